Source: an optimization exercise on an open RTL-to-GDS flow (aim: small area). Production flows keep margins and buffers that such runs may drop. Where RTL was checked, it was by simulation tests only, not by an equivalence proof against the original. Runs are listed by start time; runs that overlapped did not see each other's results, and the first one shown may already differ from the original design. The series may have gaps, and a smaller design here may also do less where the tests do not look. For run 4, only the layout was checked, not whether the RTL still works. The clock port is modelled as an ideal driver; clocking choices that lean on that would not hold on a real chip. Power and IR drop assume default switching activity.

[flow/design.v]
`timescale 1ns / 1ps
module clk_divider(
	input clk_in,
	input rst,
	output reg divided_clk,
	output tick
    );
parameter toggle_value = 4;
reg [2:0] cnt;
assign tick = (cnt==toggle_value) & ~divided_clk;
always@(posedge clk_in)
begin
	if (rst) begin
		cnt <= 0;
		divided_clk <= 0;
	end
	else begin
		if (cnt==toggle_value) begin
			cnt <= 0;
			divided_clk <= ~divided_clk;
		end
		else begin
			cnt <= cnt +1;
			divided_clk <= divided_clk;		
		end
	end
end
endmodule
`timescale 1ns / 1ps
module debouncer(
	input 		clk,
	input 		rst,
	input 		ce,
	input 		noisy_in,  
	output reg 	clean_out  
    );
reg noisy_in_reg;
reg clean_out_tmp1;  
reg clean_out_tmp2;  
always@(posedge clk)
begin
	if (rst==1'b1) begin
		noisy_in_reg <= 0;
		clean_out_tmp1 <= 0;
		clean_out_tmp2 <= 0;
		clean_out <= 0;
	end
	else if (ce) begin
		noisy_in_reg <= noisy_in; 
		clean_out_tmp1 <= noisy_in_reg;
		clean_out_tmp2 <= clean_out_tmp1;
		clean_out <= ~clean_out_tmp2 & clean_out_tmp1;  
	end
end
endmodule
`timescale 1ns / 1ps
module hockey(
    input clk,
    input rst,
    input ce,
    input BTNA,
    input BTNB,
    input [1:0] DIRA,
    input [1:0] DIRB,
    input [2:0] YA,
    input [2:0] YB,
    output reg LEDA,
    output reg LEDB,
    output reg [4:0] LEDX,
    output reg [6:0] SSD7,
    output reg [6:0] SSD6,
    output reg [6:0] SSD5,
    output reg [6:0] SSD4, 
    output reg [6:0] SSD3,
    output reg [6:0] SSD2,
    output reg [6:0] SSD1,
    output reg [6:0] SSD0   
    );
    reg [2:0] X_COORD;
	reg [2:0] Y_COORD;
    localparam [9:0] mytime = 10'b0001100100;
    reg [2:0] blink ;
    reg [9:0] counter;
    parameter IDLE   = 4'b0000;
    parameter DISP   = 4'b0001;
    parameter HIT_B  = 4'b0010;
    parameter HIT_A  = 4'b0011;
    parameter SEND_A = 4'b0100;
    parameter SEND_B = 4'b0101;
    parameter RESP_A = 4'b0110;
    parameter RESP_B = 4'b0111;
    parameter GOAL_A = 4'b1000;
    parameter GOAL_B = 4'b1001;
    parameter ENDstate = 4'b1010;
    reg [3:0] current_state;
    reg [3:0] next_state;
    reg [1:0] a_score;
    reg [1:0] b_score;
    reg turn;
    reg [1:0] dirY;
    always @(posedge clk)begin
        if (rst)begin
            counter <= 0;
            a_score <= 0;
            b_score <=0;
            X_COORD <= 0;
            Y_COORD <= 0;
            current_state <= IDLE;
            dirY <= 0;
            blink <= 0;
            turn <= 0;
        end 
        else if (ce) case(current_state)
            IDLE:
            begin
                if (BTNA == 1 && BTNB == 0)begin
                   turn <= 0;
                   current_state <= DISP;           
                end
                else if (BTNA == 0 && BTNB == 1)begin
                    turn <= 1;
                    current_state <= DISP;
                end
                else if (BTNA == 0 && BTNB == 0)begin
                    current_state <= IDLE;
                end
                else begin
                    current_state <= IDLE;
                end
            end
            DISP:
            begin
                if (counter < mytime) begin
                    counter <= counter + 1;
                    current_state <= DISP;
                end
                else begin
                    counter <= 0;
                    if (turn == 1)begin
                        current_state <= HIT_B;
                    end
                    else begin
                        current_state <= HIT_A;
                    end
                end
            end
            HIT_A:
            begin
                if (BTNA == 1 && YA < 5 )begin
                    X_COORD <= 0;
                    Y_COORD <= YA;
                    dirY <= DIRA;
                    current_state <= SEND_B;
                end
                else begin
                    current_state <= HIT_A;
                end
            end
            HIT_B:
            begin
                if (BTNB == 1 && YB < 5)begin
                    X_COORD <= 4;
                    Y_COORD <= YB;
                    dirY <= DIRB;
                    current_state <= SEND_A;
                end
                else begin
                    current_state <= HIT_B;
                end
            end
            SEND_A:
            begin
                if (counter < mytime) begin
                    counter <= counter + 1;
                    current_state <= SEND_A;
                end 
                else begin
                    counter <= 0;
                    if(dirY == 2'b10)begin
                        if(Y_COORD == 0)begin
                            dirY <= 2'b01;
                            Y_COORD <= Y_COORD + 1;
                            if(X_COORD > 1)begin
                                X_COORD <= X_COORD - 1;
                                current_state <= SEND_A;
                            end
                            else begin
                                X_COORD <= 0;
                                current_state <= RESP_A;
                            end
                        end
                        else begin
                            Y_COORD <= Y_COORD - 1;
                            if(X_COORD > 1)begin
                                X_COORD <= X_COORD - 1;
                                current_state <= SEND_A;
                            end
                            else begin
                                X_COORD <= 0;
                                current_state <= RESP_A;
                            end
                        end
                    end
                    else if(dirY == 2'b01)begin
                        if(Y_COORD == 4)begin
                            dirY <= 2'b10;
                            Y_COORD <= Y_COORD - 1;
                            if(X_COORD > 1)begin
                                X_COORD <= X_COORD - 1;
                                current_state <= SEND_A;
                            end
                            else begin
                                X_COORD <= 0;
                                current_state <= RESP_A;
                            end
                        end
                        else begin
                            Y_COORD <= Y_COORD + 1;
                            if(X_COORD > 1)begin
                                X_COORD <= X_COORD - 1;
                                current_state <= SEND_A;
                            end
                            else begin
                                X_COORD <= 0;
                                current_state <= RESP_A;
                            end
                        end
                    end
                    else if (dirY == 2'b00)begin
                        if(X_COORD > 1)begin
                            X_COORD <= X_COORD - 1;
                            current_state <= SEND_A;
                        end
                        else begin
                            X_COORD <= 0;
                            current_state <= RESP_A;
                        end
                    end
                    else begin
                        if(X_COORD > 1)begin
                            X_COORD <= X_COORD + 1;
                            current_state <= SEND_A;
                        end
                        else begin
                            X_COORD <= 0;
                            current_state <= RESP_A;
                        end
                    end
                end
            end
            RESP_A:
            begin
                if (counter < mytime) begin
                    if(BTNA == 1 && Y_COORD == YA)begin
                        X_COORD <= 1;
                        counter <= 0;
                        if(DIRA == 2'b00)begin
                            dirY <= DIRA;
                            current_state <= SEND_B;
                        end
                        else if(DIRA == 2'b01)begin
                            if(Y_COORD == 4)begin
                                dirY <= 2'b10;
                                Y_COORD <= Y_COORD - 1;
                                current_state <= SEND_B;
                            end
                            else begin
                                dirY <= DIRA;
                                Y_COORD <= Y_COORD + 1;
                                current_state <= SEND_B;
                            end
                        end
                        else if(DIRA == 2'b10)begin
                            if(Y_COORD == 0)begin
                                dirY <= 2'b01;
                                Y_COORD <= Y_COORD + 1;
                                current_state <= SEND_B;
                            end
                            else begin
                                dirY <= DIRA;
                                Y_COORD <= Y_COORD -1;
                                current_state <= SEND_B;
                            end
                        end
                        else begin
                            dirY <= DIRA;
                            current_state <= SEND_B;
                        end
                    end
                    else begin
                        counter <= counter + 1;
                        current_state <= RESP_A;
                    end
                end 
                else begin
                    counter <= 0;
                    b_score <= b_score + 1;
                    current_state <= GOAL_B;                                       
               end
            end
            GOAL_B:
            begin
                if (counter < mytime) begin
                    counter <= counter + 1;
                    current_state <= GOAL_B;
                end 
                else begin
                    counter <= 0;
                    if(b_score == 3)begin
                        turn <= 1;
                        counter <= 0;
                        current_state <= ENDstate;
                    end
                    else begin
                        current_state <= HIT_A;
                    end
                end
            end
            SEND_B:
            begin
                if (counter < mytime) begin
                    counter <= counter + 1;
                    current_state <= SEND_B;
                end 
                else begin
                    counter <= 0;
                    if(dirY == 2'b10)begin
                        if(Y_COORD == 0)begin
                            dirY <= 2'b01;
                            Y_COORD <= Y_COORD + 1;
                            if(X_COORD < 3)begin
                                X_COORD <= X_COORD + 1;
                                current_state <= SEND_B;
                            end
                            else begin
                                X_COORD <= 4;
                                current_state <= RESP_B;
                            end
                        end
                        else begin
                            Y_COORD <= Y_COORD - 1;
                            if(X_COORD < 3)begin
                                X_COORD <= X_COORD + 1;
                                current_state <= SEND_B;
                            end
                            else begin
                                X_COORD <= 4;
                                current_state <= RESP_B;
                            end
                        end
                    end
                    else if(dirY == 2'b01)begin
                        if(Y_COORD == 4)begin
                            dirY <= 2'b10;
                            Y_COORD <= Y_COORD - 1;
                            if(X_COORD < 3)begin
                                X_COORD <= X_COORD + 1;
                                current_state <= SEND_B;
                            end
                            else begin
                                X_COORD <= 4;
                                current_state <= RESP_B;
                            end
                        end
                        else begin
                            Y_COORD <= Y_COORD + 1;
                            if(X_COORD < 3)begin
                                X_COORD <= X_COORD + 1;
                                current_state <= SEND_B;
                            end
                            else begin
                                X_COORD <= 4;
                                current_state <= RESP_B;
                            end
                        end
                    end
                    else if (dirY == 2'b00)begin
                        if(X_COORD < 3)begin
                            X_COORD <= X_COORD + 1;
                            current_state <= SEND_B;
                        end
                        else begin
                            X_COORD <= 4;
                            current_state <= RESP_B;
                        end
                    end
                    else begin
                        if(X_COORD < 3)begin
                            X_COORD <= X_COORD + 1;
                            current_state <= SEND_B;
                        end
                        else begin
                            X_COORD <= 4;
                            current_state <= RESP_B;
                        end
                    end
                end
            end
            RESP_B:
            begin
                if (counter < mytime) begin
                    if (BTNB == 1 && Y_COORD == YB)begin
                        X_COORD <= 3;
                        counter <= 0;
                        if (DIRB == 2'b00)begin
                            dirY <= DIRB;
                            current_state <= SEND_A;
                        end
                        if (DIRB == 2'b01)begin
                            if (Y_COORD == 4) begin
                                dirY <= 2'b10;
                                Y_COORD <= Y_COORD - 1;
                                current_state <= SEND_A;
                            end
                            else begin
                                dirY <= DIRB;
                                Y_COORD <= Y_COORD + 1;
                                current_state <= SEND_A;
                            end
                        end
                        if (DIRB == 2'b10) begin
                            if (Y_COORD == 0) begin
                                dirY <= 2'b01;
                                Y_COORD <= Y_COORD + 1;
                                current_state <= SEND_A;
                            end
                            else begin
                                dirY <= DIRB;
                                Y_COORD <= Y_COORD - 1;
                                current_state <= SEND_A;
                            end
                        end
                        else begin
                            dirY <= DIRB;
                            current_state <= SEND_A;
                        end
                    end
                    else begin
                        counter <= counter + 1;
                        current_state <= RESP_B;
                    end
                end
                else begin
                    counter <= 0;
                    a_score <= a_score + 1;
                    current_state <= GOAL_A;
                end
            end
            GOAL_A:
            begin
                if (counter < mytime) begin
                    counter <= counter + 1;
                    current_state <= GOAL_A;
                end    
                else begin
                    counter <= 0;
                    if (a_score == 3) begin
                        turn <= 0;
                        counter <= 0;
                        current_state <= ENDstate;
                    end
                    else begin
                        current_state <= HIT_B;
                    end
                end
            end
            ENDstate:
            begin
                current_state <= ENDstate;
                if(counter < (mytime/2))begin
                    counter <= 1+ counter;
                    blink <= 0;
                end
                else if (counter< mytime)begin
                    counter <= counter + 1;
                    blink <= 1;
                end
                else begin
                    counter <= 0;
                    blink <= 0;
                end        
            end
            default:
            begin
                current_state <= ENDstate;
                if(counter < (mytime/2))begin
                    counter <= 1+ counter;
                    blink <= 0;
                end
                else if (counter< mytime)begin
                    counter <= counter + 1;
                    blink <= 1;
                end
                else begin
                    counter <= 0;
                    blink <= 0;
                end        
            end
        endcase
    end
    always @ (*)
    begin
        SSD3 = 7'b1111111;
        SSD5 = 7'b1111111;
        SSD6 = 7'b1111111;
        SSD7 = 7'b1111111;
        case (current_state)
            IDLE:
            begin
                SSD0 = 7'b1100000;
                SSD1 = 7'b1111110;
                SSD2 = 7'b0001000;
                SSD4 = 7'b1111111;
            end
            DISP:
            begin
                SSD0 = 7'b0000001;
                SSD1 = 7'b1111110;
                SSD2 = 7'b0000001;
                SSD4 = 7'b1111111;
            end
            HIT_A:
            begin
                if(YA < 3'b101)
                begin
                    if(YA == 3'b000)
                    begin
                        SSD0 = 7'b1111111;
                        SSD1 = 7'b1111111;
                        SSD2 = 7'b1111111;
                        SSD4 = 7'b0000001;
                    end
                    else if(YA == 3'b001)
                    begin
                        SSD0 = 7'b1111111;
                        SSD1 = 7'b1111111;
                        SSD2 = 7'b1111111;
                        SSD4 = 7'b1001111;
                    end
                    else if(YA == 3'b010)
                    begin
                        SSD0 = 7'b1111111;
                        SSD1 = 7'b1111111;
                        SSD2 = 7'b1111111;
                        SSD4 = 7'b0010010;
                    end
                    else if(YA == 3'b011)
                    begin
                        SSD0 = 7'b1111111;
                        SSD1 = 7'b1111111;
                        SSD2 = 7'b1111111;
                        SSD4 = 7'b0000110;
                    end
                    else if(YA == 3'b100)
                    begin
                        SSD0 = 7'b1111111;
                        SSD1 = 7'b1111111;
                        SSD2 = 7'b1111111;
                        SSD4 = 7'b1001100;
                    end
                    else
                    begin
                        SSD0 = 7'b1111111;
                        SSD1 = 7'b1111111;
                        SSD2 = 7'b1111111;
                        SSD4 = 7'b1001100;
                    end
                end
                else
                begin
                    SSD0 = 7'b1111111;
                    SSD1 = 7'b1111111;
                    SSD2 = 7'b1111111;
                    SSD4 = 7'b1111110;
                end
            end
            HIT_B:
            begin
                if(YB < 3'b101)
                begin
                    if(YB == 3'b000)
                    begin
                        SSD0 = 7'b1111111;
                        SSD1 = 7'b1111111;
                        SSD2 = 7'b1111111;
                        SSD4 = 7'b0000001;
                    end
                    else if(YB == 3'b001)
                    begin
                        SSD0 = 7'b1111111;
                        SSD1 = 7'b1111111;
                        SSD2 = 7'b1111111;
                        SSD4 = 7'b1001111;
                    end
                    else if(YB == 3'b010)
                    begin
                        SSD0 = 7'b1111111;
                        SSD1 = 7'b1111111;
                        SSD2 = 7'b1111111;
                        SSD4 = 7'b0010010;
                    end
                    else if(YB == 3'b011)
                    begin
                        SSD0 = 7'b1111111;
                        SSD1 = 7'b1111111;
                        SSD2 = 7'b1111111;
                        SSD4 = 7'b0000110;
                    end
                    else if(YB == 3'b100)
                    begin
                        SSD0 = 7'b1111111;
                        SSD1 = 7'b1111111;
                        SSD2 = 7'b1111111;
                        SSD4 = 7'b1001100;
                    end
                    else
                    begin
                        SSD0 = 7'b1111111;
                        SSD1 = 7'b1111111;
                        SSD2 = 7'b1111111;
                        SSD4 = 7'b1001100;
                    end
                end
                else
                begin
                    SSD0 = 7'b1111111;
                    SSD1 = 7'b1111111;
                    SSD2 = 7'b1111111;
                    SSD4 = 7'b1111110;
                end
            end
            RESP_A:
            begin
                if(Y_COORD == 3'b000)
                begin
                    SSD0 = 7'b1111111;
                    SSD1 = 7'b1111111;
                    SSD2 = 7'b1111111;
                    SSD4 = 7'b0000001;
                end
                else if(Y_COORD == 3'b001)
                begin
                    SSD0 = 7'b1111111;
                    SSD1 = 7'b1111111;
                    SSD2 = 7'b1111111;
                    SSD4 = 7'b1001111;
                end
                else if(Y_COORD == 3'b010)
                begin
                    SSD0 = 7'b1111111;
                    SSD1 = 7'b1111111;
                    SSD2 = 7'b1111111;
                    SSD4 = 7'b0010010;
                end
                else if(Y_COORD == 3'b011)
                begin
                    SSD0 = 7'b1111111;
                    SSD1 = 7'b1111111;
                    SSD2 = 7'b1111111;
                    SSD4 = 7'b0000110;
                end
                else if(Y_COORD == 3'b100)
                begin
                    SSD0 = 7'b1111111;
                    SSD1 = 7'b1111111;
                    SSD2 = 7'b1111111;
                    SSD4 = 7'b1001100;
                end
                else
                    begin
                        SSD0 = 7'b1111111;
                        SSD1 = 7'b1111111;
                        SSD2 = 7'b1111111;
                        SSD4 = 7'b1001100;
                    end
            end
            RESP_B:
            begin
                if(Y_COORD == 3'b000)
                begin
                    SSD0 = 7'b1111111;
                    SSD1 = 7'b1111111;
                    SSD2 = 7'b1111111;
                    SSD4 = 7'b0000001;
                end
                else if(Y_COORD == 3'b001)
                begin
                    SSD0 = 7'b1111111;
                    SSD1 = 7'b1111111;
                    SSD2 = 7'b1111111;
                    SSD4 = 7'b1001111;
                end
                else if(Y_COORD == 3'b010)
                begin
                    SSD0 = 7'b1111111;
                    SSD1 = 7'b1111111;
                    SSD2 = 7'b1111111;
                    SSD4 = 7'b0010010;
                end
                else if(Y_COORD == 3'b011)
                begin
                    SSD0 = 7'b1111111;
                    SSD1 = 7'b1111111;
                    SSD2 = 7'b1111111;
                    SSD4 = 7'b0000110;
                end
                else if(Y_COORD == 3'b100)
                begin
                    SSD0 = 7'b1111111;
                    SSD1 = 7'b1111111;
                    SSD2 = 7'b1111111;
                    SSD4 = 7'b1001100;
                end
                else
                    begin
                        SSD0 = 7'b1111111;
                        SSD1 = 7'b1111111;
                        SSD2 = 7'b1111111;
                        SSD4 = 7'b1001100;
                    end
            end
            SEND_A:
            begin
                if(Y_COORD == 3'b000)
                begin
                    SSD0 = 7'b1111111;
                    SSD1 = 7'b1111111;
                    SSD2 = 7'b1111111;
                    SSD4 = 7'b0000001;
                end
                else if(Y_COORD == 3'b001)
                begin
                    SSD0 = 7'b1111111;
                    SSD1 = 7'b1111111;
                    SSD2 = 7'b1111111;
                    SSD4 = 7'b1001111;
                end
                else if(Y_COORD == 3'b010)
                begin
                    SSD0 = 7'b1111111;
                    SSD1 = 7'b1111111;
                    SSD2 = 7'b1111111;
                    SSD4 = 7'b0010010;
                end
                else if(Y_COORD == 3'b011)
                begin
                    SSD0 = 7'b1111111;
                    SSD1 = 7'b1111111;
                    SSD2 = 7'b1111111;
                    SSD4 = 7'b0000110;
                end
                else if(Y_COORD == 3'b100)
                begin
                    SSD0 = 7'b1111111;
                    SSD1 = 7'b1111111;
                    SSD2 = 7'b1111111;
                    SSD4 = 7'b1001100;
                end
                else
                    begin
                        SSD0 = 7'b1111111;
                        SSD1 = 7'b1111111;
                        SSD2 = 7'b1111111;
                        SSD4 = 7'b1001100;
                    end
            end
            SEND_B:
            begin
                if(Y_COORD == 3'b000)
                begin
                    SSD0 = 7'b1111111;
                    SSD1 = 7'b1111111;
                    SSD2 = 7'b1111111;
                    SSD4 = 7'b0000001;
                end
                else if(Y_COORD == 3'b001)
                begin
                    SSD0 = 7'b1111111;
                    SSD1 = 7'b1111111;
                    SSD2 = 7'b1111111;
                    SSD4 = 7'b1001111;
                end
                else if(Y_COORD == 3'b010)
                begin
                    SSD0 = 7'b1111111;
                    SSD1 = 7'b1111111;
                    SSD2 = 7'b1111111;
                    SSD4 = 7'b0010010;
                end
                else if(Y_COORD == 3'b011)
                begin
                    SSD0 = 7'b1111111;
                    SSD1 = 7'b1111111;
                    SSD2 = 7'b1111111;
                    SSD4 = 7'b0000110;
                end
                else if(Y_COORD == 3'b100)
                begin
                    SSD0 = 7'b1111111;
                    SSD1 = 7'b1111111;
                    SSD2 = 7'b1111111;
                    SSD4 = 7'b1001100;
                end
                else 
                    begin
                        SSD0 = 7'b1111111;
                        SSD1 = 7'b1111111;
                        SSD2 = 7'b1111111;
                        SSD4 = 7'b1001100;
                    end
            end
            GOAL_A:
            begin
                if(a_score == 3'b000)
                begin
                    SSD2 = 7'b0000001;
                end
                else if(a_score == 3'b001)
                begin
                    SSD2 = 7'b1001111;
                end
                else if(a_score == 3'b010)
                begin
                    SSD2 = 7'b0010010;
                end
                else if(a_score == 3'b011)
                begin
                    SSD2 = 7'b0000110;
                end
                else
                begin
                    SSD2 = 7'b0000110;
                    SSD4 = 7'b1111111;
                    SSD1 = 7'b1111110;
                    SSD0 = 7'b0000001;
                end
                if(b_score == 3'b000)
                begin
                    SSD4 = 7'b1111111;
                    SSD1 = 7'b1111110;
                    SSD0 = 7'b0000001;
                end
                else if(b_score == 3'b001)
                begin
                    SSD4 = 7'b1111111;
                    SSD1 = 7'b1111110;
                    SSD0 = 7'b1001111;
                end
                else if(b_score == 3'b010)
                begin
                    SSD4 = 7'b1111111;
                    SSD1 = 7'b1111110;
                    SSD0 = 7'b0010010;
                end
                else if(b_score == 3'b011)
                begin
                    SSD4 = 7'b1111111;
                    SSD1 = 7'b1111110;
                    SSD0 = 7'b0000110;
                end
                else
                begin
                    SSD2 = 7'b0000110;
                    SSD4 = 7'b1111111;
                    SSD1 = 7'b1111110;
                    SSD0 = 7'b0000110;
                end
            end
            GOAL_B:
            begin
                if(a_score == 3'b000)
                begin
                    SSD2 = 7'b0000001;
                end
                else if(a_score == 3'b001)
                begin
                    SSD2 = 7'b1001111;
                end
                else if(a_score == 3'b010)
                begin
                    SSD2 = 7'b0010010;
                end
                else if(a_score == 3'b011)
                begin
                    SSD2 = 7'b0000110;
                end
                else 
                begin
                    SSD2 = 7'b0000110;
                    SSD4 = 7'b1111111;
                    SSD1 = 7'b1111110;
                    SSD0 = 7'b0000001;
                end
                if(b_score == 3'b000)
                begin
                    SSD4 = 7'b1111111;
                    SSD1 = 7'b1111110;
                    SSD0 = 7'b0000001;
                end
                else if(b_score == 3'b001)
                begin
                    SSD4 = 7'b1111111;
                    SSD1 = 7'b1111110;
                    SSD0 = 7'b1001111;
                end
                else if(b_score == 3'b010)
                begin
                    SSD4 = 7'b1111111;
                    SSD1 = 7'b1111110;
                    SSD0 = 7'b0010010;
                end
                else if(b_score == 3'b011)
                begin
                    SSD4 = 7'b1111111;
                    SSD1 = 7'b1111110;
                    SSD0 = 7'b0000110;
                end
                else 
                begin
                    SSD2 = 7'b0000110;
                    SSD4 = 7'b1111111;
                    SSD1 = 7'b1111110;
                    SSD0 = 7'b0000001;
                end
            end
            ENDstate:
            begin
                if(a_score == 3)
                begin
                    SSD4 = 7'b0001000;
                    SSD2 = 7'b0000110;
                    SSD1 = 7'b1111110;
                    if(b_score == 3'b000)
                    begin
                        SSD0 = 7'b0000001;
                    end
                    else if(b_score == 3'b001)
                    begin
                        SSD0 = 7'b1001111;
                    end
                    else if(b_score == 3'b010)
                    begin
                        SSD0 = 7'b0010010;
                    end
                    else
                    begin
                        SSD0 = 7'b0010010;
                    end
                end
                else if(b_score == 3)
                begin
                    SSD4 = 7'b1100000;
                    SSD1 = 7'b1111110;
                    SSD0 = 7'b0000110;
                    if(a_score == 3'b000)
                    begin
                        SSD2 = 7'b0000001;
                    end
                    else if(a_score == 3'b001)
                    begin
                        SSD2 = 7'b1001111;
                    end
                    else if(a_score == 3'b010)
                    begin
                        SSD2 = 7'b0010010;
                    end
                    else
                    begin
                        SSD2 = 7'b0010010;
                    end
                end
                else if(b_score == 3)
                begin
                    SSD4 = 7'b1100000;
                    SSD1 = 7'b1111110;
                    SSD0 = 7'b0000110;
                    if(a_score == 3'b000)
                    begin
                        SSD2 = 7'b0000001;
                    end
                    else if(a_score == 3'b001)
                    begin
                        SSD2 = 7'b1001111;
                    end
                    else if(a_score == 3'b010)
                    begin
                        SSD2 = 7'b0010010;
                    end
                    else
                    begin
                        SSD2 = 7'b0010010;
                    end
                end
                else
                begin
                    SSD4 = 7'b1100000;
                    SSD1 = 7'b1111110;
                    SSD0 = 7'b0000110;
                    if(a_score == 3'b000)
                    begin
                        SSD2 = 7'b0000001;
                    end
                    else if(a_score == 3'b001)
                    begin
                        SSD2 = 7'b1001111;
                    end
                    else if(a_score == 3'b010)
                    begin
                        SSD2 = 7'b0010010;
                    end
                    else
                    begin
                        SSD2 = 7'b0010010;
                    end
                end
            end
            default:
            begin
                if(a_score == 3)
                begin
                    SSD4 = 7'b0001000;
                    SSD2 = 7'b0000110;
                    SSD1 = 7'b1111110;
                    if(b_score == 3'b000)
                    begin
                        SSD0 = 7'b0000001;
                    end
                    else if(b_score == 3'b001)
                    begin
                        SSD0 = 7'b1001111;
                    end
                    else if(b_score == 3'b010)
                    begin
                        SSD0 = 7'b0010010;
                    end
                    else
                    begin
                        SSD0 = 7'b0010010;
                    end
                end
                else if(b_score == 3)
                begin
                    SSD4 = 7'b1100000;
                    SSD1 = 7'b1111110;
                    SSD0 = 7'b0000110;
                    if(a_score == 3'b000)
                    begin
                        SSD2 = 7'b0000001;
                    end
                    else if(a_score == 3'b001)
                    begin
                        SSD2 = 7'b1001111;
                    end
                    else if(a_score == 3'b010)
                    begin
                        SSD2 = 7'b0010010;
                    end
                    else
                    begin
                        SSD2 = 7'b0010010;
                    end
                end
                else if(b_score == 3)
                begin
                    SSD4 = 7'b1100000;
                    SSD1 = 7'b1111110;
                    SSD0 = 7'b0000110;
                    if(a_score == 3'b000)
                    begin
                        SSD2 = 7'b0000001;
                    end
                    else if(a_score == 3'b001)
                    begin
                        SSD2 = 7'b1001111;
                    end
                    else if(a_score == 3'b010)
                    begin
                        SSD2 = 7'b0010010;
                    end
                    else
                    begin
                        SSD2 = 7'b0010010;
                    end
                end
                else
                begin
                    SSD4 = 7'b1100000;
                    SSD1 = 7'b1111110;
                    SSD0 = 7'b0000110;
                    if(a_score == 3'b000)
                    begin
                        SSD2 = 7'b0000001;
                    end
                    else if(a_score == 3'b001)
                    begin
                        SSD2 = 7'b1001111;
                    end
                    else if(a_score == 3'b010)
                    begin
                        SSD2 = 7'b0010010;
                    end
                    else
                    begin
                        SSD2 = 7'b0010010;
                    end
                end
            end
        endcase
    end
    always @ (*)
    begin
        case(current_state)
        IDLE:
        begin
            LEDA = 1;
            LEDB = 1;
            LEDX[0]= 0;
            LEDX[1]= 0;
            LEDX[2]= 0;
            LEDX[3]= 0;
            LEDX[4]= 0;
        end
        DISP:
        begin
            LEDA = 0;
            LEDB = 0;
            LEDX[0]= 1;
            LEDX[1]= 1;
            LEDX[2]= 1;
            LEDX[3]= 1;
            LEDX[4]= 1;
        end
        HIT_B:
        begin
            LEDA = 0;
            LEDB = 1;
            LEDX[0]= 0;
            LEDX[1]= 0;
            LEDX[2]= 0;
            LEDX[3]= 0;
            LEDX[4]= 0;
        end
        HIT_A:
        begin
            LEDA = 1;
            LEDB = 0;
            LEDX[0]= 0;
            LEDX[1]= 0;
            LEDX[2]= 0;
            LEDX[3]= 0;
            LEDX[4]= 0;
        end
        GOAL_A:
        begin
            LEDA = 0;
            LEDB = 0;
            LEDX[0]= 1;
            LEDX[1]= 1;
            LEDX[2]= 1;
            LEDX[3]= 1;
            LEDX[4]= 1;
        end
        GOAL_B:
        begin
            LEDA = 0;
            LEDB = 0;
            LEDX[0]= 1;
            LEDX[1]= 1;
            LEDX[2]= 1;
            LEDX[3]= 1;
            LEDX[4]= 1;
        end
        SEND_A:
        begin
            if(X_COORD == 3'b000)
            begin
                LEDA = 0;
                LEDB = 0;
                LEDX[0]= 0;
                LEDX[1]= 0;
                LEDX[2]= 0;
                LEDX[3]= 0;
                LEDX[4]= 1;
            end
            else if(X_COORD == 3'b001)
            begin
                LEDA = 0;
                LEDB = 0;
                LEDX[0]= 0;
                LEDX[1]= 0;
                LEDX[2]= 0;
                LEDX[3]= 1;
                LEDX[4]= 0;
            end
           else if(X_COORD == 3'b010)
            begin
                LEDA = 0;
                LEDB = 0;
                LEDX[0]= 0;
                LEDX[1]= 0;
                LEDX[2]= 1;
                LEDX[3]= 0;
                LEDX[4]= 0;
            end
            else if(X_COORD == 3'b011)
            begin
                LEDA = 0;
                LEDB = 0;
                LEDX[0]= 0;
                LEDX[1]= 1;
                LEDX[2]= 0;
                LEDX[3]= 0;
                LEDX[4]= 0;
            end
            else if(X_COORD == 3'b100)
            begin
                LEDA = 0;
                LEDB = 0;
                LEDX[0]= 1;
                LEDX[1]= 0;
                LEDX[2]= 0;
                LEDX[3]= 0;
                LEDX[4]= 0;
            end
            else
            begin
                LEDA = 0;
                LEDB = 0;
                LEDX[0]= 1;
                LEDX[1]= 0;
                LEDX[2]= 0;
                LEDX[3]= 0;
                LEDX[4]= 0;
            end
        end
        SEND_B:
        begin
            if(X_COORD == 3'b000)
            begin
                LEDA = 0;
                LEDB = 0;
                LEDX[0]= 0;
                LEDX[1]= 0;
                LEDX[2]= 0;
                LEDX[3]= 0;
                LEDX[4]= 1;
            end
            else if(X_COORD == 3'b001)
            begin
                LEDA = 0;
                LEDB = 0;
                LEDX[0]= 0;
                LEDX[1]= 0;
                LEDX[2]= 0;
                LEDX[3]= 1;
                LEDX[4]= 0;
            end
            else if(X_COORD == 3'b010)
            begin
                LEDA = 0;
                LEDB = 0;
                LEDX[0]= 0;
                LEDX[1]= 0;
                LEDX[2]= 1;
                LEDX[3]= 0;
                LEDX[4]= 0;
            end
            else if(X_COORD == 3'b011)
            begin
                LEDA = 0;
                LEDB = 0;
                LEDX[0]= 0;
                LEDX[1]= 1;
                LEDX[2]= 0;
                LEDX[3]= 0;
                LEDX[4]= 0;
            end
            else if(X_COORD == 3'b100)
            begin
                LEDA = 0;
                LEDB = 0;
                LEDX[0]= 1;
                LEDX[1]= 0;
                LEDX[2]= 0;
                LEDX[3]= 0;
                LEDX[4]= 0;
            end
            else
            begin
                LEDA = 0;
                LEDB = 0;
                LEDX[0]= 1;
                LEDX[1]= 0;
                LEDX[2]= 0;
                LEDX[3]= 0;
                LEDX[4]= 0;
            end
        end
        RESP_A:
        begin
            LEDA = 1;
            LEDB = 0;
            LEDX[0]= 0;
            LEDX[1]= 0;
            LEDX[2]= 0;
            LEDX[3]= 0;
            LEDX[4]= 1;
        end
        RESP_B:
        begin
            LEDA = 0;
            LEDB = 1;
            LEDX[0]= 1;
            LEDX[1]= 0;
            LEDX[2]= 0;
            LEDX[3]= 0;
            LEDX[4]= 0;
        end
        ENDstate:
        begin
            LEDA = 0;
            LEDB = 0;
            if(blink == 0)
            begin
                LEDX[0]= 1;
                LEDX[1]= 0;
                LEDX[2]= 1;
                LEDX[3]= 0;
                LEDX[4]= 1;
            end
            else if(blink == 1)
            begin
                LEDX[0]= 0;
                LEDX[1]= 1;
                LEDX[2]= 0;
                LEDX[3]= 1;
                LEDX[4]= 0;   
            end   
            else
            begin
                LEDX[0]= 0;
                LEDX[1]= 1;
                LEDX[2]= 0;
                LEDX[3]= 1;
                LEDX[4]= 0;   
            end                       
        end
        default:
        begin
            LEDA = 0;
            LEDB = 0;
            if(blink == 0)
            begin
                LEDX[0]= 1;
                LEDX[1]= 0;
                LEDX[2]= 1;
                LEDX[3]= 0;
                LEDX[4]= 1;
            end
            else if(blink == 1)
            begin
                LEDX[0]= 0;
                LEDX[1]= 1;
                LEDX[2]= 0;
                LEDX[3]= 1;
                LEDX[4]= 0;   
            end   
            else
            begin
                LEDX[0]= 0;
                LEDX[1]= 1;
                LEDX[2]= 0;
                LEDX[3]= 1;
                LEDX[4]= 0;   
            end  
        end
        endcase
    end
endmodule
`timescale 1ns / 1ps
module ssd(
    input clk,
    input rst,
    input [6:0] SSD7,
    input [6:0] SSD6,
    input [6:0] SSD5,
    input [6:0] SSD4,
    input [6:0] SSD3,
    input [6:0] SSD2,
    input [6:0] SSD1,
    input [6:0] SSD0,
    output reg a_out,
    output reg b_out,
    output reg c_out,
    output reg d_out,
    output reg e_out,
    output reg f_out,
    output reg g_out,
    output reg p_out,
	output reg [7:0] an
          );
reg [2:0] state; 
reg [6:0] counter; 
always @ (posedge clk) begin  
	if(rst) begin	 
		state <= 0;  
		counter <= 0;
	end 
	else begin  
		if(counter == 7'd99) begin	  
			state <= state + 1;
			counter <= 0;
		end
		else
			counter <= counter + 1;  
	end
end
always@(posedge clk)
begin
	if(rst) 
	begin
		an[7:0] <= 8'b11111111;
		a_out <= 1;
		b_out  <= 1;
		c_out  <= 1;
		d_out  <= 1;
		e_out  <= 1;
		f_out  <= 1;
		g_out  <= 1;
		p_out  <= 1;
	end
	else
	begin
	   case(state)
	   0:
	   begin
            an[7:0] <= 8'b11111110;
            a_out  <= SSD0[6];
            b_out  <= SSD0[5];
            c_out  <= SSD0[4];
            d_out  <= SSD0[3];
            e_out  <= SSD0[2];
            f_out  <= SSD0[1];
            g_out  <= SSD0[0];
	   end
	   1:
	   begin
            an[7:0] <= 8'b11111101;
            a_out  <= SSD1[6];
            b_out  <= SSD1[5];
            c_out  <= SSD1[4];
            d_out  <= SSD1[3];
            e_out  <= SSD1[2];
            f_out  <= SSD1[1];
            g_out  <= SSD1[0];
	   end
	   2:
	   begin
            an[7:0] <= 8'b11111011;
            a_out  <= SSD2[6];
            b_out  <= SSD2[5];
            c_out  <= SSD2[4];
            d_out  <= SSD2[3];
            e_out  <= SSD2[2];
            f_out  <= SSD2[1];
            g_out  <= SSD2[0];
	   end
	   3:
	   begin
            an[7:0] <= 8'b11110111;
            a_out  <= SSD3[6];
            b_out  <= SSD3[5];
            c_out  <= SSD3[4];
            d_out  <= SSD3[3];
            e_out  <= SSD3[2];
            f_out  <= SSD3[1];
            g_out  <= SSD3[0];
	   end
	   4:
	   begin
            an[7:0] <= 8'b11101111;
            a_out  <= SSD4[6];
            b_out  <= SSD4[5];
            c_out  <= SSD4[4];
            d_out  <= SSD4[3];
            e_out  <= SSD4[2];
            f_out  <= SSD4[1];
            g_out  <= SSD4[0];
	   end
	   5:
	   begin
            an[7:0] <= 8'b11011111;
            a_out  <= SSD5[6];
            b_out  <= SSD5[5];
            c_out  <= SSD5[4];
            d_out  <= SSD5[3];
            e_out  <= SSD5[2];
            f_out  <= SSD5[1];
            g_out  <= SSD5[0];
	   end
	   6:
	   begin
            an[7:0] <= 8'b10111111;
            a_out  <= SSD6[6];
            b_out  <= SSD6[5];
            c_out  <= SSD6[4];
            d_out  <= SSD6[3];
            e_out  <= SSD6[2];
            f_out  <= SSD6[1];
            g_out  <= SSD6[0];
	   end
	   7:
	   begin
            an[7:0] <= 8'b01111111;
            a_out  <= SSD7[6];
            b_out  <= SSD7[5];
            c_out  <= SSD7[4];
            d_out  <= SSD7[3];
            e_out  <= SSD7[2];
            f_out  <= SSD7[1];
            g_out  <= SSD7[0];
	   end
	   endcase
	end
end
endmodule
`timescale 1ns / 1ps
module top_module(
    input clk,
    input rst,
    input BTNA,
    input BTNB,
    input [1:0] DIRA,
    input [1:0] DIRB,
    input [2:0] YA,
    input [2:0] YB,
    output LEDA,
    output LEDB,
    output [4:0] LEDX,
    output a_out,b_out,c_out,d_out,e_out,f_out,g_out,p_out,
    output [7:0]an
);
wire clock ,tick ,btn_a ,btn_b;
wire [6:0] ssd0;
wire [6:0] ssd1;
wire [6:0] ssd2;
wire [6:0] ssd3;
wire [6:0] ssd4;
wire [6:0] ssd5;
wire [6:0] ssd6;
wire [6:0] ssd7;
clk_divider dividermodule (clk,rst,clock,tick);
debouncer A (clk,rst,tick,BTNA,btn_a);
debouncer B (clk,rst,tick,BTNB,btn_b);
hockey mymodule (clk,rst,tick,btn_a,btn_b,DIRA,DIRB,YA,YB,LEDA,LEDB,LEDX,ssd7,ssd6,ssd5,ssd4,ssd3,ssd2,ssd1,ssd0);
ssd displa_ssd (clk,rst,ssd7,ssd6,ssd5,ssd4,ssd3,ssd2,ssd1,ssd0,a_out,b_out,c_out,d_out,e_out,f_out,g_out,p_out,an);
endmodule
[flow/config.mk]
export PLATFORM = sky130hd
export DESIGN_NAME = top_module
export DESIGN_NICKNAME = top_module
export VERILOG_FILES = /design/flow/design.v
export SDC_FILE = /design/flow/constraint.sdc
export NUM_CORES = 4
export LEC_CHECK = 0
export CAP_MARGIN = 20
export CORE_MARGIN = 2
export CORE_UTILIZATION = 40
export PLACE_DENSITY = 0.6
export SLEW_MARGIN = 20
[flow/constraint.sdc]
create_clock -name core_clock -period 5.0 [get_ports {clk}]
set_input_delay 1.0000 -clock core_clock [delete_from_list [all_inputs] [get_ports {clk}]]
set_output_delay 1.0000 -clock core_clock [all_outputs]
set_load 0.01 [all_outputs]
[flow/run.sh]
#!/bin/bash
# synth_recipe.tcl (not shown) runs the flow's synth.tcl, then flattens the netlist and writes it again
# the make line also repeats each setting of config.mk as NAME=value (left out here)
make -C /OpenROAD-flow-scripts/flow DESIGN_CONFIG=/design/flow/config.mk WORK_HOME=/design/flow/orfs CLKGATE_MAP_FILE= SYNTH_SCRIPT=/design/flow/synth_recipe.tcl finish
==> flow_summary.ini, run 1 <==
[timing]
final.setup.tns_ns = 0
final_max_slew_viol_count = 0
final_hold_viol_count = 0
timing.final.crit_share = 0.759
slew_headroom = 0.399
worst_slew_pin_slew_ns = 0.898
max_freq_ghz = 0.264
period_needed_ns = 3.79
grt_setup_unrepaired = no
fin_skew_ns = 0.00894
final-setup-viol-count = 0

[floorplanning]
floorplan.initialDensity = 0.413
core.rowCount = 39
floorplan.die_area_um2 = 12800
die_w_um = 113
design.core.area_um2 = 11600
num_ports = 37
die_height_um = 113

[global_routing]
globalRoute.totalOverflow = 0
grt_max_degree = 37
globalRouteTotalUtil = 0.209
grt_pass1_vias = 4216
grt_pass1_wl_um = 21500
antenna_violations_before_repair = 0

[layout]
max_flop_register = mymodule.counter
number_of_fill_cells = 1153
largest_register_ff_count = 10
diodes = 0
final_core_utilization = 0.474
multiInputGateArea_um2 = 3190
seq_area_um2 = 1300
biggestRegsByFlops = mymodule.counter (10), displa_ssd.an (8), displa_ssd.counter (7)
fin_nets = 673
area.growth.synth_to_final_pct = 14.7
final_layout_size_suffix_gt1_frac = 0.0701

[hold_path]
holdCritPathClass = flop to flop
timing.hold.worst.start = displa_ssd.counter[0]
worstHoldPathCells = 1
holdPathEnd = displa_ssd.counter[0]

[logic_synthesis]
ys_top_cells_by_area = sky130_fd_sc_hd__dfxtp_1 27%, sky130_fd_sc_hd__ha_1 9.4%, sky130_fd_sc_hd__a21oi_1 5.7%
synth_common_cells = 70 x sky130_fd_sc_hd__nor2_1, 65 x sky130_fd_sc_hd__dfxtp_1, 54 x sky130_fd_sc_hd__a21oi_1
synthDistinctLibCells = 87
postSynth.topFlopCell = sky130_fd_sc_hd__dfxtp_1
synth-warning-count = 4
yosysMostFrequentCell = sky130_fd_sc_hd__nor2_1
post_synth_instance_area_um2 = 4780
synth_enable_flop_cells = 0
yosysTopAreaCellShare = 0.272
post_synthesis_cell_count = 612
synth-async-reset-ratio = 0
syn_nets = 662
post-synth-top-area-cell = sky130_fd_sc_hd__dfxtp_1
post_synth.cell_area_avg_um2 = 7.81
synth-seq-cells = 65
synth_seq_area_share = 0.272

[place]
io_buffer_count = 35
place.detailed.hpwl_um = 9610
finalWeightedCongestion = 0.901

[clock_tree]
worstSkewPairLatency_ns = 0.34
cts_inserted_buffers = 9
cts_setup_buffers = 0
tritoncts_num_sinks = 65
root_buffer = sky130_fd_sc_hd__clkbuf_16
post_cts_hold_buffer_count = 0
cts.reportedPaths.clkPinSlew_ns = 0.05
max-clock-path-buffers = 2
h-tree-depth = 3
cts_resized = 0
tritoncts = built

[setup_path]
critical-path-slowest-cell = sky130_fd_sc_hd__dfxtp_1
cp_max_fo = 20
worst_ep_arrival_time_ns = 2.79
timing_worst_setup_path_type = flop to output pin
crit_path_start_kind = flop
crit_path_cell_trace = nand2b_1, nor2_1, o21ai_0, o211ai_1, clkdlybuf4s50_1
r2r_cells = 5
critical_path_rt_ns = 4.00
timing.reg2reg.setup_slack_ns = 2.33
setup.worst_path.end_class = output pin
crit_path_max_incr_delay_ns = 0.72
r2r_start = mymodule.current_state[3]
r2r_end = mymodule.Y_COORD[2]

[power]
power.density_cell_area_nw_per_um2 = 241
leakage_nw = 1.94
power.ir.vdd_worst_mv = 0.133

[detailed_routing]
remaining_drcs = 0
detail_route.iter0.violations = 378
drt_pre_antenna_iters = 5
via_per_inst = 5.91
vias = 4555
avgRoutedWirePerCell_um = 17.2
postRouteWirelength_um = 13300
antenna_left = 0

[run]
max_cap_violations = 0

[outcome]
outcome = no timing/DRC/antenna violations
==> logic make-up after synthesis <==
group | Yosys count | share of synthesized area
other | 1 | 0.000784
flip-flops | 65 | 0.272
buffers and inverters | 68 | 0.0612
AND/OR/NAND/NOR | 232 | 0.245
AO/OA/AOI/OAI | 168 | 0.245
XOR/XNOR | 31 | 0.0568
adder cells (fa/ha/maj) | 36 | 0.0942
multiplexers | 11 | 0.0243
==> critical path: cells and delay by family, from the launching register on <==
kind            cells  cell delay [ns]
simple gates        2             0.83
buf+inv             1             0.49
flops               1             0.72
compound gates      2             0.41
==> layer usage <==
layer | wire, um | track usage | up-vias | part of all wire
li1 | - | - | 2220 | -
met2 | 5950 | 0.322 | 150 | 0.45
met5 | 0 | 0 | - | 0
met1 | 6230 | 0.284 | 2167 | 0.47
met4 | 274 | 0.0797 | 0 | 0.021
met3 | 838 | 0.0482 | 18 | 0.063
==> per-stage QoR <==
step	instance area (um^2)	std cells	power [mW]	setup WS, ns	hold WS [ns]
2_1_floorplan	4780	612	0.609	2.45	0.413
3_3_place_gp	5160	755	0.650	1.68	0.422
3_5_place_dp	5160	755	0.652	1.59	0.439
4_1_cts	5480	771	1.34	1.23	0.451
5_1_grt	5480	771	1.37	1.03	0.481
6_report	5480	771	1.32	1.21	0.445
==> layout by cell type (no fill, tap or decap), types with 6 or more instances in the layout <==
cell type and instances:
sky130_fd_sc_hd__nor2_1 70, sky130_fd_sc_hd__dfxtp_1 65, sky130_fd_sc_hd__a21oi_1 54, sky130_fd_sc_hd__nand2_1 51, sky130_fd_sc_hd__ha_1 36, sky130_fd_sc_hd__clkdlybuf4s50_1 35
sky130_fd_sc_hd__o21ai_0 29, sky130_fd_sc_hd__inv_1 26, sky130_fd_sc_hd__nor3_1 25, sky130_fd_sc_hd__xnor2_1 23, sky130_fd_sc_hd__nand3_1 16, sky130_fd_sc_hd__nand2b_1 11
sky130_fd_sc_hd__mux2i_1 9, sky130_fd_sc_hd__clkbuf_16 9, sky130_fd_sc_hd__nor2b_1 8, sky130_fd_sc_hd__o211ai_1 8, sky130_fd_sc_hd__xor2_1 8, sky130_fd_sc_hd__a21o_1 7
sky130_fd_sc_hd__nand3b_1 7, sky130_fd_sc_hd__nand4_1 6
==> worst max path at each step <==
stage          cells past startpoint                 startpoint                   to
4_1_cts                            5  mymodule.current_state[3]              LEDX[0]
3_3_place_gp                       5  mymodule.current_state[3]              LEDX[0]
6_report                           5  mymodule.current_state[3]              LEDX[0]
2_1_floorplan                      7                      YB[2]  mymodule.Y_COORD[2]
5_1_grt                            5  mymodule.current_state[3]              LEDX[0]
3_5_place_dp                       5  mymodule.current_state[3]              LEDX[0]
==> power breakdown <==
group	total [mW]	leakage, nW	internal [mW]	switching [mW]
Sequential	0.534	0.527	0.527	0.00683
Clock	0.682	0.159	0.449	0.233
Combinational	0.107	1.25	0.0475	0.0599
==> layout make-up <==
class	count	area share
Inverter	28	0.0192
Sequential cell	65	0.237
Timing Repair Buffer	40	0.0708
Tap cell	143	0.0326
Multi-Input combinational cell	479	0.581
Clock inverter	5	0.0144
Clock buffer	11	0.0443
==> inputs of run 2 (changes only) <==
==> flow/design.v (replaced) <==
`timescale 1ns / 1ps
module clk_divider(
	input clk_in,
	input rst,
	output tick,
	output reg [2:0] digit,
	output [2:0] digit_nx,
	output reg first
    );
reg [3:0] p;
reg [3:0] t;
wire p9 = p[3] & p[0];
wire t9 = t[3] & t[0];
wire c99 = p9 & t9;
assign tick = ~p[2] & p[1] & p[0];
wire [3:0] p_inc = {p[3] ^ (p[2] & p[1] & p[0]), p[2] ^ (p[1] & p[0]), p[1] ^ p[0], ~p[0]};
wire [3:0] t_inc = {t[3] ^ (t[2] & t[1] & t[0]), t[2] ^ (t[1] & t[0]), t[1] ^ t[0], ~t[0]};
assign digit_nx = c99 ? {digit[2] ^ (digit[1] & digit[0]), digit[1] ^ digit[0], ~digit[0]} : digit;
always @(posedge clk_in) begin
	first <= rst;
	if (rst) begin
		p <= 4'd9;
		t <= 4'd9;
		digit <= 3'd7;
	end
	else begin
		p <= p9 ? 4'd0 : p_inc;
		if (p9) t <= t9 ? 4'd0 : t_inc;
		digit <= digit_nx;
	end
end
endmodule
`timescale 1ns / 1ps
module debouncer(
	input 		clk,
	input 		rst,
	input 		ce,
	input 		noisy_in,  
	output reg 	clean_out  
    );
reg noisy_in_reg;
reg clean_out_tmp1;
reg clean_out_tmp2;
always @(posedge clk) begin
	if (rst) begin
		noisy_in_reg <= 0;
		clean_out_tmp1 <= 0;
		clean_out_tmp2 <= 0;
		clean_out <= 0;
	end
	else if (ce) begin
		noisy_in_reg <= noisy_in;
		clean_out_tmp1 <= noisy_in_reg;
		clean_out_tmp2 <= clean_out_tmp1;
		clean_out <= ~clean_out_tmp2 & clean_out_tmp1;
	end
end
endmodule
`timescale 1ns / 1ps
module hockey(
    input clk,
    input rst,
    input ce,
    input BTNA,
    input BTNB,
    input [1:0] DIRA,
    input [1:0] DIRB,
    input [2:0] YA,
    input [2:0] YB,
    output LEDA,
    output LEDB,
    output [4:0] LEDX,
    input [2:0] digit_nx,     
    output reg [3:0] sym_nx   
    );
    localparam [3:0] IDLE   = 4'b1100;
    localparam [3:0] HIT_A  = 4'b0100;
    localparam [3:0] HIT_B  = 4'b0000;
    localparam [3:0] RESP_A = 4'b0101;
    localparam [3:0] RESP_B = 4'b0001;
    localparam [3:0] SEND_A = 4'b0111;
    localparam [3:0] SEND_B = 4'b0011;
    localparam [3:0] GOAL_A = 4'b0110;
    localparam [3:0] GOAL_B = 4'b0010;
    localparam [3:0] ENDST  = 4'b1010;
    localparam [6:0] CNT0 = 7'd13;
    reg [3:0] st;
    reg [6:0] cnt;
    reg [2:0] X;
    reg [2:0] Y;
    reg [1:0] dirY;
    reg [1:0] a_score;
    reg [1:0] b_score;
    wire done = cnt[6] & cnt[5] & cnt[4] & cnt[0];
    wire blink = cnt[6];
    wire e = st[3];
    wire s = st[2];
    wire is_idle = e & s;
    wire is_end  = e & ~s;
    wire is_hit  = ~e & ~st[1] & ~st[0];
    wire is_resp = ~st[1] & st[0];
    wire is_send = st[1] & st[0];
    wire is_goal = ~e & st[1] & ~st[0];
    wire is_sc   = st[1] & ~st[0];         
    wire is_mov  = st[0];                  
    wire btn  = s ? BTNA : BTNB;           
    wire [2:0] yin = s ? YA : YB;
    wire [1:0] din = s ? DIRA : DIRB;
    wire [1:0] score = s ? a_score : b_score;
    wire serve = btn & ~(yin[2] & (yin[1] | yin[0]));
    wire ret   = btn & (Y == yin);
    wire [1:0] d = is_resp ? din : dirY;
    reg [2:0] my;
    reg [1:0] md;
    always @(*) begin
        my = Y;
        md = d;
        if (d == 2'b10) begin
            if (Y == 3'd0) begin md = 2'b01; my = 3'd1; end
            else my = {1'b0, ~(Y[1] ^ Y[0]), ~Y[0]};
        end
        else if (d == 2'b01) begin
            if (Y[2]) begin md = 2'b10; my = 3'd3; end
            else my = {Y[1] & Y[0], Y[1] ^ Y[0], ~Y[0]};
        end
        if (is_resp & ~s & (DIRB == 2'b01)) md = 2'b01;
    end
    wire up = s ? is_resp | (dirY == 2'b11) : is_send;
    wire up_b = ~s | is_resp;
    wire [2:0] x_up = {X[2] ^ (X[1] & X[0]), X[1] ^ X[0], ~X[0] & (X[2] | X[1] | up_b)};
    wire [2:0] x_dn = {X[2] & (X[1] | X[0]), ~(X[1] ^ X[0]), ~X[0]};
    wire last = s ? ~X[2] & ~X[1] : X[1] & X[0];
    wire step = is_send ? done : (is_resp & ~done & ret);
    wire [6:0] cnt_inc;
    assign cnt_inc[0] = ~cnt[0];
    genvar i;
    generate for (i = 1; i < 7; i = i + 1) begin : g_inc
        assign cnt_inc[i] = cnt[i] ^ (&cnt[i-1:0]);
    end endgenerate
    always @(posedge clk) begin
        if (rst) begin
            st <= IDLE;
            cnt <= CNT0;
            X <= 0;
            Y <= 0;
            dirY <= 0;
            a_score <= 0;
            b_score <= 0;
        end
        else if (ce) begin
            cnt <= (is_hit | is_idle | done | step) ? CNT0 : cnt_inc;
            if (is_hit & serve) begin
                X <= s ? 3'd0 : 3'd4;
                Y <= yin;
                dirY <= din;
                st <= {1'b0, ~s, 2'b11};    
            end
            if (step) begin
                X <= up ? x_up : x_dn;
                Y <= my;
                dirY <= md;
                if (is_resp) st <= {1'b0, ~s, 2'b11};    
                else if (last) st <= {1'b0, s, 2'b01};   
            end
            if (is_resp & done) begin
                st <= {1'b0, ~s, 2'b10};                 
                if (s) b_score <= {b_score[1] ^ b_score[0], ~b_score[0]};
                else a_score <= {a_score[1] ^ a_score[0], ~a_score[0]};
            end
            if (is_goal & done)
                st <= (score == 2'd3) ? ENDST : {1'b0, ~s, 2'b00};
            if (is_idle) begin
                if (BTNA & ~BTNB) st <= GOAL_B;
                else if (~BTNA & BTNB) st <= GOAL_A;
            end
        end
    end
    assign LEDA = ~st[1] & s & (~e | ~st[0]) & ~is_send | is_idle;
    assign LEDB = ~e & ~s & ~st[1] | is_idle;
    wire [2:0] xm = X;
    assign LEDX = is_goal ? 5'b11111 :
                  is_end  ? (blink ? 5'b01010 : 5'b10101) :
                  is_mov  ? {xm == 3'd0, xm == 3'd1, xm == 3'd2, xm == 3'd3, xm[2]} :
                  5'b00000;
    localparam [3:0] S_DASH  = 4'd5;
    localparam [3:0] S_BLANK = 4'd8;
    localparam [3:0] S_A     = 4'd9;
    localparam [3:0] S_B     = 4'd10;
    always @(*) begin
        sym_nx = S_BLANK;
        case (digit_nx)
        3'd0: sym_nx = is_idle ? S_B : is_sc ? {2'b00, b_score} : S_BLANK;
        3'd1: sym_nx = (is_idle | is_sc) ? S_DASH : S_BLANK;
        3'd2: sym_nx = is_idle ? S_A : is_sc ? {2'b00, a_score} : S_BLANK;
        3'd4: sym_nx = is_hit ? {1'b0, yin} : is_mov ? {1'b0, Y} :
                       is_end ? ((a_score == 2'd3) ? S_A : S_B) : S_BLANK;
        default: sym_nx = S_BLANK;
        endcase
    end
endmodule
`timescale 1ns / 1ps
module ssd(
    input clk,
    input rst,
    input first,
    input [2:0] digit,
    input [3:0] sym_nx,
    output a_out,
    output b_out,
    output c_out,
    output d_out,
    output e_out,
    output f_out,
    output g_out,
    output p_out,
    output [7:0] an
    );
reg [3:0] sym;
reg [6:0] seg;
always @(posedge clk) begin
	if (rst) sym <= 4'd8;
	else sym <= sym_nx;
end
wire [2:0] n = sym[2:0];
wire dsh = n[2] & (n[1] | n[0]);
wire [6:0] dig;
assign dig[6] = (n == 3'd1) | (n == 3'd4) | dsh;            
assign dig[5] = dsh;                                       
assign dig[4] = (n == 3'd2) | dsh;                          
assign dig[3] = (n == 3'd1) | (n == 3'd4) | dsh;            
assign dig[2] = (n == 3'd1) | (n == 3'd3) | (n == 3'd4) | dsh;  
assign dig[1] = (n == 3'd1) | (n == 3'd2) | (n == 3'd3) | dsh;  
assign dig[0] = ~n[2] & ~n[1];                              
always @(*) begin
	if (~sym[3]) seg = dig;
	else if (sym[1:0] == 2'd1) seg = 7'b0001000;
	else if (sym[1:0] == 2'd2) seg = 7'b1100000;
	else seg = 7'b1111111;
end
assign {a_out, b_out, c_out, d_out, e_out, f_out, g_out} = seg;
assign p_out = 1'b1;
genvar i;
generate for (i = 0; i < 8; i = i + 1) begin : g_an
	assign an[i] = first | (digit != i);
end endgenerate
endmodule
`timescale 1ns / 1ps
module top_module(
    input clk,
    input rst,
    input BTNA,
    input BTNB,
    input [1:0] DIRA,
    input [1:0] DIRB,
    input [2:0] YA,
    input [2:0] YB,
    output LEDA,
    output LEDB,
    output [4:0] LEDX,
    output a_out,b_out,c_out,d_out,e_out,f_out,g_out,p_out,
    output [7:0]an
);
wire tick, first, btn_a, btn_b;
wire [2:0] digit, digit_nx;
wire [3:0] sym_nx;
clk_divider dividermodule (.clk_in(clk), .rst(rst), .tick(tick), .digit(digit), .digit_nx(digit_nx), .first(first));
debouncer A (clk, rst, tick, BTNA, btn_a);
debouncer B (clk, rst, tick, BTNB, btn_b);
hockey mymodule (.clk(clk), .rst(rst), .ce(tick), .BTNA(btn_a), .BTNB(btn_b),
    .DIRA(DIRA), .DIRB(DIRB), .YA(YA), .YB(YB),
    .LEDA(LEDA), .LEDB(LEDB), .LEDX(LEDX),
    .digit_nx(digit_nx), .sym_nx(sym_nx));
ssd displa_ssd (.clk(clk), .rst(rst), .first(first), .digit(digit), .sym_nx(sym_nx),
    .a_out(a_out), .b_out(b_out), .c_out(c_out), .d_out(d_out), .e_out(e_out),
    .f_out(f_out), .g_out(g_out), .p_out(p_out), .an(an));
endmodule
--- a/flow/config.mk
+++ b/flow/config.mk
@@ -7,2 +7,3 @@
 export LEC_CHECK = 0
+export ABC_AREA = 1
 export CAP_MARGIN = 20
==> run 2 against run 1 <==
- clock power down 59%
- cell count down 23%
- final area down 34%
- sequential share of layout area up 2.1 points
- combinational power rose to 2.6 times the previous value
- routed wire length down 44%
- clock skew down 0.0049 ns
- hold slack better by 0.0012 ns
- setup slack better by 0.31 ns
- first-iteration DRC count down 58%
- critical path type unchanged
==> flow_summary.ini, run 2 <==
[detailed_routing]
postRouteWirelength_um = 7480
remaining_drcs = 0
vias = 3028
antenna_left = 0
drt_pre_antenna_iters = 4
detail_route.iter0.violations = 157
via_per_inst = 5.07
avgRoutedWirePerCell_um = 12.5

[logic_synthesis]
synth-async-reset-ratio = 0
synth_seq_area_share = 0.302
synth-warning-count = 4
yosysMostFrequentCell = sky130_fd_sc_hd__nand2_1
synthDistinctLibCells = 41
synth_common_cells = 106 x sky130_fd_sc_hd__nand2_1, 61 x sky130_fd_sc_hd__inv_1, 48 x sky130_fd_sc_hd__nor2_1
ys_top_cells_by_area = sky130_fd_sc_hd__dfxtp_1 30%, sky130_fd_sc_hd__nand2_1 13%, sky130_fd_sc_hd__ha_1 10%
post-synth-top-area-cell = sky130_fd_sc_hd__dfxtp_1
yosysTopAreaCellShare = 0.302
synth-seq-cells = 47
post_synth.cell_area_avg_um2 = 6.72
synth_enable_flop_cells = 0
postSynth.topFlopCell = sky130_fd_sc_hd__dfxtp_1
syn_nets = 502
post_synth_instance_area_um2 = 3110
post_synthesis_cell_count = 463

[global_routing]
grt_pass1_wl_um = 13000
grt_pass1_vias = 2879
antenna_violations_before_repair = 0
grt_max_degree = 25
globalRouteTotalUtil = 0.184
globalRoute.totalOverflow = 0

[timing]
final_hold_viol_count = 0
max_freq_ghz = 0.287
grt_setup_unrepaired = no
fin_skew_ns = 0.00402
final.setup.tns_ns = 0
timing.final.crit_share = 0.696
final_max_slew_viol_count = 0
slew_headroom = 0.431
final-setup-viol-count = 0
worst_slew_pin_slew_ns = 0.852
period_needed_ns = 3.48
finalHoldWorstSlack_ns = 0.446

[setup_path]
crit_path_max_incr_delay_ns = 0.89
crit_path_start_kind = flop
worst_ep_arrival_time_ns = 2.48
timing_worst_setup_path_type = flop to output pin
cp_max_fo = 24
critical-path-top-cell-by-count = sky130_fd_sc_hd__nand2_1
critical-path-slowest-cell = sky130_fd_sc_hd__dfxtp_1
crit_path_cell_trace = nor2_1, nor3_1, nand2_1, nand2_1, clkdlybuf4s50_1
critical_path_rt_ns = 4.00
setup.worst_path.end_class = output pin

[layout]
max_flop_register = mymodule.cnt
fin_nets = 534
area.growth.synth_to_final_pct = 17.0
final_layout_size_suffix_gt1_frac = 0.0626
layout.cells.most_common = sky130_fd_sc_hd__nand2_1
largest_register_ff_count = 7
diodes = 0
most_frequent_cells_in_the_layout = 106 x sky130_fd_sc_hd__nand2_1, 61 x sky130_fd_sc_hd__inv_1, 48 x sky130_fd_sc_hd__nor2_1
final_core_utilization = 0.476

[power]
leakage_nw = 1.62
power.ir.vdd_worst_mv = 0.142
power.density_cell_area_nw_per_um2 = 268

[run]
max_cap_violations = 0

[clock_tree]
cts.reportedPaths.clkPinSlew_ns = 0.09
cts_inserted_buffers = 5
worstSkewPairLatency_ns = 0.30
post_cts_hold_buffer_count = 0
root_buffer = sky130_fd_sc_hd__clkbuf_8
h-tree-depth = 2
cts_resized = 0
max-clock-path-buffers = 2
tritoncts = built
cts_setup_buffers = 0
tritoncts_num_sinks = 47

[floorplanning]
num_ports = 37
floorplan.die_area_um2 = 8500
die_w_um = 92.2
die_height_um = 92.2
floorplan.initialDensity = 0.407
core.rowCount = 32
design.core.area_um2 = 7650

[outcome]
outcome = no timing/DRC/antenna violations

[place]
io_buffer_count = 35
finalWeightedCongestion = 0.856
place.detailed.hpwl_um = 5640

[hold_path]
holdCritPathClass = flop to flop
-- run 2: cell count changes after synthesis, moves of 11 or more --
cell | before | now
sky130_fd_sc_hd__a21oi_1 | 54 | 24
sky130_fd_sc_hd__buf_2 | 14 | 2
sky130_fd_sc_hd__clkbuf_1 | 16 | 5
sky130_fd_sc_hd__dfxtp_1 | 65 | 47
sky130_fd_sc_hd__ha_1 | 36 | 25
sky130_fd_sc_hd__inv_1 | 26 | 61
sky130_fd_sc_hd__nand2_1 | 51 | 106
sky130_fd_sc_hd__nand2b_1 | 11 | 0
sky130_fd_sc_hd__nand3_1 | 16 | 30
sky130_fd_sc_hd__nor2_1 | 70 | 48
sky130_fd_sc_hd__nor3_1 | 25 | 5
sky130_fd_sc_hd__xnor2_1 | 23 | 1
-- run 2: area by class of cell --
class / count / area (um^2)
Clock buffer: 5 / 68.8
Clock inverter: 2 / 37.5
Fill cell: 795 / 4010
Inverter: 65 / 249
Multi-Input combinational cell: 339 / 1850
Sequential cell: 47 / 941
Tap cell: 102 / 128
Timing Repair Buffer: 37 / 365
-- run 2: layer usage --
layer / GRT usage / wire length [um] / vias to the layer above
li1: - / - / 1569
met1: 0.231 / 3440 / 1393
met2: 0.328 / 3660 / 53
met3: 0.0247 / 237 / 13
met4: 0.0535 / 143 / 0
met5: 0 / 0 / -
-- run 2: stage by stage --
| step | cells | area (um^2) | worst slack (ns) | power, mW |
|---|---|---|---|---|
| after floorplan | 463 | 3110 | 2.72 | 0.594 |
| after global placement | 590 | 3530 | 1.95 | 0.702 |
| after detailed placement | 590 | 3530 | 1.88 | 0.706 |
| after CTS | 597 | 3640 | 1.56 | 0.985 |
| after global routing | 597 | 3640 | 1.36 | 1.04 |
| final | 597 | 3640 | 1.52 | 0.976 |
-- run 2: power by group --
part,total (mW),internal [mW],switching [mW]
clock,0.279,0.146,0.133
combinational,0.275,0.123,0.152
sequential,0.421,0.397,0.0244
-- run 2: worst max-delay path, delay by kind of cell (launching register included) --
kind / cells / cell delay [ns]
buffers and inverters: 1 / 0.53
flip-flops: 1 / 0.89
AND/OR/NAND/NOR: 4 / 0.75
-- run 2: kinds of logic after synthesis --
group | share of synthesized area
AND/OR/NAND/NOR | 0.301
AO/OA/AOI/OAI | 0.175
buffers and inverters | 0.103
flip-flops | 0.302
adder cells (fa/ha/maj) | 0.100
XOR/XNOR | 0.0169
other | 0.00120
-- run 2: final timing paths --
path                                         start                  to  cells after the start  slack, ns
worst max-delay path                mymodule.st[2]             LEDX[4]                      5       1.52
worst min-delay path            dividermodule.p[0]  dividermodule.p[0]                      1       0.45
worst min register to register  dividermodule.p[0]  dividermodule.p[0]                      1       0.45
worst max register to register      mymodule.st[2]       mymodule.Y[0]                     12       2.24
==> inputs of run 3 (changes only) <==
==> flow/flow/run.sh (new file) <==
#!/bin/bash
# Own layout flow: the standard ORFS flow with
#  - synthesis: the standard script with an area-oriented ABC mapping (flow/synth.tcl),
#  - port buffers of the smallest buffer cell (buf_1) instead of the default choice,
#  - CTS without dummy loads.
# Each tool's full output is in the ORFS logs under orfs/logs; make's own output
# goes to flow_make.log in this folder.
set -euo pipefail
W=$(pwd)
F=$W/flow
bash "$W/standard.sh" \
  "SYNTH_SCRIPT=$F/synth.tcl" \
  "ADDER_MAP_FILE=" \
  "BUFFER_PORTS_ARGS=-buffer_cell sky130_fd_sc_hd__buf_1" \
  "CTS_ARGS=-sink_clustering_enable -repair_clock_nets -dont_use_dummy_load" \
  finish > "$W/flow_make.log" 2>&1
==> flow/flow/area.abc (new file) <==
strash
dc2
dch -f
map -a
strash
dc2
dch -f
map -a
topo
==> flow/flow/synth.tcl (new file) <==
# The standard synthesis (synth_recipe.tcl), with only the combinational
# technology mapping changed: ABC runs an area-oriented script instead of
# ORFS's, and adders are left to ABC instead of being mapped to ha/fa cells.
# Registers, their names and their cell types are those of the standard run.
set own_abc_script [file join [file dirname [file normalize [info script]]] area.abc]
proc synth {args} { yosys synth -nofsm -noshare {*}$args }
proc abc {args} {
  set i [lsearch -exact $args -script]
  if { $i >= 0 } {
    set args [lreplace $args $i [expr { $i + 1 }] -script $::own_abc_script]
  }
  yosys abc {*}$args
}
source $::env(SCRIPTS_DIR)/synth.tcl
# left out here: clear keep_hierarchy, flatten, clean up, hide names made inside functions, write 1_2_yosys.v
==> flow/standard.sh (new file) <==
#!/bin/bash
# synth_recipe.tcl (not shown) runs the flow's synth.tcl, then flattens the netlist and writes it again
# the make line also repeats each setting of config.mk as NAME=value (left out here)
make -C /OpenROAD-flow-scripts/flow DESIGN_CONFIG=/design/flow/config.mk WORK_HOME=/design/flow/orfs CLKGATE_MAP_FILE= SYNTH_SCRIPT=/design/flow/synth_recipe.tcl "${@:-finish}"
--- a/flow/config.mk
+++ b/flow/config.mk
@@ -7,3 +7,2 @@
 export LEC_CHECK = 0
-export ABC_AREA = 1
 export CAP_MARGIN = 20
removed: flow/run.sh
==> run 3 against run 2 <==
- core utilization down 1.5 points
- clock power fell by 25%
- highest routed layer unchanged
- critical path depth increased by 5
- non-clock buffer count rose by 1
- fmax fell by 6.4%
- clock skew rose by 0.021 ns
- final area is 20% lower
- hold slack lost 0.013 ns
- via count down 10%
- still clean
- first-iteration DRC count down 15%
==> flow_summary.ini, run 3 <==
[detailed_routing]
detail_route.iter0.violations = 133
postRouteWirelength_um = 6140
vias = 2717
remaining_drcs = 0
drt_pre_antenna_iters = 5
via_per_inst = 5.21
avgRoutedWirePerCell_um = 11.8
antenna_left = 0

[timing]
period_needed_ns = 3.72
fin_skew_ns = 0.0253
final-setup-viol-count = 0
timing.final.crit_share = 0.743
worst_slew_pin_slew_ns = 0.986
final_max_slew_viol_count = 0
slew_headroom = 0.336
setup_ws_ns = 1.28
final.setup.tns_ns = 0
max_freq_ghz = 0.269
grt_setup_unrepaired = no
final_hold_viol_count = 0

[setup_path]
timing_worst_setup_path_type = flop to flop
critical_path_rt_ns = 5.22
r2r_start = mymodule.st[2]
worst_ep_arrival_time_ns = 3.93
r2r_end = mymodule.Y[1]
crit_path_max_incr_delay_ns = 0.86
r2r_cells = 10
top_family_by_delay_on_critical_path = compound AO/OA/AOI/OAI gates
cp.buffers_inverters = 1
critical-path-slowest-cell = sky130_fd_sc_hd__o21ai_0
crit_path_start_kind = flop
crit_path_cell_trace = clkinv_1, or2_2, o21ai_0, xor2_1, nand4_1, nand2_1, o21ai_0, or2_2, o21ai_0, a21oi_1
critical-path-top-cell-by-count = sky130_fd_sc_hd__o21ai_0
setup.worst_path.end_class = flop
cp_max_fo = 18
timing.reg2reg.setup_slack_ns = 1.28

[layout]
diodes = 0
multiInputGateArea_um2 = 1370
area.growth.synth_to_final_pct = 12.0
fin_nets = 460
number_of_fill_cells = 695
max_flop_register = mymodule.cnt
layout.cells.most_common = sky130_fd_sc_hd__clkinv_1
final_design_area_no_fill_um2 = 2910
largest_register_ff_count = 7
final_core_utilization = 0.461
final_layout_size_suffix_gt1_frac = 0.0293
most_frequent_cells_in_the_layout = 74 x sky130_fd_sc_hd__clkinv_1, 68 x sky130_fd_sc_hd__nor2_1, 59 x sky130_fd_sc_hd__nand2_1
seq_area_um2 = 941

[hold_path]
holdPathEnd = dividermodule.p[0]
timing.hold.worst.start = dividermodule.p[0]
worstHoldPathCells = 1
holdCritPathClass = flop to flop

[logic_synthesis]
synth_common_cells = 74 x sky130_fd_sc_hd__clkinv_1, 68 x sky130_fd_sc_hd__nor2_1, 59 x sky130_fd_sc_hd__nand2_1
yosysTopAreaCellShare = 0.362
synth_seq_area_share = 0.362
post_synthesis_cell_count = 402
synth-warning-count = 4
synthDistinctLibCells = 29
synth_enable_flop_cells = 0
syn_nets = 416
synth-seq-cells = 47
post_synth_instance_area_um2 = 2600
synth-async-reset-ratio = 0
ys_top_cells_by_area = sky130_fd_sc_hd__dfxtp_1 36%, sky130_fd_sc_hd__clkinv_1 11%, sky130_fd_sc_hd__nor2_1 9.8%
postSynth.topFlopCell = sky130_fd_sc_hd__dfxtp_1
post-synth-top-area-cell = sky130_fd_sc_hd__dfxtp_1
post_synth.cell_area_avg_um2 = 6.47
yosysMostFrequentCell = sky130_fd_sc_hd__clkinv_1

[clock_tree]
root_buffer = sky130_fd_sc_hd__clkbuf_8
post_cts_hold_buffer_count = 0
tritoncts = built
cts_inserted_buffers = 5
cts_resized = 0
h-tree-depth = 2
cts.reportedPaths.clkPinSlew_ns = 0.08
cts_setup_buffers = 0
worstSkewPairLatency_ns = 0.31
max-clock-path-buffers = 2
tritoncts_num_sinks = 47

[floorplanning]
die_w_um = 84.6
design.core.area_um2 = 6310
floorplan.initialDensity = 0.412
core.rowCount = 29
num_ports = 37
floorplan.die_area_um2 = 7160
die_height_um = 84.6

[place]
placed_cell_area_um2 = 2840
io_buffer_count = 35
place.detailed.hpwl_um = 4590
finalWeightedCongestion = 0.915
detailedPlace.worstSlack_ns = 1.33

[global_routing]
globalRoute.totalOverflow = 0
grt_pass1_vias = 2466
grt_pass1_wl_um = 11000
antenna_violations_before_repair = 0
grt_max_degree = 20
globalRouteTotalUtil = 0.184

[run]
max_cap_violations = 0

[power]
leakage_nw = 0.985
power.density_cell_area_nw_per_um2 = 263
finalPower_mw = 0.765
power.ir.vdd_worst_mv = 0.128

[outcome]
outcome = no timing/DRC/antenna violations
## run 3: changes by cell type in the layout (fill, tap and decap cells not counted), sizes merged, moves of 6 or more
| cell | previous run | this run |
|---|---|---|
| buf | 2 | 38 |
| nor2 | 51 | 68 |
| nand3 | 30 | 8 |
| clkinv | 0 | 74 |
| nand2 | 112 | 59 |
| a21oi | 25 | 31 |
| nor3 | 5 | 16 |
| inv | 65 | 0 |
| clkdlybuf4s50 | 35 | 0 |
| ha | 25 | 0 |
## run 3: through the flow
| stage | instances | hold WS, ns |
|---|---|---|
| 2_1_floorplan | 402 | 0.393 |
| 3_3_place_gp | 516 | 0.410 |
| 3_5_place_dp | 516 | 0.415 |
| 4_1_cts | 521 | 0.436 |
| 5_1_grt | 521 | 0.456 |
| 6_report | 521 | 0.434 |
## run 3: where the power goes
group	internal (mW)	switching, mW	leakage (nW)
logic	0.0474	0.0995	0.566
registers	0.392	0.0165	0.383
clock network	0.0904	0.119	0.0359
## run 3: layout make-up
cell class	count	area share
clock buffer	5	0.0236
inverter	74	0.0954
multi-input combinational	280	0.472
sequential	47	0.323
tap	77	0.0331
timing repair buffer	38	0.0529
## run 3: layer usage
metal  wire, um  track usage  part of all wire
met1       3070        0.250              0.50
met2       2710        0.295              0.44
met3        302       0.0383             0.049
met4         55       0.0534            0.0090
met5          0            0                 0
## run 3: logic make-up (layout without fill, tap and decap cells)
kind of cell | Yosys count | after routing | share of synthesized area
xor+xnor | 3 | 3 | 0.0101
other cells | 1 | 1 | 0.00144
buf+inv | 75 | 117 | 0.110
mux | 3 | 3 | 0.0116
simple gates | 169 | 169 | 0.273
compound gates | 104 | 104 | 0.232
flops | 47 | 47 | 0.362
## run 3: worst max-delay path by stage
stage,start,endpoint,slack (ns),cells past startpoint
after detailed placement,mymodule.st[2],mymodule.Y[2],1.33,10
final,mymodule.st[2],mymodule.Y[1],1.28,10
after floorplan,YA[0],mymodule.Y[1],2.04,9
after global routing,mymodule.st[2],mymodule.Y[2],0.90,10
after global placement,mymodule.st[2],mymodule.Y[2],1.54,10
after CTS,mymodule.st[2],mymodule.Y[2],1.34,10
==> inputs of run 4 (changes only) <==
==> flow/design.v (replaced) <==
`timescale 1ns / 1ps
module clk_divider(
	input clk_in,
	input rst,
	output tick,
	output reg [2:0] digit,
	output [2:0] digit_nx,
	output first
    );
reg [3:0] p;
reg [3:0] t;
wire p9 = p[3] & p[0];
wire t9 = t[3] & t[0];
wire c99 = p9 & t9;
assign tick = ~p[2] & p[1] & p[0];
assign first = p[3] & p[2];
wire [3:0] p_inc = {p[3] ^ (p[2] & p[1] & p[0]), p[2] ^ (p[1] & p[0]), p[1] ^ p[0], ~p[0]};
wire [3:0] t_inc = {t[3] ^ (t[2] & t[1] & t[0]), t[2] ^ (t[1] & t[0]), t[1] ^ t[0], ~t[0]};
assign digit_nx = c99 ? {digit[2] ^ (digit[1] & digit[0]), digit[1] ^ digit[0], ~digit[0]} : digit;
always @(posedge clk_in) begin
	if (rst) begin
		p <= 4'd15;
		t <= 4'd9;
		digit <= 3'd7;
	end
	else begin
		p <= p9 ? 4'd0 : p_inc;
		if (p9) t <= t9 ? 4'd0 : t_inc;
		digit <= digit_nx;
	end
end
endmodule
`timescale 1ns / 1ps
module debouncer(
	input 		clk,
	input 		rst,
	input 		ce,
	input 		noisy_in,  
	output 		clean_out  
    );
reg noisy_in_reg;
reg clean_out_tmp1;
reg clean_out_tmp2;
reg clean_out_tmp3;
assign clean_out = clean_out_tmp2 & ~clean_out_tmp3;
always @(posedge clk) begin
	if (rst) begin
		noisy_in_reg <= 0;
		clean_out_tmp1 <= 0;
		clean_out_tmp2 <= 0;
		clean_out_tmp3 <= 0;
	end
	else if (ce) begin
		noisy_in_reg <= noisy_in;
		clean_out_tmp1 <= noisy_in_reg;
		clean_out_tmp2 <= clean_out_tmp1;
		clean_out_tmp3 <= clean_out_tmp2;
	end
end
endmodule
`timescale 1ns / 1ps
module hockey(
    input clk,
    input rst,
    input ce,
    input BTNA,
    input BTNB,
    input [1:0] DIRA,
    input [1:0] DIRB,
    input [2:0] YA,
    input [2:0] YB,
    output LEDA,
    output LEDB,
    output [4:0] LEDX,
    input [2:0] digit_nx,     
    output reg [3:0] sym_nx   
    );
    localparam [6:0] CNT0 = 7'd13;
    reg e, s, p1, p0;
    reg [6:0] cnt;
    reg [2:0] X;
    reg [2:0] Y;
    reg [1:0] dirY;
    reg [1:0] a_score;
    reg [1:0] b_score;
    wire done  = cnt[6] & cnt[5] & cnt[4] & cnt[0];
    wire blink = cnt[6];
    wire is_idle = e & ~p1;
    wire is_end  = e & p1;
    wire hit  = ~e & ~p1 & ~p0;
    wire resp = ~p1 & p0;
    wire send = p1 & p0;
    wire goal = ~e & p1 & ~p0;
    wire sc   = p1 & ~p0;                  
    wire mov  = p0;                        
    wire btn = s ? BTNA : BTNB;
    wire [2:0] yin = s ? YA : YB;
    wire [1:0] din = s ? DIRA : DIRB;
    wire score3 = s ? (a_score[1] & a_score[0]) : (b_score[1] & b_score[0]);
    wire serve = btn & ~(yin[2] & (yin[1] | yin[0]));
    wire ret   = btn & (Y == yin);
    wire last  = s ? ~X[2] & ~X[1] : X[1] & X[0];
    wire step  = send & done | resp & ~done & ret;
    wire [1:0] d = resp ? din : dirY;
    wire y0 = ~Y[2] & ~Y[1] & ~Y[0];
    wire [2:0] my = (d == 2'b10) ? (y0 ? 3'd1 : {1'b0, ~(Y[1] ^ Y[0]), ~Y[0]}) :
                    (d == 2'b01) ? (Y[2] ? 3'd3 : {Y[1] & Y[0], Y[1] ^ Y[0], ~Y[0]}) : Y;
    wire [1:0] md = (d == 2'b10) ? (y0 ? 2'b01 : 2'b10) :
                    (d == 2'b01) ? ((Y[2] & ~(resp & ~s)) ? 2'b10 : 2'b01) : d;
    wire up = s ? resp | (dirY == 2'b11) : send;
    wire [2:0] mx = up ? {X[2] ^ (X[1] & X[0]), X[1] ^ X[0], ~X[0] & (X[2] | X[1] | ~s | resp)}
                       : {X[2] & (X[1] | X[0]), ~(X[1] ^ X[0]), ~X[0]};
    wire flip = hit & serve | resp & (done | ret) | goal & done;
    always @(posedge clk) begin
        if (rst) begin
            e <= 1'b1; s <= 1'b1; p1 <= 1'b0; p0 <= 1'b0;
            cnt <= CNT0;
            X <= 0;
            Y <= 0;
            dirY <= 0;
            a_score <= 0;
            b_score <= 0;
        end
        else if (ce) begin
            e  <= is_idle & ~(BTNA ^ BTNB) | goal & done & score3 | is_end;
            s  <= is_idle ? ~BTNA | BTNB : s ^ flip;
            p1 <= is_idle ? BTNA ^ BTNB :
                  hit ? serve :
                  send ? ~(done & last) :
                  resp ? done | ret :
                  goal ? ~done | score3 : 1'b1;
            p0 <= hit ? serve : send ? 1'b1 : resp ? ~done : 1'b0;
            cnt <= (~p1 & ~p0 | done | resp & ret) ? CNT0 : cnt + 7'd1;
            if (hit & serve) begin
                X <= s ? 3'd0 : 3'd4;
                Y <= yin;
                dirY <= din;
            end
            if (step) begin
                X <= mx;
                Y <= my;
                dirY <= md;
            end
            if (resp & done) begin
                if (s) b_score <= b_score + 2'd1;
                else a_score <= a_score + 2'd1;
            end
        end
    end
    assign LEDA = ~p1 & s & ~(e & p0) | is_idle;
    assign LEDB = ~p1 & ~s & ~e | is_idle;
    assign LEDX = goal ? 5'b11111 :
                  is_end ? (blink ? 5'b01010 : 5'b10101) :
                  mov ? {X == 3'd0, X == 3'd1, X == 3'd2, X == 3'd3, X[2]} :
                  5'b00000;
    localparam [3:0] S_DASH  = 4'd5;
    localparam [3:0] S_BLANK = 4'd8;
    localparam [3:0] S_A     = 4'd9;
    localparam [3:0] S_B     = 4'd10;
    always @(*) begin
        case (digit_nx)
        3'd0: sym_nx = is_idle ? S_B : sc ? {2'b00, b_score} : S_BLANK;
        3'd1: sym_nx = (is_idle | sc) ? S_DASH : S_BLANK;
        3'd2: sym_nx = is_idle ? S_A : sc ? {2'b00, a_score} : S_BLANK;
        3'd4: sym_nx = hit ? {1'b0, yin} : mov ? {1'b0, Y} :
                       is_end ? (s ? S_B : S_A) : S_BLANK;
        default: sym_nx = S_BLANK;
        endcase
    end
endmodule
`timescale 1ns / 1ps
module ssd(
    input clk,
    input rst,
    input first,
    input [2:0] digit,
    input [3:0] sym_nx,
    output a_out,
    output b_out,
    output c_out,
    output d_out,
    output e_out,
    output f_out,
    output g_out,
    output p_out,
    output [7:0] an
    );
reg [3:0] sym;
reg [6:0] seg;
always @(posedge clk) begin
	if (rst) sym <= 4'd8;
	else sym <= sym_nx;
end
wire [2:0] n = sym[2:0];
wire dsh = n[2] & (n[1] | n[0]);
wire [6:0] dig;
assign dig[6] = (n == 3'd1) | (n == 3'd4) | dsh;            
assign dig[5] = dsh;                                       
assign dig[4] = (n == 3'd2) | dsh;                          
assign dig[3] = (n == 3'd1) | (n == 3'd4) | dsh;            
assign dig[2] = (n == 3'd1) | (n == 3'd3) | (n == 3'd4) | dsh;  
assign dig[1] = (n == 3'd1) | (n == 3'd2) | (n == 3'd3) | dsh;  
assign dig[0] = ~n[2] & ~n[1];                              
always @(*) begin
	if (~sym[3]) seg = dig;
	else if (sym[1:0] == 2'd1) seg = 7'b0001000;
	else if (sym[1:0] == 2'd2) seg = 7'b1100000;
	else seg = 7'b1111111;
end
assign {a_out, b_out, c_out, d_out, e_out, f_out, g_out} = seg;
assign p_out = 1'b1;
genvar i;
generate for (i = 0; i < 8; i = i + 1) begin : g_an
	assign an[i] = first | (digit != i);
end endgenerate
endmodule
`timescale 1ns / 1ps
module top_module(
    input clk,
    input rst,
    input BTNA,
    input BTNB,
    input [1:0] DIRA,
    input [1:0] DIRB,
    input [2:0] YA,
    input [2:0] YB,
    output LEDA,
    output LEDB,
    output [4:0] LEDX,
    output a_out,b_out,c_out,d_out,e_out,f_out,g_out,p_out,
    output [7:0]an
);
wire tick, first, btn_a, btn_b;
wire [2:0] digit, digit_nx;
wire [3:0] sym_nx;
clk_divider dividermodule (.clk_in(clk), .rst(rst), .tick(tick), .digit(digit), .digit_nx(digit_nx), .first(first));
debouncer A (clk, rst, tick, BTNA, btn_a);
debouncer B (clk, rst, tick, BTNB, btn_b);
hockey mymodule (.clk(clk), .rst(rst), .ce(tick), .BTNA(btn_a), .BTNB(btn_b),
    .DIRA(DIRA), .DIRB(DIRB), .YA(YA), .YB(YB),
    .LEDA(LEDA), .LEDB(LEDB), .LEDX(LEDX),
    .digit_nx(digit_nx), .sym_nx(sym_nx));
ssd displa_ssd (.clk(clk), .rst(rst), .first(first), .digit(digit), .sym_nx(sym_nx),
    .a_out(a_out), .b_out(b_out), .c_out(c_out), .d_out(d_out), .e_out(e_out),
    .f_out(f_out), .g_out(g_out), .p_out(p_out), .an(an));
endmodule
--- a/flow/flow/run.sh
+++ b/flow/flow/run.sh
@@ -4,3 +4,3 @@
 #  - port buffers of the smallest buffer cell (buf_1) instead of the default choice,
-#  - CTS without dummy loads.
+#  - CTS with small clock buffers and no dummy loads.
 # Each tool's full output is in the ORFS logs under orfs/logs; make's own output
@@ -10,2 +10,5 @@
 F=$W/flow
+CTS_BUFS=${CTS_BUFS:-"sky130_fd_sc_hd__clkbuf_4"}
+CTS_CLUSTER=${CTS_CLUSTER:-"-sink_clustering_size 50 -sink_clustering_max_diameter 200"}
+[[ -f "$F/cts.sh" ]] && source "$F/cts.sh"
 bash "$W/standard.sh" \
@@ -14,3 +17,3 @@
   "BUFFER_PORTS_ARGS=-buffer_cell sky130_fd_sc_hd__buf_1" \
-  "CTS_ARGS=-sink_clustering_enable -repair_clock_nets -dont_use_dummy_load" \
+  "CTS_ARGS=-sink_clustering_enable -repair_clock_nets -dont_use_dummy_load -buf_list {$CTS_BUFS} $CTS_CLUSTER" \
   finish > "$W/flow_make.log" 2>&1
==> flow/flow/area.abc (replaced) <==
strash
&get -n
&deepsyn -J 300
&put
map -a
topo
==> flow/flow/cts.sh (new file) <==
CTS_BUFS="sky130_fd_sc_hd__clkbuf_2 sky130_fd_sc_hd__clkbuf_4 sky130_fd_sc_hd__clkbuf_8"; CTS_CLUSTER="-sink_clustering_size 25 -sink_clustering_max_diameter 100"
==> run 4 against run 3 <==
- clock skew is 0.010 ns lower
- hold slack better by 0.023 ns
- area after synthesis is 6.9% lower
- power is 17% higher
- final area is 7.0% lower
- combinational power is 86% higher
- cell count is 6.9% lower
- largest cell class unchanged
- critical path depth is 4 higher
- global-route usage is 0.22 points lower
- first-iteration DRC count is 15% higher
- fmax is 9.6% higher
==> flow_summary.ini, run 4 <==
[layout]
largest_register_ff_count = 7
final_layout_size_suffix_gt1_frac = 0.0293
area.growth.synth_to_final_pct = 11.8
max_flop_register = mymodule.cnt
final_design_area_no_fill_um2 = 2710
fin_nets = 426
layout.cells.most_common = sky130_fd_sc_hd__nor2_1
most_frequent_cells_in_the_layout = 66 x sky130_fd_sc_hd__nor2_1, 64 x sky130_fd_sc_hd__clkinv_1, 59 x sky130_fd_sc_hd__nand2_1
diodes = 0

[hold_path]
worstHoldPathCells = 1
timing.hold.worst.start = dividermodule.p[0]
holdCritPathClass = flop to flop
holdPathEnd = dividermodule.p[0]

[setup_path]
cp.buffers_inverters = 2
crit_path_max_incr_delay_ns = 0.54
cp_max_fo = 10
timing.reg2reg.setup_slack_ns = 1.61
r2r_cells = 14
critical-path-slowest-cell = sky130_fd_sc_hd__dfxtp_1
crit_path_start_kind = flop
top_family_by_delay_on_critical_path = compound AO/OA/AOI/OAI gates
crit_start = mymodule.s
setup.worst_path.end_class = flop
timing_worst_setup_path_type = flop to flop
worst_ep_arrival_time_ns = 3.57
r2r_start = mymodule.s
crit_path_cell_trace = clkinv_1, a21oi_1, o21ai_0, o41ai_1, a21oi_1, nor2_1, nand2_1, or3b_2, nand2_1, nor2_1, clkinv_1, nor2_1, a31oi_1, o21ai_0
critical-path-top-cell-by-count = sky130_fd_sc_hd__nor2_1
critical_path_rt_ns = 5.18
r2r_end = mymodule.Y[1]

[logic_synthesis]
synthDistinctLibCells = 32
post-synth-top-area-cell = sky130_fd_sc_hd__dfxtp_1
post_synth_instance_area_um2 = 2420
postSynth.topFlopCell = sky130_fd_sc_hd__dfxtp_1
yosysTopAreaCellShare = 0.380
yosysMostFrequentCell = sky130_fd_sc_hd__nor2_1
syn_nets = 385
synth_seq_area_share = 0.380
synth-warning-count = 4
synth-async-reset-ratio = 0
ys_top_cells_by_area = sky130_fd_sc_hd__dfxtp_1 38%, sky130_fd_sc_hd__nor2_1 10%, sky130_fd_sc_hd__clkinv_1 9.9%
synth_common_cells = 66 x sky130_fd_sc_hd__nor2_1, 64 x sky130_fd_sc_hd__clkinv_1, 59 x sky130_fd_sc_hd__nand2_1
post_synthesis_cell_count = 371
post_synth.cell_area_avg_um2 = 6.53
synth-seq-cells = 46
synth_enable_flop_cells = 0

[detailed_routing]
vias = 2543
detail_route.iter0.violations = 153
remaining_drcs = 0
antenna_left = 0
postRouteWirelength_um = 5710
via_per_inst = 5.24
avgRoutedWirePerCell_um = 11.8
drt_pre_antenna_iters = 5

[clock_tree]
cts_setup_buffers = 0
h-tree-depth = 2
max-clock-path-buffers = 2
tritoncts_num_sinks = 46
worstSkewPairLatency_ns = 0.30
cts_inserted_buffers = 5
cts.reportedPaths.clkPinSlew_ns = 0.09
root_buffer = sky130_fd_sc_hd__clkbuf_8
cts_resized = 0
post_cts_hold_buffer_count = 0
tritoncts = built

[global_routing]
grt_pass1_vias = 2176
groute.layer.met2.usage = 0.287
grt_max_degree = 19
globalRouteTotalUtil = 0.182
global_route.peak_usage_layer = met2
antenna_violations_before_repair = 0
groute.layer.met1.usage = 0.231
globalRoute.totalOverflow = 0
grt_pass1_wl_um = 9380
met3_global_route_usage = 0.0451

[timing]
worst_slew_pin_slew_ns = 0.757
final_max_slew_viol_count = 0
final.setup.tns_ns = 0
timing.final.crit_share = 0.678
grt_setup_unrepaired = no
final-setup-viol-count = 0
max_freq_ghz = 0.295
slew_headroom = 0.491
final_hold_viol_count = 0
fin_skew_ns = 0.0151
period_needed_ns = 3.39

[floorplanning]
core.rowCount = 28
floorplan.initialDensity = 0.411
num_ports = 37
die_w_um = 81.8
floorplan.die_area_um2 = 6690
die_height_um = 81.8
design.core.area_um2 = 5890

[power]
power_frac_comb = 0.304
power.ir.vdd_worst_mv = 0.129
power.density_cell_area_nw_per_um2 = 332
power.share.switching = 0.363
pwr-share-clk = 0.225
leakage_nw = 0.940
netSwitchingPower_mw = 0.326
power_frac_seq = 0.471
internal-power_mw = 0.572

[outcome]
outcome = no timing/DRC/antenna violations

[place]
place.detailed.hpwl_um = 4480
placed_cell_area_um2 = 2640
io_buffer_count = 35
finalWeightedCongestion = 0.931

[run]
max_cap_violations = 0
run 4: changes by cell type in the layout (fill, tap and decap cells not counted), moves of 3 or more:
cell / before / now
sky130_fd_sc_hd__clkinv_1: 74 / 64
sky130_fd_sc_hd__nand4_1: 10 / 2
sky130_fd_sc_hd__o21ai_0: 40 / 34
sky130_fd_sc_hd__a21oi_1: 31 / 26
sky130_fd_sc_hd__nand3_1: 8 / 13
sky130_fd_sc_hd__o211ai_1: 7 / 2
sky130_fd_sc_hd__a211oi_1: 7 / 3
sky130_fd_sc_hd__o22ai_1: 3 / 7
sky130_fd_sc_hd__buf_4: 3 / 0
sky130_fd_sc_hd__mux2i_1: 3 / 0
run 4: worst reg2reg max path, delay by kind of cell, from the launching register on:
| family | cells | cell delay, ns |
|---|---|---|
| buffers and inverters | 2 | 0.44 |
| and+or+nand+nor | 6 | 1.06 |
| DFF | 1 | 0.54 |
| AOI/OAI and AO/OA | 6 | 1.22 |
run 4: final cells by class:
type / count / area, um^2
Multi-Input combinational cell: 260 / 1250
Fill cell: 646 / 3180
Tap cell: 75 / 93.8
Inverter: 64 / 240
Sequential cell: 46 / 921
Timing Repair Buffer: 35 / 131
Clock buffer: 5 / 68.8
run 4: power by group through the flow:
stage | registers [mW] | clock network [mW] | logic [mW]
floorplan | 0.423 | 0 | 0.201
global placement | 0.431 | 0 | 0.270
detailed placement | 0.432 | 0 | 0.271
CTS | 0.422 | 0.211 | 0.272
global route | 0.428 | 0.224 | 0.311
finish | 0.423 | 0.202 | 0.273
run 4: cell families after synthesis:
family,synth area share
buffers and inverters,0.102
AOI/OAI and AO/OA,0.225
and+or+nand+nor,0.280
other,0.00155
DFF,0.380
xor gates and xnor gates,0.0109
run 4: how the worst max path moves through the flow:
stage                    end  slack [ns]  depth (start not counted)
2_1_floorplan  mymodule.Y[1]        1.98                         14
3_3_place_gp   mymodule.Y[1]        1.57                         12
3_5_place_dp   mymodule.Y[1]        1.46                         12
4_1_cts        mymodule.Y[1]        1.66                         14
5_1_grt        mymodule.Y[1]        1.25                         15
6_report       mymodule.Y[1]        1.61                         14
run 4: routing by layer:
layer	part of all wire	vias up
met5	0	-
li1	-	1340
met4	0.029	0
met1	0.48	1121
met2	0.44	66
met3	0.050	16
run 4: metrics by stage:
stage	utilization	cells	setup slack, ns	hold slack, ns	total power [mW]
2_1_floorplan	-	371	1.98	0.417	0.624
3_3_place_gp	0.448	480	1.57	0.436	0.701
3_5_place_dp	0.448	480	1.46	0.441	0.703
4_1_cts	0.460	485	1.66	0.464	0.906
5_1_grt	0.460	485	1.25	0.489	0.962
6_report	0.460	485	1.61	0.457	0.898
==> inputs of run 5 (changes only) <==
--- a/flow/design.v
+++ b/flow/design.v
@@ -133,3 +133,3 @@
             cnt <= (~p1 & ~p0 | done | resp & ret) ? CNT0 : cnt + 7'd1;
-            if (hit & serve) begin
+            if (~p0) begin
                 X <= s ? 3'd0 : 3'd4;
@@ -138,3 +138,3 @@
             end
-            if (step) begin
+            else if (step) begin
                 X <= mx;
--- a/flow/flow/run.sh
+++ b/flow/flow/run.sh
@@ -10,5 +10,4 @@
 F=$W/flow
-CTS_BUFS=${CTS_BUFS:-"sky130_fd_sc_hd__clkbuf_4"}
-CTS_CLUSTER=${CTS_CLUSTER:-"-sink_clustering_size 50 -sink_clustering_max_diameter 200"}
-[[ -f "$F/cts.sh" ]] && source "$F/cts.sh"
+CTS_BUFS=${CTS_BUFS:-"sky130_fd_sc_hd__clkbuf_8"}
+CTS_CLUSTER=${CTS_CLUSTER:-"-sink_clustering_size 25 -sink_clustering_max_diameter 100"}
 bash "$W/standard.sh" \
==> flow/flow/area.abc (replaced) <==
strash
&get -n
&deepsyn -J 300
&put
dch -f
amap
topo
removed: flow/flow/cts.sh
==> run 5 against run 4 <==
- routed wire length decreased by 1.7%
- critical path depth stayed put
- still clean on timing, DRC and antenna
- first-iteration DRC count down 4.6%
- critical endpoint unchanged
- via count fell by 6.7%
- largest cell class unchanged
- clock power rose by 2%
==> flow_summary.ini, run 5 <==
[detailed_routing]
detail_route.iter0.violations = 146
via_per_inst = 5.47
vias = 2373
postRouteWirelength_um = 5610
avgRoutedWirePerCell_um = 12.9
remaining_drcs = 0
drt_pre_antenna_iters = 4
antenna_left = 0

[logic_synthesis]
post_synth.cell_area_avg_um2 = 7.24
synth_seq_area_share = 0.394
ys_top_cells_by_area = sky130_fd_sc_hd__dfxtp_1 39%, sky130_fd_sc_hd__nor2_1 9.5%, sky130_fd_sc_hd__clkinv_1 6.7%
synth-async-reset-ratio = 0
synth-seq-cells = 46
yosysTopAreaCellShare = 0.394
post_synth_instance_area_um2 = 2340
synth_enable_flop_cells = 0
syn_nets = 337
post_synthesis_cell_count = 323
yosysMostFrequentCell = sky130_fd_sc_hd__nor2_1
synth-warning-count = 4
post-synth-top-area-cell = sky130_fd_sc_hd__dfxtp_1
synth_common_cells = 59 x sky130_fd_sc_hd__nor2_1, 46 x sky130_fd_sc_hd__dfxtp_1, 42 x sky130_fd_sc_hd__clkinv_1
synthDistinctLibCells = 35
postSynth.topFlopCell = sky130_fd_sc_hd__dfxtp_1

[global_routing]
globalRouteTotalUtil = 0.184
globalRoute.totalOverflow = 0
grt_pass1_vias = 2097
grt_max_degree = 19
grt_pass1_wl_um = 9460
antenna_violations_before_repair = 0

[timing]
finalHoldWorstSlack_ns = 0.460
worst_slew_pin_slew_ns = 0.776
grt_setup_unrepaired = no
timing.final.crit_share = 0.742
final_hold_viol_count = 0
final_max_slew_viol_count = 0
final-setup-viol-count = 0
fin_skew_ns = 0.0162
period_needed_ns = 3.71
slew_headroom = 0.481
max_freq_ghz = 0.269
final.setup.tns_ns = 0

[floorplanning]
die_w_um = 80.4
num_ports = 37
core.rowCount = 27
design.core.area_um2 = 5570
floorplan.die_area_um2 = 6470
die_height_um = 80.4
floorplan.initialDensity = 0.419

[setup_path]
timing_worst_setup_path_type = flop to flop
setup.worst_path.end_class = flop
crit_path_max_incr_delay_ns = 0.63
cp_max_fo = 14
crit_path_start_kind = flop
worst_ep_arrival_time_ns = 3.92
r2r_start = mymodule.s
crit_start = mymodule.s
cp.buffers_inverters = 3
crit_path_cell_trace = clkinv_1, o22ai_1, a21oi_1, o221ai_1, a211o_1, a31oi_1, nor3_1, clkinv_1, nand2_1, clkinv_1, o21ai_0, a21oi_1, or2_0, o221ai_1
critical-path-slowest-cell = sky130_fd_sc_hd__dfxtp_1
critical_path_rt_ns = 5.20
critical-path-top-cell-by-count = sky130_fd_sc_hd__clkinv_1
top_family_by_delay_on_critical_path = compound AO/OA/AOI/OAI gates
timing.reg2reg.setup_slack_ns = 1.29

[layout]
final_layout_size_suffix_gt1_frac = 0.0138
layout.cells.most_common = sky130_fd_sc_hd__nor2_1
max_flop_register = mymodule.cnt
final_design_area_no_fill_um2 = 2620
final_core_utilization = 0.470
most_frequent_cells_in_the_layout = 59 x sky130_fd_sc_hd__nor2_1, 46 x sky130_fd_sc_hd__dfxtp_1, 42 x sky130_fd_sc_hd__clkinv_1
largest_register_ff_count = 7
diodes = 0
area.growth.synth_to_final_pct = 12.1
fin_nets = 378

[power]
power_frac_seq = 0.492
netSwitchingPower_mw = 0.305
leakage_nw = 0.898
finalPower_mw = 0.873
pwr-share-clk = 0.236
power_frac_comb = 0.272
power.ir.vdd_worst_mv = 0.137
internal-power_mw = 0.568
power.share.switching = 0.349
power.density_cell_area_nw_per_um2 = 333

[clock_tree]
cts.reportedPaths.clkPinSlew_ns = 0.09
cts_resized = 0
h-tree-depth = 2
cts_inserted_buffers = 5
cts_setup_buffers = 0
root_buffer = sky130_fd_sc_hd__clkbuf_8
max-clock-path-buffers = 2
tritoncts_num_sinks = 46
tritoncts = built
post_cts_hold_buffer_count = 0
worstSkewPairLatency_ns = 0.30

[place]
placed_cell_area_um2 = 2550
io_buffer_count = 35
place.detailed.hpwl_um = 4340
finalWeightedCongestion = 0.884

[run]
max_cap_violations = 0

[hold_path]
timing.hold.worst.start = mymodule.a_score[1]
holdCritPathClass = flop to flop

[outcome]
outcome = no timing/DRC/antenna violations
-- run 5: worst paths after layout --
kind                                            end  cells past startpoint
worst max-delay path                  mymodule.Y[1]                     14
worst min-delay path            mymodule.a_score[1]                      1
worst max register to register        mymodule.Y[1]                     14
worst min register to register  mymodule.a_score[1]                      1
-- run 5: area by class of cell --
class                           count  area (um^2)
Fill cell                         606         2950
Multi-Input combinational cell    234         1250
Inverter                           42          158
Tap cell                           72         90.1
Clock buffer                        5         68.8
Sequential cell                    46          921
Timing Repair Buffer               35          131
-- run 5: kinds of logic (layout without fill, tap and decap cells) --
kind of cell	after synthesis	in the layout	share of synthesized area
other	1	1	0.00160
buffers and inverters	43	82	0.0707
DFF	46	46	0.394
AOI/OAI and AO/OA	97	97	0.272
and+or+nand+nor	136	136	0.261
-- run 5: layer usage --
metal,track usage,wire [um],vias up
met3,0.0348,259,7
met4,0.0644,72,0
met1,0.252,2770,1079
li1,-,-,1232
met5,0,0,-
met2,0.288,2510,55
-- run 5: power groups by stage --
stage	registers, mW	logic [mW]	clock network, mW
floorplan	0.429	0.177	0
global placement	0.437	0.235	0
detailed placement	0.437	0.236	0
CTS	0.429	0.238	0.213
global route	0.435	0.270	0.226
finish	0.429	0.238	0.206
-- run 5: per-stage QoR --
stage / std cells / worst slack [ns]
floorplan: 323 / 2.00
global placement: 429 / 1.50
detailed placement: 429 / 1.36
CTS: 434 / 1.32
global route: 434 / 0.714
finish: 434 / 1.29
-- run 5: worst reg2reg max path: stages (launching register included) --
cell and delay, ns:
sky130_fd_sc_hd__dfxtp_1 0.63, sky130_fd_sc_hd__clkinv_1 0.47, sky130_fd_sc_hd__o22ai_1 0.49, sky130_fd_sc_hd__a21oi_1 0.13
sky130_fd_sc_hd__o221ai_1 0.08, sky130_fd_sc_hd__a211o_1 0.13, sky130_fd_sc_hd__a31oi_1 0.11, sky130_fd_sc_hd__nor3_1 0.36
sky130_fd_sc_hd__clkinv_1 0.23, sky130_fd_sc_hd__nand2_1 0.16, sky130_fd_sc_hd__clkinv_1 0.11, sky130_fd_sc_hd__o21ai_0 0.17
sky130_fd_sc_hd__a21oi_1 0.12, sky130_fd_sc_hd__or2_0 0.27, sky130_fd_sc_hd__o221ai_1 0.17
==> inputs of run 6 (changes only) <==
--- a/flow/design.v
+++ b/flow/design.v
@@ -80,3 +80,3 @@
     reg [6:0] cnt;
-    reg [2:0] X;
+    reg [1:0] X;
     reg [2:0] Y;
@@ -88,3 +88,3 @@
     wire is_idle = e & ~p1;
-    wire is_end  = e & p1;
+    wire is_end  = e & p1 & ~p0;
     wire hit  = ~e & ~p1 & ~p0;
@@ -101,3 +101,3 @@
     wire ret   = btn & (Y == yin);
-    wire last  = s ? ~X[2] & ~X[1] : X[1] & X[0];
+    wire last  = s ? ~e & ~X[1] : X[1] & X[0];
     wire step  = send & done | resp & ~done & ret;
@@ -109,5 +109,5 @@
                     (d == 2'b01) ? ((Y[2] & ~(resp & ~s)) ? 2'b10 : 2'b01) : d;
-    wire up = s ? resp | (dirY == 2'b11) : send;
-    wire [2:0] mx = up ? {X[2] ^ (X[1] & X[0]), X[1] ^ X[0], ~X[0] & (X[2] | X[1] | ~s | resp)}
-                       : {X[2] & (X[1] | X[0]), ~(X[1] ^ X[0]), ~X[0]};
+    wire up = ~s | (dirY == 2'b11);
+    wire [2:0] mx = up ? {e ^ (X[1] & X[0]), X[1] ^ X[0], ~X[0] & (e | X[1] | ~s)}
+                       : {e & (X[1] | X[0]), ~(X[1] ^ X[0]), ~X[0]};
     wire flip = hit & serve | resp & (done | ret) | goal & done;
@@ -117,5 +117,2 @@
             cnt <= CNT0;
-            X <= 0;
-            Y <= 0;
-            dirY <= 0;
             a_score <= 0;
@@ -124,3 +121,4 @@
         else if (ce) begin
-            e  <= is_idle & ~(BTNA ^ BTNB) | goal & done & score3 | is_end;
+            e  <= is_idle & ~(BTNA ^ BTNB) | goal & done & score3 | is_end |
+                  hit & serve & ~s | send & (done ? ~last & mx[2] : e);
             s  <= is_idle ? ~BTNA | BTNB : s ^ flip;
@@ -134,3 +132,3 @@
             if (~p0) begin
-                X <= s ? 3'd0 : 3'd4;
+                X <= 2'd0;
                 Y <= yin;
@@ -139,3 +137,3 @@
             else if (step) begin
-                X <= mx;
+                X <= resp ? {~s, 1'b1} : mx[1:0];
                 Y <= my;
@@ -149,12 +147,14 @@
     end
-    assign LEDA = ~p1 & s & ~(e & p0) | is_idle;
-    assign LEDB = ~p1 & ~s & ~e | is_idle;
+    assign LEDA = ~p1 & s;
+    assign LEDB = ~p1 & (~s | e);
+    wire [2:0] xc = {e, X};
     assign LEDX = goal ? 5'b11111 :
                   is_end ? (blink ? 5'b01010 : 5'b10101) :
-                  mov ? {X == 3'd0, X == 3'd1, X == 3'd2, X == 3'd3, X[2]} :
+                  send ? {xc == 3'd0, xc == 3'd1, xc == 3'd2, xc == 3'd3, e} :
+                  resp ? {s, 3'b000, ~s} :
                   5'b00000;
     localparam [3:0] S_DASH  = 4'd5;
-    localparam [3:0] S_BLANK = 4'd8;
-    localparam [3:0] S_A     = 4'd9;
-    localparam [3:0] S_B     = 4'd10;
+    localparam [3:0] S_BLANK = 4'd12;
+    localparam [3:0] S_A     = 4'd10;
+    localparam [3:0] S_B     = 4'd8;
     always @(*) begin
@@ -188,23 +188,14 @@
 reg [3:0] sym;
-reg [6:0] seg;
+wire [6:0] seg;
 always @(posedge clk) begin
-	if (rst) sym <= 4'd8;
+	if (rst) sym <= 4'd12;
 	else sym <= sym_nx;
 end
-wire [2:0] n = sym[2:0];
-wire dsh = n[2] & (n[1] | n[0]);
-wire [6:0] dig;
-assign dig[6] = (n == 3'd1) | (n == 3'd4) | dsh;            
-assign dig[5] = dsh;                                       
-assign dig[4] = (n == 3'd2) | dsh;                          
-assign dig[3] = (n == 3'd1) | (n == 3'd4) | dsh;            
-assign dig[2] = (n == 3'd1) | (n == 3'd3) | (n == 3'd4) | dsh;  
-assign dig[1] = (n == 3'd1) | (n == 3'd2) | (n == 3'd3) | dsh;  
-assign dig[0] = ~n[2] & ~n[1];                              
-always @(*) begin
-	if (~sym[3]) seg = dig;
-	else if (sym[1:0] == 2'd1) seg = 7'b0001000;
-	else if (sym[1:0] == 2'd2) seg = 7'b1100000;
-	else seg = 7'b1111111;
-end
+assign seg[6] = (sym[3] & ~sym[1]) | (sym[2]) | (~sym[1] & sym[0]);
+assign seg[5] = (sym[3] & ~sym[1]) | (sym[2] & sym[1]) | (sym[2] & sym[0]);
+assign seg[4] = (~sym[3] & sym[1] & ~sym[0]) | (sym[3] & sym[2]) | (sym[2] & sym[0]);
+assign seg[3] = (sym[3] & sym[1]) | (sym[2]) | (~sym[1] & sym[0]);
+assign seg[2] = (sym[2]) | (sym[0]);
+assign seg[1] = (~sym[3] & sym[1]) | (sym[3] & sym[2]) | (sym[0]);
+assign seg[0] = (~sym[3] & ~sym[2] & ~sym[1]) | (sym[3] & sym[2]);
 assign {a_out, b_out, c_out, d_out, e_out, f_out, g_out} = seg;
--- a/flow/config.mk
+++ b/flow/config.mk
@@ -9,4 +9,4 @@
 export CORE_MARGIN = 2
-export CORE_UTILIZATION = 40
-export PLACE_DENSITY = 0.6
+export CORE_UTILIZATION = 60
+export PLACE_DENSITY = 0.75
 export SLEW_MARGIN = 20
==> run 6 against run 5 <==
- combinational power fell by 48%
- global-route usage grew 8.0 points
- critical path depth fell by 6
- register-to-register slack got worse by 0.13 ns
- largest power group unchanged
- clock skew grew 0.0055 ns
- largest cell class unchanged
- hold slack worse by 0.022 ns
- die area fell by 33%
- flip-flop and latch count fell by 1
- sequential share of layout area rose by 2.7 points
==> flow_summary.ini, run 6 <==
[outcome]
outcome = no timing/DRC/antenna violations

[place]
place.detailed.hpwl_um = 3900
placed_cells_incl_taps = 396
detailedPlace.worstSlack_ns = 1.24
finalWeightedCongestion = 0.903
io_buffer_count = 35

[clock_tree]
h-tree-depth = 2
tritoncts = built
cts_setup_buffers = 0
worstSkewPairLatency_ns = 0.31
cts_resized = 0
tritoncts_num_sinks = 45
max-clock-path-buffers = 2
cts.reportedPaths.clkPinSlew_ns = 0.09
cts_inserted_buffers = 5
post_cts_hold_buffer_count = 0
root_buffer = sky130_fd_sc_hd__clkbuf_8

[power]
power.density_cell_area_nw_per_um2 = 286
leakage_nw = 0.859
power.ir.vdd_worst_mv = 0.250

[setup_path]
crit_path_max_incr_delay_ns = 0.69
cp_max_fo = 16
crit_start = mymodule.s
crit_path_start_kind = flop
critical-path-top-cell-by-count = sky130_fd_sc_hd__clkinv_1
crit_path_cell_trace = clkinv_1, o22ai_1, clkinv_1, a221oi_1, nor4b_1, nor2_1, a211oi_1, nor2b_1
timing_worst_setup_path_type = flop to flop
critical_path_rt_ns = 4.97
top_family_by_delay_on_critical_path = compound AO/OA/AOI/OAI gates
r2r_start = mymodule.s
worst_ep_arrival_time_ns = 3.81
r2r_cells = 8
timing.reg2reg.setup_slack_ns = 1.16
cp.buffers_inverters = 2
critical-path-slowest-cell = sky130_fd_sc_hd__a211oi_1
setup.worst_path.end_class = flop
r2r_end = mymodule.Y[2]

[logic_synthesis]
synth-seq-cells = 45
post_synth_instance_area_um2 = 2310
yosysMostFrequentCell = sky130_fd_sc_hd__nor2_1
synth_common_cells = 59 x sky130_fd_sc_hd__nor2_1, 50 x sky130_fd_sc_hd__clkinv_1, 38 x sky130_fd_sc_hd__dfxtp_1
synth_enable_flop_cells = 7
yosysTopAreaCellShare = 0.329
synth_seq_area_share = 0.420
post_synthesis_cell_count = 314
syn_nets = 328
postSynth.topFlopCell = sky130_fd_sc_hd__dfxtp_1
synth-async-reset-ratio = 0
ys_top_cells_by_area = sky130_fd_sc_hd__dfxtp_1 33%, sky130_fd_sc_hd__nor2_1 9.6%, sky130_fd_sc_hd__edfxtp_1 9.1%
post-synth-top-area-cell = sky130_fd_sc_hd__dfxtp_1
synthDistinctLibCells = 37
synth-warning-count = 4
post_synth.cell_area_avg_um2 = 7.36

[layout]
area.growth.synth_to_final_pct = 10.9
largest_register_ff_count = 7
number_of_fill_cells = 329
max_flop_register = mymodule.cnt
final_layout_size_suffix_gt1_frac = 0.0142
diodes = 0
layout.cells.most_common = sky130_fd_sc_hd__nor2_1
final_cells = 401
most_frequent_cells_in_the_layout = 59 x sky130_fd_sc_hd__nor2_1, 50 x sky130_fd_sc_hd__clkinv_1, 38 x sky130_fd_sc_hd__dfxtp_1
final_core_utilization = 0.695
fin_nets = 369

[global_routing]
grt_pass1_wl_um = 8910
grt_max_degree = 17
antenna_violations_before_repair = 0
globalRoute.totalOverflow = 0
globalRouteTotalUtil = 0.264
grt_pass1_vias = 2036

[floorplanning]
die_w_um = 66.1
num_ports = 37
design.core.area_um2 = 3690
core.rowCount = 22
floorplan.die_area_um2 = 4370
die_height_um = 66.1
floorplan.initialDensity = 0.627

[timing]
final_hold_viol_count = 0
max_freq_ghz = 0.260
fin_skew_ns = 0.0217
final-setup-viol-count = 0
final_max_slew_viol_count = 0
slew_headroom = 0.477
period_needed_ns = 3.84
timing.final.crit_share = 0.769
setup_ws_ns = 1.16
final.setup.tns_ns = 0
worst_slew_pin_slew_ns = 0.778
grt_setup_unrepaired = no
finalHoldWorstSlack_ns = 0.438

[detailed_routing]
detail_route.iter0.violations = 140
via_per_inst = 5.81
remaining_drcs = 0
antenna_left = 0
postRouteWirelength_um = 5230
drt_pre_antenna_iters = 5
avgRoutedWirePerCell_um = 13.0
vias = 2329

[hold_path]
holdCritPathClass = flop to flop
timing.hold.worst.start = dividermodule.p[0]
holdPathEnd = dividermodule.p[0]
worstHoldPathCells = 1

[run]
max_cap_violations = 0
-- run 6: cell count changes in the layout (fill, tap and decap cells not counted), moves of 3 or more --
cell	previous run	this run
sky130_fd_sc_hd__a32o_1	7	1
sky130_fd_sc_hd__edfxtp_1	0	7
sky130_fd_sc_hd__a211oi_1	1	6
sky130_fd_sc_hd__o31ai_1	1	6
sky130_fd_sc_hd__o21a_1	6	3
sky130_fd_sc_hd__nand3_1	4	1
sky130_fd_sc_hd__o21ai_0	25	34
sky130_fd_sc_hd__nor3_1	15	10
sky130_fd_sc_hd__a21oi_1	20	9
sky130_fd_sc_hd__o221ai_1	8	1
sky130_fd_sc_hd__o22ai_1	11	15
sky130_fd_sc_hd__clkinv_1	42	50
sky130_fd_sc_hd__dfxtp_1	46	38
-- run 6: routing by layer --
| metal | vias up | GRT usage | part of all wire |
|---|---|---|---|
| met5 | - | 0 | 0 |
| met2 | 100 | 0.415 | 0.43 |
| met3 | 16 | 0.0630 | 0.072 |
| met1 | 1021 | 0.351 | 0.48 |
| li1 | 1192 | - | - |
| met4 | 0 | 0.0995 | 0.024 |
-- run 6: power breakdown --
part / switching, mW / internal [mW] / leakage, nW / total, mW
clock network: 0.114 / 0.0902 / 0.0359 / 0.205
registers: 0.0180 / 0.388 / 0.374 / 0.406
logic: 0.0814 / 0.0423 / 0.449 / 0.124
-- run 6: worst max-delay path by stage --
stage | slack [ns] | to | depth (start not counted)
global route | 0.84 | mymodule.Y[1] | 8
global placement | 1.37 | mymodule.Y[0] | 8
CTS | 1.22 | mymodule.Y[2] | 8
finish | 1.16 | mymodule.Y[2] | 8
floorplan | 1.89 | mymodule.Y[0] | 7
detailed placement | 1.24 | mymodule.Y[1] | 8
-- run 6: cells by family (layout without fill, tap and decap cells) --
kind of cell	Yosys count	count (layout)	synth area share
buf+inv	51	90	0.0844
other cells	1	1	0.00162
compound gates	94	94	0.259
flops	45	45	0.420
simple gates	123	123	0.235
-- run 6: layout make-up --
type	count	area, um^2	share of cell area
clock buffer	5	68.8	0.0268
inverter	50	188	0.0732
multi-input combinational	218	1150	0.447
sequential	45	971	0.379
tap	48	60.1	0.0234
timing repair buffer	35	131	0.0512
-- run 6: worst reg2reg max path, stage by stage (launching register included) --
cell and delay, ns:
sky130_fd_sc_hd__dfxtp_1 0.67, sky130_fd_sc_hd__clkinv_1 0.47, sky130_fd_sc_hd__o22ai_1 0.43, sky130_fd_sc_hd__clkinv_1 0.15, sky130_fd_sc_hd__a221oi_1 0.31, sky130_fd_sc_hd__nor4b_1 0.34, sky130_fd_sc_hd__nor2_1 0.11, sky130_fd_sc_hd__a211oi_1 0.69
sky130_fd_sc_hd__nor2b_1 0.35
-- run 6: metrics by stage --
| step | cell area, um^2 | total power [mW] |
|---|---|---|
| after floorplan | 2310 | 0.502 |
| after global placement | 2500 | 0.534 |
| after detailed placement | 2500 | 0.536 |
| after CTS | 2560 | 0.737 |
| after global routing | 2560 | 0.773 |
| final | 2560 | 0.734 |
==> inputs of run 7 (changes only) <==
--- a/flow/flow/run.sh
+++ b/flow/flow/run.sh
@@ -10,3 +10,3 @@
 F=$W/flow
-CTS_BUFS=${CTS_BUFS:-"sky130_fd_sc_hd__clkbuf_8"}
+CTS_BUFS="sky130_fd_sc_hd__clkbuf_4"
 CTS_CLUSTER=${CTS_CLUSTER:-"-sink_clustering_size 25 -sink_clustering_max_diameter 100"}
@@ -17,2 +17,3 @@
   "CTS_ARGS=-sink_clustering_enable -repair_clock_nets -dont_use_dummy_load -buf_list {$CTS_BUFS} $CTS_CLUSTER" \
+  "POST_CTS_TCL=$F/post_cts.tcl" \
   finish > "$W/flow_make.log" 2>&1
==> flow/flow/post_cts.tcl (new file) <==
set own_max_fanout 12
set own_changed 0
foreach inst [get_cells *] {
  set master [get_property $inst ref_name]
  if { $master != "sky130_fd_sc_hd__clkbuf_4" } { continue }
  set net [get_nets -of_objects [get_pins [get_full_name $inst]/X]]
  set fanout [expr { [llength [get_pins -of_objects $net]] - 1 }]
  if { $fanout > $own_max_fanout } {
    puts "post_cts: [get_full_name $inst] drives $fanout pins, upsizing to clkbuf_8"
    replace_cell $inst sky130_fd_sc_hd__clkbuf_8
    incr own_changed
  }
}
if { $own_changed > 0 } {
  detailed_placement
  check_placement -verbose
  estimate_parasitics -placement
}
==> run 7 against run 6 <==
- final area shrank 0.73%
- still clean on timing, DRC and antenna
- synthesized cell count unchanged
- largest power group unchanged
- fmax shrank 0.68%
- cell count stayed put
- power decreased by 3.9%
- via count is 0.17% lower
- largest cell class unchanged
- combinational power hardly changed
- setup slack lost 0.026 ns
- clock skew about the same
- global-route usage is the same
==> flow_summary.ini, run 7 <==
[outcome]
outcome = no timing/DRC/antenna violations

[global_routing]
antenna_violations_before_repair = 0
grt_pass1_vias = 2028
grt_pass1_wl_um = 8940
globalRoute.totalOverflow = 0
grt_max_degree = 17
globalRouteTotalUtil = 0.264

[power]
leakage_nw = 0.852
internal-power_mw = 0.494
power.share.switching = 0.299
power_frac_seq = 0.575
netSwitchingPower_mw = 0.211
power_frac_comb = 0.175
power.ir.vdd_worst_mv = 0.273
pwr-share-clk = 0.250
power.density_cell_area_nw_per_um2 = 277
finalPower_mw = 0.706

[logic_synthesis]
synth-async-reset-ratio = 0
yosysTopAreaCellShare = 0.329
syn_nets = 328
post-synth-top-area-cell = sky130_fd_sc_hd__dfxtp_1
synth_enable_flop_cells = 7
synthDistinctLibCells = 37
postSynth.topFlopCell = sky130_fd_sc_hd__dfxtp_1
post_synthesis_cell_count = 314
post_synth_instance_area_um2 = 2310
synth_seq_area_share = 0.420
synth-seq-cells = 45
ys_top_cells_by_area = sky130_fd_sc_hd__dfxtp_1 33%, sky130_fd_sc_hd__nor2_1 9.6%, sky130_fd_sc_hd__edfxtp_1 9.1%
synth-warning-count = 4
synth_common_cells = 59 x sky130_fd_sc_hd__nor2_1, 50 x sky130_fd_sc_hd__clkinv_1, 38 x sky130_fd_sc_hd__dfxtp_1
post_synth.cell_area_avg_um2 = 7.36
yosysMostFrequentCell = sky130_fd_sc_hd__nor2_1

[layout]
area.growth.synth_to_final_pct = 10.1
diodes = 0
max_flop_register = mymodule.cnt
most_frequent_cells_in_the_layout = 59 x sky130_fd_sc_hd__nor2_1, 50 x sky130_fd_sc_hd__clkinv_1, 38 x sky130_fd_sc_hd__dfxtp_1
number_of_fill_cells = 336
layout.cells.most_common = sky130_fd_sc_hd__nor2_1
largest_register_ff_count = 7
final_cells = 401
fin_nets = 369
final_layout_size_suffix_gt1_frac = 0.0142

[detailed_routing]
via_per_inst = 5.80
avgRoutedWirePerCell_um = 13.1
drt_pre_antenna_iters = 5
postRouteWirelength_um = 5230
vias = 2325
antenna_left = 0
detail_route.iter0.violations = 144
remaining_drcs = 0

[floorplanning]
floorplan.initialDensity = 0.627
die_w_um = 66.1
floorplan.die_area_um2 = 4370
die_height_um = 66.1
design.core.area_um2 = 3690
num_ports = 37
core.rowCount = 22

[hold_path]
holdCritPathClass = flop to flop

[setup_path]
crit_path_max_incr_delay_ns = 0.69
crit_path_cell_trace = clkinv_1, o22ai_1, clkinv_1, a221oi_1, nor4b_1, nor2_1, a211oi_1, nor2b_1
setup.worst_path.end_class = flop
timing_worst_setup_path_type = flop to flop
cp_max_fo = 16
cp.buffers_inverters = 2
critical-path-top-cell-by-count = sky130_fd_sc_hd__clkinv_1
worst_ep_arrival_time_ns = 3.91
crit_path_start_kind = flop
critical-path-slowest-cell = sky130_fd_sc_hd__dfxtp_1
critical_path_rt_ns = 5.04
top_family_by_delay_on_critical_path = compound AO/OA/AOI/OAI gates

[place]
io_buffer_count = 35
placed_cells_incl_taps = 396
place.detailed.hpwl_um = 3900
finalWeightedCongestion = 0.903
detailedPlace.worstSlack_ns = 1.24

[timing]
slew_headroom = 0.478
grt_setup_unrepaired = no
final-setup-viol-count = 0
final.setup.tns_ns = 0
final_hold_viol_count = 0
period_needed_ns = 3.87
timing.final.crit_share = 0.774
worst_slew_pin_slew_ns = 0.776
fin_skew_ns = 0.0214
final_max_slew_viol_count = 0
max_freq_ghz = 0.258
setup_ws_ns = 1.13

[clock_tree]
tritoncts = built
cts.reportedPaths.clkPinSlew_ns = 0.10
tritoncts_num_sinks = 45
worstSkewPairLatency_ns = 0.36

[run]
max_cap_violations = 0
-- run 7: worst register-to-register path: stages, from the launching register on --
cell and delay [ns]:
sky130_fd_sc_hd__dfxtp_1 0.69, sky130_fd_sc_hd__clkinv_1 0.46, sky130_fd_sc_hd__o22ai_1 0.44, sky130_fd_sc_hd__clkinv_1 0.15
sky130_fd_sc_hd__a221oi_1 0.32, sky130_fd_sc_hd__nor4b_1 0.33, sky130_fd_sc_hd__nor2_1 0.11, sky130_fd_sc_hd__a211oi_1 0.69
sky130_fd_sc_hd__nor2b_1 0.36
-- run 7: cells by family (layout without fill, tap and decap cells) --
family,after synthesis,in the layout,synth area share
AO/OA/AOI/OAI,94,94,0.259
buffers and inverters,51,90,0.0844
flip-flops,45,45,0.420
other,1,1,0.00162
AND/OR/NAND/NOR,123,123,0.235
-- run 7: layout make-up --
class                      count  area (um^2)  share of cell area
tap                           48         60.1              0.0236
sequential                    45          971               0.381
multi-input combinational    218         1150               0.450
clock buffer                   5         50.0              0.0197
timing repair buffer          35          131              0.0516
inverter                      50          188              0.0737
-- run 7: per-stage QoR --
| step | util | cell area, um^2 | hold WS (ns) |
|---|---|---|---|
| final | 0.690 | 2550 | 0.438 |
| after global placement | 0.677 | 2500 | 0.406 |
| after floorplan | - | 2310 | 0.388 |
| after global routing | 0.690 | 2550 | 0.473 |
| after detailed placement | 0.677 | 2500 | 0.410 |
-- run 7: metal layers --
| layer | vias up | GRT usage | part of all wire |
|---|---|---|---|
| li1 | 1191 | - | - |
| met1 | 1002 | 0.355 | 0.47 |
| met2 | 111 | 0.409 | 0.42 |
| met3 | 21 | 0.0596 | 0.079 |
| met4 | 0 | 0.110 | 0.026 |
| met5 | - | 0 | 0 |
-- run 7: power groups by stage --
stage	clock [mW]	combinational (mW)	sequential, mW
2_1_floorplan	0	0.0924	0.409
3_3_place_gp	0	0.120	0.413
3_5_place_dp	0	0.122	0.414
5_1_grt	0.192	0.143	0.409
6_report	0.176	0.124	0.406
-- run 7: path summary, 6_finish.rpt --
kind,from,end,slack (ns),cells past startpoint
worst max register to register,mymodule.s,mymodule.Y[1],1.13,8
worst min register to register,dividermodule.p[0],dividermodule.p[0],0.44,1
worst max-delay path,mymodule.s,mymodule.Y[1],1.13,8
worst min-delay path,dividermodule.p[0],dividermodule.p[0],0.44,1
==> inputs of run 8 (changes only) <==
--- a/flow/flow/run.sh
+++ b/flow/flow/run.sh
@@ -4,3 +4,4 @@
 #  - port buffers of the smallest buffer cell (buf_1) instead of the default choice,
-#  - CTS with small clock buffers and no dummy loads.
+#  - CTS with clkbuf_4 buffers and no dummy loads; a leaf buffer that drives
+#    more than 12 flip-flops is then upsized to clkbuf_8 (flow/post_cts.tcl).
 # Each tool's full output is in the ORFS logs under orfs/logs; make's own output
@@ -11,3 +12,3 @@
 CTS_BUFS="sky130_fd_sc_hd__clkbuf_4"
-CTS_CLUSTER=${CTS_CLUSTER:-"-sink_clustering_size 25 -sink_clustering_max_diameter 100"}
+CTS_CLUSTER="-sink_clustering_size 25 -sink_clustering_max_diameter 100"
 bash "$W/standard.sh" \
==> flow/flow/area.abc (replaced) <==
strash
&get -n
&deepsyn -J 300 -S @SEED@
&put
dch -f
amap
topo
==> flow/flow/synth.tcl (replaced) <==
# The standard synthesis (synth_recipe.tcl), with only the combinational
# technology mapping changed: ABC runs an area-oriented script (deep AIG
# synthesis, then area mapping) instead of ORFS's, once per random seed of
# the deep synthesis, and the smallest result is kept; adders are left to
# ABC instead of being mapped to ha/fa cells (run.sh sets ADDER_MAP_FILE
# empty). Registers, their names and their cell types are those of the
# standard run. Every step is deterministic.
set own_flow_dir [file dirname [file normalize [info script]]]
set own_seeds {0 1 2 3 4 5 6 7}
proc synth {args} { yosys synth -nofsm -noshare {*}$args }
proc own_area {} {
  set out [tee -q -s result.string stat {*}$::lib_args]
  if { [regexp {Chip area for module[^:]*:\s*([0-9.]+)} $out -> a] } { return $a }
  error "own_area: no chip area in stat output"
}
proc abc {args} {
  set i [lsearch -exact $args -script]
  set template [read [open [file join $::own_flow_dir area.abc]]]
  yosys design -save own_pre_abc
  set best ""
  foreach seed $::own_seeds {
    set f [file join $::env(OBJECTS_DIR) own_area_$seed.abc]
    set fh [open $f w]
    puts -nonewline $fh [string map [list @SEED@ $seed] $template]
    close $fh
    set a2 [lreplace $args $i [expr { $i + 1 }] -script $f]
    yosys design -load own_pre_abc
    yosys abc {*}$a2
    set area [own_area]
    puts "own abc: seed $seed area $area"
    if { $best == "" || $area < $best } {
      set best $area
      yosys design -save own_best_abc
    }
  }
  yosys design -load own_best_abc
  puts "own abc: kept area $best"
}
source $::env(SCRIPTS_DIR)/synth.tcl
# left out here: clear keep_hierarchy, flatten, clean up, hide names made inside functions, write 1_2_yosys.v
==> run 8 against run 7 <==
- hold slack better by 0.0022 ns
- count of clock-buffer cells in the layout unchanged
- flip-flop and latch count unchanged
- setup slack better by 0.34 ns
- cell count down 3.5%
- routed wire length down 2.8%
- combinational power about the same
- critical path type unchanged
- largest power group unchanged
==> flow_summary.ini, run 8 <==
[setup_path]
crit_path_start_kind = flop
setup.worst_path.end_class = flop
cp_max_fo = 15
timing_worst_setup_path_type = flop to flop
critical_path_rt_ns = 5.03
worst_ep_arrival_time_ns = 3.55

[clock_tree]
tritoncts_num_sinks = 45
tritoncts = built
worstSkewPairLatency_ns = 0.34
cts.reportedPaths.clkPinSlew_ns = 0.09

[layout]
multiInputGateArea_um2 = 1170
most_frequent_cells_in_the_layout = 52 x sky130_fd_sc_hd__nor2_1, 38 x sky130_fd_sc_hd__dfxtp_1, 37 x sky130_fd_sc_hd__clkinv_1
largest_register_ff_count = 7
number_of_fill_cells = 329
diodes = 0
area.growth.synth_to_final_pct = 10.2
final_cells = 387
fin_nets = 355
final_core_utilization = 0.688
final_layout_size_suffix_gt1_frac = 0.0147
layout.cells.most_common = sky130_fd_sc_hd__nor2_1
max_flop_register = mymodule.cnt
seq_area_um2 = 971

[floorplanning]
floorplan.initialDensity = 0.624
floorplan.die_area_um2 = 4320
design.core.area_um2 = 3660
die_height_um = 65.7
num_ports = 37
core.rowCount = 22
die_w_um = 65.7

[place]
io_buffer_count = 35
place.detailed.hpwl_um = 3760
placed_cells_incl_taps = 382
finalWeightedCongestion = 0.929

[global_routing]
globalRouteTotalUtil = 0.253
grt_pass1_vias = 1978
globalRoute.totalOverflow = 0
grt_max_degree = 17
grt_pass1_wl_um = 8670
antenna_violations_before_repair = 0

[detailed_routing]
avgRoutedWirePerCell_um = 13.1
vias = 2288
drt_pre_antenna_iters = 5
antenna_left = 0
postRouteWirelength_um = 5090
detail_route.iter0.violations = 226
via_per_inst = 5.91
remaining_drcs = 0

[logic_synthesis]
postSynth.topFlopCell = sky130_fd_sc_hd__dfxtp_1
synth_enable_flop_cells = 7
synth-warning-count = 4
post_synth.cell_area_avg_um2 = 7.62
ys_top_cells_by_area = sky130_fd_sc_hd__dfxtp_1 33%, sky130_fd_sc_hd__edfxtp_1 9.2%, sky130_fd_sc_hd__nor2_1 8.5%
synth_seq_area_share = 0.425
post_synthesis_cell_count = 300
yosysMostFrequentCell = sky130_fd_sc_hd__nor2_1
synth-async-reset-ratio = 0
yosysTopAreaCellShare = 0.333
synth-seq-cells = 45
synthDistinctLibCells = 35
post-synth-top-area-cell = sky130_fd_sc_hd__dfxtp_1
syn_nets = 314
synth_common_cells = 52 x sky130_fd_sc_hd__nor2_1, 38 x sky130_fd_sc_hd__dfxtp_1, 37 x sky130_fd_sc_hd__clkinv_1
post_synth_instance_area_um2 = 2280

[hold_path]
holdCritPathClass = flop to flop

[timing]
max_freq_ghz = 0.283
slew_headroom = 0.447
final-setup-viol-count = 0
final.setup.tns_ns = 0
timing.final.crit_share = 0.706
grt_setup_unrepaired = no
final_max_slew_viol_count = 0
final_hold_viol_count = 0
worst_slew_pin_slew_ns = 0.827
period_needed_ns = 3.53
fin_skew_ns = 0.0265
finalHoldWorstSlack_ns = 0.440

[power]
power.density_cell_area_nw_per_um2 = 275
leakage_nw = 0.841
power.ir.vdd_worst_mv = 0.275

[run]
max_cap_violations = 0

[outcome]
outcome = no timing/DRC/antenna violations
[run 8: changes by cell type after synthesis, moves of 3 or more]
cell and change:
sky130_fd_sc_hd__o21a_1 -3, sky130_fd_sc_hd__o22ai_1 -6, sky130_fd_sc_hd__o21ai_0 -3, sky130_fd_sc_hd__a21oi_1 +6, sky130_fd_sc_hd__o221ai_1 +5, sky130_fd_sc_hd__a32o_1 +5, sky130_fd_sc_hd__nand2_1 +3, sky130_fd_sc_hd__clkinv_1 -13
sky130_fd_sc_hd__nor2_1 -7
[run 8: where the power goes]
group	internal [mW]	switching (mW)
Sequential	0.387	0.0180
Clock	0.0642	0.0991
Combinational	0.0424	0.0811
Total	0.494	0.198
[run 8: layout make-up]
| cell class | instances | area share |
|---|---|---|
| clock buffer | 5 | 0.0199 |
| inverter | 37 | 0.0551 |
| multi-input combinational | 217 | 0.463 |
| sequential | 45 | 0.385 |
| tap | 48 | 0.0238 |
| timing repair buffer | 35 | 0.0522 |
[run 8: routing by layer]
metal | share of wire | track usage | wire, um
met1 | 0.47 | 0.348 | 2410
met5 | 0 | 0 | 0
met4 | 0.0071 | 0.0625 | 36
met2 | 0.46 | 0.412 | 2360
met3 | 0.055 | 0.0462 | 282
[run 8: kinds of logic after synthesis]
family                 count (synthesis)  share of synthesized area
and+or+nand+nor                      119                      0.231
AOI/OAI and AO/OA                     97                      0.278
DFF                                   45                      0.425
buffers and inverters                 38                     0.0641
other                                  1                    0.00164
[run 8: final timing paths]
| kind | cells after the start | endpoint | start | slack (ns) |
|---|---|---|---|---|
| setup / recovery | 7 | mymodule.Y[1] | mymodule.s | 1.47 |
| hold / removal | 1 | dividermodule.p[0] | dividermodule.p[0] | 0.44 |
| setup reg to reg | 7 | mymodule.Y[1] | mymodule.s | 1.47 |
| hold reg to reg | 1 | dividermodule.p[0] | dividermodule.p[0] | 0.44 |
[run 8: critical path, stage by stage, from the launching register on]
cell                       delay, ns
sky130_fd_sc_hd__dfxtp_1        0.61
sky130_fd_sc_hd__clkinv_1       0.48
sky130_fd_sc_hd__o22ai_1        0.48
sky130_fd_sc_hd__o22ai_1        0.13
sky130_fd_sc_hd__a221oi_1       0.30
sky130_fd_sc_hd__a21oi_1        0.18
sky130_fd_sc_hd__a211oi_1       0.70
sky130_fd_sc_hd__nor2b_1        0.33
[run 8: through the flow]
stage	setup slack (ns)	area [um^2]	power (mW)
floorplan	2.08	2280	0.500
detailed placement	1.58	2470	0.536
global placement	1.68	2470	0.533
global route	1.16	2520	0.734
finish	1.47	2520	0.692
==> inputs of run 9 (changes only) <==
--- a/flow/design.v
+++ b/flow/design.v
@@ -9,10 +9,11 @@
     );
-reg [3:0] p;
+reg pa;
+reg [2:0] pb;
 reg [3:0] t;
-wire p9 = p[3] & p[0];
+wire p9 = pa & pb[2];
 wire t9 = t[3] & t[0];
 wire c99 = p9 & t9;
-assign tick = ~p[2] & p[1] & p[0];
-assign first = p[3] & p[2];
-wire [3:0] p_inc = {p[3] ^ (p[2] & p[1] & p[0]), p[2] ^ (p[1] & p[0]), p[1] ^ p[0], ~p[0]};
+assign tick = pa & pb[1] & pb[0];
+assign first = pb[2] & pb[1];
+wire [2:0] pb_nx = pb[2] ? 3'd0 : {pb[1] & pb[0], pb[1] ^ pb[0], ~pb[0]};
 wire [3:0] t_inc = {t[3] ^ (t[2] & t[1] & t[0]), t[2] ^ (t[1] & t[0]), t[1] ^ t[0], ~t[0]};
@@ -21,3 +22,4 @@
 	if (rst) begin
-		p <= 4'd15;
+		pa <= 1'b1;
+		pb <= 3'd6;
 		t <= 4'd9;
@@ -26,3 +28,4 @@
 	else begin
-		p <= p9 ? 4'd0 : p_inc;
+		pa <= ~pa;
+		pb <= pb_nx;
 		if (p9) t <= t9 ? 4'd0 : t_inc;
@@ -110,3 +113,3 @@
     wire up = ~s | (dirY == 2'b11);
-    wire [2:0] mx = up ? {e ^ (X[1] & X[0]), X[1] ^ X[0], ~X[0] & (e | X[1] | ~s)}
+    wire [2:0] mx = up ? {e ^ (X[1] & X[0]), X[1] ^ X[0], ~X[0]}
                        : {e & (X[1] | X[0]), ~(X[1] ^ X[0]), ~X[0]};
==> run 9 against run 8 <==
- area after synthesis decreased by 1.7%
- via count down 1.6%
- die area shrank 1.6%
- flip-flop and latch count did not move
- cell count grew 1.3%
- clock power grew 4%
- non-clock buffer count did not move
- setup slack improved by 0.12 ns
- sequential share of layout area rose by 0.60 points
- critical path depth shrank 2
- largest cell class unchanged
- largest power group unchanged
==> flow_summary.ini, run 9 <==
[layout]
most_frequent_cells_in_the_layout = 65 x sky130_fd_sc_hd__nor2_1, 50 x sky130_fd_sc_hd__clkinv_1, 38 x sky130_fd_sc_hd__dfxtp_1
largest_register_ff_count = 7
number_of_fill_cells = 349
biggestRegsByFlops = mymodule.cnt (7), displa_ssd.sym (4), dividermodule.t (4)
multiInputGateArea_um2 = 1080
max_flop_register = mymodule.cnt
area.growth.synth_to_final_pct = 10.4
diodes = 0
final_core_utilization = 0.683
final_layout_size_suffix_gt1_frac = 0.0145
seq_area_um2 = 971
fin_nets = 360
layout.cells.most_common = sky130_fd_sc_hd__nor2_1

[timing]
timing.final.crit_share = 0.681
final.setup.tns_ns = 0
final_max_slew_viol_count = 0
finalHoldWorstSlack_ns = 0.389
grt_setup_unrepaired = no
fin_skew_ns = 0.0243
final-setup-viol-count = 0
max_freq_ghz = 0.294
slew_headroom = 0.603
final_hold_viol_count = 0
worst_slew_pin_slew_ns = 0.595
period_needed_ns = 3.41

[clock_tree]
tritoncts = built
cts.reportedPaths.clkPinSlew_ns = 0.08
worstSkewPairLatency_ns = 0.34
tritoncts_num_sinks = 45

[floorplanning]
core.rowCount = 22
die_height_um = 65.2
floorplan.die_area_um2 = 4250
num_ports = 37
design.core.area_um2 = 3630
die_w_um = 65.2
floorplan.initialDensity = 0.618

[logic_synthesis]
post_synth_instance_area_um2 = 2250
yosysMostFrequentCell = sky130_fd_sc_hd__nor2_1
synth_seq_area_share = 0.432
post-synth-top-area-cell = sky130_fd_sc_hd__dfxtp_1
ys_top_cells_by_area = sky130_fd_sc_hd__dfxtp_1 34%, sky130_fd_sc_hd__nor2_1 11%, sky130_fd_sc_hd__edfxtp_1 9.4%
syn_nets = 319
synth-async-reset-ratio = 0
synth_common_cells = 65 x sky130_fd_sc_hd__nor2_1, 50 x sky130_fd_sc_hd__clkinv_1, 38 x sky130_fd_sc_hd__dfxtp_1
synth_enable_flop_cells = 7
synth-seq-cells = 45
synthDistinctLibCells = 36
post_synth.cell_area_avg_um2 = 7.36
yosysTopAreaCellShare = 0.339
post_synthesis_cell_count = 305
postSynth.topFlopCell = sky130_fd_sc_hd__dfxtp_1
synth-warning-count = 4

[detailed_routing]
vias = 2252
remaining_drcs = 0
avgRoutedWirePerCell_um = 13.3
via_per_inst = 5.74
drt_pre_antenna_iters = 5
postRouteWirelength_um = 5230
antenna_left = 0
detail_route.iter0.violations = 181

[global_routing]
antenna_violations_before_repair = 0
global_route.peak_usage_layer = met2
groute.layer.met1.usage = 0.337
grt_pass1_vias = 2007
met3_global_route_usage = 0.0582
groute.layer.met2.usage = 0.444
grt_pass1_wl_um = 8800
grt_max_degree = 17
globalRoute.totalOverflow = 0
globalRouteTotalUtil = 0.264

[run]
max_cap_violations = 0

[setup_path]
crit_path_max_incr_delay_ns = 0.71
timing.reg2reg.setup_slack_ns = 1.71
r2r_start = mymodule.s
setup.worst_path.end_class = output pin
crit_path_cell_trace = clkinv_1, nor2_1, o21ai_0, a21oi_1, buf_1
critical_path_rt_ns = 4.00
critical-path-slowest-cell = sky130_fd_sc_hd__dfxtp_1
cp_max_fo = 16
r2r_cells = 8
worst_ep_arrival_time_ns = 2.41
r2r_end = mymodule.Y[0]
timing_worst_setup_path_type = flop to output pin
crit_path_start_kind = flop

[place]
finalWeightedCongestion = 0.904
place.detailed.hpwl_um = 3990
io_buffer_count = 35

[power]
power.ir.vdd_worst_mv = 0.231
finalPower_mw = 0.648
power.density_cell_area_nw_per_um2 = 261
leakage_nw = 0.821

[hold_path]
worstHoldPathCells = 1
holdCritPathClass = flop to flop
timing.hold.worst.start = dividermodule.pa
holdPathEnd = dividermodule.pa

[outcome]
outcome = no timing/DRC/antenna violations
[run 9: worst max path at each step]
stage          slack [ns]            end   startpoint  depth (start not counted)
2_1_floorplan        2.17  mymodule.Y[0]        YA[0]                          7
3_3_place_gp         1.91  mymodule.Y[0]        YA[0]                          8
3_5_place_dp         1.79  mymodule.Y[1]   mymodule.s                          8
5_1_grt              1.37  mymodule.Y[2]   mymodule.s                          8
6_report             1.59        LEDX[0]  mymodule.p1                          5
[run 9: stage by stage]
stage	instances	worst slack [ns]	instance area (um^2)
finish	392	1.59	2480
floorplan	305	2.17	2250
detailed placement	387	1.79	2430
global route	392	1.37	2480
global placement	387	1.91	2430
[run 9: cells by family (layout without fill, tap and decap cells)]
family | after synthesis | after routing | share of synthesized area
AOI/OAI and AO/OA | 88 | 88 | 0.250
buffers and inverters | 51 | 90 | 0.0869
DFF | 45 | 45 | 0.432
other | 1 | 1 | 0.00167
and+or+nand+nor | 120 | 120 | 0.230
[run 9: cell type report]
type | count | area share
Clock buffer | 5 | 0.0202
Inverter | 50 | 0.0757
Multi-Input combinational cell | 209 | 0.435
Sequential cell | 45 | 0.392
Tap cell | 48 | 0.0242
Timing Repair Buffer | 35 | 0.0530
[run 9: power breakdown]
part           switching (mW)  internal (mW)
Clock                   0.106         0.0643
Sequential             0.0111          0.381
Combinational          0.0571         0.0290
[run 9: critical path, delay by kind of cell, from the launching register on]
kind | cells | cell delay, ns
buffers and inverters | 2 | 0.59
AND/OR/NAND/NOR | 1 | 0.29
flip-flops | 1 | 0.71
AO/OA/AOI/OAI | 2 | 0.49
[run 9: metal layers]
layer / share of wire / vias up
li1: - / 1156
met1: 0.44 / 997
met2: 0.46 / 91
met3: 0.077 / 8
met4: 0.015 / 0
met5: 0 / -
==> inputs of run 10 (changes only) <==
==> flow/flow/synth.tcl (replaced) <==
# The standard synthesis (synth_recipe.tcl), with only the combinational
# technology mapping changed: ABC runs an area-oriented script (deep AIG
# synthesis, then area mapping; flow/area.abc) instead of ORFS's, once per
# random seed of the deep synthesis, and the smallest result is kept. The
# seeds run as separate Yosys processes on the netlist as it stands before
# ABC, NUM_CORES at a time; each writes its log next to its result under
# objects/.../own_abc. Adders are left to ABC instead of being mapped to
# ha/fa cells (run.sh sets ADDER_MAP_FILE empty). Registers, their names and
# their cell types are those of the standard run. Every step is
# deterministic.
set own_flow_dir [file dirname [file normalize [info script]]]
set own_seeds {0 1 2 3 4 5 6 7 8 9 10 11 12 13 14 15 16 17 18 19 20 21 22 23}
proc synth {args} { yosys synth -nofsm -noshare {*}$args }
proc abc {args} {
  set i [lsearch -exact $args -script]
  set dir [file join $::env(OBJECTS_DIR) own_abc]
  file delete -force $dir
  file mkdir $dir
  yosys write_rtlil [file join $dir pre.il]
  set fh [open [file join $::own_flow_dir area.abc]]
  set template [read $fh]
  close $fh
  set jobs {}
  foreach seed $::own_seeds {
    set sf [file join $dir seed$seed.abc]
    set fh [open $sf w]
    puts -nonewline $fh [string map [list @SEED@ $seed] $template]
    close $fh
    set a2 [lreplace $args $i [expr { $i + 1 }] -script $sf]
    set ys [file join $dir seed$seed.ys]
    set fh [open $ys w]
    puts $fh "read_rtlil [file join $dir pre.il]"
    puts $fh "abc $a2"
    puts $fh "write_rtlil [file join $dir out$seed.il]"
    puts $fh "tee -q -o [file join $dir area$seed.txt] stat $::lib_args"
    close $fh
    lappend jobs $ys
  }
  set yosys_exe [expr { [info exists ::env(YOSYS_EXE)] ? $::env(YOSYS_EXE) : "yosys" }]
  set ncores [expr { [info exists ::env(NUM_CORES)] ? $::env(NUM_CORES) : 4 }]
  set fh [open [file join $dir jobs.txt] w]
  puts $fh [join $jobs "\n"]
  close $fh
  exec sh -c "xargs -P $ncores -I@ sh -c '\"$yosys_exe\" -q -l @.log -s @ > /dev/null 2>&1' < [file join $dir jobs.txt]"
  set best ""
  set best_seed ""
  foreach seed $::own_seeds {
    set fh [open [file join $dir area$seed.txt]]
    set out [read $fh]
    close $fh
    if { ![regexp {Chip area for module[^:]*:\s*([0-9.]+)} $out -> area] } {
      error "own abc: no area for seed $seed"
    }
    puts "own abc: seed $seed area $area"
    if { $best == "" || $area < $best } {
      set best $area
      set best_seed $seed
    }
  }
  puts "own abc: kept seed $best_seed, area $best"
  yosys design -reset
  yosys read_rtlil [file join $dir out$best_seed.il]
}
source $::env(SCRIPTS_DIR)/synth.tcl
# left out here: clear keep_hierarchy, flatten, clean up, hide names made inside functions, write 1_2_yosys.v
==> run 10 against run 9 <==
- flip-flop and latch count unchanged
- combinational power about the same
- power unchanged
- fmax unchanged
- die area unchanged
- register-to-register slack about the same
- non-clock buffer count unchanged
- area after synthesis unchanged
- clock power about the same
- highest routed layer unchanged
- via count unchanged
==> flow_summary.ini, run 10 <==
[logic_synthesis]
synth-async-reset-ratio = 0
synthDistinctLibCells = 36
synth-warning-count = 4
post_synthesis_cell_count = 305
compound_gate_portion_of_the_synthesized_area = 0.250
yosysTopAreaCellShare = 0.339
synth_xor_area_frac = 0
synth_seq_area_share = 0.432
synth_enable_flop_cells = 7
synth_common_cells = 65 x sky130_fd_sc_hd__nor2_1, 50 x sky130_fd_sc_hd__clkinv_1, 38 x sky130_fd_sc_hd__dfxtp_1
largest_family_of_logic_cells_by_synthesized_area = compound AO/OA/AOI/OAI gates
post_synth.cell_area_avg_um2 = 7.36
synth-seq-cells = 45
synth_mux_area_frac = 0
syn_nets = 319
post-synth-top-area-cell = sky130_fd_sc_hd__dfxtp_1
synth_adder_area_share = 0
postSynth.topFlopCell = sky130_fd_sc_hd__dfxtp_1
post_synth_instance_area_um2 = 2250
post_synth_and_or_nand_nor_area_fraction = 0.230
ys_top_cells_by_area = sky130_fd_sc_hd__dfxtp_1 34%, sky130_fd_sc_hd__nor2_1 11%, sky130_fd_sc_hd__edfxtp_1 9.4%
yosysMostFrequentCell = sky130_fd_sc_hd__nor2_1

[timing]
worst_slew_pin_slew_ns = 0.595
final_hold_viol_count = 0
period_needed_ns = 3.41
timing.final.crit_share = 0.681
final_max_slew_viol_count = 0
final-setup-viol-count = 0
setup_ws_ns = 1.59
max_freq_ghz = 0.294
grt_setup_unrepaired = no
final.setup.tns_ns = 0
fin_skew_ns = 0.0243
slew_headroom = 0.603

[setup_path]
top_family_by_delay_on_critical_path = flip-flops
cp.buffers_inverters = 2
critical-path-slowest-cell = sky130_fd_sc_hd__dfxtp_1
cp_max_fo = 16
crit_path_start_kind = flop
timing_worst_setup_path_type = flop to output pin
r2r_cells = 8
setup.worst_path.end_class = output pin
timing.critical_path.depth = 5
worst_ep_arrival_time_ns = 2.41
critical_path_rt_ns = 4.00
crit_path_cell_trace = clkinv_1, nor2_1, o21ai_0, a21oi_1, buf_1
timing.reg2reg.setup_slack_ns = 1.71
crit_path_max_incr_delay_ns = 0.71

[detailed_routing]
antenna_left = 0
detail_route.iter0.violations = 181
via_per_inst = 5.74
avgRoutedWirePerCell_um = 13.3
vias = 2252
remaining_drcs = 0
drt_pre_antenna_iters = 5
postRouteWirelength_um = 5230

[layout]
biggestRegsByFlops = mymodule.cnt (7), displa_ssd.sym (4), dividermodule.t (4)
number_of_fill_cells = 349
largest_register_ff_count = 7
max_flop_register = mymodule.cnt
area.growth.synth_to_final_pct = 10.4
fin_nets = 360
layout.cells.most_common = sky130_fd_sc_hd__nor2_1
final_cells = 392
diodes = 0
final_core_utilization = 0.683
final_layout_size_suffix_gt1_frac = 0.0145
most_frequent_cells_in_the_layout = 65 x sky130_fd_sc_hd__nor2_1, 50 x sky130_fd_sc_hd__clkinv_1, 38 x sky130_fd_sc_hd__dfxtp_1

[place]
placed_cells_incl_taps = 387
io_buffer_count = 35
place.detailed.hpwl_um = 3990
detailedPlace.worstSlack_ns = 1.79
finalWeightedCongestion = 0.904

[clock_tree]
tritoncts_num_sinks = 45
worstSkewPairLatency_ns = 0.34
cts.reportedPaths.clkPinSlew_ns = 0.08
tritoncts = built

[global_routing]
grt_pass1_wl_um = 8800
antenna_violations_before_repair = 0
grt_pass1_vias = 2007
globalRouteTotalUtil = 0.264
globalRoute.totalOverflow = 0
grt_max_degree = 17

[power]
power.ir.vdd_worst_mv = 0.231
power.density_cell_area_nw_per_um2 = 261
leakage_nw = 0.821

[floorplanning]
num_ports = 37
floorplan.initialDensity = 0.618
design.core.area_um2 = 3630
die_height_um = 65.2
floorplan.die_area_um2 = 4250
core.rowCount = 22
die_w_um = 65.2

[run]
max_cap_violations = 0

[outcome]
outcome = no timing/DRC/antenna violations

[hold_path]
worstHoldPathCells = 1
holdCritPathClass = flop to flop
==> run 10: through the flow <==
stage / area [um^2] / power, mW / hold slack (ns)
after floorplan: 2250 / 0.460 / 0.362
after detailed placement: 2430 / 0.486 / 0.375
after global placement: 2430 / 0.483 / 0.369
final: 2480 / 0.648 / 0.389
after global routing: 2480 / 0.677 / 0.412
==> run 10: layout make-up <==
type,instances,area [um^2],area share
Multi-Input combinational cell,209,1080,0.435
Sequential cell,45,971,0.392
Inverter,50,188,0.0757
Timing Repair Buffer,35,131,0.0530
Tap cell,48,60.1,0.0242
Clock buffer,5,50.0,0.0202
==> run 10: worst paths after layout <==
kind,startpoint,end
worst min-delay path,dividermodule.pa,dividermodule.pa
worst max register to register,mymodule.s,mymodule.Y[0]
worst max-delay path,mymodule.p1,LEDX[0]
worst min register to register,dividermodule.pa,dividermodule.pa
==> run 10: report_power, final <==
part	leakage [nW]	switching, mW	internal, mW
Sequential	0.374	0.0111	0.381
Combinational	0.419	0.0571	0.0290
Clock	0.0282	0.106	0.0643
Total	0.821	0.174	0.474
==> run 10: logic make-up (layout without fill, tap and decap cells) <==
logic type | count (synthesis) | count (layout)
AO/OA/AOI/OAI | 88 | 88
buffers and inverters | 51 | 90
flip-flops | 45 | 45
other | 1 | 1
AND/OR/NAND/NOR | 120 | 120
==> run 10: metal layers <==
metal,routed length [um],global-route usage,vias up
li1,-,-,1156
met1,2320,0.337,997
met2,2430,0.444,91
met3,403,0.0582,8
met4,79,0.0859,0
met5,0,0,-
==> inputs of run 11 (changes only) <==
--- a/flow/flow/run.sh
+++ b/flow/flow/run.sh
@@ -12,3 +12,3 @@
 CTS_BUFS="sky130_fd_sc_hd__clkbuf_4"
-CTS_CLUSTER="-sink_clustering_size 25 -sink_clustering_max_diameter 100"
+CTS_CLUSTER="-sink_clustering_size 10 -sink_clustering_max_diameter 60"
 bash "$W/standard.sh" \
==> run 11 against run 10 <==
- still clean
- final area unchanged
- non-clock buffer count is the same
- sequential share of layout area unchanged
- hold slack did not move
- largest power group unchanged
- critical endpoint unchanged
- power is the same
==> flow_summary.ini, run 11 <==
[setup_path]
crit_path_start_kind = flop
crit_start = mymodule.p1
r2r_start = mymodule.s
timing_worst_setup_path_type = flop to output pin
timing.reg2reg.setup_slack_ns = 1.71
worst_ep_arrival_time_ns = 2.41
r2r_end = mymodule.Y[0]
r2r_cells = 8
setup.worst_path.end_class = output pin
cp_max_fo = 16
critical_path_rt_ns = 4.00

[logic_synthesis]
synthDistinctLibCells = 36
synth_xor_area_frac = 0
synth_enable_flop_cells = 7
synth-async-reset-ratio = 0
synth_mux_area_frac = 0
synth-warning-count = 4
postSynth.topFlopCell = sky130_fd_sc_hd__dfxtp_1
post-synth-top-area-cell = sky130_fd_sc_hd__dfxtp_1
yosysMostFrequentCell = sky130_fd_sc_hd__nor2_1
syn_nets = 319
synth-seq-cells = 45
post_synth_instance_area_um2 = 2250
ys_top_cells_by_area = sky130_fd_sc_hd__dfxtp_1 34%, sky130_fd_sc_hd__nor2_1 11%, sky130_fd_sc_hd__edfxtp_1 9.4%
synth_common_cells = 65 x sky130_fd_sc_hd__nor2_1, 50 x sky130_fd_sc_hd__clkinv_1, 38 x sky130_fd_sc_hd__dfxtp_1
largest_family_of_logic_cells_by_synthesized_area = compound AO/OA/AOI/OAI gates
synth_adder_area_share = 0
post_synth_and_or_nand_nor_area_fraction = 0.230
post_synthesis_cell_count = 305
post_synth.cell_area_avg_um2 = 7.36
yosysTopAreaCellShare = 0.339
compound_gate_portion_of_the_synthesized_area = 0.250
synth_seq_area_share = 0.432

[global_routing]
antenna_violations_before_repair = 0
globalRouteTotalUtil = 0.264
grt_pass1_wl_um = 8800
globalRoute.totalOverflow = 0
grt_max_degree = 17
grt_pass1_vias = 2007

[timing]
max_freq_ghz = 0.294
final_max_slew_viol_count = 0
grt_setup_unrepaired = no
final-setup-viol-count = 0
fin_skew_ns = 0.0243
final_hold_viol_count = 0
worst_slew_pin_slew_ns = 0.595
timing.final.crit_share = 0.681
setup_ws_ns = 1.59
final.setup.tns_ns = 0
period_needed_ns = 3.41
slew_headroom = 0.603

[floorplanning]
die_w_um = 65.2
floorplan.initialDensity = 0.618
die_height_um = 65.2
core.rowCount = 22
design.core.area_um2 = 3630
num_ports = 37
floorplan.die_area_um2 = 4250

[detailed_routing]
drt_pre_antenna_iters = 5
detail_route.iter0.violations = 181
remaining_drcs = 0
vias = 2252
antenna_left = 0
avgRoutedWirePerCell_um = 13.3
postRouteWirelength_um = 5230
via_per_inst = 5.74

[layout]
area.growth.synth_to_final_pct = 10.4
final_design_area_no_fill_um2 = 2480
biggestRegsByFlops = mymodule.cnt (7), displa_ssd.sym (4), dividermodule.t (4)
layout.cells.most_common = sky130_fd_sc_hd__nor2_1
fin_nets = 360
final_layout_size_suffix_gt1_frac = 0.0145
largest_register_ff_count = 7
most_frequent_cells_in_the_layout = 65 x sky130_fd_sc_hd__nor2_1, 50 x sky130_fd_sc_hd__clkinv_1, 38 x sky130_fd_sc_hd__dfxtp_1
max_flop_register = mymodule.cnt
number_of_fill_cells = 349
diodes = 0

[place]
finalWeightedCongestion = 0.904
detailedPlace.worstSlack_ns = 1.79
place.detailed.hpwl_um = 3990
io_buffer_count = 35
placed_cell_area_um2 = 2430

[run]
max_cap_violations = 0

[power]
power_frac_comb = 0.133
power_frac_seq = 0.604
internal-power_mw = 0.474
power.ir.vdd_worst_mv = 0.231
power.share.switching = 0.269
power.density_cell_area_nw_per_um2 = 261
leakage_nw = 0.821
pwr-share-clk = 0.263
netSwitchingPower_mw = 0.174

[outcome]
outcome = no timing/DRC/antenna violations

[hold_path]
worstHoldPathCells = 1
timing.hold.worst.start = dividermodule.pa
holdCritPathClass = flop to flop
holdPathEnd = dividermodule.pa

[clock_tree]
tritoncts_num_sinks = 45
worstSkewPairLatency_ns = 0.34
tritoncts = built
cts.reportedPaths.clkPinSlew_ns = 0.08
run 11: area by class of cell:
cell class / instances / area (um^2) / share of cell area
tap: 48 / 60.1 / 0.0242
multi-input combinational: 209 / 1080 / 0.435
inverter: 50 / 188 / 0.0757
timing repair buffer: 35 / 131 / 0.0530
clock buffer: 5 / 50.0 / 0.0202
sequential: 45 / 971 / 0.392
run 11: cells by family (layout without fill, tap and decap cells):
logic type,Yosys count,after routing
compound gates,88,88
buf+inv,51,90
flops,45,45
other cells,1,1
simple gates,120,120
run 11: power by group through the flow:
| stage | Clock (mW) | Sequential, mW | Combinational [mW] |
|---|---|---|---|
| after global routing | 0.185 | 0.394 | 0.0978 |
| after floorplan | 0 | 0.397 | 0.0634 |
| after detailed placement | 0 | 0.400 | 0.0857 |
| after global placement | 0 | 0.399 | 0.0837 |
| final | 0.170 | 0.392 | 0.0861 |
run 11: worst max-delay path by stage:
stage / endpoint / slack [ns] / cells past startpoint
after global routing: mymodule.Y[2] / 1.37 / 8
after global placement: mymodule.Y[0] / 1.91 / 8
after floorplan: mymodule.Y[0] / 2.17 / 7
final: LEDX[0] / 1.59 / 5
after detailed placement: mymodule.Y[1] / 1.79 / 8
run 11: metrics by stage:
step	hold slack [ns]	power, mW	instances	util
3_3_place_gp	0.369	0.483	387	0.669
2_1_floorplan	0.362	0.460	305	-
6_report	0.389	0.648	392	0.683
3_5_place_dp	0.375	0.486	387	0.669
5_1_grt	0.412	0.677	392	0.683
run 11: worst max-delay path, stage by stage, from the launching register on:
cell                       delay (ns)
sky130_fd_sc_hd__dfxtp_1         0.71
sky130_fd_sc_hd__clkinv_1        0.42
sky130_fd_sc_hd__nor2_1          0.29
sky130_fd_sc_hd__o21ai_0         0.27
sky130_fd_sc_hd__a21oi_1         0.22
sky130_fd_sc_hd__buf_1           0.17
run 11: per-layer routing:
layer,part of all wire,global-route usage,vias up
li1,-,-,1156
met2,0.46,0.444,91
met1,0.44,0.337,997
met5,0,0,-
met4,0.015,0.0859,0
met3,0.077,0.0582,8
==> inputs of run 12 (changes only) <==
--- a/flow/flow/run.sh
+++ b/flow/flow/run.sh
@@ -12,3 +12,3 @@
 CTS_BUFS="sky130_fd_sc_hd__clkbuf_4"
-CTS_CLUSTER="-sink_clustering_size 10 -sink_clustering_max_diameter 60"
+CTS_CLUSTER="-sink_clustering_size 25 -sink_clustering_max_diameter 100"
 bash "$W/standard.sh" \
--- a/flow/flow/synth.tcl
+++ b/flow/flow/synth.tcl
@@ -43,3 +43,4 @@
   close $fh
-  exec sh -c "xargs -P $ncores -I@ sh -c '\"$yosys_exe\" -q -l @.log -s @ > /dev/null 2>&1' < [file join $dir jobs.txt]"
+  # a seed whose run fails is left out (xargs then exits non-zero)
+  catch { exec sh -c "xargs -P $ncores -I@ sh -c '\"$yosys_exe\" -q -l @.log -s @ > /dev/null 2>&1' < [file join $dir jobs.txt]" }
   set best ""
@@ -47,3 +48,9 @@
   foreach seed $::own_seeds {
-    set fh [open [file join $dir area$seed.txt]]
+    set af [file join $dir area$seed.txt]
+    set of [file join $dir out$seed.il]
+    if { ![file exists $af] || ![file exists $of] } {
+      puts "own abc: seed $seed failed, left out"
+      continue
+    }
+    set fh [open $af]
     set out [read $fh]
@@ -51,3 +58,4 @@
     if { ![regexp {Chip area for module[^:]*:\s*([0-9.]+)} $out -> area] } {
-      error "own abc: no area for seed $seed"
+      puts "own abc: seed $seed gave no area, left out"
+      continue
     }
@@ -59,2 +67,3 @@
   }
+  if { $best_seed == "" } { error "own abc: every seed failed" }
   puts "own abc: kept seed $best_seed, area $best"
==> run 12 against run 11 <==
- power unchanged
- combinational power about the same
- clock power about the same
- largest cell class unchanged
- synthesized cell count did not move
- first-iteration DRC count is the same
==> flow_summary.ini, run 12 <==
[outcome]
outcome = no timing/DRC/antenna violations

[global_routing]
grt_pass1_wl_um = 8800
grt_max_degree = 17
globalRouteTotalUtil = 0.264
grt_pass1_vias = 2007
antenna_violations_before_repair = 0
globalRoute.totalOverflow = 0

[layout]
largest_register_ff_count = 7
diodes = 0
final_design_area_no_fill_um2 = 2480
final_layout_size_suffix_gt1_frac = 0.0145
area.growth.synth_to_final_pct = 10.4
max_flop_register = mymodule.cnt
most_frequent_cells_in_the_layout = 65 x sky130_fd_sc_hd__nor2_1, 50 x sky130_fd_sc_hd__clkinv_1, 38 x sky130_fd_sc_hd__dfxtp_1
layout.cells.most_common = sky130_fd_sc_hd__nor2_1
fin_nets = 360
biggestRegsByFlops = mymodule.cnt (7), displa_ssd.sym (4), dividermodule.t (4)

[timing]
worst_slew_pin_slew_ns = 0.595
final-setup-viol-count = 0
max_freq_ghz = 0.294
period_needed_ns = 3.41
final.setup.tns_ns = 0
final_hold_viol_count = 0
grt_setup_unrepaired = no
fin_skew_ns = 0.0243
slew_headroom = 0.603
final_max_slew_viol_count = 0
timing.final.crit_share = 0.681

[setup_path]
cp.buffers_inverters = 2
timing_worst_setup_path_type = flop to output pin
crit_path_max_incr_delay_ns = 0.71
crit_path_cell_trace = clkinv_1, nor2_1, o21ai_0, a21oi_1, buf_1
critical-path-slowest-cell = sky130_fd_sc_hd__dfxtp_1
cp_max_fo = 16
setup.worst_path.end_class = output pin
worst_ep_arrival_time_ns = 2.41
critical_path_rt_ns = 4.00
top_family_by_delay_on_critical_path = flip-flops
timing.reg2reg.setup_slack_ns = 1.71
crit_path_start_kind = flop

[logic_synthesis]
synth_seq_area_share = 0.432
syn_nets = 319
synth_xor_area_frac = 0
postSynth.topFlopCell = sky130_fd_sc_hd__dfxtp_1
largest_family_of_logic_cells_by_synthesized_area = compound AO/OA/AOI/OAI gates
post_synth.cell_area_avg_um2 = 7.36
synth_mux_area_frac = 0
yosysMostFrequentCell = sky130_fd_sc_hd__nor2_1
yosysTopAreaCellShare = 0.339
post-synth-top-area-cell = sky130_fd_sc_hd__dfxtp_1
synth-seq-cells = 45
synth_common_cells = 65 x sky130_fd_sc_hd__nor2_1, 50 x sky130_fd_sc_hd__clkinv_1, 38 x sky130_fd_sc_hd__dfxtp_1
ys_top_cells_by_area = sky130_fd_sc_hd__dfxtp_1 34%, sky130_fd_sc_hd__nor2_1 11%, sky130_fd_sc_hd__edfxtp_1 9.4%
synthDistinctLibCells = 36
synth_adder_area_share = 0
synth-async-reset-ratio = 0
post_synthesis_cell_count = 305
post_synth_and_or_nand_nor_area_fraction = 0.230
synth-warning-count = 4
post_synth_instance_area_um2 = 2250
synth_enable_flop_cells = 7
compound_gate_portion_of_the_synthesized_area = 0.250

[power]
leakage_nw = 0.821
power.share.switching = 0.269
pwr-share-clk = 0.263
power.ir.vdd_worst_mv = 0.231
internal-power_mw = 0.474
power_frac_seq = 0.604
power.density_cell_area_nw_per_um2 = 261
netSwitchingPower_mw = 0.174
power_frac_comb = 0.133

[floorplanning]
floorplan.die_area_um2 = 4250
num_ports = 37
die_height_um = 65.2
core.rowCount = 22
floorplan.initialDensity = 0.618
design.core.area_um2 = 3630
die_w_um = 65.2

[detailed_routing]
via_per_inst = 5.74
drt_pre_antenna_iters = 5
detail_route.iter0.violations = 181
vias = 2252
postRouteWirelength_um = 5230
avgRoutedWirePerCell_um = 13.3
remaining_drcs = 0
antenna_left = 0

[place]
placed_cell_area_um2 = 2430
finalWeightedCongestion = 0.904
place.detailed.hpwl_um = 3990
io_buffer_count = 35

[clock_tree]
tritoncts_num_sinks = 45
worstSkewPairLatency_ns = 0.34
tritoncts = built
cts.reportedPaths.clkPinSlew_ns = 0.08

[hold_path]
holdCritPathClass = flop to flop

[run]
max_cap_violations = 0
## run 12: worst paths after layout
path / startpoint / to / cells past startpoint
worst min register to register: dividermodule.pa / dividermodule.pa / 1
worst min-delay path: dividermodule.pa / dividermodule.pa / 1
worst max-delay path: mymodule.p1 / LEDX[0] / 5
worst max register to register: mymodule.s / mymodule.Y[0] / 8
## run 12: through the flow
step	setup slack, ns	util	power [mW]	std cells	hold slack [ns]
floorplan	2.17	-	0.460	305	0.362
global placement	1.91	0.669	0.483	387	0.369
detailed placement	1.79	0.669	0.486	387	0.375
global route	1.37	0.683	0.677	392	0.412
finish	1.59	0.683	0.648	392	0.389
## run 12: logic make-up after synthesis
family / Yosys count
and+or+nand+nor: 120
other: 1
buffers and inverters: 51
DFF: 45
AOI/OAI and AO/OA: 88
## run 12: power groups by stage
stage	clock network [mW]	registers [mW]	logic, mW
after detailed placement	0	0.400	0.0857
after global routing	0.185	0.394	0.0978
after global placement	0	0.399	0.0837
final	0.170	0.392	0.0861
after floorplan	0	0.397	0.0634
## run 12: area by class of cell
| cell class | instances | area, um^2 |
|---|---|---|
| Clock buffer | 5 | 50.0 |
| Fill cell | 349 | 1150 |
| Inverter | 50 | 188 |
| Multi-Input combinational cell | 209 | 1080 |
| Sequential cell | 45 | 971 |
| Tap cell | 48 | 60.1 |
| Timing Repair Buffer | 35 | 131 |
## run 12: per-layer routing
metal | up-vias | track usage | wire length (um)
met3 | 8 | 0.0582 | 403
met1 | 997 | 0.337 | 2320
met2 | 91 | 0.444 | 2430
li1 | 1156 | - | -
met5 | - | 0 | 0
met4 | 0 | 0.0859 | 79

-- static timing again, ports no longer ideal --
How much do the figures lean on ideal ports? The routed layouts below were timed once more, with nothing changed but the port constraints.
Step 1, drivers: a clkbuf_16 drives clk and a buf_2 each remaining input, both assumed.
Step 2 adds t to the input delays and takes it off the output delays; t is the mean of the earliest and latest rising clock arrival at the registers after step 1. Input paths then give back, and output paths get back, about the clock's delay inside the block.
Slacks: no drivers / after step 1 / after step 2; pairs: no drivers / after step 1.
run	shift t [ns]	setup WS [ns]	hold WS [ns]	slew at the worst register clock pin (ns)	worst data-port slew with drivers (ns)
run 1	0.372	1.205 / 1.165 / 1.537	0.445 / 0.445 / 0.445	0.06 / 0.06	0.04
run 2	0.326	1.520 / 1.491 / 1.817	0.446 / 0.446 / 0.446	0.09 / 0.09	0.04
run 3	0.325	1.283 / 1.283 / 1.283	0.434 / 0.434 / 0.434	0.09 / 0.09	0.03
run 4	0.325	1.610 / 1.610 / 1.457	0.457 / 0.457 / 0.457	0.09 / 0.09	0.03
run 5	0.319	1.288 / 1.288 / 1.288	0.460 / 0.460 / 0.460	0.09 / 0.09	0.03
run 6	0.323	1.157 / 1.157 / 1.157	0.438 / 0.438 / 0.438	0.09 / 0.09	0.03
run 7	0.372	1.131 / 1.131 / 1.131	0.438 / 0.438 / 0.438	0.10 / 0.10	0.03
run 8	0.352	1.472 / 1.472 / 1.472	0.440 / 0.440 / 0.440	0.10 / 0.10	0.03
run 9	0.358	1.595 / 1.569 / 1.707	0.389 / 0.389 / 0.389	0.10 / 0.10	0.03
run 10	0.358	1.595 / 1.569 / 1.707	0.389 / 0.389 / 0.389	0.10 / 0.10	0.03
run 11	0.358	1.595 / 1.569 / 1.707	0.389 / 0.389 / 0.389	0.10 / 0.10	0.03
run 12	0.358	1.595 / 1.569 / 1.707	0.389 / 0.389 / 0.389	0.10 / 0.10	0.03
After both steps setup and hold are still met in every run listed. For run 4, which loses most, drivers alone change the setup slack by 0.000 ns; drivers and shift together by -0.153 ns.
